Context: an optimization exercise on an open-source flow, tuned for small area, a short achievable clock period and few clock cycles per item. The choices shown serve that exercise and are no tape-out recipe. Only simulation tests tie the RTL to the original design; equivalence was not proved. The runs stand in the order in which they began. Some may have run side by side, so a run need not build on the results above it, and the first need not be the original design. Some runs may be left out. An edit can pass the tests and still lose a function that they never use.

### run.sh
#!/bin/bash
# synth_recipe.tcl (not shown) runs the flow's synth.tcl, then flattens the netlist and writes it again
# the make line also repeats each setting of config.mk as NAME=value (left out here)
make -C /OpenROAD-flow-scripts/flow DESIGN_CONFIG=/design/flow/config.mk WORK_HOME=/design/flow/orfs CLKGATE_MAP_FILE= SYNTH_SCRIPT=/design/flow/synth_recipe.tcl finish
### config.mk
export PLATFORM = sky130hd
export DESIGN_NAME = RSA_TOP
export DESIGN_NICKNAME = RSA_TOP
export VERILOG_FILES = /design/flow/design.v
export SDC_FILE = /design/flow/constraint.sdc
export NUM_CORES = 4
export LEC_CHECK = 0
export CAP_MARGIN = 20
export CORE_MARGIN = 2
export CORE_UTILIZATION = 40
export SLEW_MARGIN = 20
### constraint.sdc
create_clock -name core_clock -period 160.0 [get_ports {clk}]
set_input_delay 32.0000 -clock core_clock [delete_from_list [all_inputs] [get_ports {clk}]]
set_output_delay 32.0000 -clock core_clock [all_outputs]
set_load 0.01 [all_outputs]
### design.v
module RSA_IP #(parameter WIDTH = 3) (
    IN_P, IN_Q, IN_E,
    OUT_N, OUT_D
);
input  [WIDTH-1:0]   IN_P, IN_Q;
input  [WIDTH*2-1:0] IN_E;
output [WIDTH*2-1:0] OUT_N;
output signed[WIDTH*2-1:0] OUT_D;
wire signed[WIDTH*2-1:0]   x[0:WIDTH*2-2];
wire signed[WIDTH*2-1:0]   y[0:WIDTH*2-2];
wire [WIDTH*2-1:0]   a[0:WIDTH*2-2];
wire [WIDTH*2-1:0]   b[0:WIDTH*2-2];
wire [WIDTH*2-1:0] phi;
assign phi = (IN_P-1)* (IN_Q-1);
assign OUT_N = IN_P* IN_Q;
wire [WIDTH*2-1:0] tmp_result[0:WIDTH*2-1];
genvar i;
generate
assign OUT_D = (y[0][WIDTH*2-1])? y[0] + phi: y[0] ;
for ( i=0; i<WIDTH*2-1; i=i+1) begin: loop_l
    if(i==0)begin
        assign a[i] = IN_E;
        assign b[i] = phi % IN_E;
        assign x[i] = y[1];
        assign y[i] = x[1] - (phi/IN_E)*y[1];
    end
    else begin
        assign a[i] = b[i-1];
        assign b[i] = a[i-1] % b[i-1];
        assign x[i] = (b[i-1]==1)? 'd0 : y[i+1];
        assign y[i] = (b[i-1]==1)? 'd1 : x[i+1] - (a[i-1]/b[i-1])*y[i+1];
    end    
end
endgenerate
endmodule
module RSA_TOP (
    clk, rst_n, in_valid,
    in_p, in_q, in_e, in_c,
    out_valid, out_m
);
input clk, rst_n, in_valid;
input [3:0] in_p, in_q;
input [7:0] in_e, in_c;
output reg out_valid;
output reg [7:0] out_m;
parameter IDLE = 2'b00;
parameter LOAD = 2'b01;
parameter CAL  = 2'b11;
parameter OUT  = 2'b10;
integer i;
reg [1:0] current_state, next_state;
wire [7:0] out_n, out_d;
reg [3:0] in_q_reg;
reg [3:0] in_p_reg;
reg [7:0] in_e_reg;
reg ld_flag;
wire out_flag;
reg [7:0] private_key;
reg [15:0] res;
reg [15:0] base;
reg [7:0] exp;
reg [7:0] mod;
reg [7:0] message [0:7];
reg [2:0] counter;
RSA_IP #(4) I_RSA_IP ( .IN_P(in_p_reg), .IN_Q(in_q_reg), .IN_E(in_e_reg), .OUT_N(out_n), .OUT_D(out_d) );
assign out_flag = (counter == 'd7 && ld_flag)?1:0;
always @(posedge clk or negedge rst_n)begin
	if(!rst_n) res <= 'd1;
	else if(ld_flag) res <= 'd1;
	else if(exp[0] == 1'b1) res <= (res * base) % mod;
end
always @(posedge clk or negedge rst_n)begin
	if(!rst_n) exp <= 8'b0;
	else if(in_valid) exp <= 8'b0;
	else if(ld_flag) exp <= private_key;
	else exp <= exp >> 1;
end
always @(posedge clk or negedge rst_n)begin
	if(!rst_n) base <= 'd0;
	else if(ld_flag) begin
		case(counter)
		0: base <= message[1];
		1: base <= message[2];
		2: base <= message[3];
		3: base <= message[4];
		4: base <= message[5];
		5: base <= message[6];
		6: base <= message[7];
		7: base <= message[0];
		endcase
	end 
	else base <= (base * base) % mod;
end
always @(*)begin
	if(!rst_n) ld_flag = 0;
	else if(exp == 8'b0) ld_flag = 1;
	else ld_flag = 0;
end
always @(posedge clk) begin
	if(in_valid && counter == 0)begin
		in_q_reg <= in_q;
		in_p_reg <= in_p;
		in_e_reg <= in_e;	
	end			
end
always @(posedge clk) begin
	if(in_valid && counter == 1)
		mod <= out_n;			
end
always @(posedge clk) begin
	if(in_valid && counter == 1)
		private_key <= out_d;			
end
always @(posedge clk or negedge rst_n) begin
	if (!rst_n) counter <= 0;
	else if(in_valid)
		counter <= (counter==7)?counter: counter + 1;			
	else if(current_state[0] && ld_flag)
		counter <= counter + 1;
	else if(current_state == OUT)
		counter <= counter + 1;
	else if(current_state == IDLE)
		counter <= 0;
end
always @(posedge clk or negedge rst_n)begin
	if(!rst_n)begin
		for(i=0; i<8; i=i+1) message[i] <= 'd0;
	end 
	else if(in_valid) begin
		message[counter] <= in_c;
	end
	else if(current_state==CAL && ld_flag)begin
		message[counter] <= res;
	end
end
always @(posedge clk or negedge rst_n) begin
    if (!rst_n) current_state <= IDLE;
    else        current_state <= next_state;
end 
always @(*) begin
    if (!rst_n) next_state = IDLE;
    else begin
        case (current_state)
        IDLE : next_state = (in_valid)? LOAD: IDLE;
        LOAD : next_state = (!in_valid)? CAL: LOAD;
        CAL  : next_state = (out_flag)? OUT: CAL;
		OUT  : next_state = (counter == 'd7)? IDLE: OUT;
        default: next_state = IDLE;
        endcase
    end
end
always@(posedge clk or negedge rst_n) begin
	if(!rst_n) begin
		out_valid   <= 'd0 ;
        out_m <= 'd0;
	end
	else if(current_state == OUT) begin 
		out_valid   <= 'd1 ;
        out_m <= message[counter];
	end 
	else begin
		out_valid   <= 'd0 ;
        out_m <= 'd0;
	end
end
endmodule
==> results of run 1 <==
logic make-up (layout without fill, tap and decap cells):
| kind of cell | after synthesis | after routing | share of synthesized area, % |
|---|---|---|---|
| and+or+nand+nor | 7281 | 7288 | 29.26 |
| AOI/OAI and AO/OA | 5277 | 5277 | 29.30 |
| adders and majority gates | 2004 | 2004 | 21.58 |
| buffers and inverters | 1285 | 1614 | 4.090 |
| xor gates and xnor gates | 1076 | 1076 | 7.607 |
| muxes | 576 | 576 | 5.022 |
| DFF | 150 | 150 | 3.138 |
| other | 1 | 101 | 0.003006 |
final cells by class:
| cell class | count | area, um^2 | share of cell area [%] |
|---|---|---|---|
| diodes | 1 | 2.502 | 0.001827 |
| clock buffers | 20 | 457.9 | 0.3344 |
| clock inverters | 12 | 142.6 | 0.1042 |
| inverters | 813 | 3078 | 2.248 |
| multi-input cells | 16320 | 118300 | 86.35 |
| flip-flops and latches | 150 | 3915 | 2.859 |
| well taps | 4140 | 5180 | 3.782 |
| repair buffers | 768 | 5907 | 4.313 |
| repair inverters | 1 | 3.754 | 0.002741 |
synthesized netlist by cell type, types with 56 or more instances:
cell,count,share of area (%)
sky130_fd_sc_hd__nor2_1,1810,5.4
sky130_fd_sc_hd__ha_1,1741,17
sky130_fd_sc_hd__nand2_1,1566,4.7
sky130_fd_sc_hd__nor3_1,1198,4.8
sky130_fd_sc_hd__a21oi_1,1036,4.2
sky130_fd_sc_hd__o21a_1,965,5.8
sky130_fd_sc_hd__inv_1,789,2.4
sky130_fd_sc_hd__o21ai_0,766,3.1
sky130_fd_sc_hd__xnor2_1,694,4.9
sky130_fd_sc_hd__o31ai_1,473,2.8
sky130_fd_sc_hd__nand3_1,429,1.7
sky130_fd_sc_hd__xor2_1,377,2.6
sky130_fd_sc_hd__mux2_2,360,3.2
sky130_fd_sc_hd__a21o_1,335,2.0
sky130_fd_sc_hd__clkbuf_1,319,0.96
sky130_fd_sc_hd__and2_1,313,1.6
sky130_fd_sc_hd__nand2b_1,255,1.3
sky130_fd_sc_hd__fa_1,251,4.0
sky130_fd_sc_hd__nand4_1,230,1.2
sky130_fd_sc_hd__nor2b_1,224,1.1
sky130_fd_sc_hd__mux2i_1,204,1.6
sky130_fd_sc_hd__or2_2,196,0.98
sky130_fd_sc_hd__or3_1,191,0.96
sky130_fd_sc_hd__and3_1,189,0.95
sky130_fd_sc_hd__a31oi_1,171,0.86
sky130_fd_sc_hd__a211oi_1,160,0.96
sky130_fd_sc_hd__nor4_1,150,0.75
sky130_fd_sc_hd__o211ai_1,135,0.81
sky130_fd_sc_hd__dfrtp_1,117,2.3
sky130_fd_sc_hd__o21bai_1,98,0.59
sky130_fd_sc_hd__o21ai_1,79,0.32
sky130_fd_sc_hd__buf_2,76,0.30
sky130_fd_sc_hd__or4_1,73,0.44
sky130_fd_sc_hd__a211o_1,71,0.50
sky130_fd_sc_hd__and4_1,65,0.46
sky130_fd_sc_hd__o31a_1,59,0.41
sky130_fd_sc_hd__o22ai_1,58,0.29
sky130_fd_sc_hd__a21boi_0,56,0.34
stage by stage:
step	setup TNS (ps)	utilization, %	cells	hold WS [ps]	area, um^2
after floorplan	0	-	17750	455.8	125400
after global placement	-15560	42.76	21990	470.3	133000
after detailed placement	-31200	42.77	21990	473.1	133100
after CTS	0	43.01	22030	488.9	133800
after global routing	-5771	44.02	22230	519.3	136900
final	0	44.02	22230	486.9	136900
layer usage:
| layer | global-route usage, % | up-vias |
|---|---|---|
| li1 | - | 67000 |
| met1 | 33.61 | 62730 |
| met2 | 41.89 | 3075 |
| met3 | 1.273 | 545 |
| met4 | 5.351 | 4 |
| met5 | 0 | - |
repair_timing:
action / CTS / global route
hold buffers: 0 / 0
setup buffers: 8 / 182
resized for setup: 30 / 382
gates cloned: 1 / 9
hold endpoints to repair: 0 / 0
endpoints found under the setup margin: 8 / 8
pin swaps: 6 / 126
==> impl_results.md, run 1 <==
* Number of unique standard cell types used by synthesis at ~170
* Registers with the highest flip-flop counts: message (64), res (16), base (15)
* Die span in x at approximately 560 um
* Global-route usage over all layers at about 24%
* Beginning of the worst register-to-register path: in_q_reg[0]$_DFFE_PP_
* Sink count of the clock tree at 150
* Cell seen most often among critical-path stages: sky130_fd_sc_hd__o21a_1
* GPL Wtd Cong at approximately 1
* Cells on worst reg2reg path at about 790
* Pre-antenna DRT Iters at 8
* Worst stage delay on the critical path at 640 ps
* Data arrival time at the worst-slack endpoint at roughly 150000 ps
* Slack of the worst reg-to-reg path at 8490 ps
* Worst Min Path Start: private_key[6]$_DFFE_PP_
* Area growth from synthesis to layout at 9.764%
* Sum of met2 wire segment lengths after detailed routing at between 150 and 200 mm
* Post-detailed-route DRC marker count at 0
* Port-buffer cells at 35
* Endpoint of the most critical setup path: private_key[5]$_DFFE_PP_
* Register area share after synthesis at 3.138%
* Launch point of the critical path: in_q_reg[0]$_DFFE_PP_
* Async set-or-reset flop fraction in the synthesized netlist at between 70% and 80%
* Clock latency (worst-skew pair) at 440 ps
* Maximum fanout count along the critical path at 13
* Buffers from clock root to sink, at most at 2
* Average cell area after synthesis at slightly above 7 um^2
* Worst slew margin relative to its limit at 11.89%
* Endpoint with the worst hold slack: exp[6]$_DFF_PN0_
* Most frequent cells in the layout: 1757 x sky130_fd_sc_hd__nor2_1, 1728 x sky130_fd_sc_hd__ha_1, 1560 x sky130_fd_sc_hd__nand2_1
* Kind of end point of the critical path: register
* Endpoint of the worst-slack reg-to-reg timing path: private_key[5]$_DFFE_PP_
* Fmax at 0.006600 GHz
* NumNets Final at between 20000 and 25000
* Global-route congestion overflow total at 0
* Met3 layer wire length in the routed design at about 17 mm
* Number of warnings printed during yosys synthesis at 3
* Top-level I/O count at 36
* Initial standard-cell utilization of the core at between 40% and 50%
* CTS Buf Count at 17
* H-tree depth at 4
* Netlist area before placement at 0.1248 mm^2
* Worst Hold Path Cells at 2
* Setup clock skew after layout at about 7.9 ps
* Number of enable-type register cells in the synthesized netlist at 32
* ANT nets after route at 0
* Die Y at about 560 um
* Placeable core region at ~0.31 mm^2
* Transition at the pin with the smallest max-transition slack at 1310 ps
* Final setup violation count at 0
* Buffers plus inverters on the worst setup path at a little over 80
* Max capacitance violation total at 0
* Max FFs per register at 64
* Fraction of layout cells with a size suffix above 1 at between 10% and 20%
* Crit path required time at 160180 ps
* Pin count of the biggest net entering global routing at 51
* Post-DP HPWL at about 330 mm
* Final count of hold timing violations at 0
* Share of the cycle needed by the critical path after routing at between 90% and 100%
* Final Slew Violations at 0
* Top flip-flop cell by instance count after synthesis: sky130_fd_sc_hd__dfrtp_1
* DR top layer: met5
* Worst slack at placement at -4013 ps
* Result of the run: complete, no violations
* Die area at approximately 0.32 mm^2
* Std-Cell Rows at 205
* Number of vias per cell after detailed routing at between 5 and 6
* Clock root buffer: sky130_fd_sc_hd__clkbuf_16
* CP Class: reg -> reg
* First-pass GRT wire length at about 660 mm
* Largest reg by FF count: message
* Register clock-pin slew on the reported worst setup and hold paths at 70 ps
* Routed length per placed instance at 18.39 um
* Shortest clock period the worst path allows after layout at around 150000 ps
* Number of standard cells after synthesis at 17650
* Filler cells at approximately 32000
* Type of element launching the critical path: register
* Most common cell after layout, fill and taps aside: sky130_fd_sc_hd__nor2_1
* Via count at ~130k
* Initial antenna violation count at 6
* Via count of the first global-routing pass at ~120k
* Synthesized flop and latch total at 150
* PnR worst setup slack at ~8500 ps
* WL met1 at 193.2 mm
* Logic depth of the worst setup path including buffers at around 910
* Worst hold path type: reg -> reg
* Final wirelength at about 410 mm
* Cell family contributing the most delay on the critical path: compound AO/OA/AOI/OAI gates
* Cell type of the slowest stage on the worst timing path: sky130_fd_sc_hd__or4b_2
* Clock tree from TritonCTS: done
* Violation count after the first detailed-routing iteration at between 9000 and 10000
Testbench counts, summed over its fixed seeds: cycles 27,528, items 480.
Power of run 1 is not shown: the default activity estimate is doubtful for this run.
==> run 2, diff against run 1 <==
==> design.v (replaced) <==
module RSA_MOD8 (input [7:0] X, input [3:0] M, output [3:0] R);
  wire [8:0] r3 = {1'b0, X};
  wire [8:0] d3 = r3 - {2'b0, M, 3'b0};
  wire [7:0] x3 = d3[8] ? r3[7:0] : d3[7:0];
  wire [7:0] d2 = {1'b0, x3[6:0]} - {2'b0, M, 2'b0};
  wire [6:0] x2 = d2[7] ? x3[6:0] : d2[6:0];
  wire [6:0] d1 = {1'b0, x2[5:0]} - {2'b0, M, 1'b0};
  wire [5:0] x1 = d1[6] ? x2[5:0] : d1[5:0];
  wire [5:0] d0 = {1'b0, x1[4:0]} - {2'b0, M};
  wire [4:0] x0 = d0[5] ? x1[4:0] : d0[4:0];
  assign R = x0[3:0];
endmodule
module RSA_POW (input [3:0] P, input [6:0] E, input [3:0] R, output reg [3:0] Y);
  always @(*) begin
    Y = R;
    case (P)
      4'd5: if (E[1]) case (R) 4'd2: Y = 4'd3; 4'd3: Y = 4'd2; default: Y = R; endcase
      4'd7: if ((E % 3) == 2) case (R)
              4'd2: Y = 4'd4; 4'd4: Y = 4'd2; 4'd3: Y = 4'd5; 4'd5: Y = 4'd3; default: Y = R; endcase
      4'd11: case (E % 10)
              7'd3: case (R) 4'd2: Y=4'd7; 4'd3: Y=4'd9; 4'd4: Y=4'd5; 4'd5: Y=4'd3; 4'd6: Y=4'd8;
                              4'd7: Y=4'd6; 4'd8: Y=4'd2; 4'd9: Y=4'd4; default: Y=R; endcase
              7'd7: case (R) 4'd2: Y=4'd8; 4'd3: Y=4'd5; 4'd4: Y=4'd9; 4'd5: Y=4'd4; 4'd6: Y=4'd7;
                              4'd7: Y=4'd2; 4'd8: Y=4'd6; 4'd9: Y=4'd3; default: Y=R; endcase
              7'd9: case (R) 4'd2: Y=4'd6; 4'd3: Y=4'd4; 4'd4: Y=4'd3; 4'd5: Y=4'd9; 4'd6: Y=4'd2;
                              4'd7: Y=4'd8; 4'd8: Y=4'd7; 4'd9: Y=4'd5; default: Y=R; endcase
              default: Y = R;
            endcase
      4'd13: case (E % 12)
              7'd5: case (R) 4'd2: Y=4'd6; 4'd3: Y=4'd9; 4'd4: Y=4'd10; 4'd5: Y=4'd5; 4'd6: Y=4'd2;
                              4'd7: Y=4'd11; 4'd8: Y=4'd8; 4'd9: Y=4'd3; 4'd10: Y=4'd4; 4'd11: Y=4'd7; 4'd12: Y=4'd12; default: Y=R; endcase
              7'd7: case (R) 4'd2: Y=4'd11; 4'd3: Y=4'd3; 4'd4: Y=4'd4; 4'd5: Y=4'd8; 4'd6: Y=4'd7;
                              4'd7: Y=4'd6; 4'd8: Y=4'd5; 4'd9: Y=4'd9; 4'd10: Y=4'd10; 4'd11: Y=4'd2; 4'd12: Y=4'd12; default: Y=R; endcase
              7'd11: case (R) 4'd2: Y=4'd7; 4'd3: Y=4'd9; 4'd4: Y=4'd10; 4'd5: Y=4'd8; 4'd6: Y=4'd11;
                              4'd7: Y=4'd2; 4'd8: Y=4'd5; 4'd9: Y=4'd3; 4'd10: Y=4'd4; 4'd11: Y=4'd6; 4'd12: Y=4'd12; default: Y=R; endcase
              default: Y = R;
            endcase
      default: Y = R;
    endcase
  end
endmodule
module RSA_IP (
    input  [3:0] IN_P, IN_Q,
    input  [6:0] IN_E,
    input  [7:0] IN_C,
    output [7:0] OUT_M
);
  wire       swp = IN_Q > IN_P;
  wire [3:0] s = swp ? IN_P : IN_Q;    
  wire [3:0] b = swp ? IN_Q : IN_P;    
  wire [3:0] rs, rb, ms, mb;
  RSA_MOD8 u_ms (.X(IN_C), .M(s), .R(rs));
  RSA_MOD8 u_mb (.X(IN_C), .M(b), .R(rb));
  RSA_POW  u_ps (.P(s), .E(IN_E), .R(rs), .Y(ms));
  RSA_POW  u_pb (.P(b), .E(IN_E), .R(rb), .Y(mb));
  reg [3:0] sinv;
  always @(*) begin
    case ({s, b})
      {4'd2, 4'd5}: sinv = 4'd3;  {4'd2, 4'd7}: sinv = 4'd4;  {4'd2, 4'd11}: sinv = 4'd6;  {4'd2, 4'd13}: sinv = 4'd7;
      {4'd3, 4'd5}: sinv = 4'd2;  {4'd3, 4'd7}: sinv = 4'd5;  {4'd3, 4'd11}: sinv = 4'd4;  {4'd3, 4'd13}: sinv = 4'd9;
      {4'd5, 4'd7}: sinv = 4'd3;  {4'd5, 4'd11}: sinv = 4'd9; {4'd5, 4'd13}: sinv = 4'd8;
      {4'd7, 4'd11}: sinv = 4'd8; {4'd7, 4'd13}: sinv = 4'd2; {4'd11, 4'd13}: sinv = 4'd6;
      default: sinv = 4'd1;
    endcase
  end
  wire [4:0] w0 = {1'b0, mb} - {1'b0, ms};
  wire [3:0] w  = w0[4] ? w0[3:0] + b : w0[3:0];
  wire [7:0] wk = w * sinv;
  wire [3:0] t;
  RSA_MOD8 u_mt (.X(wk), .M(b), .R(t));
  assign OUT_M = ms + s * t;
endmodule
module RSA_TOP (
    clk, rst_n, in_valid,
    in_p, in_q, in_e, in_c,
    out_valid, out_m
);
input clk, rst_n, in_valid;
input [3:0] in_p, in_q;
input [7:0] in_e, in_c;
output out_valid;
output [7:0] out_m;
reg [3:0] st;
always @(posedge clk or negedge rst_n) begin
  if (!rst_n) st <= 4'd0;
  else if (st[3]) st <= (st[2:0] == 3'd7) ? {3'd0, in_valid} : st + 4'd1;
  else if (in_valid) st <= 4'd1;
  else st <= {st[0], 3'd0};
end
wire first = in_valid & (st[3] | ~st[0]);
reg [3:0] kp, kq;
reg [6:0] ke;
always @(posedge clk) if (first) begin
  kp <= in_p; kq <= in_q; ke <= in_e[6:0];
end
reg [7:0] dl [0:7];
reg [7:0] mo;
integer i;
wire [7:0] m_w;
always @(posedge clk) begin
  dl[0] <= in_c;
  for (i = 1; i < 8; i = i + 1) dl[i] <= dl[i-1];
  mo <= m_w;
end
RSA_IP I_RSA_IP (.IN_P(kp), .IN_Q(kq), .IN_E(ke), .IN_C(dl[7]), .OUT_M(m_w));
assign out_valid = st[3];
assign out_m = mo & {8{st[3]}};
endmodule
--- a/config.mk
+++ b/config.mk
@@ -6,6 +6,7 @@
 export NUM_CORES = 4
 export LEC_CHECK = 0
+export ABC_AREA = 1
 export CAP_MARGIN = 20
 export CORE_MARGIN = 2
-export CORE_UTILIZATION = 40
+export CORE_UTILIZATION = 60
 export SLEW_MARGIN = 20
==> impl_results.md, run 2 <==
* Most frequent cells in the layout: 336 x sky130_fd_sc_hd__nand2_1, 203 x sky130_fd_sc_hd__inv_1, 123 x sky130_fd_sc_hd__nor2_1 (was 1757 x sky130_fd_sc_hd__nor2_1, 1728 x sky130_fd_sc_hd__ha_1, 1560 x sky130_fd_sc_hd__nand2_1)
* Setup TNS at 0 ps (unchanged)
* Final wirelength at 20.73 mm (was 408.7 mm)
* Port-buffer cells at 34 (was 35)
* Worst slew margin relative to its limit at 43.30% (was 11.89%)
* Slack of the worst reg-to-reg path at 137760 ps (was 8490 ps)
* Pre-antenna DRT Iters at 5 (was 8)
* Initial antenna violation count at 0 (was 6)
* Largest family of logic cells by synthesized area: simple AND/OR/NAND/NOR gates (was compound AO/OA/AOI/OAI gates)
* Die area at 0.01626 mm^2 (was 0.3164 mm^2)
* Launch point of the critical path: st[3]$_DFF_PN0_ (was in_q_reg[0]$_DFFE_PP_)
* Crit path required time at 128000 ps (was 160180 ps)
* First-pass GRT wire length at 35.58 mm (was 655.2 mm)
* Die span in x at 127.5 um (was 562.5 um)
* Xor and xnor area share after synthesis at 3.253% (was 7.607%)
* Buffers from clock root to sink, at most at 2 (unchanged)
* Number of unique standard cell types used by synthesis at 59 (was 168)
* Top-level I/O count at 36 (unchanged)
* Cts repair resizes at 0 (was 30)
* Worst slack at placement at 126810 ps (was -4013 ps)
* Endpoint of the worst-slack reg-to-reg timing path: mo[6]$_DFF_P_ (was private_key[5]$_DFFE_PP_)
* Placeable core region at 0.01503 mm^2 (was 0.3111 mm^2)
* Count of hold-fix buffers inserted at cts at 0 (unchanged)
* Top flip-flop cell by instance count after synthesis: sky130_fd_sc_hd__dfxtp_1 (was sky130_fd_sc_hd__dfrtp_1)
* Beginning of the worst register-to-register path: kq[3]$_DFFE_PP_ (was in_q_reg[0]$_DFFE_PP_)
* Worst slack on hold paths at 325.3 ps (was 486.9 ps)
* Cell types occupying the most area after synthesis: sky130_fd_sc_hd__dfxtp_1 16%, sky130_fd_sc_hd__nand2_1 14%, sky130_fd_sc_hd__ha_1 13% (was sky130_fd_sc_hd__ha_1 17%, sky130_fd_sc_hd__o21a_1 5.8%, sky130_fd_sc_hd__nor2_1 5.4%)
* Clock root buffer: sky130_fd_sc_hd__clkbuf_16 (unchanged)
* Largest reg by FF count: dl (was message)
* Number of post-CTS setup repair buffers at 0 (was 8)
* PnR worst setup slack at 126450 ps (was 8494 ps)
* Fmax at 0.02981 GHz (was 0.006600 GHz)
* Via count at 8512 (was 133400)
* Netlist area before placement at 0.009155 mm^2 (was 0.1248 mm^2)
* Shortest clock period the worst path allows after layout at 33550 ps (was 151510 ps)
* Max capacitance violation total at 0 (unchanged)
* Final Slew Violations at 0 (unchanged)
* Data arrival time at the worst-slack endpoint at 1550 ps (was 151690 ps)
* Fraction of layout cells with a size suffix above 1 at 8.327% (was 10.89%)
* Setup clock skew after layout at 3.722 ps (was 7.887 ps)
* Clock tree from TritonCTS: done (unchanged)
* Transition at the pin with the smallest max-transition slack at 841.7 ps (was 1310 ps)
* ANT nets after route at 0 (unchanged)
* Type of element launching the critical path: register (unchanged)
* ANT cells at 0 (was 1)
* Library cell occupying the most area in the post-synthesis netlist: sky130_fd_sc_hd__dfxtp_1 (was sky130_fd_sc_hd__ha_1)
* Register clock-pin slew on the reported worst setup and hold paths at 60 ps (was 70 ps)
* Average cell area after synthesis at 6.817 um^2 (was 7.069 um^2)
* Maximum fanout count along the critical path at 11 (was 13)
* Number of enable-type register cells in the synthesized netlist at 15 (was 32)
* Result of the run: complete, no violations (unchanged)
* Max FFs per register at 64 (unchanged)
* Sink count of the clock tree at 91 (was 150)
* Worst hold path type: reg -> reg (unchanged)
* Multiplexer share of the synthesized area at 0.2323% (was 5.022%)
* Registers with the highest flip-flop counts: dl (64), mo (8), ke (7) (was message (64), res (16), base (15))
* Number of standard cells after synthesis at 1343 (was 17650)
* GPL Wtd Cong at 0.9560 (was 0.9950)
* Area growth from synthesis to layout at 8.678% (was 9.764%)
* Synthesized-area fraction occupied by ao, oa, aoi and oai cells at 11.64% (was 29.30%)
* Number of warnings printed during yosys synthesis at 5 (was 3)
* Synthesized flop and latch total at 91 (was 150)
* Std-Cell Rows at 45 (was 205)
* Via count of the first global-routing pass at 7738 (was 124100)
* Number of vias per cell after detailed routing at 5.425 (was 6.000)
* Clock latency (worst-skew pair) at 330 ps (was 440 ps)
* Routed length per placed instance at 13.21 um (was 18.39 um)
* Final setup violation count at 0 (unchanged)
* Endpoint of the most critical setup path: out_m[6] (was private_key[5]$_DFFE_PP_)
* Share of synthesized cell area in full adder, half adder and majority cells at 18.45% (was 21.58%)
* Initial standard-cell utilization of the core at 60.90% (was 40.10%)
* NumNets Final at 1523 (was 20090)
* Die Y at 127.5 um (was 562.5 um)
* Cells on worst reg2reg path at 111 (was 792)
* CP Class: reg -> out (was reg -> reg)
* Leading cell type by number of instances after synthesis: sky130_fd_sc_hd__nand2_1 (was sky130_fd_sc_hd__nor2_1)
* Post-DP HPWL at 16.22 mm (was 330.8 mm)
* Violation count after the first detailed-routing iteration at 718 (was 9307)
* Share of synthesized cell area in and, or, nand and nor gates at 34.43% (was 29.26%)
* Cell types with the highest counts after synthesis: 336 x sky130_fd_sc_hd__nand2_1, 203 x sky130_fd_sc_hd__inv_1, 123 x sky130_fd_sc_hd__nor2_1 (was 1810 x sky130_fd_sc_hd__nor2_1, 1741 x sky130_fd_sc_hd__ha_1, 1566 x sky130_fd_sc_hd__nand2_1)
* Kind of end point of the critical path: output pin (was register)
* CTS Buf Count at 9 (was 17)
* Pin count of the biggest net entering global routing at 17 (was 51)
* Global-route usage over all layers at 26.01% (was 24.46%)
* Share of the cycle needed by the critical path after routing at 20.97% (was 94.69%)
* Async set-or-reset flop fraction in the synthesized netlist at 4.396% (was 78.67%)
* Final count of hold timing violations at 0 (unchanged)
* Top-area cell type share of the netlist area at 15.74% (was 17.46%)
* Setup repair after global routing missed its margin: no
* Most common cell after layout, fill and taps aside: sky130_fd_sc_hd__nand2_1 (was sky130_fd_sc_hd__nor2_1)
* H-tree depth at 3 (was 4)
* Register area share after synthesis at 21.76% (was 3.138%)
* Global-route congestion overflow total at 0 (unchanged)
* Post-detailed-route DRC marker count at 0 (unchanged)
[run 2: cell count changes after synthesis, moves of 333 or more]
cell / before / now
sky130_fd_sc_hd__o21a_1: 965 / 1
sky130_fd_sc_hd__xnor2_1: 694 / 10
sky130_fd_sc_hd__nor3_1: 1198 / 10
sky130_fd_sc_hd__nand2_1: 1566 / 336
sky130_fd_sc_hd__o31ai_1: 473 / 2
sky130_fd_sc_hd__o21ai_0: 766 / 63
sky130_fd_sc_hd__mux2_2: 360 / 1
sky130_fd_sc_hd__nor2_1: 1810 / 123
sky130_fd_sc_hd__a21o_1: 335 / 2
sky130_fd_sc_hd__inv_1: 789 / 203
sky130_fd_sc_hd__ha_1: 1741 / 95
sky130_fd_sc_hd__a21oi_1: 1036 / 52
sky130_fd_sc_hd__xor2_1: 377 / 24
[run 2: stage by stage]
step,utilization (%),area (um^2),instances
finish,66.18,9950,1569
global route,66.18,9950,1569
CTS,66.18,9950,1569
detailed placement,64.19,9649,1553
global placement,64.19,9649,1553
floorplan,-,9155,1343
[run 2: kinds of logic (layout without fill, tap and decap cells)]
kind of cell,after synthesis,after routing
flops,91,91
mux,2,2
fa+ha+maj,120,120
buf+inv,235,273
simple gates,680,680
xor+xnor,34,34
compound gates,181,181
[run 2: layout make-up]
type / instances / area (um^2)
flip-flops and latches: 91 / 1992
fillers: 1384 / 5084
inverters: 219 / 825.8
multi-input cells: 1017 / 6226
clock buffers: 10 / 229.0
repair buffers: 38 / 370.4
clock inverters: 6 / 71.32
well taps: 188 / 235.2
[run 2: worst min-delay path by stage]
stage / from / endpoint / slack [ps] / cells after the start
after global placement: dl[0][7]$_DFF_P_ / dl[1][7]$_DFF_P_ / 310 / 0
after global routing: dl[3][2]$_DFF_P_ / dl[4][2]$_DFF_P_ / 330 / 0
after floorplan: dl[0][0]$_DFF_P_ / dl[1][0]$_DFF_P_ / 310 / 0
after CTS: dl[3][2]$_DFF_P_ / dl[4][2]$_DFF_P_ / 330 / 0
final: dl[2][5]$_DFF_P_ / dl[3][5]$_DFF_P_ / 330 / 0
after detailed placement: dl[0][3]$_DFF_P_ / dl[1][3]$_DFF_P_ / 310 / 0
[run 2: per-layer routing]
layer	track usage, %	up-vias	wire length (um)
met5	0	-	0
met4	5.688	0	286
met3	2.010	27	1113
met2	42.91	243	9430
met1	37.42	3797	9901
li1	-	4445	-
[run 2: critical path, cell delays in order (launching register included)]
cell                              delay (ps)
sky130_fd_sc_hd__dfrtp_1                 530
sky130_fd_sc_hd__nand2_1                  90
sky130_fd_sc_hd__inv_1                    70
sky130_fd_sc_hd__clkdlybuf4s50_1         530
Testbench counts for the RTL of run 2, summed over its fixed seeds: cycles 8,160, items 480.
Power of run 2 is left out: the tool's default activity adds up to more than one toggle a clock period on the data nets, which glitch-free logic cannot reach.
==> run 3, diff against run 2 <==
==> design.v (replaced) <==
module RSA_CS #(parameter W = 5) (input [W-1:0] X, input [W-1:0] M, output [W-1:0] Y);
  wire [W:0] br;
  wire [W-1:0] d;
  assign br[0] = 1'b0;
  genvar i;
  generate for (i = 0; i < W; i = i + 1) begin : g
    assign d[i] = X[i] ^ M[i] ^ br[i];
    assign br[i+1] = (~X[i] & M[i]) | (~(X[i] ^ M[i]) & br[i]);
  end endgenerate
  assign Y = br[W] ? X : d;
endmodule
module RSA_MOD (input [7:0] X, input [3:0] M, output [3:0] R);
  wire [4:0] y3, y2, y1, y0;
  RSA_CS #(5) s3 (.X(X[7:3]),            .M({1'b0, M}), .Y(y3));
  RSA_CS #(5) s2 (.X({y3[3:0], X[2]}),   .M({1'b0, M}), .Y(y2));
  RSA_CS #(5) s1 (.X({y2[3:0], X[1]}),   .M({1'b0, M}), .Y(y1));
  RSA_CS #(5) s0 (.X({y1[3:0], X[0]}),   .M({1'b0, M}), .Y(y0));
  assign R = y0[3:0];
endmodule
module RSA_ADD #(parameter W = 8) (input [W-1:0] A, input [W-1:0] B, output [W-1:0] S);
  wire [W:0] c;
  assign c[0] = 1'b0;
  genvar i;
  generate for (i = 0; i < W; i = i + 1) begin : g
    assign S[i] = A[i] ^ B[i] ^ c[i];
    assign c[i+1] = (A[i] & B[i]) | ((A[i] ^ B[i]) & c[i]);
  end endgenerate
endmodule
module RSA_IP (
    input  [3:0] IN_P, IN_Q,
    input  [6:0] IN_E,
    input  [7:0] IN_C,
    output [7:0] OUT_M
);
  wire [5:0] ph = {IN_P == 4'd13, IN_P == 4'd11, IN_P == 4'd7, IN_P == 4'd5, IN_P == 4'd3, IN_P == 4'd2};
  wire [5:0] qh = {IN_Q == 4'd13, IN_Q == 4'd11, IN_Q == 4'd7, IN_Q == 4'd5, IN_Q == 4'd3, IN_Q == 4'd2};
  wire plt = ~|(qh & ~(ph | (ph << 1) | (ph << 2) | (ph << 3) | (ph << 4) | (ph << 5)));
  wire [5:0] sh = plt ? ph : qh;    
  wire [5:0] bh = plt ? qh : ph;    
  wire [3:0] s  = plt ? IN_P : IN_Q;
  wire [3:0] b  = plt ? IN_Q : IN_P;
  wire [4:0] ef = {2'b0, IN_E[6:4]} + {1'b0, IN_E[3:0]};
  reg x3;             
  reg [1:0] k11;      
  always @(*) begin
    case (ef)
      5'd2, 5'd5, 5'd8, 5'd11, 5'd14, 5'd17, 5'd20: x3 = 1'b1;
      default: x3 = 1'b0;
    endcase
    case (ef)
      5'd2, 5'd7, 5'd12, 5'd17, 5'd22: k11 = 2'd1;
      5'd3, 5'd8, 5'd13, 5'd18:        k11 = 2'd2;
      5'd4, 5'd9, 5'd14, 5'd19:        k11 = 2'd3;
      default: k11 = 2'd0;
    endcase
  end
  wire x4 = IN_E[1];                        
  wire [3:0] rs, rb;
  RSA_MOD u_rs (.X(IN_C), .M(s), .R(rs));
  RSA_MOD u_rb (.X(IN_C), .M(b), .R(rb));
  wire [3:0] r5  = sh[2] ? rs : rb;
  wire [3:0] r7  = sh[3] ? rs : rb;
  wire [3:0] r11 = sh[4] ? rs : rb;
  wire [3:0] y5, y7, y11, y13;
  RSA_POW5  u_p5  (.K(x4),        .R(r5),  .Y(y5));
  RSA_POW7  u_p7  (.K(x3),        .R(r7),  .Y(y7));
  RSA_POW11 u_p11 (.K(k11),       .R(r11), .Y(y11));
  RSA_POW13 u_p13 (.K({x4, x3}),  .R(rb),  .Y(y13));
  wire [3:0] ms = ({4{sh[0] | sh[1]}} & rs) | ({4{sh[2]}} & y5) | ({4{sh[3]}} & y7) | ({4{sh[4]}} & y11);
  wire [3:0] mb = ({4{bh[1]}} & rb) | ({4{bh[2]}} & y5) | ({4{bh[3]}} & y7) | ({4{bh[4]}} & y11) | ({4{bh[5]}} & y13);
  wire [4:0] wd;
  RSA_ADD #(5) u_wd (.A({1'b0, mb}), .B({1'b1, ~ms}), .S(wd));    
  wire [3:0] wn;
  RSA_ADD #(4) u_wn (.A(wd[3:0]), .B(4'd1), .S(wn));
  wire [3:0] wb;
  RSA_ADD #(4) u_wb (.A(wd[3:0]), .B(b + 4'd1), .S(wb));
  wire [3:0] w = wd[4] ? wb : wn;
  wire [13:0] pr = {sh[4] & bh[5], sh[3] & bh[5], sh[3] & bh[4], sh[2] & bh[5], sh[2] & bh[4], sh[2] & bh[3],
                    sh[1] & bh[5], sh[1] & bh[4], sh[1] & bh[3], sh[1] & bh[2],
                    sh[0] & bh[5], sh[0] & bh[4], sh[0] & bh[3], sh[0] & bh[2]};
  wire [3:0] t;
  RSA_TINV u_t (.PR(pr), .W(w), .T(t));
  wire [7:0] e48 = s[2] ? {2'd0, t, 2'd0} : s[3] ? {1'd0, t, 3'd0} : 8'd0;
  wire [7:0] e2  = {3'd0, t & {4{s[1]}}, 1'b0};
  wire [7:0] e1  = {4'd0, t & {4{s[0]}}};
  wire [7:0] a0, a1;
  RSA_ADD #(8) u_a0 (.A(e1), .B({4'd0, ms}), .S(a0));
  RSA_ADD #(8) u_a1 (.A(a0), .B(e2), .S(a1));
  RSA_ADD #(8) u_a2 (.A(a1), .B(e48), .S(OUT_M));
endmodule
module RSA_POW5 (input [0:0] K, input [3:0] R, output reg [3:0] Y);
  always @(*) begin
    case ({K, R})
      {1'd0, 4'd0}: Y = 4'd0;
      {1'd0, 4'd1}: Y = 4'd1;
      {1'd0, 4'd2}: Y = 4'd2;
      {1'd0, 4'd3}: Y = 4'd3;
      {1'd0, 4'd4}: Y = 4'd4;
      {1'd1, 4'd0}: Y = 4'd0;
      {1'd1, 4'd1}: Y = 4'd1;
      {1'd1, 4'd2}: Y = 4'd3;
      {1'd1, 4'd3}: Y = 4'd2;
      {1'd1, 4'd4}: Y = 4'd4;
      default: Y = 4'd0;
    endcase
  end
endmodule
module RSA_POW7 (input [0:0] K, input [3:0] R, output reg [3:0] Y);
  always @(*) begin
    case ({K, R})
      {1'd0, 4'd0}: Y = 4'd0;
      {1'd0, 4'd1}: Y = 4'd1;
      {1'd0, 4'd2}: Y = 4'd2;
      {1'd0, 4'd3}: Y = 4'd3;
      {1'd0, 4'd4}: Y = 4'd4;
      {1'd0, 4'd5}: Y = 4'd5;
      {1'd0, 4'd6}: Y = 4'd6;
      {1'd1, 4'd0}: Y = 4'd0;
      {1'd1, 4'd1}: Y = 4'd1;
      {1'd1, 4'd2}: Y = 4'd4;
      {1'd1, 4'd3}: Y = 4'd5;
      {1'd1, 4'd4}: Y = 4'd2;
      {1'd1, 4'd5}: Y = 4'd3;
      {1'd1, 4'd6}: Y = 4'd6;
      default: Y = 4'd0;
    endcase
  end
endmodule
module RSA_POW11 (input [1:0] K, input [3:0] R, output reg [3:0] Y);
  always @(*) begin
    case ({K, R})
      {2'd0, 4'd0}: Y = 4'd0;
      {2'd0, 4'd1}: Y = 4'd1;
      {2'd0, 4'd2}: Y = 4'd2;
      {2'd0, 4'd3}: Y = 4'd3;
      {2'd0, 4'd4}: Y = 4'd4;
      {2'd0, 4'd5}: Y = 4'd5;
      {2'd0, 4'd6}: Y = 4'd6;
      {2'd0, 4'd7}: Y = 4'd7;
      {2'd0, 4'd8}: Y = 4'd8;
      {2'd0, 4'd9}: Y = 4'd9;
      {2'd0, 4'd10}: Y = 4'd10;
      {2'd1, 4'd0}: Y = 4'd0;
      {2'd1, 4'd1}: Y = 4'd1;
      {2'd1, 4'd2}: Y = 4'd8;
      {2'd1, 4'd3}: Y = 4'd5;
      {2'd1, 4'd4}: Y = 4'd9;
      {2'd1, 4'd5}: Y = 4'd4;
      {2'd1, 4'd6}: Y = 4'd7;
      {2'd1, 4'd7}: Y = 4'd2;
      {2'd1, 4'd8}: Y = 4'd6;
      {2'd1, 4'd9}: Y = 4'd3;
      {2'd1, 4'd10}: Y = 4'd10;
      {2'd2, 4'd0}: Y = 4'd0;
      {2'd2, 4'd1}: Y = 4'd1;
      {2'd2, 4'd2}: Y = 4'd7;
      {2'd2, 4'd3}: Y = 4'd9;
      {2'd2, 4'd4}: Y = 4'd5;
      {2'd2, 4'd5}: Y = 4'd3;
      {2'd2, 4'd6}: Y = 4'd8;
      {2'd2, 4'd7}: Y = 4'd6;
      {2'd2, 4'd8}: Y = 4'd2;
      {2'd2, 4'd9}: Y = 4'd4;
      {2'd2, 4'd10}: Y = 4'd10;
      {2'd3, 4'd0}: Y = 4'd0;
      {2'd3, 4'd1}: Y = 4'd1;
      {2'd3, 4'd2}: Y = 4'd6;
      {2'd3, 4'd3}: Y = 4'd4;
      {2'd3, 4'd4}: Y = 4'd3;
      {2'd3, 4'd5}: Y = 4'd9;
      {2'd3, 4'd6}: Y = 4'd2;
      {2'd3, 4'd7}: Y = 4'd8;
      {2'd3, 4'd8}: Y = 4'd7;
      {2'd3, 4'd9}: Y = 4'd5;
      {2'd3, 4'd10}: Y = 4'd10;
      default: Y = 4'd0;
    endcase
  end
endmodule
module RSA_POW13 (input [1:0] K, input [3:0] R, output reg [3:0] Y);
  always @(*) begin
    case ({K, R})
      {2'd0, 4'd0}: Y = 4'd0;
      {2'd0, 4'd1}: Y = 4'd1;
      {2'd0, 4'd2}: Y = 4'd2;
      {2'd0, 4'd3}: Y = 4'd3;
      {2'd0, 4'd4}: Y = 4'd4;
      {2'd0, 4'd5}: Y = 4'd5;
      {2'd0, 4'd6}: Y = 4'd6;
      {2'd0, 4'd7}: Y = 4'd7;
      {2'd0, 4'd8}: Y = 4'd8;
      {2'd0, 4'd9}: Y = 4'd9;
      {2'd0, 4'd10}: Y = 4'd10;
      {2'd0, 4'd11}: Y = 4'd11;
      {2'd0, 4'd12}: Y = 4'd12;
      {2'd1, 4'd0}: Y = 4'd0;
      {2'd1, 4'd1}: Y = 4'd1;
      {2'd1, 4'd2}: Y = 4'd6;
      {2'd1, 4'd3}: Y = 4'd9;
      {2'd1, 4'd4}: Y = 4'd10;
      {2'd1, 4'd5}: Y = 4'd5;
      {2'd1, 4'd6}: Y = 4'd2;
      {2'd1, 4'd7}: Y = 4'd11;
      {2'd1, 4'd8}: Y = 4'd8;
      {2'd1, 4'd9}: Y = 4'd3;
      {2'd1, 4'd10}: Y = 4'd4;
      {2'd1, 4'd11}: Y = 4'd7;
      {2'd1, 4'd12}: Y = 4'd12;
      {2'd2, 4'd0}: Y = 4'd0;
      {2'd2, 4'd1}: Y = 4'd1;
      {2'd2, 4'd2}: Y = 4'd11;
      {2'd2, 4'd3}: Y = 4'd3;
      {2'd2, 4'd4}: Y = 4'd4;
      {2'd2, 4'd5}: Y = 4'd8;
      {2'd2, 4'd6}: Y = 4'd7;
      {2'd2, 4'd7}: Y = 4'd6;
      {2'd2, 4'd8}: Y = 4'd5;
      {2'd2, 4'd9}: Y = 4'd9;
      {2'd2, 4'd10}: Y = 4'd10;
      {2'd2, 4'd11}: Y = 4'd2;
      {2'd2, 4'd12}: Y = 4'd12;
      {2'd3, 4'd0}: Y = 4'd0;
      {2'd3, 4'd1}: Y = 4'd1;
      {2'd3, 4'd2}: Y = 4'd7;
      {2'd3, 4'd3}: Y = 4'd9;
      {2'd3, 4'd4}: Y = 4'd10;
      {2'd3, 4'd5}: Y = 4'd8;
      {2'd3, 4'd6}: Y = 4'd11;
      {2'd3, 4'd7}: Y = 4'd2;
      {2'd3, 4'd8}: Y = 4'd5;
      {2'd3, 4'd9}: Y = 4'd3;
      {2'd3, 4'd10}: Y = 4'd4;
      {2'd3, 4'd11}: Y = 4'd6;
      {2'd3, 4'd12}: Y = 4'd12;
      default: Y = 4'd0;
    endcase
  end
endmodule
module RSA_TINV (input [13:0] PR, input [3:0] W, output [3:0] T);
  reg [3:0] t0;
  always @(*) case (W) 4'd0: t0 = 4'd0; 4'd1: t0 = 4'd3; 4'd2: t0 = 4'd1; 4'd3: t0 = 4'd4; 4'd4: t0 = 4'd2; default: t0 = 4'd0; endcase
  reg [3:0] t1;
  always @(*) case (W) 4'd0: t1 = 4'd0; 4'd1: t1 = 4'd4; 4'd2: t1 = 4'd1; 4'd3: t1 = 4'd5; 4'd4: t1 = 4'd2; 4'd5: t1 = 4'd6; 4'd6: t1 = 4'd3; default: t1 = 4'd0; endcase
  reg [3:0] t2;
  always @(*) case (W) 4'd0: t2 = 4'd0; 4'd1: t2 = 4'd6; 4'd2: t2 = 4'd1; 4'd3: t2 = 4'd7; 4'd4: t2 = 4'd2; 4'd5: t2 = 4'd8; 4'd6: t2 = 4'd3; 4'd7: t2 = 4'd9; 4'd8: t2 = 4'd4; 4'd9: t2 = 4'd10; 4'd10: t2 = 4'd5; default: t2 = 4'd0; endcase
  reg [3:0] t3;
  always @(*) case (W) 4'd0: t3 = 4'd0; 4'd1: t3 = 4'd7; 4'd2: t3 = 4'd1; 4'd3: t3 = 4'd8; 4'd4: t3 = 4'd2; 4'd5: t3 = 4'd9; 4'd6: t3 = 4'd3; 4'd7: t3 = 4'd10; 4'd8: t3 = 4'd4; 4'd9: t3 = 4'd11; 4'd10: t3 = 4'd5; 4'd11: t3 = 4'd12; 4'd12: t3 = 4'd6; default: t3 = 4'd0; endcase
  reg [3:0] t4;
  always @(*) case (W) 4'd0: t4 = 4'd0; 4'd1: t4 = 4'd2; 4'd2: t4 = 4'd4; 4'd3: t4 = 4'd1; 4'd4: t4 = 4'd3; default: t4 = 4'd0; endcase
  reg [3:0] t5;
  always @(*) case (W) 4'd0: t5 = 4'd0; 4'd1: t5 = 4'd5; 4'd2: t5 = 4'd3; 4'd3: t5 = 4'd1; 4'd4: t5 = 4'd6; 4'd5: t5 = 4'd4; 4'd6: t5 = 4'd2; default: t5 = 4'd0; endcase
  reg [3:0] t6;
  always @(*) case (W) 4'd0: t6 = 4'd0; 4'd1: t6 = 4'd4; 4'd2: t6 = 4'd8; 4'd3: t6 = 4'd1; 4'd4: t6 = 4'd5; 4'd5: t6 = 4'd9; 4'd6: t6 = 4'd2; 4'd7: t6 = 4'd6; 4'd8: t6 = 4'd10; 4'd9: t6 = 4'd3; 4'd10: t6 = 4'd7; default: t6 = 4'd0; endcase
  reg [3:0] t7;
  always @(*) case (W) 4'd0: t7 = 4'd0; 4'd1: t7 = 4'd9; 4'd2: t7 = 4'd5; 4'd3: t7 = 4'd1; 4'd4: t7 = 4'd10; 4'd5: t7 = 4'd6; 4'd6: t7 = 4'd2; 4'd7: t7 = 4'd11; 4'd8: t7 = 4'd7; 4'd9: t7 = 4'd3; 4'd10: t7 = 4'd12; 4'd11: t7 = 4'd8; 4'd12: t7 = 4'd4; default: t7 = 4'd0; endcase
  reg [3:0] t8;
  always @(*) case (W) 4'd0: t8 = 4'd0; 4'd1: t8 = 4'd3; 4'd2: t8 = 4'd6; 4'd3: t8 = 4'd2; 4'd4: t8 = 4'd5; 4'd5: t8 = 4'd1; 4'd6: t8 = 4'd4; default: t8 = 4'd0; endcase
  reg [3:0] t9;
  always @(*) case (W) 4'd0: t9 = 4'd0; 4'd1: t9 = 4'd9; 4'd2: t9 = 4'd7; 4'd3: t9 = 4'd5; 4'd4: t9 = 4'd3; 4'd5: t9 = 4'd1; 4'd6: t9 = 4'd10; 4'd7: t9 = 4'd8; 4'd8: t9 = 4'd6; 4'd9: t9 = 4'd4; 4'd10: t9 = 4'd2; default: t9 = 4'd0; endcase
  reg [3:0] t10;
  always @(*) case (W) 4'd0: t10 = 4'd0; 4'd1: t10 = 4'd8; 4'd2: t10 = 4'd3; 4'd3: t10 = 4'd11; 4'd4: t10 = 4'd6; 4'd5: t10 = 4'd1; 4'd6: t10 = 4'd9; 4'd7: t10 = 4'd4; 4'd8: t10 = 4'd12; 4'd9: t10 = 4'd7; 4'd10: t10 = 4'd2; 4'd11: t10 = 4'd10; 4'd12: t10 = 4'd5; default: t10 = 4'd0; endcase
  reg [3:0] t11;
  always @(*) case (W) 4'd0: t11 = 4'd0; 4'd1: t11 = 4'd8; 4'd2: t11 = 4'd5; 4'd3: t11 = 4'd2; 4'd4: t11 = 4'd10; 4'd5: t11 = 4'd7; 4'd6: t11 = 4'd4; 4'd7: t11 = 4'd1; 4'd8: t11 = 4'd9; 4'd9: t11 = 4'd6; 4'd10: t11 = 4'd3; default: t11 = 4'd0; endcase
  reg [3:0] t12;
  always @(*) case (W) 4'd0: t12 = 4'd0; 4'd1: t12 = 4'd2; 4'd2: t12 = 4'd4; 4'd3: t12 = 4'd6; 4'd4: t12 = 4'd8; 4'd5: t12 = 4'd10; 4'd6: t12 = 4'd12; 4'd7: t12 = 4'd1; 4'd8: t12 = 4'd3; 4'd9: t12 = 4'd5; 4'd10: t12 = 4'd7; 4'd11: t12 = 4'd9; 4'd12: t12 = 4'd11; default: t12 = 4'd0; endcase
  reg [3:0] t13;
  always @(*) case (W) 4'd0: t13 = 4'd0; 4'd1: t13 = 4'd6; 4'd2: t13 = 4'd12; 4'd3: t13 = 4'd5; 4'd4: t13 = 4'd11; 4'd5: t13 = 4'd4; 4'd6: t13 = 4'd10; 4'd7: t13 = 4'd3; 4'd8: t13 = 4'd9; 4'd9: t13 = 4'd2; 4'd10: t13 = 4'd8; 4'd11: t13 = 4'd1; 4'd12: t13 = 4'd7; default: t13 = 4'd0; endcase
  assign T = ({4{PR[0]}} & t0) | ({4{PR[1]}} & t1) | ({4{PR[2]}} & t2) | ({4{PR[3]}} & t3) | ({4{PR[4]}} & t4) | ({4{PR[5]}} & t5) | ({4{PR[6]}} & t6) | ({4{PR[7]}} & t7) | ({4{PR[8]}} & t8) | ({4{PR[9]}} & t9) | ({4{PR[10]}} & t10) | ({4{PR[11]}} & t11) | ({4{PR[12]}} & t12) | ({4{PR[13]}} & t13);
endmodule
module RSA_TOP (
    clk, rst_n, in_valid,
    in_p, in_q, in_e, in_c,
    out_valid, out_m
);
input clk, rst_n, in_valid;
input [3:0] in_p, in_q;
input [7:0] in_e, in_c;
output out_valid;
output [7:0] out_m;
reg [3:0] st;
always @(posedge clk or negedge rst_n) begin
  if (!rst_n) st <= 4'd0;
  else if (st[3]) st <= (st[2:0] == 3'd7) ? {3'd0, in_valid} : st + 4'd1;
  else if (in_valid) st <= 4'd1;
  else st <= {st[0], 3'd0};
end
wire first = in_valid & (st[3] | ~st[0]);
reg [3:0] kp, kq;
reg [6:0] ke;
always @(posedge clk) if (first) begin
  kp <= in_p; kq <= in_q; ke <= in_e[6:0];
end
reg [7:0] dl [0:7];
reg [7:0] mo;
integer i;
wire [7:0] m_w;
always @(posedge clk) begin
  dl[0] <= in_c;
  for (i = 1; i < 8; i = i + 1) dl[i] <= dl[i-1];
  mo <= m_w;
end
RSA_IP I_RSA_IP (.IN_P(kp), .IN_Q(kq), .IN_E(ke), .IN_C(dl[7]), .OUT_M(m_w));
assign out_valid = st[3];
assign out_m = mo & {8{st[3]}};
endmodule
==> flow/run.sh (new file) <==
#!/bin/bash
# Standard ORFS layout with two changes to how it is made:
#  - synthesis is the standard flow's own script, but ABC maps for minimum area (deepsyn +
#    area mapping, flow/abc_min.script) instead of minimum delay, and full
#    adders are left to ABC instead of being extracted first;
#  - the port buffers are the smallest buffer cell.
# Each tool's output goes to its own log in this folder (synth.log, layout.log)
# besides ORFS's logs under orfs/logs.
set -euo pipefail
W=$PWD
{
  head -n 1 synth_recipe.tcl
  cat <<TCL
proc abc {args} {
  set i [lsearch -exact \$args -script]
  if { \$i >= 0 } { set args [lreplace \$args [expr {\$i + 1}] [expr {\$i + 1}] $W/flow/abc_min.script] }
  yosys abc {*}\$args
}
proc extract_fa {args} {}
TCL
  tail -n +2 synth_recipe.tcl
} > my_synth.tcl
sed "s#SYNTH_SCRIPT=[^ ]*#SYNTH_SCRIPT=$W/my_synth.tcl#" standard.sh > my_standard.sh
bash my_standard.sh synth > synth.log 2>&1
bash standard.sh "BUFFER_PORTS_ARGS=-buffer_cell sky130_fd_sc_hd__buf_1" finish > layout.log 2>&1
==> flow/abc_min.script (new file) <==
strash
&get -n
&deepsyn -T 300
&put
dch
amap
topo
==> standard.sh (new file) <==
#!/bin/bash
# synth_recipe.tcl (not shown) runs the flow's synth.tcl, then flattens the netlist and writes it again
# the make line also repeats each setting of config.mk as NAME=value (left out here)
make -C /OpenROAD-flow-scripts/flow DESIGN_CONFIG=/design/flow/config.mk WORK_HOME=/design/flow/orfs CLKGATE_MAP_FILE= SYNTH_SCRIPT=/design/flow/synth_recipe.tcl "${@:-finish}"
--- a/config.mk
+++ b/config.mk
@@ -6,7 +6,7 @@
 export NUM_CORES = 4
 export LEC_CHECK = 0
-export ABC_AREA = 1
 export CAP_MARGIN = 20
 export CORE_MARGIN = 2
 export CORE_UTILIZATION = 60
+export CTS_BUF_LIST = sky130_fd_sc_hd__clkbuf_8
 export SLEW_MARGIN = 20
removed: run.sh
==> impl_results.md, run 3 <==
* Cells traversed along the worst timing path: clkinv_1 > nor2b_1 > buf_1 (was nand2_1 > inv_1 > clkdlybuf4s50_1)
* Pre-antenna DRT Iters at 5 (unchanged)
* Die Y at 97.48 um (was 127.5 um)
* Filler cells at 704 (was 1384)
* Final count of hold timing violations at 0 (unchanged)
* Worst slew margin relative to its limit at 26.39% (was 43.30%)
* Data arrival time at the worst-slack endpoint at 1480 ps (was 1550 ps)
* Via count of the first global-routing pass at 5526 (was 7738)
* Sum of met2 wire segment lengths after detailed routing at 7.392 mm (was 9.430 mm)
* Post-DP HPWL at 11.36 mm (was 16.22 mm)
* NumNets Final at 822 (was 1523)
* DR top layer: met4 (unchanged)
* Violation count after the first detailed-routing iteration at 504 (was 718)
* Setup TNS at 0 ps (unchanged)
* Worst slack on hold paths at 320.2 ps (was 325.3 ps)
* Finished Cell Area at 0.005768 mm^2 (was 0.009950 mm^2)
* Clock tree from TritonCTS: done (unchanged)
* Clock root buffer: sky130_fd_sc_hd__clkbuf_8 (was sky130_fd_sc_hd__clkbuf_16)
* Setup repair after global routing missed its margin: no (unchanged)
* Cell types occupying the most area after synthesis: sky130_fd_sc_hd__dfxtp_1 27%, sky130_fd_sc_hd__nor2_1 14%, sky130_fd_sc_hd__edfxtp_1 8.6% (was sky130_fd_sc_hd__dfxtp_1 16%, sky130_fd_sc_hd__nand2_1 14%, sky130_fd_sc_hd__ha_1 13%)
* Initial standard-cell utilization of the core at 61.01% (was 60.90%)
* Placeable core region at 0.008593 mm^2 (was 0.01503 mm^2)
* Port-buffer cells at 34 (unchanged)
* Kind of end point of the critical path: output pin (unchanged)
* Buffers from clock root to sink, at most at 2 (unchanged)
* Top-level I/O count at 36 (unchanged)
* First-pass GRT wire length at 25.96 mm (was 35.58 mm)
* Average cell area after synthesis at 7.046 um^2 (was 6.817 um^2)
* Routed length per placed instance at 17.47 um (was 13.21 um)
* Fraction of layout cells with a size suffix above 1 at 2.750% (was 8.327%)
* Worst stage delay on the critical path at 460 ps (was 530 ps)
* Worst hold path type: reg -> reg (unchanged)
* Number of enable-type register cells in the synthesized netlist at 15 (unchanged)
* Count of hold-fix buffers inserted at cts at 0 (unchanged)
* Cell types with the highest counts after synthesis: 201 x sky130_fd_sc_hd__nor2_1, 78 x sky130_fd_sc_hd__clkinv_1, 72 x sky130_fd_sc_hd__dfxtp_1 (was 336 x sky130_fd_sc_hd__nand2_1, 203 x sky130_fd_sc_hd__inv_1, 123 x sky130_fd_sc_hd__nor2_1)
* Buffers plus inverters on the worst setup path at 2 (unchanged)
* Leading cell type by number of instances after synthesis: sky130_fd_sc_hd__nor2_1 (was sky130_fd_sc_hd__nand2_1)
* Std-Cell Rows at 34 (was 45)
* Share of the cycle needed by the critical path after routing at 20.92% (was 20.97%)
* Registers with the highest flip-flop counts: dl (64), mo (8), ke (7) (unchanged)
* Netlist area before placement at 0.005243 mm^2 (was 0.009155 mm^2)
* Number of warnings printed during yosys synthesis at 9 (was 5)
* Shortest clock period the worst path allows after layout at 33480 ps (was 33550 ps)
* Final wirelength at 15.87 mm (was 20.73 mm)
* CP Class: reg -> out (unchanged)
* Max capacitance violation total at 0 (unchanged)
* Initial antenna violation count at 0 (unchanged)
* GPL Wtd Cong at 0.9692 (was 0.9560)
* Crit path required time at 128000 ps (about the same)
* Register area share after synthesis at 38.00% (was 21.76%)
* Cts repair resizes at 0 (unchanged)
* Result of the run: complete, no violations (unchanged)
* WL met1 at 6.193 mm (was 9.901 mm)
* Area growth from synthesis to layout at 10.02% (was 8.678%)
* Cell family contributing the most delay on the critical path: flip-flops (was buffers and inverters)
* Final standard cell utilization of the core at 67.12% (was 66.18%)
* Type of element launching the critical path: register (unchanged)
* Max FFs per register at 64 (unchanged)
* Global-route congestion overflow total at 0 (unchanged)
* Pin count of the biggest net entering global routing at 19 (was 17)
* Fmax at 0.02987 GHz (was 0.02981 GHz)
* Die span in x at 97.48 um (was 127.5 um)
* Top flip-flop cell by instance count after synthesis: sky130_fd_sc_hd__dfxtp_1 (unchanged)
* Final setup violation count at 0 (unchanged)
* Register clock-pin slew on the reported worst setup and hold paths at 110 ps (was 60 ps)
* Async set-or-reset flop fraction in the synthesized netlist at 4.396% (unchanged)
* Most common cell after layout, fill and taps aside: sky130_fd_sc_hd__nor2_1 (was sky130_fd_sc_hd__nand2_1)
* H-tree depth at 3 (unchanged)
* Library cell occupying the most area in the post-synthesis netlist: sky130_fd_sc_hd__dfxtp_1 (unchanged)
* Number of post-CTS setup repair buffers at 0 (unchanged)
* Global-route usage over all layers at 33.37% (was 26.01%)
* Post-detailed-route DRC marker count at 0 (unchanged)
* ANT cells at 0 (unchanged)
* Maximum fanout count along the critical path at 10 (was 11)
* CTS Buf Count at 9 (unchanged)
* Largest reg by FF count: dl (unchanged)
* Top-area cell type share of the netlist area at 27.49% (was 15.74%)
* Transition at the pin with the smallest max-transition slack at 1104 ps (was 841.7 ps)
* Setup clock skew after layout at 15.39 ps (was 3.722 ps)
* Final Slew Violations at 0 (unchanged)
* Most frequent cells in the layout: 201 x sky130_fd_sc_hd__nor2_1, 78 x sky130_fd_sc_hd__clkinv_1, 72 x sky130_fd_sc_hd__dfxtp_1 (was 336 x sky130_fd_sc_hd__nand2_1, 203 x sky130_fd_sc_hd__inv_1, 123 x sky130_fd_sc_hd__nor2_1)
* ANT nets after route at 0 (unchanged)
* Cell type of the slowest stage on the worst timing path: sky130_fd_sc_hd__dfrtp_1 (unchanged)
* Met3 layer wire length in the routed design at 1.529 mm (was 1.113 mm)
* Number of standard cells after synthesis at 744 (was 1343)
* Number of unique standard cell types used by synthesis at 44 (was 59)
* Placement-stage cell area at 0.005550 mm^2 (was 0.009649 mm^2)
* Sink count of the clock tree at 91 (unchanged)
* Die area at 0.009501 mm^2 (was 0.01626 mm^2)
* Number of vias per cell after detailed routing at 6.471 (was 5.425)
* Via count at 5876 (was 8512)
* Synthesized flop and latch total at 91 (unchanged)
* Clock latency (worst-skew pair) at 370 ps (was 330 ps)
==> run 3: through the flow <==
stage | worst slack, ps | cells
floorplan | 127100 | 744
global placement | 126870 | 892
detailed placement | 126820 | 892
CTS | 126520 | 908
global route | 126390 | 908
finish | 126520 | 908
==> run 3: worst paths after layout <==
path                                   from                to  slack, ps  cells after the start
setup / recovery            st[3]$_DFF_PN0_          out_m[0]     126520                      3
hold / removal             dl[2][0]$_DFF_P_  dl[3][0]$_DFF_P_        320                      0
setup reg to reg            kq[1]$_DFFE_PP_     mo[6]$_DFF_P_     140590                     79
hold reg to reg            dl[2][0]$_DFF_P_  dl[3][0]$_DFF_P_        320                      0
max in group asynchronous             rst_n   st[1]$_DFF_PN0_     128360                      1
min in group asynchronous             rst_n   st[3]$_DFF_PN0_      31440                      1
==> run 3: area by class of cell <==
cell class	count	area, um^2	area share, %
clock inverter	7	93.84	1.627
tap	108	135.1	2.343
multi-input combinational	575	2958	51.28
inverter	78	292.8	5.076
clock buffer	9	123.9	2.148
timing repair buffer	40	172.7	2.994
sequential	91	1992	34.53
==> run 3: cell families (layout without fill, tap and decap cells) <==
| group | after synthesis | in the layout | share of synthesized area (%) |
|---|---|---|---|
| AOI/OAI and AO/OA | 234 | 234 | 28.57 |
| DFF | 91 | 91 | 38.00 |
| buffers and inverters | 78 | 134 | 5.585 |
| and+or+nand+nor | 341 | 341 | 27.85 |
==> run 3: worst reg2reg max path, delay by kind of cell, from the launching register on <==
family	cells	cell delay [ps]
flops	1	420
compound gates	37	10150
buf+inv	9	2140
simple gates	33	6670
==> run 3: metal layers <==
layer  vias up  global-route usage [%]
met2       405                   55.38
met5         -                       0
met3        93                   5.899
met4         0                   16.13
met1      2633                   42.09
li1       2745                       -
Testbench counts for the RTL of run 3, summed over its fixed seeds: cycles 8,160, items 480.
Power of run 3 is left out for the same reason.
==> run 4, diff against run 3 <==
--- a/design.v
+++ b/design.v
@@ -59,33 +59,32 @@
   RSA_MOD u_rs (.X(IN_C), .M(s), .R(rs));
   RSA_MOD u_rb (.X(IN_C), .M(b), .R(rb));
-  wire [3:0] r5  = sh[2] ? rs : rb;
-  wire [3:0] r7  = sh[3] ? rs : rb;
   wire [3:0] r11 = sh[4] ? rs : rb;
-  wire [3:0] y5, y7, y11, y13;
-  RSA_POW5  u_p5  (.K(x4),        .R(r5),  .Y(y5));
-  RSA_POW7  u_p7  (.K(x3),        .R(r7),  .Y(y7));
-  RSA_POW11 u_p11 (.K(k11),       .R(r11), .Y(y11));
-  RSA_POW13 u_p13 (.K({x4, x3}),  .R(rb),  .Y(y13));
-  wire [3:0] ms = ({4{sh[0] | sh[1]}} & rs) | ({4{sh[2]}} & y5) | ({4{sh[3]}} & y7) | ({4{sh[4]}} & y11);
-  wire [3:0] mb = ({4{bh[1]}} & rb) | ({4{bh[2]}} & y5) | ({4{bh[3]}} & y7) | ({4{bh[4]}} & y11) | ({4{bh[5]}} & y13);
-  wire [4:0] wd;
-  RSA_ADD #(5) u_wd (.A({1'b0, mb}), .B({1'b1, ~ms}), .S(wd));    
-  wire [3:0] wn;
-  RSA_ADD #(4) u_wn (.A(wd[3:0]), .B(4'd1), .S(wn));
-  wire [3:0] wb;
-  RSA_ADD #(4) u_wb (.A(wd[3:0]), .B(b + 4'd1), .S(wb));
-  wire [3:0] w = wd[4] ? wb : wn;
+  wire [3:0] ys5, ys7, yb5, yb7, y11, y13;
+  RSA_POW5  u_ps5 (.K(x4),       .R(rs),  .Y(ys5));
+  RSA_POW7  u_ps7 (.K(x3),       .R(rs),  .Y(ys7));
+  RSA_POW5  u_pb5 (.K(x4),       .R(rb),  .Y(yb5));
+  RSA_POW7  u_pb7 (.K(x3),       .R(rb),  .Y(yb7));
+  RSA_POW11 u_p11 (.K(k11),      .R(r11), .Y(y11));
+  RSA_POW13 u_p13 (.K({x4, x3}), .R(rb),  .Y(y13));
+  wire [3:0] ms = ({4{sh[0] | sh[1]}} & rs) | ({4{sh[2]}} & ys5) | ({4{sh[3]}} & ys7) | ({4{sh[4]}} & y11);
+  wire [3:0] mb = ({4{bh[1]}} & rb) | ({4{bh[2]}} & yb5) | ({4{bh[3]}} & yb7) | ({4{bh[4]}} & y11) | ({4{bh[5]}} & y13);
+  wire [3:0] mbs;
+  RSA_MODS u_mbs (.SH(sh[4:0]), .M(mb), .R(mbs));
+  wire [4:0] vd;
+  RSA_ADD #(5) u_vd (.A({1'b0, ms}), .B({1'b1, ~mbs}), .S(vd));    
+  wire [3:0] vn, vs;
+  RSA_ADD #(4) u_vn (.A(vd[3:0]), .B(4'd1), .S(vn));
+  RSA_ADD #(4) u_vs (.A(vd[3:0]), .B(s + 4'd1), .S(vs));
+  wire [3:0] v = vd[4] ? vs : vn;
   wire [13:0] pr = {sh[4] & bh[5], sh[3] & bh[5], sh[3] & bh[4], sh[2] & bh[5], sh[2] & bh[4], sh[2] & bh[3],
                     sh[1] & bh[5], sh[1] & bh[4], sh[1] & bh[3], sh[1] & bh[2],
                     sh[0] & bh[5], sh[0] & bh[4], sh[0] & bh[3], sh[0] & bh[2]};
-  wire [3:0] t;
-  RSA_TINV u_t (.PR(pr), .W(w), .T(t));
-  wire [7:0] e48 = s[2] ? {2'd0, t, 2'd0} : s[3] ? {1'd0, t, 3'd0} : 8'd0;
-  wire [7:0] e2  = {3'd0, t & {4{s[1]}}, 1'b0};
-  wire [7:0] e1  = {4'd0, t & {4{s[0]}}};
-  wire [7:0] a0, a1;
-  RSA_ADD #(8) u_a0 (.A(e1), .B({4'd0, ms}), .S(a0));
-  RSA_ADD #(8) u_a1 (.A(a0), .B(e2), .S(a1));
-  RSA_ADD #(8) u_a2 (.A(a1), .B(e48), .S(OUT_M));
+  wire [3:0] u;
+  RSA_UINV u_u (.PR(pr), .V(v), .U(u));
+  wire [7:0] a0, a1, a2;
+  RSA_ADD #(8) u_a0 (.A({4'd0, u}), .B({4'd0, mb}), .S(a0));
+  RSA_ADD #(8) u_a1 (.A(a0), .B({3'd0, u & {4{b[1]}}, 1'b0}), .S(a1));
+  RSA_ADD #(8) u_a2 (.A(a1), .B({2'd0, u & {4{b[2]}}, 2'b0}), .S(a2));
+  RSA_ADD #(8) u_a3 (.A(a2), .B({1'd0, u & {4{b[3]}}, 3'b0}), .S(OUT_M));
 endmodule
 module RSA_POW5 (input [0:0] K, input [3:0] R, output reg [3:0] Y);
@@ -237,34 +236,47 @@
   end
 endmodule
-module RSA_TINV (input [13:0] PR, input [3:0] W, output [3:0] T);
-  reg [3:0] t0;
-  always @(*) case (W) 4'd0: t0 = 4'd0; 4'd1: t0 = 4'd3; 4'd2: t0 = 4'd1; 4'd3: t0 = 4'd4; 4'd4: t0 = 4'd2; default: t0 = 4'd0; endcase
-  reg [3:0] t1;
-  always @(*) case (W) 4'd0: t1 = 4'd0; 4'd1: t1 = 4'd4; 4'd2: t1 = 4'd1; 4'd3: t1 = 4'd5; 4'd4: t1 = 4'd2; 4'd5: t1 = 4'd6; 4'd6: t1 = 4'd3; default: t1 = 4'd0; endcase
-  reg [3:0] t2;
-  always @(*) case (W) 4'd0: t2 = 4'd0; 4'd1: t2 = 4'd6; 4'd2: t2 = 4'd1; 4'd3: t2 = 4'd7; 4'd4: t2 = 4'd2; 4'd5: t2 = 4'd8; 4'd6: t2 = 4'd3; 4'd7: t2 = 4'd9; 4'd8: t2 = 4'd4; 4'd9: t2 = 4'd10; 4'd10: t2 = 4'd5; default: t2 = 4'd0; endcase
-  reg [3:0] t3;
-  always @(*) case (W) 4'd0: t3 = 4'd0; 4'd1: t3 = 4'd7; 4'd2: t3 = 4'd1; 4'd3: t3 = 4'd8; 4'd4: t3 = 4'd2; 4'd5: t3 = 4'd9; 4'd6: t3 = 4'd3; 4'd7: t3 = 4'd10; 4'd8: t3 = 4'd4; 4'd9: t3 = 4'd11; 4'd10: t3 = 4'd5; 4'd11: t3 = 4'd12; 4'd12: t3 = 4'd6; default: t3 = 4'd0; endcase
-  reg [3:0] t4;
-  always @(*) case (W) 4'd0: t4 = 4'd0; 4'd1: t4 = 4'd2; 4'd2: t4 = 4'd4; 4'd3: t4 = 4'd1; 4'd4: t4 = 4'd3; default: t4 = 4'd0; endcase
-  reg [3:0] t5;
-  always @(*) case (W) 4'd0: t5 = 4'd0; 4'd1: t5 = 4'd5; 4'd2: t5 = 4'd3; 4'd3: t5 = 4'd1; 4'd4: t5 = 4'd6; 4'd5: t5 = 4'd4; 4'd6: t5 = 4'd2; default: t5 = 4'd0; endcase
-  reg [3:0] t6;
-  always @(*) case (W) 4'd0: t6 = 4'd0; 4'd1: t6 = 4'd4; 4'd2: t6 = 4'd8; 4'd3: t6 = 4'd1; 4'd4: t6 = 4'd5; 4'd5: t6 = 4'd9; 4'd6: t6 = 4'd2; 4'd7: t6 = 4'd6; 4'd8: t6 = 4'd10; 4'd9: t6 = 4'd3; 4'd10: t6 = 4'd7; default: t6 = 4'd0; endcase
-  reg [3:0] t7;
-  always @(*) case (W) 4'd0: t7 = 4'd0; 4'd1: t7 = 4'd9; 4'd2: t7 = 4'd5; 4'd3: t7 = 4'd1; 4'd4: t7 = 4'd10; 4'd5: t7 = 4'd6; 4'd6: t7 = 4'd2; 4'd7: t7 = 4'd11; 4'd8: t7 = 4'd7; 4'd9: t7 = 4'd3; 4'd10: t7 = 4'd12; 4'd11: t7 = 4'd8; 4'd12: t7 = 4'd4; default: t7 = 4'd0; endcase
-  reg [3:0] t8;
-  always @(*) case (W) 4'd0: t8 = 4'd0; 4'd1: t8 = 4'd3; 4'd2: t8 = 4'd6; 4'd3: t8 = 4'd2; 4'd4: t8 = 4'd5; 4'd5: t8 = 4'd1; 4'd6: t8 = 4'd4; default: t8 = 4'd0; endcase
-  reg [3:0] t9;
-  always @(*) case (W) 4'd0: t9 = 4'd0; 4'd1: t9 = 4'd9; 4'd2: t9 = 4'd7; 4'd3: t9 = 4'd5; 4'd4: t9 = 4'd3; 4'd5: t9 = 4'd1; 4'd6: t9 = 4'd10; 4'd7: t9 = 4'd8; 4'd8: t9 = 4'd6; 4'd9: t9 = 4'd4; 4'd10: t9 = 4'd2; default: t9 = 4'd0; endcase
-  reg [3:0] t10;
-  always @(*) case (W) 4'd0: t10 = 4'd0; 4'd1: t10 = 4'd8; 4'd2: t10 = 4'd3; 4'd3: t10 = 4'd11; 4'd4: t10 = 4'd6; 4'd5: t10 = 4'd1; 4'd6: t10 = 4'd9; 4'd7: t10 = 4'd4; 4'd8: t10 = 4'd12; 4'd9: t10 = 4'd7; 4'd10: t10 = 4'd2; 4'd11: t10 = 4'd10; 4'd12: t10 = 4'd5; default: t10 = 4'd0; endcase
-  reg [3:0] t11;
-  always @(*) case (W) 4'd0: t11 = 4'd0; 4'd1: t11 = 4'd8; 4'd2: t11 = 4'd5; 4'd3: t11 = 4'd2; 4'd4: t11 = 4'd10; 4'd5: t11 = 4'd7; 4'd6: t11 = 4'd4; 4'd7: t11 = 4'd1; 4'd8: t11 = 4'd9; 4'd9: t11 = 4'd6; 4'd10: t11 = 4'd3; default: t11 = 4'd0; endcase
-  reg [3:0] t12;
-  always @(*) case (W) 4'd0: t12 = 4'd0; 4'd1: t12 = 4'd2; 4'd2: t12 = 4'd4; 4'd3: t12 = 4'd6; 4'd4: t12 = 4'd8; 4'd5: t12 = 4'd10; 4'd6: t12 = 4'd12; 4'd7: t12 = 4'd1; 4'd8: t12 = 4'd3; 4'd9: t12 = 4'd5; 4'd10: t12 = 4'd7; 4'd11: t12 = 4'd9; 4'd12: t12 = 4'd11; default: t12 = 4'd0; endcase
-  reg [3:0] t13;
-  always @(*) case (W) 4'd0: t13 = 4'd0; 4'd1: t13 = 4'd6; 4'd2: t13 = 4'd12; 4'd3: t13 = 4'd5; 4'd4: t13 = 4'd11; 4'd5: t13 = 4'd4; 4'd6: t13 = 4'd10; 4'd7: t13 = 4'd3; 4'd8: t13 = 4'd9; 4'd9: t13 = 4'd2; 4'd10: t13 = 4'd8; 4'd11: t13 = 4'd1; 4'd12: t13 = 4'd7; default: t13 = 4'd0; endcase
-  assign T = ({4{PR[0]}} & t0) | ({4{PR[1]}} & t1) | ({4{PR[2]}} & t2) | ({4{PR[3]}} & t3) | ({4{PR[4]}} & t4) | ({4{PR[5]}} & t5) | ({4{PR[6]}} & t6) | ({4{PR[7]}} & t7) | ({4{PR[8]}} & t8) | ({4{PR[9]}} & t9) | ({4{PR[10]}} & t10) | ({4{PR[11]}} & t11) | ({4{PR[12]}} & t12) | ({4{PR[13]}} & t13);
+module RSA_MODS (input [4:0] SH, input [3:0] M, output [3:0] R);
+  reg [3:0] r0;
+  always @(*) case (M) 4'd0: r0 = 4'd0; 4'd1: r0 = 4'd1; 4'd2: r0 = 4'd0; 4'd3: r0 = 4'd1; 4'd4: r0 = 4'd0; 4'd5: r0 = 4'd1; 4'd6: r0 = 4'd0; 4'd7: r0 = 4'd1; 4'd8: r0 = 4'd0; 4'd9: r0 = 4'd1; 4'd10: r0 = 4'd0; 4'd11: r0 = 4'd1; 4'd12: r0 = 4'd0; default: r0 = 4'd0; endcase
+  reg [3:0] r1;
+  always @(*) case (M) 4'd0: r1 = 4'd0; 4'd1: r1 = 4'd1; 4'd2: r1 = 4'd2; 4'd3: r1 = 4'd0; 4'd4: r1 = 4'd1; 4'd5: r1 = 4'd2; 4'd6: r1 = 4'd0; 4'd7: r1 = 4'd1; 4'd8: r1 = 4'd2; 4'd9: r1 = 4'd0; 4'd10: r1 = 4'd1; 4'd11: r1 = 4'd2; 4'd12: r1 = 4'd0; default: r1 = 4'd0; endcase
+  reg [3:0] r2;
+  always @(*) case (M) 4'd0: r2 = 4'd0; 4'd1: r2 = 4'd1; 4'd2: r2 = 4'd2; 4'd3: r2 = 4'd3; 4'd4: r2 = 4'd4; 4'd5: r2 = 4'd0; 4'd6: r2 = 4'd1; 4'd7: r2 = 4'd2; 4'd8: r2 = 4'd3; 4'd9: r2 = 4'd4; 4'd10: r2 = 4'd0; 4'd11: r2 = 4'd1; 4'd12: r2 = 4'd2; default: r2 = 4'd0; endcase
+  reg [3:0] r3;
+  always @(*) case (M) 4'd0: r3 = 4'd0; 4'd1: r3 = 4'd1; 4'd2: r3 = 4'd2; 4'd3: r3 = 4'd3; 4'd4: r3 = 4'd4; 4'd5: r3 = 4'd5; 4'd6: r3 = 4'd6; 4'd7: r3 = 4'd0; 4'd8: r3 = 4'd1; 4'd9: r3 = 4'd2; 4'd10: r3 = 4'd3; 4'd11: r3 = 4'd4; 4'd12: r3 = 4'd5; default: r3 = 4'd0; endcase
+  reg [3:0] r4;
+  always @(*) case (M) 4'd0: r4 = 4'd0; 4'd1: r4 = 4'd1; 4'd2: r4 = 4'd2; 4'd3: r4 = 4'd3; 4'd4: r4 = 4'd4; 4'd5: r4 = 4'd5; 4'd6: r4 = 4'd6; 4'd7: r4 = 4'd7; 4'd8: r4 = 4'd8; 4'd9: r4 = 4'd9; 4'd10: r4 = 4'd10; 4'd11: r4 = 4'd0; 4'd12: r4 = 4'd1; default: r4 = 4'd0; endcase
+  assign R = ({4{SH[0]}} & r0) | ({4{SH[1]}} & r1) | ({4{SH[2]}} & r2) | ({4{SH[3]}} & r3) | ({4{SH[4]}} & r4);
+endmodule
+module RSA_UINV (input [13:0] PR, input [3:0] V, output [3:0] U);
+  reg [3:0] u0;
+  always @(*) case (V) 4'd0: u0 = 4'd0; 4'd1: u0 = 4'd1; default: u0 = 4'd0; endcase
+  reg [3:0] u1;
+  always @(*) case (V) 4'd0: u1 = 4'd0; 4'd1: u1 = 4'd1; default: u1 = 4'd0; endcase
+  reg [3:0] u2;
+  always @(*) case (V) 4'd0: u2 = 4'd0; 4'd1: u2 = 4'd1; default: u2 = 4'd0; endcase
+  reg [3:0] u3;
+  always @(*) case (V) 4'd0: u3 = 4'd0; 4'd1: u3 = 4'd1; default: u3 = 4'd0; endcase
+  reg [3:0] u4;
+  always @(*) case (V) 4'd0: u4 = 4'd0; 4'd1: u4 = 4'd2; 4'd2: u4 = 4'd1; default: u4 = 4'd0; endcase
+  reg [3:0] u5;
+  always @(*) case (V) 4'd0: u5 = 4'd0; 4'd1: u5 = 4'd1; 4'd2: u5 = 4'd2; default: u5 = 4'd0; endcase
+  reg [3:0] u6;
+  always @(*) case (V) 4'd0: u6 = 4'd0; 4'd1: u6 = 4'd2; 4'd2: u6 = 4'd1; default: u6 = 4'd0; endcase
+  reg [3:0] u7;
+  always @(*) case (V) 4'd0: u7 = 4'd0; 4'd1: u7 = 4'd1; 4'd2: u7 = 4'd2; default: u7 = 4'd0; endcase
+  reg [3:0] u8;
+  always @(*) case (V) 4'd0: u8 = 4'd0; 4'd1: u8 = 4'd3; 4'd2: u8 = 4'd1; 4'd3: u8 = 4'd4; 4'd4: u8 = 4'd2; default: u8 = 4'd0; endcase
+  reg [3:0] u9;
+  always @(*) case (V) 4'd0: u9 = 4'd0; 4'd1: u9 = 4'd1; 4'd2: u9 = 4'd2; 4'd3: u9 = 4'd3; 4'd4: u9 = 4'd4; default: u9 = 4'd0; endcase
+  reg [3:0] u10;
+  always @(*) case (V) 4'd0: u10 = 4'd0; 4'd1: u10 = 4'd2; 4'd2: u10 = 4'd4; 4'd3: u10 = 4'd1; 4'd4: u10 = 4'd3; default: u10 = 4'd0; endcase
+  reg [3:0] u11;
+  always @(*) case (V) 4'd0: u11 = 4'd0; 4'd1: u11 = 4'd2; 4'd2: u11 = 4'd4; 4'd3: u11 = 4'd6; 4'd4: u11 = 4'd1; 4'd5: u11 = 4'd3; 4'd6: u11 = 4'd5; default: u11 = 4'd0; endcase
+  reg [3:0] u12;
+  always @(*) case (V) 4'd0: u12 = 4'd0; 4'd1: u12 = 4'd6; 4'd2: u12 = 4'd5; 4'd3: u12 = 4'd4; 4'd4: u12 = 4'd3; 4'd5: u12 = 4'd2; 4'd6: u12 = 4'd1; default: u12 = 4'd0; endcase
+  reg [3:0] u13;
+  always @(*) case (V) 4'd0: u13 = 4'd0; 4'd1: u13 = 4'd6; 4'd2: u13 = 4'd1; 4'd3: u13 = 4'd7; 4'd4: u13 = 4'd2; 4'd5: u13 = 4'd8; 4'd6: u13 = 4'd3; 4'd7: u13 = 4'd9; 4'd8: u13 = 4'd4; 4'd9: u13 = 4'd10; 4'd10: u13 = 4'd5; default: u13 = 4'd0; endcase
+  assign U = ({4{PR[0]}} & u0) | ({4{PR[1]}} & u1) | ({4{PR[2]}} & u2) | ({4{PR[3]}} & u3) | ({4{PR[4]}} & u4) | ({4{PR[5]}} & u5) | ({4{PR[6]}} & u6) | ({4{PR[7]}} & u7) | ({4{PR[8]}} & u8) | ({4{PR[9]}} & u9) | ({4{PR[10]}} & u10) | ({4{PR[11]}} & u11) | ({4{PR[12]}} & u12) | ({4{PR[13]}} & u13);
 endmodule
 module RSA_TOP (
@@ -277,29 +289,30 @@
 input [7:0] in_e, in_c;
 output out_valid;
-output [7:0] out_m;
+output reg [7:0] out_m;
 reg [3:0] st;
+wire [3:0] st_nx = st[3]     ? ((st[2:0] == 3'd7) ? {3'd0, in_valid} : st + 4'd1) :
+                   in_valid  ? 4'd1 : {st[0], 3'd0};
 always @(posedge clk or negedge rst_n) begin
   if (!rst_n) st <= 4'd0;
-  else if (st[3]) st <= (st[2:0] == 3'd7) ? {3'd0, in_valid} : st + 4'd1;
-  else if (in_valid) st <= 4'd1;
-  else st <= {st[0], 3'd0};
+  else st <= st_nx;
 end
 wire first = in_valid & (st[3] | ~st[0]);
 reg [3:0] kp, kq;
-reg [6:0] ke;
+reg [6:0] ke;    
 always @(posedge clk) if (first) begin
   kp <= in_p; kq <= in_q; ke <= in_e[6:0];
 end
 reg [7:0] dl [0:7];
-reg [7:0] mo;
 integer i;
-wire [7:0] m_w;
 always @(posedge clk) begin
   dl[0] <= in_c;
   for (i = 1; i < 8; i = i + 1) dl[i] <= dl[i-1];
-  mo <= m_w;
 end
+wire [7:0] m_w;
 RSA_IP I_RSA_IP (.IN_P(kp), .IN_Q(kq), .IN_E(ke), .IN_C(dl[7]), .OUT_M(m_w));
+always @(posedge clk or negedge rst_n) begin
+  if (!rst_n) out_m <= 8'd0;
+  else out_m <= m_w & {8{st_nx[3]}};
+end
 assign out_valid = st[3];
-assign out_m = mo & {8{st[3]}};
 endmodule
==> impl_results.md, run 4 <==
* Register area share after synthesis at 41.13% (was 38.00%)
* Area growth from synthesis to layout at 9.828% (was 10.02%)
* Shortest clock period the worst path allows after layout at 32900 ps (was 33480 ps)
* Xor and xnor area share after synthesis at 0.1773% (was 0%)
* Buffers from clock root to sink, at most at 2 (unchanged)
* Filler cells at 682 (was 704)
* Cell family contributing the most delay on the critical path: compound AO/OA/AOI/OAI gates (was flip-flops)
* Most common cell after layout, fill and taps aside: sky130_fd_sc_hd__nor2_1 (unchanged)
* Top-area cell type share of the netlist area at 25.94% (was 27.49%)
* Largest family of logic cells by synthesized area: compound AO/OA/AOI/OAI gates (unchanged)
* Result of the run: complete, no violations (unchanged)
* GPL Wtd Cong at 0.9991 (was 0.9692)
* Maximum fanout count along the critical path at 5 (was 10)
* Initial antenna violation count at 0 (unchanged)
* PnR worst setup slack at 127100 ps (was 126520 ps)
* Std-Cell Rows at 33 (was 34)
* Final setup violation count at 0 (unchanged)
* Fmax at 0.03040 GHz (was 0.02987 GHz)
* Setup repair after global routing missed its margin: no (unchanged)
* Worst Min Path Start: dl[1][7]$_DFF_P_ (was dl[2][0]$_DFF_P_)
* Max capacitance violation total at 0 (unchanged)
* Number of post-CTS setup repair buffers at 0 (unchanged)
* Setup clock skew after layout at 13.27 ps (was 15.39 ps)
* Clock root buffer: sky130_fd_sc_hd__clkbuf_8 (unchanged)
* Die Y at 94.74 um (was 97.48 um)
* Pre-antenna DRT Iters at 5 (unchanged)
* Die area at 0.008975 mm^2 (was 0.009501 mm^2)
* Worst slew margin relative to its limit at 27.03% (was 26.39%)
* Top-level I/O count at 36 (unchanged)
* Number of unique standard cell types used by synthesis at 38 (was 44)
* Number of enable-type register cells in the synthesized netlist at 15 (unchanged)
* Library cell occupying the most area in the post-synthesis netlist: sky130_fd_sc_hd__dfxtp_1 (unchanged)
* Async set-or-reset flop fraction in the synthesized netlist at 13.19% (was 4.396%)
* Number of standard cells after synthesis at 686 (was 744)
* Data arrival time at the worst-slack endpoint at 33170 ps (was 1480 ps)
* Cts repair resizes at 0 (unchanged)
* ANT cells at 0 (unchanged)
* Share of synthesized cell area in and, or, nand and nor gates at 22.44% (was 27.85%)
* Max FFs per register at 64 (unchanged)
* Kind of end point of the critical path: register (was output pin)
* Placement-stage cell area at 0.005244 mm^2 (was 0.005550 mm^2)
* Global-route congestion overflow total at 0 (unchanged)
* CP Class: in -> reg (was reg -> out)
* CTS Buf Count at 9 (unchanged)
* Cell type of the slowest stage on the worst timing path: sky130_fd_sc_hd__a31oi_1 (was sky130_fd_sc_hd__dfrtp_1)
* Final wirelength at 12.43 mm (was 15.87 mm)
* Fraction of layout cells with a size suffix above 1 at 2.965% (was 2.750%)
* Number of vias per cell after detailed routing at 5.982 (was 6.471)
* Violation count after the first detailed-routing iteration at 290 (was 504)
* Buffers plus inverters on the worst setup path at 2 (unchanged)
* Crit path required time at 160270 ps (was 128000 ps)
* Share of synthesized cell area in full adder, half adder and majority cells at 0% (unchanged)
* Largest reg by FF count: dl (unchanged)
* Average cell area after synthesis at 7.201 um^2 (was 7.046 um^2)
* Share of the cycle needed by the critical path after routing at 20.56% (was 20.92%)
* Die span in x at 94.74 um (was 97.48 um)
* Launch point of the critical path: in_valid (was st[3]$_DFF_PN0_)
* Register clock-pin slew on the reported worst setup and hold paths at 90 ps (was 110 ps)
* Number of warnings printed during yosys synthesis at 10 (was 9)
* Clock latency (worst-skew pair) at 350 ps (was 370 ps)
* Finished Cell Area at 0.005425 mm^2 (was 0.005768 mm^2)
* Worst slack at placement at 126750 ps (was 126820 ps)
* First-pass GRT wire length at 20.78 mm (was 25.96 mm)
* Registers with the highest flip-flop counts: dl (64), out_m (8), ke (7) (was dl (64), mo (8), ke (7))
* Multiplexer share of the synthesized area at 0% (unchanged)
* Worst hold path type: reg -> reg (unchanged)
* Beginning of the worst register-to-register path: kq[2]$_DFFE_PP_ (was kq[1]$_DFFE_PP_)
* Global-route usage over all layers at 29.07% (was 33.37%)
* Via count of the first global-routing pass at 4789 (was 5526)
* Initial standard-cell utilization of the core at 61.04% (was 61.01%)
* Port-buffer cells at 34 (unchanged)
* Transition at the pin with the smallest max-transition slack at 1095 ps (was 1104 ps)
* Type of element launching the critical path: primary input (was register)
* Most frequent cells in the layout: 158 x sky130_fd_sc_hd__nor2_1, 85 x sky130_fd_sc_hd__clkinv_1, 65 x sky130_fd_sc_hd__o21ai_0 (was 201 x sky130_fd_sc_hd__nor2_1, 78 x sky130_fd_sc_hd__clkinv_1, 72 x sky130_fd_sc_hd__dfxtp_1)
* Pin count of the biggest net entering global routing at 18 (was 19)
* Cell types with the highest counts after synthesis: 158 x sky130_fd_sc_hd__nor2_1, 85 x sky130_fd_sc_hd__clkinv_1, 65 x sky130_fd_sc_hd__o21ai_0 (was 201 x sky130_fd_sc_hd__nor2_1, 78 x sky130_fd_sc_hd__clkinv_1, 72 x sky130_fd_sc_hd__dfxtp_1)
* Worst stage delay on the critical path at 420 ps (was 460 ps)
* Netlist area before placement at 0.004940 mm^2 (was 0.005243 mm^2)
* Leading cell type by number of instances after synthesis: sky130_fd_sc_hd__nor2_1 (unchanged)
* H-tree depth at 3 (unchanged)
* Post-DP HPWL at 9.489 mm (was 11.36 mm)
* Final count of hold timing violations at 0 (unchanged)
* Clock tree from TritonCTS: done (unchanged)
* Post-detailed-route DRC marker count at 0 (unchanged)
* Cell types occupying the most area after synthesis: sky130_fd_sc_hd__dfxtp_1 26%, sky130_fd_sc_hd__nor2_1 12%, sky130_fd_sc_hd__edfxtp_1 9.1% (was sky130_fd_sc_hd__dfxtp_1 27%, sky130_fd_sc_hd__nor2_1 14%, sky130_fd_sc_hd__edfxtp_1 8.6%)
* Final Slew Violations at 0 (unchanged)
* Setup TNS at 0 ps (unchanged)
* Synthesized-area fraction occupied by ao, oa, aoi and oai cells at 29.79% (was 28.57%)
* Synthesized flop and latch total at 91 (unchanged)
* Top flip-flop cell by instance count after synthesis: sky130_fd_sc_hd__dfxtp_1 (unchanged)
* Sink count of the clock tree at 91 (unchanged)
* Routed length per placed instance at 14.67 um (was 17.47 um)
* Count of hold-fix buffers inserted at cts at 0 (unchanged)
* ANT nets after route at 0 (unchanged)
* Worst slack on hold paths at 332.3 ps (was 320.2 ps)
* Via count at 5067 (was 5876)
* Cells traversed along the worst timing path: buf_1 > clkinv_1 > a31oi_1 > a21oi_1 > o21ai_0 > nand2_1 > o22ai_1 (was clkinv_1 > nor2b_1 > buf_1)
* NumNets Final at 764 (was 822)
* Placeable core region at 0.008093 mm^2 (was 0.008593 mm^2)
## run 4: changes by cell type in the layout (fill, tap and decap cells not counted), moves of 9 or more
cell,change
sky130_fd_sc_hd__a21oi_1,+11
sky130_fd_sc_hd__nand2_1,+9
sky130_fd_sc_hd__o22ai_1,-11
sky130_fd_sc_hd__nor2_1,-43
sky130_fd_sc_hd__a31oi_1,+10
sky130_fd_sc_hd__nor3_1,-11
## run 4: routing by layer
layer  track usage, %  wire length (um)  vias to the layer above
met5                0                 0                        -
met4            14.13               420                        0
met3            3.911               655                       47
met2            50.71              5976                      191
met1            35.23              5373                     2294
li1                 -                 -                     2535
## run 4: final cells by class
class	count	area (um^2)	share of cell area, %
flip-flops and latches	91	2032	37.45
clock buffers	9	123.9	2.283
repair buffers	40	172.7	3.183
inverters	85	319.1	5.881
multi-input cells	510	2589	47.72
well taps	105	131.4	2.422
clock inverters	7	57.56	1.061
## run 4: per-stage QoR
| stage | std cells | utilization (%) |
|---|---|---|
| after floorplan | 686 | - |
| after global placement | 831 | 64.80 |
| after detailed placement | 831 | 64.80 |
| after CTS | 847 | 67.04 |
| after global routing | 847 | 67.04 |
| final | 847 | 67.04 |
## run 4: path summary, 6_finish.rpt
kind                                       to  slack (ps)  depth (start not counted)
max                        out_m[5]$_DFF_PN0_      127100                          7
min                          dl[2][7]$_DFF_P_         330                          0
max reg2reg                out_m[6]$_DFF_PN0_      141000                         96
min reg2reg                  dl[2][7]$_DFF_P_         330                          0
max in group asynchronous     st[0]$_DFF_PN0_      127940                          1
min in group asynchronous  out_m[0]$_DFF_PN0_       31640                          1
## run 4: logic make-up after synthesis
| logic type | Yosys count |
|---|---|
| buf+inv | 85 |
| compound gates | 238 |
| flops | 91 |
| xor+xnor | 1 |
| simple gates | 271 |
## run 4: worst reg2reg max path: cells and delay by family (launching register included)
family	cells	cell delay [ps]
compound gates	43	9500
simple gates	37	6090
buf+inv	15	2530
flops	1	490
xor+xnor	1	250
Testbench counts for the RTL of run 4, summed over its fixed seeds: cycles 8,160, items 480.
Power of run 4 is left out for the same reason.
==> run 5, diff against run 4 <==
--- a/design.v
+++ b/design.v
@@ -299,7 +299,7 @@
 wire first = in_valid & (st[3] | ~st[0]);
 reg [3:0] kp, kq;
-reg [6:0] ke;    
+reg [6:1] ke;
 always @(posedge clk) if (first) begin
-  kp <= in_p; kq <= in_q; ke <= in_e[6:0];
+  kp <= in_p; kq <= in_q; ke <= in_e[6:1];
 end
 reg [7:0] dl [0:7];
@@ -310,5 +310,5 @@
 end
 wire [7:0] m_w;
-RSA_IP I_RSA_IP (.IN_P(kp), .IN_Q(kq), .IN_E(ke), .IN_C(dl[7]), .OUT_M(m_w));
+RSA_IP I_RSA_IP (.IN_P(kp), .IN_Q(kq), .IN_E({ke, 1'b1}), .IN_C(dl[7]), .OUT_M(m_w));
 always @(posedge clk or negedge rst_n) begin
   if (!rst_n) out_m <= 8'd0;
--- a/flow/run.sh
+++ b/flow/run.sh
@@ -4,5 +4,6 @@
 #    area mapping, flow/abc_min.script) instead of minimum delay, and full
 #    adders are left to ABC instead of being extracted first;
-#  - the port buffers are the smallest buffer cell.
+#  - the port buffers are the smallest buffer cell;
+#  - clock tree synthesis adds no dummy loads to the clock tree leaves.
 # Each tool's output goes to its own log in this folder (synth.log, layout.log)
 # besides ORFS's logs under orfs/logs.
@@ -23,3 +24,5 @@
 sed "s#SYNTH_SCRIPT=[^ ]*#SYNTH_SCRIPT=$W/my_synth.tcl#" standard.sh > my_standard.sh
 bash my_standard.sh synth > synth.log 2>&1
-bash standard.sh "BUFFER_PORTS_ARGS=-buffer_cell sky130_fd_sc_hd__buf_1" finish > layout.log 2>&1
+bash standard.sh "BUFFER_PORTS_ARGS=-buffer_cell sky130_fd_sc_hd__buf_1" \
+  "CTS_ARGS=-sink_clustering_enable -repair_clock_nets -dont_use_dummy_load -buf_list sky130_fd_sc_hd__clkbuf_8" \
+  finish > layout.log 2>&1
==> flow/abc_min.script (replaced) <==
strash
&get -n
&deepsyn -T 90
&put
dch
amap
topo
==> impl_results.md, run 5 <==
* Fmax at 0.03031 GHz (was 0.03040 GHz)
* Routed length per placed instance at 14.35 um (was 14.67 um)
* Pin count of the biggest net entering global routing at 20 (was 18)
* H-tree depth at 3 (unchanged)
* Cell types occupying the most area after synthesis: sky130_fd_sc_hd__dfxtp_1 25%, sky130_fd_sc_hd__nor2_1 13%, sky130_fd_sc_hd__edfxtp_1 8.3% (was sky130_fd_sc_hd__dfxtp_1 26%, sky130_fd_sc_hd__nor2_1 12%, sky130_fd_sc_hd__edfxtp_1 9.1%)
* Synthesized-area fraction occupied by ao, oa, aoi and oai cells at 28.92% (was 29.79%)
* GPL Wtd Cong at 1.001 (was 0.9991)
* Cell count after placement at 855 (was 831)
* Cell types with the highest counts after synthesis: 173 x sky130_fd_sc_hd__nor2_1, 96 x sky130_fd_sc_hd__clkinv_1, 68 x sky130_fd_sc_hd__o21ai_0 (was 158 x sky130_fd_sc_hd__nor2_1, 85 x sky130_fd_sc_hd__clkinv_1, 65 x sky130_fd_sc_hd__o21ai_0)
* ANT cells at 0 (unchanged)
* Fraction of layout cells with a size suffix above 1 at 1.713% (was 2.965%)
* Registers with the highest flip-flop counts: dl (64), out_m (8), ke (6) (was dl (64), out_m (8), ke (7))
* Synthesized flop and latch total at 90 (was 91)
* NumNets Final at 788 (was 764)
* Std-Cell Rows at 33 (unchanged)
* Setup repair after global routing missed its margin: no (unchanged)
* Transition at the pin with the smallest max-transition slack at 1014 ps (was 1095 ps)
* Count of hold-fix buffers inserted at cts at 0 (unchanged)
* Kind of end point of the critical path: register (unchanged)
* Via count at 5202 (was 5067)
* Placeable core region at 0.008175 mm^2 (was 0.008093 mm^2)
* Largest family of logic cells by synthesized area: compound AO/OA/AOI/OAI gates (unchanged)
* Setup clock skew after layout at 23.36 ps (was 13.27 ps)
* Post-detailed-route DRC marker count at 0 (unchanged)
* Worst slew margin relative to its limit at 32.41% (was 27.03%)
* Port-buffer cells at 33 (was 34)
* Launch point of the critical path: in_valid (unchanged)
* Post-DP HPWL at 9.551 mm (was 9.489 mm)
* Number of post-CTS setup repair buffers at 0 (unchanged)
* Data arrival time at the worst-slack endpoint at 33260 ps (was 33170 ps)
* Worst hold path type: reg -> reg (unchanged)
* First-pass GRT wire length at 20.59 mm (was 20.78 mm)
* Most frequent cells in the layout: 173 x sky130_fd_sc_hd__nor2_1, 96 x sky130_fd_sc_hd__clkinv_1, 67 x sky130_fd_sc_hd__o21ai_0 (was 158 x sky130_fd_sc_hd__nor2_1, 85 x sky130_fd_sc_hd__clkinv_1, 65 x sky130_fd_sc_hd__o21ai_0)
* Most common cell after layout, fill and taps aside: sky130_fd_sc_hd__nor2_1 (unchanged)
* Final setup violation count at 0 (unchanged)
* Crit path required time at 160260 ps (was 160270 ps)
* Library cell occupying the most area in the post-synthesis netlist: sky130_fd_sc_hd__dfxtp_1 (unchanged)
* Worst Min Path Start: dl[1][7]$_DFF_P_ (unchanged)
* Setup TNS at 0 ps (unchanged)
* Final count of hold timing violations at 0 (unchanged)
* Global-route congestion overflow total at 0 (unchanged)
* Result of the run: complete, no violations (unchanged)
* Async set-or-reset flop fraction in the synthesized netlist at 13.33% (was 13.19%)
* Buffers from clock root to sink, at most at 2 (unchanged)
* Share of the cycle needed by the critical path after routing at 20.62% (was 20.56%)
* Number of enable-type register cells in the synthesized netlist at 14 (was 15)
* Final wirelength at 12.40 mm (was 12.43 mm)
* Share of synthesized cell area in full adder, half adder and majority cells at 0% (unchanged)
* CP Class: in -> reg (unchanged)
* Leading cell type by number of instances after synthesis: sky130_fd_sc_hd__nor2_1 (unchanged)
* Die Y at 95.65 um (was 94.74 um)
* Initial standard-cell utilization of the core at 61.65% (was 61.04%)
* Top-level I/O count at 36 (unchanged)
* Shortest clock period the worst path allows after layout at 33000 ps (was 32900 ps)
* Largest reg by FF count: dl (unchanged)
* Share of synthesized cell area in and, or, nand and nor gates at 23.86% (was 22.44%)
* Area growth from synthesis to layout at 8.093% (was 9.828%)
* Final Instance Count excl. Fillers at 864 (was 847)
* Number of standard cells after synthesis at 714 (was 686)
* Violation count after the first detailed-routing iteration at 341 (was 290)
* Top flip-flop cell by instance count after synthesis: sky130_fd_sc_hd__dfxtp_1 (unchanged)
* Beginning of the worst register-to-register path: kp[3]$_DFFE_PP_ (was kq[2]$_DFFE_PP_)
* Clock root buffer: sky130_fd_sc_hd__clkbuf_8 (unchanged)
* Average cell area after synthesis at 7.059 um^2 (was 7.201 um^2)
* Max capacitance violation total at 0 (unchanged)
* Die area at 0.009149 mm^2 (was 0.008975 mm^2)
* Sink count of the clock tree at 90 (was 91)
* Die span in x at 95.65 um (was 94.74 um)
* Max FFs per register at 64 (unchanged)
* Netlist area before placement at 0.005040 mm^2 (was 0.004940 mm^2)
* Type of element launching the critical path: primary input (unchanged)
* Number of vias per cell after detailed routing at 6.021 (was 5.982)
* Maximum fanout count along the critical path at 6 (was 5)
* Final standard cell utilization of the core at 66.64% (was 67.04%)
* Initial antenna violation count at 0 (unchanged)
* Clock tree from TritonCTS: done (unchanged)
* Cts repair resizes at 0 (unchanged)
* Top-area cell type share of the netlist area at 25.42% (was 25.94%)
* Multiplexer share of the synthesized area at 0% (unchanged)
* Register area share after synthesis at 39.72% (was 41.13%)
* Final Slew Violations at 0 (unchanged)
* Register clock-pin slew on the reported worst setup and hold paths at 100 ps (was 90 ps)
* Clock latency (worst-skew pair) at 370 ps (was 350 ps)
* Pre-antenna DRT Iters at 7 (was 5)
* Global-route usage over all layers at 28.66% (was 29.07%)
* CTS Buf Count at 9 (unchanged)
* Xor and xnor area share after synthesis at 0.3476% (was 0.1773%)
* Via count of the first global-routing pass at 4578 (was 4789)
* Number of warnings printed during yosys synthesis at 10 (unchanged)
* Number of unique standard cell types used by synthesis at 43 (was 38)
* ANT nets after route at 0 (unchanged)
[run 5: layer usage]
metal	part of all wire, %	GRT usage [%]	vias up
met4	2.3	9.524	0
met2	45	45.86	242
li1	-	-	2624
met1	45	38.90	2302
met3	7.9	5.613	34
met5	0	0	-
[run 5: cell type report]
class	instances	area, um^2
clock buffers	9	123.9
inverters	96	360.3
repair buffers	36	146.4
well taps	105	131.4
fillers	711	2728
multi-input cells	528	2684
flip-flops and latches	90	2002
[run 5: kinds of logic after synthesis]
logic type             after synthesis
flip-flops                          90
XOR/XNOR                             2
buffers and inverters               96
AO/OA/AOI/OAI                      236
AND/OR/NAND/NOR                    290
[run 5: final timing paths]
path / slack (ps) / cells past startpoint / endpoint
max: 127000 / 6 / out_m[4]$_DFF_PN0_
min: 300 / 0 / dl[2][7]$_DFF_P_
max reg2reg: 139960 / 97 / out_m[5]$_DFF_PN0_
min reg2reg: 300 / 0 / dl[2][7]$_DFF_P_
max in group asynchronous: 127890 / 1 / st[3]$_DFF_PN0_
min in group asynchronous: 31660 / 1 / st[2]$_DFF_PN0_
[run 5: through the flow]
stage / setup WS (ps) / hold WS, ps / instance area (um^2)
final: 127000 / 302.7 / 5448
after global routing: 126850 / 310.7 / 5448
after CTS: 127030 / 310.3 / 5441
after detailed placement: 126680 / 312.1 / 5318
after global placement: 126740 / 309.6 / 5318
after floorplan: 126800 / 309.6 / 5040
[run 5: critical path: stages]
cell                       delay, ps
sky130_fd_sc_hd__buf_1            70
sky130_fd_sc_hd__clkinv_1         60
sky130_fd_sc_hd__a21oi_1          70
sky130_fd_sc_hd__a31oi_1         440
sky130_fd_sc_hd__clkinv_1        340
sky130_fd_sc_hd__a211oi_1        280
Testbench counts for the RTL of run 5, summed over its fixed seeds: cycles 8,160, items 480.
Power of run 5 is left out for the same reason.
==> run 6, diff against run 5 <==
--- a/design.v
+++ b/design.v
@@ -28,16 +28,31 @@
 endmodule
 module RSA_IP (
-    input  [3:0] IN_P, IN_Q,
+    input  [3:0] IN_X,     
+    input        IN_H,     
     input  [6:0] IN_E,
     input  [7:0] IN_C,
     output [7:0] OUT_M
 );
-  wire [5:0] ph = {IN_P == 4'd13, IN_P == 4'd11, IN_P == 4'd7, IN_P == 4'd5, IN_P == 4'd3, IN_P == 4'd2};
-  wire [5:0] qh = {IN_Q == 4'd13, IN_Q == 4'd11, IN_Q == 4'd7, IN_Q == 4'd5, IN_Q == 4'd3, IN_Q == 4'd2};
-  wire plt = ~|(qh & ~(ph | (ph << 1) | (ph << 2) | (ph << 3) | (ph << 4) | (ph << 5)));
-  wire [5:0] sh = plt ? ph : qh;    
-  wire [5:0] bh = plt ? qh : ph;    
-  wire [3:0] s  = plt ? IN_P : IN_Q;
-  wire [3:0] b  = plt ? IN_Q : IN_P;
+  wire [13:0] pr;
+  assign pr[ 0] = (IN_X == 4'd7);    
+  assign pr[ 1] = (IN_X == 4'd5);    
+  assign pr[ 2] = (IN_X == 4'd9);    
+  assign pr[ 3] = (IN_X == 4'd15);    
+  assign pr[ 4] = (IN_X == 4'd6) & IN_H;    
+  assign pr[ 5] = (IN_X == 4'd4);    
+  assign pr[ 6] = (IN_X == 4'd8) & IN_H;    
+  assign pr[ 7] = (IN_X == 4'd14) & IN_H;    
+  assign pr[ 8] = (IN_X == 4'd2);    
+  assign pr[ 9] = (IN_X == 4'd14) & ~IN_H;    
+  assign pr[10] = (IN_X == 4'd8) & ~IN_H;    
+  assign pr[11] = (IN_X == 4'd12);    
+  assign pr[12] = (IN_X == 4'd10);    
+  assign pr[13] = (IN_X == 4'd6) & ~IN_H;    
+  wire [5:0] sh = {1'b0, pr[13], pr[12] | pr[11], pr[10] | pr[9] | pr[8],
+                   pr[7] | pr[6] | pr[5] | pr[4], pr[3] | pr[2] | pr[1] | pr[0]};
+  wire [5:0] bh = {pr[13] | pr[12] | pr[10] | pr[7] | pr[3], pr[11] | pr[9] | pr[6] | pr[2],
+                   pr[8] | pr[5] | pr[1], pr[4] | pr[0], 2'b00};
+  wire [3:0] s = {sh[4], sh[2] | sh[3], sh[0] | sh[1] | sh[3] | sh[4], sh[1] | sh[2] | sh[3] | sh[4]};
+  wire [3:0] b = {bh[4] | bh[5], bh[2] | bh[3] | bh[5], bh[1] | bh[3] | bh[4], 1'b1};
   wire [4:0] ef = {2'b0, IN_E[6:4]} + {1'b0, IN_E[3:0]};
   reg x3;             
@@ -77,7 +92,4 @@
   RSA_ADD #(4) u_vs (.A(vd[3:0]), .B(s + 4'd1), .S(vs));
   wire [3:0] v = vd[4] ? vs : vn;
-  wire [13:0] pr = {sh[4] & bh[5], sh[3] & bh[5], sh[3] & bh[4], sh[2] & bh[5], sh[2] & bh[4], sh[2] & bh[3],
-                    sh[1] & bh[5], sh[1] & bh[4], sh[1] & bh[3], sh[1] & bh[2],
-                    sh[0] & bh[5], sh[0] & bh[4], sh[0] & bh[3], sh[0] & bh[2]};
   wire [3:0] u;
   RSA_UINV u_u (.PR(pr), .V(v), .U(u));
@@ -298,8 +310,11 @@
 end
 wire first = in_valid & (st[3] | ~st[0]);
-reg [3:0] kp, kq;
+reg [3:0] kx;
+reg       kh;
 reg [6:1] ke;
 always @(posedge clk) if (first) begin
-  kp <= in_p; kq <= in_q; ke <= in_e[6:1];
+  kx <= in_p ^ in_q;
+  kh <= (~in_p[3] & ~in_p[2] & in_p[0]) | (~in_q[3] & ~in_q[2] & in_q[0]);
+  ke <= in_e[6:1];
 end
 reg [7:0] dl [0:7];
@@ -310,5 +325,5 @@
 end
 wire [7:0] m_w;
-RSA_IP I_RSA_IP (.IN_P(kp), .IN_Q(kq), .IN_E({ke, 1'b1}), .IN_C(dl[7]), .OUT_M(m_w));
+RSA_IP I_RSA_IP (.IN_X(kx), .IN_H(kh), .IN_E({ke, 1'b1}), .IN_C(dl[7]), .OUT_M(m_w));
 always @(posedge clk or negedge rst_n) begin
   if (!rst_n) out_m <= 8'd0;
==> impl_results.md, run 6 <==
* Worst stage delay on the critical path at 820 ps (was 440 ps)
* Final setup violation count at 0 (unchanged)
* Leading cell type by number of instances after synthesis: sky130_fd_sc_hd__nor2_1 (unchanged)
* CTS Buf Count at 9 (unchanged)
* Routed length per placed instance at 14.35 um (about the same)
* Port-buffer cells at 33 (unchanged)
* Cell types with the highest counts after synthesis: 153 x sky130_fd_sc_hd__nor2_1, 86 x sky130_fd_sc_hd__clkinv_1, 66 x sky130_fd_sc_hd__o21ai_0 (was 173 x sky130_fd_sc_hd__nor2_1, 96 x sky130_fd_sc_hd__clkinv_1, 68 x sky130_fd_sc_hd__o21ai_0)
* Worst hold path type: reg -> reg (unchanged)
* Cell types occupying the most area after synthesis: sky130_fd_sc_hd__dfxtp_1 27%, sky130_fd_sc_hd__nor2_1 12%, sky130_fd_sc_hd__edfxtp_1 6.9% (was sky130_fd_sc_hd__dfxtp_1 25%, sky130_fd_sc_hd__nor2_1 13%, sky130_fd_sc_hd__edfxtp_1 8.3%)
* Via count of the first global-routing pass at 4479 (was 4578)
* Slack of the worst reg-to-reg path at 137400 ps (was 139960 ps)
* Flip-flop and latch area at 0.001912 mm^2 (was 0.002002 mm^2)
* Clock root buffer: sky130_fd_sc_hd__clkbuf_8 (unchanged)
* Number of enable-type register cells in the synthesized netlist at 11 (was 14)
* Worst slew margin relative to its limit at 28.14% (was 32.41%)
* Logic depth of the worst setup path including buffers at 3 (was 6)
* Initial antenna violation count at 0 (unchanged)
* Largest reg by FF count: dl (unchanged)
* ANT nets after route at 0 (unchanged)
* Final count of hold timing violations at 0 (unchanged)
* Pre-antenna DRT Iters at 6 (was 7)
* Most common cell after layout, fill and taps aside: sky130_fd_sc_hd__nor2_1 (unchanged)
* Cell count after placement at 818 (was 855)
* Beginning of the worst register-to-register path: kx[1]$_DFFE_PP_ (was kp[3]$_DFFE_PP_)
* Library cell occupying the most area in the post-synthesis netlist: sky130_fd_sc_hd__dfxtp_1 (unchanged)
* Register clock-pin slew on the reported worst setup and hold paths at 70 ps (was 100 ps)
* Placeable core region at 0.007767 mm^2 (was 0.008175 mm^2)
* Setup clock skew after layout at 28.44 ps (was 23.36 ps)
* Cell family contributing the most delay on the critical path: compound AO/OA/AOI/OAI gates (unchanged)
* Filler cells at 682 (was 711)
* Pin count of the biggest net entering global routing at 21 (was 20)
* Count of hold-fix buffers inserted at cts at 0 (unchanged)
* Global-route usage over all layers at 28.45% (was 28.66%)
* Setup repair after global routing missed its margin: no (unchanged)
* Shortest clock period the worst path allows after layout at 33040 ps (was 33000 ps)
* Synthesized flop and latch total at 87 (was 90)
* CP Class: in -> reg (unchanged)
* ANT cells at 0 (unchanged)
* Final wirelength at 11.87 mm (was 12.40 mm)
* Multi-input logic area at 0.002582 mm^2 (was 0.002684 mm^2)
* Worst slack on hold paths at 313.9 ps (was 302.7 ps)
* Top-level I/O count at 36 (unchanged)
* Data arrival time at the worst-slack endpoint at 33000 ps (was 33260 ps)
* Register area share after synthesis at 39.69% (was 39.72%)
* Max capacitance violation total at 0 (unchanged)
* Top-area cell type share of the netlist area at 26.60% (was 25.42%)
* Clock latency (worst-skew pair) at 370 ps (about the same)
* Result of the run: complete, no violations (unchanged)
* Cells traversed along the worst timing path: buf_1 > clkinv_1 > a21oi_1 (was buf_1 > clkinv_1 > a21oi_1 > a31oi_1 > clkinv_1 > a211oi_1)
* Crit path required time at 159960 ps (was 160260 ps)
* Clock tree from TritonCTS: done (unchanged)
* First-pass GRT wire length at 19.95 mm (was 20.59 mm)
* Post-DP HPWL at 9.126 mm (was 9.551 mm)
* Netlist area before placement at 0.004817 mm^2 (was 0.005040 mm^2)
* Maximum fanout count along the critical path at 11 (was 6)
* Number of warnings printed during yosys synthesis at 10 (unchanged)
* Buffers from clock root to sink, at most at 2 (unchanged)
* Die Y at 93.60 um (was 95.65 um)
* Launch point of the critical path: in_valid (unchanged)
* Number of vias per cell after detailed routing at 5.960 (was 6.021)
* H-tree depth at 3 (unchanged)
* Endpoint of the most critical setup path: ke[6]$_DFFE_PP_ (was out_m[4]$_DFF_PN0_)
* GPL Wtd Cong at 0.9981 (was 1.001)
* Buffers plus inverters on the worst setup path at 2 (was 3)
* Fmax at 0.03027 GHz (was 0.03031 GHz)
* Setup TNS at 0 ps (unchanged)
* Number of unique standard cell types used by synthesis at 42 (was 43)
* Final Slew Violations at 0 (unchanged)
* Via count at 4929 (was 5202)
* Die span in x at 93.60 um (was 95.65 um)
* Post-detailed-route DRC marker count at 0 (unchanged)
* Number of standard cells after synthesis at 677 (was 714)
* Transition at the pin with the smallest max-transition slack at 1078 ps (was 1014 ps)
* Type of element launching the critical path: primary input (unchanged)
* Most frequent cells in the layout: 153 x sky130_fd_sc_hd__nor2_1, 86 x sky130_fd_sc_hd__clkinv_1, 66 x sky130_fd_sc_hd__o21ai_0 (was 173 x sky130_fd_sc_hd__nor2_1, 96 x sky130_fd_sc_hd__clkinv_1, 67 x sky130_fd_sc_hd__o21ai_0)
* Global-route congestion overflow total at 0 (unchanged)
* Violation count after the first detailed-routing iteration at 436 (was 341)
* Fraction of layout cells with a size suffix above 1 at 2.069% (was 1.713%)
* Top flip-flop cell by instance count after synthesis: sky130_fd_sc_hd__dfxtp_1 (unchanged)
* Cell type of the slowest stage on the worst timing path: sky130_fd_sc_hd__a21oi_1 (was sky130_fd_sc_hd__a31oi_1)
* Die area at 0.008761 mm^2 (was 0.009149 mm^2)
* Registers with the highest flip-flop counts: dl (64), out_m (8), ke (6) (unchanged)
* Average cell area after synthesis at 7.115 um^2 (was 7.059 um^2)
* Area growth from synthesis to layout at 8.727% (was 8.093%)
* Number of post-CTS setup repair buffers at 0 (unchanged)
* NumNets Final at 754 (was 788)
* Max FFs per register at 64 (unchanged)
* Std-Cell Rows at 32 (was 33)
* Cts repair resizes at 0 (unchanged)
* Kind of end point of the critical path: register (unchanged)
* Endpoint of the worst-slack reg-to-reg timing path: out_m[6]$_DFF_PN0_ (was out_m[5]$_DFF_PN0_)
* Final Instance Count excl. Fillers at 827 (was 864)
* Sink count of the clock tree at 87 (was 90)
* Cells on worst reg2reg path at 100 (was 97)
* Initial standard-cell utilization of the core at 62.02% (was 61.65%)
* Async set-or-reset flop fraction in the synthesized netlist at 13.79% (was 13.33%)
* Share of the cycle needed by the critical path after routing at 20.65% (was 20.62%)
-- run 6: cell types whose count changed in the layout (fill, tap and decap cells not counted), sizes merged, moves of 6 or more --
cell,before,now
nand2,54,64
o22ai,43,26
a21oi,53,59
nor3,27,20
nor2,173,153
clkinv,96,86
a211oi,13,20
-- run 6: cell families (layout without fill, tap and decap cells) --
logic type	after synthesis	after routing	synth area share, %
buffers and inverters	86	134	6.701
AOI/OAI and AO/OA	235	235	30.62
and+or+nand+nor	269	269	22.99
DFF	87	87	39.69
-- run 6: layer usage --
layer | part of all wire [%] | track usage, % | vias up
met5 | 0 | 0 | -
met4 | 2.1 | 11.23 | 0
li1 | - | - | 2512
met3 | 6.9 | 5.318 | 24
met1 | 45 | 36.33 | 2188
met2 | 46 | 47.72 | 205
-- run 6: stage by stage --
step                      area (um^2)  setup slack (ps)  utilization [%]
final                            5238            126960            67.43
after global routing             5238            126860            67.43
after CTS                        5238            126960            67.43
after detailed placement         5114            126590            65.83
after global placement           5114            126690            65.83
after floorplan                  4817            126970                -
-- run 6: how the worst min path moves through the flow --
stage,startpoint,end,slack [ps],cells after the start
floorplan,dl[0][0]$_DFF_P_,dl[1][0]$_DFF_P_,310,0
global placement,dl[1][5]$_DFF_P_,dl[2][5]$_DFF_P_,310,0
detailed placement,dl[2][5]$_DFF_P_,dl[3][5]$_DFF_P_,310,0
CTS,dl[2][4]$_DFF_P_,dl[3][4]$_DFF_P_,310,0
global route,dl[2][4]$_DFF_P_,dl[3][4]$_DFF_P_,320,0
finish,dl[6][2]$_DFF_P_,dl[7][2]$_DFF_P_,310,0
-- run 6: cell type report --
cell class	instances	share of cell area, %
clock buffers	9	2.365
repair buffers	39	3.225
inverters	86	6.163
well taps	102	2.437
multi-input cells	504	49.31
flip-flops and latches	87	36.50
Testbench counts for the RTL of run 6, summed over its fixed seeds: cycles 8,160, items 480.
Power of run 6 is left out for the same reason.
==> run 7, diff against run 6 <==
--- a/design.v
+++ b/design.v
@@ -30,5 +30,7 @@
     input  [3:0] IN_X,     
     input        IN_H,     
-    input  [6:0] IN_E,
+    input        IN_X3,    
+    input        IN_X4,    
+    input  [1:0] IN_K11,   
     input  [7:0] IN_C,
     output [7:0] OUT_M
@@ -55,20 +57,7 @@
   wire [3:0] s = {sh[4], sh[2] | sh[3], sh[0] | sh[1] | sh[3] | sh[4], sh[1] | sh[2] | sh[3] | sh[4]};
   wire [3:0] b = {bh[4] | bh[5], bh[2] | bh[3] | bh[5], bh[1] | bh[3] | bh[4], 1'b1};
-  wire [4:0] ef = {2'b0, IN_E[6:4]} + {1'b0, IN_E[3:0]};
-  reg x3;             
-  reg [1:0] k11;      
-  always @(*) begin
-    case (ef)
-      5'd2, 5'd5, 5'd8, 5'd11, 5'd14, 5'd17, 5'd20: x3 = 1'b1;
-      default: x3 = 1'b0;
-    endcase
-    case (ef)
-      5'd2, 5'd7, 5'd12, 5'd17, 5'd22: k11 = 2'd1;
-      5'd3, 5'd8, 5'd13, 5'd18:        k11 = 2'd2;
-      5'd4, 5'd9, 5'd14, 5'd19:        k11 = 2'd3;
-      default: k11 = 2'd0;
-    endcase
-  end
-  wire x4 = IN_E[1];                        
+  wire x3 = IN_X3;
+  wire x4 = IN_X4;
+  wire [1:0] k11 = IN_K11;
   wire [3:0] rs, rb;
   RSA_MOD u_rs (.X(IN_C), .M(s), .R(rs));
@@ -292,4 +281,75 @@
   assign U = ({4{PR[0]}} & u0) | ({4{PR[1]}} & u1) | ({4{PR[2]}} & u2) | ({4{PR[3]}} & u3) | ({4{PR[4]}} & u4) | ({4{PR[5]}} & u5) | ({4{PR[6]}} & u6) | ({4{PR[7]}} & u7) | ({4{PR[8]}} & u8) | ({4{PR[9]}} & u9) | ({4{PR[10]}} & u10) | ({4{PR[11]}} & u11) | ({4{PR[12]}} & u12) | ({4{PR[13]}} & u13);
 endmodule
+module RSA_ECLS (input [6:1] E, output reg X3, output reg [1:0] K11);
+  always @(*) begin
+    case (E)
+      6'd0: begin X3 = 1'b0; K11 = 2'd0; end
+      6'd1: begin X3 = 1'b0; K11 = 2'd2; end
+      6'd2: begin X3 = 1'b1; K11 = 2'd0; end
+      6'd3: begin X3 = 1'b0; K11 = 2'd1; end
+      6'd4: begin X3 = 1'b0; K11 = 2'd3; end
+      6'd5: begin X3 = 1'b1; K11 = 2'd0; end
+      6'd6: begin X3 = 1'b0; K11 = 2'd2; end
+      6'd7: begin X3 = 1'b0; K11 = 2'd0; end
+      6'd8: begin X3 = 1'b1; K11 = 2'd1; end
+      6'd9: begin X3 = 1'b0; K11 = 2'd3; end
+      6'd10: begin X3 = 1'b0; K11 = 2'd0; end
+      6'd11: begin X3 = 1'b1; K11 = 2'd2; end
+      6'd12: begin X3 = 1'b0; K11 = 2'd0; end
+      6'd13: begin X3 = 1'b0; K11 = 2'd1; end
+      6'd14: begin X3 = 1'b1; K11 = 2'd3; end
+      6'd15: begin X3 = 1'b0; K11 = 2'd0; end
+      6'd16: begin X3 = 1'b0; K11 = 2'd2; end
+      6'd17: begin X3 = 1'b1; K11 = 2'd0; end
+      6'd18: begin X3 = 1'b0; K11 = 2'd1; end
+      6'd19: begin X3 = 1'b0; K11 = 2'd3; end
+      6'd20: begin X3 = 1'b1; K11 = 2'd0; end
+      6'd21: begin X3 = 1'b0; K11 = 2'd2; end
+      6'd22: begin X3 = 1'b0; K11 = 2'd0; end
+      6'd23: begin X3 = 1'b1; K11 = 2'd1; end
+      6'd24: begin X3 = 1'b0; K11 = 2'd3; end
+      6'd25: begin X3 = 1'b0; K11 = 2'd0; end
+      6'd26: begin X3 = 1'b1; K11 = 2'd2; end
+      6'd27: begin X3 = 1'b0; K11 = 2'd0; end
+      6'd28: begin X3 = 1'b0; K11 = 2'd1; end
+      6'd29: begin X3 = 1'b1; K11 = 2'd3; end
+      6'd30: begin X3 = 1'b0; K11 = 2'd0; end
+      6'd31: begin X3 = 1'b0; K11 = 2'd2; end
+      6'd32: begin X3 = 1'b1; K11 = 2'd0; end
+      6'd33: begin X3 = 1'b0; K11 = 2'd1; end
+      6'd34: begin X3 = 1'b0; K11 = 2'd3; end
+      6'd35: begin X3 = 1'b1; K11 = 2'd0; end
+      6'd36: begin X3 = 1'b0; K11 = 2'd2; end
+      6'd37: begin X3 = 1'b0; K11 = 2'd0; end
+      6'd38: begin X3 = 1'b1; K11 = 2'd1; end
+      6'd39: begin X3 = 1'b0; K11 = 2'd3; end
+      6'd40: begin X3 = 1'b0; K11 = 2'd0; end
+      6'd41: begin X3 = 1'b1; K11 = 2'd2; end
+      6'd42: begin X3 = 1'b0; K11 = 2'd0; end
+      6'd43: begin X3 = 1'b0; K11 = 2'd1; end
+      6'd44: begin X3 = 1'b1; K11 = 2'd3; end
+      6'd45: begin X3 = 1'b0; K11 = 2'd0; end
+      6'd46: begin X3 = 1'b0; K11 = 2'd2; end
+      6'd47: begin X3 = 1'b1; K11 = 2'd0; end
+      6'd48: begin X3 = 1'b0; K11 = 2'd1; end
+      6'd49: begin X3 = 1'b0; K11 = 2'd3; end
+      6'd50: begin X3 = 1'b1; K11 = 2'd0; end
+      6'd51: begin X3 = 1'b0; K11 = 2'd2; end
+      6'd52: begin X3 = 1'b0; K11 = 2'd0; end
+      6'd53: begin X3 = 1'b1; K11 = 2'd1; end
+      6'd54: begin X3 = 1'b0; K11 = 2'd3; end
+      6'd55: begin X3 = 1'b0; K11 = 2'd0; end
+      6'd56: begin X3 = 1'b1; K11 = 2'd2; end
+      6'd57: begin X3 = 1'b0; K11 = 2'd0; end
+      6'd58: begin X3 = 1'b0; K11 = 2'd1; end
+      6'd59: begin X3 = 1'b1; K11 = 2'd3; end
+      6'd60: begin X3 = 1'b0; K11 = 2'd0; end
+      6'd61: begin X3 = 1'b0; K11 = 2'd2; end
+      6'd62: begin X3 = 1'b1; K11 = 2'd0; end
+      6'd63: begin X3 = 1'b0; K11 = 2'd1; end
+      default: begin X3 = 1'b0; K11 = 2'd0; end
+    endcase
+  end
+endmodule
 module RSA_TOP (
     clk, rst_n, in_valid,
@@ -310,11 +370,16 @@
 end
 wire first = in_valid & (st[3] | ~st[0]);
+wire       ex3;
+wire [1:0] ek11;
+RSA_ECLS I_RSA_ECLS (.E(in_e[6:1]), .X3(ex3), .K11(ek11));
 reg [3:0] kx;
-reg       kh;
-reg [6:1] ke;
+reg       kh, kx3, kx4;
+reg [1:0] kk11;
 always @(posedge clk) if (first) begin
-  kx <= in_p ^ in_q;
-  kh <= (~in_p[3] & ~in_p[2] & in_p[0]) | (~in_q[3] & ~in_q[2] & in_q[0]);
-  ke <= in_e[6:1];
+  kx   <= in_p ^ in_q;
+  kh   <= (~in_p[3] & ~in_p[2] & in_p[0]) | (~in_q[3] & ~in_q[2] & in_q[0]);
+  kx3  <= ex3;
+  kx4  <= in_e[1];
+  kk11 <= ek11;
 end
 reg [7:0] dl [0:7];
@@ -325,5 +390,5 @@
 end
 wire [7:0] m_w;
-RSA_IP I_RSA_IP (.IN_X(kx), .IN_H(kh), .IN_E({ke, 1'b1}), .IN_C(dl[7]), .OUT_M(m_w));
+RSA_IP I_RSA_IP (.IN_X(kx), .IN_H(kh), .IN_X3(kx3), .IN_X4(kx4), .IN_K11(kk11), .IN_C(dl[7]), .OUT_M(m_w));
 always @(posedge clk or negedge rst_n) begin
   if (!rst_n) out_m <= 8'd0;
==> impl_results.md, run 7 <==
* Result of the run: complete, no violations (unchanged)
* Registers with the highest flip-flop counts: dl (64), out_m (8) (was dl (64), out_m (8), ke (6))
* Setup TNS at 0 ps (unchanged)
* ANT cells at 0 (unchanged)
* Number of standard cells after synthesis at 666 (was 677)
* Number of vias per cell after detailed routing at 6.133 (was 5.960)
* GPL Wtd Cong at 0.9454 (was 0.9981)
* Clock tree from TritonCTS: done (unchanged)
* Post-detailed-route DRC marker count at 0 (unchanged)
* Initial antenna violation count at 0 (unchanged)
* Top-area cell type share of the netlist area at 27.10% (was 26.60%)
* Beginning of the worst register-to-register path: kx[2]$_DFFE_PP_ (was kx[1]$_DFFE_PP_)
* Area growth from synthesis to layout at 8.258% (was 8.727%)
* Synthesized flop and latch total at 85 (was 87)
* Post-DP HPWL at 9.172 mm (was 9.126 mm)
* Library cell occupying the most area in the post-synthesis netlist: sky130_fd_sc_hd__dfxtp_1 (unchanged)
* Worst slack at placement at 126470 ps (was 126590 ps)
* Synthesized-area fraction occupied by ao, oa, aoi and oai cells at 32.00% (was 30.62%)
* Die span in x at 92.76 um (was 93.60 um)
* Number of post-CTS setup repair buffers at 0 (unchanged)
* Leading cell type by number of instances after synthesis: sky130_fd_sc_hd__nor2_1 (unchanged)
* Clock latency (worst-skew pair) at 350 ps (was 370 ps)
* Violation count after the first detailed-routing iteration at 395 (was 436)
* Via count of the first global-routing pass at 4418 (was 4479)
* Worst hold path type: reg -> reg (unchanged)
* Endpoint of the worst-slack reg-to-reg timing path: out_m[5]$_DFF_PN0_ (was out_m[6]$_DFF_PN0_)
* Routed length per placed instance at 14.74 um (was 14.35 um)
* Transition at the pin with the smallest max-transition slack at 1047 ps (was 1078 ps)
* First-pass GRT wire length at 19.78 mm (was 19.95 mm)
* ANT nets after route at 0 (unchanged)
* Cts repair resizes at 0 (unchanged)
* H-tree depth at 3 (unchanged)
* Count of hold-fix buffers inserted at cts at 0 (unchanged)
* Type of element launching the critical path: primary input (unchanged)
* Final count of hold timing violations at 0 (unchanged)
* Via count at 4980 (was 4929)
* Port-buffer cells at 33 (unchanged)
* Fmax at 0.03013 GHz (was 0.03027 GHz)
* CTS Buf Count at 9 (unchanged)
* Number of unique standard cell types used by synthesis at 43 (was 42)
* Global-route usage over all layers at 28.43% (was 28.45%)
* Final wirelength at 11.97 mm (was 11.87 mm)
* Netlist area before placement at 0.004727 mm^2 (was 0.004817 mm^2)
* Most common cell after layout, fill and taps aside: sky130_fd_sc_hd__nor2_1 (unchanged)
* Launch point of the critical path: in_e[2] (was in_valid)
* Pin count of the biggest net entering global routing at 20 (was 21)
* Top-level I/O count at 36 (unchanged)
* Setup repair after global routing missed its margin: no (unchanged)
* Largest reg by FF count: dl (unchanged)
* Cell types with the highest counts after synthesis: 140 x sky130_fd_sc_hd__nor2_1, 87 x sky130_fd_sc_hd__clkinv_1, 79 x sky130_fd_sc_hd__o21ai_0 (was 153 x sky130_fd_sc_hd__nor2_1, 86 x sky130_fd_sc_hd__clkinv_1, 66 x sky130_fd_sc_hd__o21ai_0)
* Filler cells at 691 (was 682)
* Share of synthesized cell area in full adder, half adder and majority cells at 0% (unchanged)
* Share of synthesized cell area in and, or, nand and nor gates at 21.92% (was 22.99%)
* Placeable core region at 0.007687 mm^2 (was 0.007767 mm^2)
* Xor and xnor area share after synthesis at 0% (unchanged)
* Initial standard-cell utilization of the core at 61.49% (was 62.02%)
* Kind of end point of the critical path: register (unchanged)
* Top flip-flop cell by instance count after synthesis: sky130_fd_sc_hd__dfxtp_1 (unchanged)
* NumNets Final at 739 (was 754)
* Data arrival time at the worst-slack endpoint at 33280 ps (was 33000 ps)
* Final standard cell utilization of the core at 66.57% (was 67.43%)
* Max capacitance violation total at 0 (unchanged)
* Final Slew Violations at 0 (unchanged)
* Final setup violation count at 0 (unchanged)
* PnR worst setup slack at 126810 ps (was 126960 ps)
* Average cell area after synthesis at 7.098 um^2 (was 7.115 um^2)
* Multiplexer share of the synthesized area at 0% (unchanged)
* Global-route congestion overflow total at 0 (unchanged)
* Crit path required time at 160090 ps (was 159960 ps)
* CP Class: in -> reg (unchanged)
* Slack of the worst reg-to-reg path at 138110 ps (was 137400 ps)
* Finished Cell Area at 0.005117 mm^2 (was 0.005238 mm^2)
* Register clock-pin slew on the reported worst setup and hold paths at 80 ps (was 70 ps)
* Endpoint of the most critical setup path: kk11[1]$_DFFE_PP_ (was ke[6]$_DFFE_PP_)
* Die Y at 92.76 um (was 93.60 um)
* Placement-stage cell area at 0.004994 mm^2 (was 0.005114 mm^2)
* Cell types occupying the most area after synthesis: sky130_fd_sc_hd__dfxtp_1 27%, sky130_fd_sc_hd__nor2_1 11%, sky130_fd_sc_hd__o21ai_0 8.4% (was sky130_fd_sc_hd__dfxtp_1 27%, sky130_fd_sc_hd__nor2_1 12%, sky130_fd_sc_hd__edfxtp_1 6.9%)
* Async set-or-reset flop fraction in the synthesized netlist at 14.12% (was 13.79%)
* Most frequent cells in the layout: 140 x sky130_fd_sc_hd__nor2_1, 87 x sky130_fd_sc_hd__clkinv_1, 79 x sky130_fd_sc_hd__o21ai_0 (was 153 x sky130_fd_sc_hd__nor2_1, 86 x sky130_fd_sc_hd__clkinv_1, 66 x sky130_fd_sc_hd__o21ai_0)
* Shortest clock period the worst path allows after layout at 33190 ps (was 33040 ps)
* Cells on worst reg2reg path at 103 (was 100)
* Number of warnings printed during yosys synthesis at 10 (unchanged)
* Clock root buffer: sky130_fd_sc_hd__clkbuf_8 (unchanged)
* Share of the cycle needed by the critical path after routing at 20.74% (was 20.65%)
* Largest family of logic cells by synthesized area: compound AO/OA/AOI/OAI gates (unchanged)
* Max FFs per register at 64 (unchanged)
* Worst slew margin relative to its limit at 29.44% (was 28.14%)
* Std-Cell Rows at 32 (unchanged)
* Fraction of layout cells with a size suffix above 1 at 1.549% (was 2.069%)
* Die area at 0.008604 mm^2 (was 0.008761 mm^2)
* Maximum fanout count along the critical path at 4 (was 11)
* Pre-antenna DRT Iters at 5 (was 6)
* Setup clock skew after layout at 30.92 ps (was 28.44 ps)
* Buffers from clock root to sink, at most at 2 (unchanged)
* Number of enable-type register cells in the synthesized netlist at 9 (was 11)
* Register area share after synthesis at 39.17% (was 39.69%)
* Sink count of the clock tree at 85 (was 87)
## run 7: changes by cell type after synthesis, sizes merged, moves of 4 or more
cell / delta
a21oi: -17
nor2: -13
o21ai: +13
nor3: +9
a31oi: +7
or2: -6
o2111ai: -4
o22ai: +4
o31ai: +4
## run 7: worst min-delay path by stage
stage	startpoint	to	cells after the start
floorplan	dl[0][0]$_DFF_P_	dl[1][0]$_DFF_P_	0
CTS	dl[2][7]$_DFF_P_	dl[3][7]$_DFF_P_	0
finish	dl[2][7]$_DFF_P_	dl[3][7]$_DFF_P_	0
detailed placement	dl[1][2]$_DFF_P_	dl[2][2]$_DFF_P_	0
global placement	dl[0][7]$_DFF_P_	dl[1][7]$_DFF_P_	0
global route	dl[3][4]$_DFF_P_	dl[4][4]$_DFF_P_	0
## run 7: per-layer routing
metal  vias up  global-route usage, %  part of all wire (%)
met1      2229                  36.18                    42
met4         0                  9.191                   2.4
li1       2487                      -                     -
met2       227                  48.43                    48
met5         -                      0                     0
met3        37                  5.696                   7.7
## run 7: layout make-up
class / count / area (um^2) / area share, %
timing repair buffer: 35 / 138.9 / 2.714
multi-input combinational: 494 / 2549 / 49.80
tap: 102 / 127.6 / 2.494
clock buffer: 9 / 123.9 / 2.421
sequential: 85 / 1852 / 36.19
inverter: 87 / 326.6 / 6.381
## run 7: metrics by stage
step	hold slack, ps	instances
2_1_floorplan	309.6	666
3_3_place_gp	309.7	803
3_5_place_dp	312.1	803
4_1_cts	306.8	812
5_1_grt	314.9	812
6_report	305.3	812
## run 7: logic make-up after synthesis
family | count (synthesis)
DFF | 85
and+or+nand+nor | 253
AOI/OAI and AO/OA | 241
buffers and inverters | 87
## run 7: critical path, stage by stage
cell	delay, ps
sky130_fd_sc_hd__buf_1	90
sky130_fd_sc_hd__nand2_1	110
sky130_fd_sc_hd__clkinv_1	120
sky130_fd_sc_hd__nor3_1	240
sky130_fd_sc_hd__or2_0	200
sky130_fd_sc_hd__nor3_1	60
sky130_fd_sc_hd__a2111oi_0	380
sky130_fd_sc_hd__a21oi_1	70
Testbench counts for the RTL of run 7, summed over its fixed seeds: cycles 8,160, items 480.
Power of run 7 is left out for the same reason.
==> run 8, diff against run 7 <==
--- a/design.v
+++ b/design.v
@@ -369,5 +369,5 @@
   else st <= st_nx;
 end
-wire first = in_valid & (st[3] | ~st[0]);
+wire kload = (st == 4'd0) | (st == 4'd15);
 wire       ex3;
 wire [1:0] ek11;
@@ -376,5 +376,5 @@
 reg       kh, kx3, kx4;
 reg [1:0] kk11;
-always @(posedge clk) if (first) begin
+always @(posedge clk) if (kload) begin
   kx   <= in_p ^ in_q;
   kh   <= (~in_p[3] & ~in_p[2] & in_p[0]) | (~in_q[3] & ~in_q[2] & in_q[0]);
--- a/config.mk
+++ b/config.mk
@@ -10,3 +10,4 @@
 export CORE_UTILIZATION = 60
 export CTS_BUF_LIST = sky130_fd_sc_hd__clkbuf_8
+export GPL_TIMING_DRIVEN = 0
 export SLEW_MARGIN = 20
==> impl_results.md, run 8 <==
* Final wirelength at 12.26 mm (was 11.97 mm)
* Die Y at 92.53 um (was 92.76 um)
* Average cell area after synthesis at 7.103 um^2 (was 7.098 um^2)
* Worst slack on hold paths at 298.4 ps (was 305.3 ps)
* Initial standard-cell utilization of the core at 61.49% (about the same)
* Max capacitance violation total at 0 (unchanged)
* Die span in x at 92.53 um (was 92.76 um)
* Register clock-pin slew on the reported worst setup and hold paths at 100 ps (was 80 ps)
* Port-buffer cells at 33 (unchanged)
* Worst slew margin relative to its limit at 35.53% (was 29.44%)
* Worst slack at placement at 126470 ps (about the same)
* Number of post-CTS setup repair buffers at 0 (unchanged)
* Via count at 4955 (was 4980)
* Largest reg by FF count: dl (unchanged)
* Top flip-flop cell by instance count after synthesis: sky130_fd_sc_hd__dfxtp_1 (unchanged)
* Final Instance Count excl. Fillers at 807 (was 812)
* Endpoint with the worst hold slack: dl[1][5]$_DFF_P_ (was dl[3][7]$_DFF_P_)
* Shortest clock period the worst path allows after layout at 33240 ps (was 33190 ps)
* First-pass GRT wire length at 20.16 mm (was 19.78 mm)
* Registers with the highest flip-flop counts: dl (64), out_m (8) (unchanged)
* Type of element launching the critical path: primary input (unchanged)
* Cts repair resizes at 0 (unchanged)
* CTS Buf Count at 9 (unchanged)
* Leading cell type by number of instances after synthesis: sky130_fd_sc_hd__nor2_1 (unchanged)
* Pre-antenna DRT Iters at 6 (was 5)
* Clock latency (worst-skew pair) at 370 ps (was 350 ps)
* GPL Wtd Cong at 0.9159 (was 0.9454)
* Fmax at 0.03009 GHz (was 0.03013 GHz)
* Cell types with the highest counts after synthesis: 156 x sky130_fd_sc_hd__nor2_1, 83 x sky130_fd_sc_hd__clkinv_1, 64 x sky130_fd_sc_hd__dfxtp_1, 64 x sky130_fd_sc_hd__o21ai_0, 59 x sky130_fd_sc_hd__nand2_1 (was 140 x sky130_fd_sc_hd__nor2_1, 87 x sky130_fd_sc_hd__clkinv_1, 79 x sky130_fd_sc_hd__o21ai_0)
* Max FFs per register at 64 (unchanged)
* Transition at the pin with the smallest max-transition slack at 960.6 ps (was 1047 ps)
* Async set-or-reset flop fraction in the synthesized netlist at 14.12% (unchanged)
* ANT nets after route at 0 (unchanged)
* Area growth from synthesis to layout at 8.249% (was 8.258%)
* Clock tree from TritonCTS: done (unchanged)
* Most common cell after layout, fill and taps aside: sky130_fd_sc_hd__nor2_1 (unchanged)
* Number of unique standard cell types used by synthesis at 40 (was 43)
* Buffers from clock root to sink, at most at 2 (unchanged)
* Final Slew Violations at 0 (unchanged)
* Kind of end point of the critical path: register (unchanged)
* Clock root buffer: sky130_fd_sc_hd__clkbuf_8 (unchanged)
* Crit path required time at 160080 ps (was 160090 ps)
* Number of enable-type register cells in the synthesized netlist at 9 (unchanged)
* Routed length per placed instance at 15.20 um (was 14.74 um)
* Maximum fanout count along the critical path at 5 (was 4)
* Cells on worst reg2reg path at 99 (was 103)
* Via count of the first global-routing pass at 4415 (was 4418)
* Worst Min Path Start: dl[0][5]$_DFF_P_ (was dl[2][7]$_DFF_P_)
* Worst hold path type: reg -> reg (unchanged)
* Cell types occupying the most area after synthesis: sky130_fd_sc_hd__dfxtp_1 27%, sky130_fd_sc_hd__nor2_1 12%, sky130_fd_sc_hd__o21ai_0 6.8% (was sky130_fd_sc_hd__dfxtp_1 27%, sky130_fd_sc_hd__nor2_1 11%, sky130_fd_sc_hd__o21ai_0 8.4%)
* Initial antenna violation count at 0 (unchanged)
* Final setup violation count at 0 (unchanged)
* Cell count after placement at 798 (was 803)
* Number of vias per cell after detailed routing at 6.140 (was 6.133)
* Std-Cell Rows at 32 (unchanged)
* Share of the cycle needed by the critical path after routing at 20.77% (was 20.74%)
* Library cell occupying the most area in the post-synthesis netlist: sky130_fd_sc_hd__dfxtp_1 (unchanged)
* Register area share after synthesis at 39.38% (was 39.17%)
* Setup clock skew after layout at 38.30 ps (was 30.92 ps)
* Fraction of layout cells with a size suffix above 1 at 1.560% (was 1.549%)
* Synthesized flop and latch total at 85 (unchanged)
* Count of hold-fix buffers inserted at cts at 0 (unchanged)
* NumNets Final at 734 (was 739)
* ANT cells at 0 (unchanged)
* Top-area cell type share of the netlist area at 27.25% (was 27.10%)
* Slack of the worst reg-to-reg path at 138590 ps (was 138110 ps)
* Global-route congestion overflow total at 0 (unchanged)
* Final count of hold timing violations at 0 (unchanged)
* Post-detailed-route DRC marker count at 0 (unchanged)
* Post-DP HPWL at 9.314 mm (was 9.172 mm)
* Sink count of the clock tree at 85 (unchanged)
* Worst Hold Path Cells at 0 (unchanged)
* Setup TNS at 0 ps (unchanged)
* CP Class: in -> reg (unchanged)
* Beginning of the worst register-to-register path: kx[0]$_DFFE_PP_ (was kx[2]$_DFFE_PP_)
* Die area at 0.008561 mm^2 (was 0.008604 mm^2)
* Global-route usage over all layers at 29.44% (was 28.43%)
* Endpoint of the worst-slack reg-to-reg timing path: out_m[6]$_DFF_PN0_ (was out_m[5]$_DFF_PN0_)
* Pin count of the biggest net entering global routing at 23 (was 20)
* H-tree depth at 3 (unchanged)
* Most frequent cells in the layout: 156 x sky130_fd_sc_hd__nor2_1, 83 x sky130_fd_sc_hd__clkinv_1, 64 x sky130_fd_sc_hd__dfxtp_1 (was 140 x sky130_fd_sc_hd__nor2_1, 87 x sky130_fd_sc_hd__clkinv_1, 79 x sky130_fd_sc_hd__o21ai_0)
* Top-level I/O count at 36 (unchanged)
* Violation count after the first detailed-routing iteration at 463 (was 395)
* Result of the run: complete, no violations (unchanged)
* Setup repair after global routing missed its margin: no (unchanged)
* Placeable core region at 0.007647 mm^2 (was 0.007687 mm^2)
* Number of standard cells after synthesis at 662 (was 666)
* Data arrival time at the worst-slack endpoint at 33320 ps (was 33280 ps)
* Filler cells at 662 (was 691)
* PnR worst setup slack at 126770 ps (was 126810 ps)
* Netlist area before placement at 0.004702 mm^2 (was 0.004727 mm^2)
* Number of warnings printed during yosys synthesis at 10 (unchanged)
-- run 8: cell types whose count changed after synthesis, moves of 5 or more --
cell / before / now
sky130_fd_sc_hd__nor2_1: 140 / 156
sky130_fd_sc_hd__o21ai_0: 79 / 64
sky130_fd_sc_hd__a21oi_1: 42 / 52
sky130_fd_sc_hd__a31oi_1: 11 / 4
sky130_fd_sc_hd__nor3_1: 29 / 22
sky130_fd_sc_hd__o221ai_1: 4 / 10
sky130_fd_sc_hd__a211oi_1: 19 / 14
sky130_fd_sc_hd__o21a_1: 9 / 14
sky130_fd_sc_hd__o31ai_1: 6 / 1
-- run 8: cells by family (layout without fill, tap and decap cells) --
group	Yosys count	after routing	share of synthesized area [%]
buf+inv	83	126	6.626
flops	85	85	39.38
simple gates	262	262	22.62
compound gates	232	232	31.37
-- run 8: through the flow --
step,utilization (%),cell area [um^2]
6_report,66.56,5090
3_3_place_gp,64.77,4954
5_1_grt,66.56,5090
3_5_place_dp,64.94,4966
4_1_cts,66.56,5090
2_1_floorplan,-,4702
-- run 8: cell type report --
class / count / area (um^2) / area share (%)
repair buffers: 34 / 131.4 / 2.581
inverters: 83 / 311.5 / 6.121
well taps: 102 / 127.6 / 2.507
clock buffers: 9 / 123.9 / 2.434
multi-input cells: 494 / 2544 / 49.98
flip-flops and latches: 85 / 1852 / 36.38
-- run 8: layer usage --
| metal | track usage, % | vias up | share of wire, % |
|---|---|---|---|
| li1 | - | 2457 | - |
| met2 | 47.57 | 263 | 46 |
| met5 | 0 | - | 0 |
| met4 | 11.82 | 0 | 2.8 |
| met3 | 5.777 | 37 | 8.7 |
| met1 | 38.79 | 2198 | 42 |
-- run 8: how the worst max path moves through the flow --
stage | start | to | slack, ps
after floorplan | in_e[2] | kk11[1]$_DFFE_PP_ | 126780
after global placement | in_e[2] | kk11[1]$_DFFE_PP_ | 126550
after detailed placement | in_e[2] | kk11[1]$_DFFE_PP_ | 126470
after CTS | in_e[2] | kk11[1]$_DFFE_PP_ | 126820
after global routing | in_e[2] | kk11[1]$_DFFE_PP_ | 126650
final | in_e[2] | kk11[1]$_DFFE_PP_ | 126770
-- run 8: critical path, stage by stage --
cell and delay (ps):
sky130_fd_sc_hd__buf_1 80, sky130_fd_sc_hd__nor2_1 290, sky130_fd_sc_hd__clkinv_1 190, sky130_fd_sc_hd__nand3_1 140, sky130_fd_sc_hd__o21ai_0 110, sky130_fd_sc_hd__nor2_1 160
sky130_fd_sc_hd__nor2_1 90, sky130_fd_sc_hd__a31oi_1 170, sky130_fd_sc_hd__o21ai_0 90
Testbench counts for the RTL of run 8, summed over its fixed seeds: cycles 8,160, items 480.
Power of run 8 is left out for the same reason.
==> run 9, diff against run 8 <==
--- a/design.v
+++ b/design.v
@@ -30,7 +30,5 @@
     input  [3:0] IN_X,     
     input        IN_H,     
-    input        IN_X3,    
-    input        IN_X4,    
-    input  [1:0] IN_K11,   
+    input  [6:0] IN_E,
     input  [7:0] IN_C,
     output [7:0] OUT_M
@@ -57,7 +55,20 @@
   wire [3:0] s = {sh[4], sh[2] | sh[3], sh[0] | sh[1] | sh[3] | sh[4], sh[1] | sh[2] | sh[3] | sh[4]};
   wire [3:0] b = {bh[4] | bh[5], bh[2] | bh[3] | bh[5], bh[1] | bh[3] | bh[4], 1'b1};
-  wire x3 = IN_X3;
-  wire x4 = IN_X4;
-  wire [1:0] k11 = IN_K11;
+  wire [4:0] ef = {2'b0, IN_E[6:4]} + {1'b0, IN_E[3:0]};
+  reg x3;             
+  reg [1:0] k11;      
+  always @(*) begin
+    case (ef)
+      5'd2, 5'd5, 5'd8, 5'd11, 5'd14, 5'd17, 5'd20: x3 = 1'b1;
+      default: x3 = 1'b0;
+    endcase
+    case (ef)
+      5'd2, 5'd7, 5'd12, 5'd17, 5'd22: k11 = 2'd1;
+      5'd3, 5'd8, 5'd13, 5'd18:        k11 = 2'd2;
+      5'd4, 5'd9, 5'd14, 5'd19:        k11 = 2'd3;
+      default: k11 = 2'd0;
+    endcase
+  end
+  wire x4 = IN_E[1];                        
   wire [3:0] rs, rb;
   RSA_MOD u_rs (.X(IN_C), .M(s), .R(rs));
@@ -281,75 +292,4 @@
   assign U = ({4{PR[0]}} & u0) | ({4{PR[1]}} & u1) | ({4{PR[2]}} & u2) | ({4{PR[3]}} & u3) | ({4{PR[4]}} & u4) | ({4{PR[5]}} & u5) | ({4{PR[6]}} & u6) | ({4{PR[7]}} & u7) | ({4{PR[8]}} & u8) | ({4{PR[9]}} & u9) | ({4{PR[10]}} & u10) | ({4{PR[11]}} & u11) | ({4{PR[12]}} & u12) | ({4{PR[13]}} & u13);
 endmodule
-module RSA_ECLS (input [6:1] E, output reg X3, output reg [1:0] K11);
-  always @(*) begin
-    case (E)
-      6'd0: begin X3 = 1'b0; K11 = 2'd0; end
-      6'd1: begin X3 = 1'b0; K11 = 2'd2; end
-      6'd2: begin X3 = 1'b1; K11 = 2'd0; end
-      6'd3: begin X3 = 1'b0; K11 = 2'd1; end
-      6'd4: begin X3 = 1'b0; K11 = 2'd3; end
-      6'd5: begin X3 = 1'b1; K11 = 2'd0; end
-      6'd6: begin X3 = 1'b0; K11 = 2'd2; end
-      6'd7: begin X3 = 1'b0; K11 = 2'd0; end
-      6'd8: begin X3 = 1'b1; K11 = 2'd1; end
-      6'd9: begin X3 = 1'b0; K11 = 2'd3; end
-      6'd10: begin X3 = 1'b0; K11 = 2'd0; end
-      6'd11: begin X3 = 1'b1; K11 = 2'd2; end
-      6'd12: begin X3 = 1'b0; K11 = 2'd0; end
-      6'd13: begin X3 = 1'b0; K11 = 2'd1; end
-      6'd14: begin X3 = 1'b1; K11 = 2'd3; end
-      6'd15: begin X3 = 1'b0; K11 = 2'd0; end
-      6'd16: begin X3 = 1'b0; K11 = 2'd2; end
-      6'd17: begin X3 = 1'b1; K11 = 2'd0; end
-      6'd18: begin X3 = 1'b0; K11 = 2'd1; end
-      6'd19: begin X3 = 1'b0; K11 = 2'd3; end
-      6'd20: begin X3 = 1'b1; K11 = 2'd0; end
-      6'd21: begin X3 = 1'b0; K11 = 2'd2; end
-      6'd22: begin X3 = 1'b0; K11 = 2'd0; end
-      6'd23: begin X3 = 1'b1; K11 = 2'd1; end
-      6'd24: begin X3 = 1'b0; K11 = 2'd3; end
-      6'd25: begin X3 = 1'b0; K11 = 2'd0; end
-      6'd26: begin X3 = 1'b1; K11 = 2'd2; end
-      6'd27: begin X3 = 1'b0; K11 = 2'd0; end
-      6'd28: begin X3 = 1'b0; K11 = 2'd1; end
-      6'd29: begin X3 = 1'b1; K11 = 2'd3; end
-      6'd30: begin X3 = 1'b0; K11 = 2'd0; end
-      6'd31: begin X3 = 1'b0; K11 = 2'd2; end
-      6'd32: begin X3 = 1'b1; K11 = 2'd0; end
-      6'd33: begin X3 = 1'b0; K11 = 2'd1; end
-      6'd34: begin X3 = 1'b0; K11 = 2'd3; end
-      6'd35: begin X3 = 1'b1; K11 = 2'd0; end
-      6'd36: begin X3 = 1'b0; K11 = 2'd2; end
-      6'd37: begin X3 = 1'b0; K11 = 2'd0; end
-      6'd38: begin X3 = 1'b1; K11 = 2'd1; end
-      6'd39: begin X3 = 1'b0; K11 = 2'd3; end
-      6'd40: begin X3 = 1'b0; K11 = 2'd0; end
-      6'd41: begin X3 = 1'b1; K11 = 2'd2; end
-      6'd42: begin X3 = 1'b0; K11 = 2'd0; end
-      6'd43: begin X3 = 1'b0; K11 = 2'd1; end
-      6'd44: begin X3 = 1'b1; K11 = 2'd3; end
-      6'd45: begin X3 = 1'b0; K11 = 2'd0; end
-      6'd46: begin X3 = 1'b0; K11 = 2'd2; end
-      6'd47: begin X3 = 1'b1; K11 = 2'd0; end
-      6'd48: begin X3 = 1'b0; K11 = 2'd1; end
-      6'd49: begin X3 = 1'b0; K11 = 2'd3; end
-      6'd50: begin X3 = 1'b1; K11 = 2'd0; end
-      6'd51: begin X3 = 1'b0; K11 = 2'd2; end
-      6'd52: begin X3 = 1'b0; K11 = 2'd0; end
-      6'd53: begin X3 = 1'b1; K11 = 2'd1; end
-      6'd54: begin X3 = 1'b0; K11 = 2'd3; end
-      6'd55: begin X3 = 1'b0; K11 = 2'd0; end
-      6'd56: begin X3 = 1'b1; K11 = 2'd2; end
-      6'd57: begin X3 = 1'b0; K11 = 2'd0; end
-      6'd58: begin X3 = 1'b0; K11 = 2'd1; end
-      6'd59: begin X3 = 1'b1; K11 = 2'd3; end
-      6'd60: begin X3 = 1'b0; K11 = 2'd0; end
-      6'd61: begin X3 = 1'b0; K11 = 2'd2; end
-      6'd62: begin X3 = 1'b1; K11 = 2'd0; end
-      6'd63: begin X3 = 1'b0; K11 = 2'd1; end
-      default: begin X3 = 1'b0; K11 = 2'd0; end
-    endcase
-  end
-endmodule
 module RSA_TOP (
     clk, rst_n, in_valid,
@@ -370,16 +310,11 @@
 end
 wire kload = (st == 4'd0) | (st == 4'd15);
-wire       ex3;
-wire [1:0] ek11;
-RSA_ECLS I_RSA_ECLS (.E(in_e[6:1]), .X3(ex3), .K11(ek11));
 reg [3:0] kx;
-reg       kh, kx3, kx4;
-reg [1:0] kk11;
+reg       kh;
+reg [6:1] ke;
 always @(posedge clk) if (kload) begin
-  kx   <= in_p ^ in_q;
-  kh   <= (~in_p[3] & ~in_p[2] & in_p[0]) | (~in_q[3] & ~in_q[2] & in_q[0]);
-  kx3  <= ex3;
-  kx4  <= in_e[1];
-  kk11 <= ek11;
+  kx <= in_p ^ in_q;
+  kh <= (~in_p[3] & ~in_p[2] & in_p[0]) | (~in_q[3] & ~in_q[2] & in_q[0]);
+  ke <= in_e[6:1];
 end
 reg [7:0] dl [0:7];
@@ -390,5 +325,5 @@
 end
 wire [7:0] m_w;
-RSA_IP I_RSA_IP (.IN_X(kx), .IN_H(kh), .IN_X3(kx3), .IN_X4(kx4), .IN_K11(kk11), .IN_C(dl[7]), .OUT_M(m_w));
+RSA_IP I_RSA_IP (.IN_X(kx), .IN_H(kh), .IN_E({ke, 1'b1}), .IN_C(dl[7]), .OUT_M(m_w));
 always @(posedge clk or negedge rst_n) begin
   if (!rst_n) out_m <= 8'd0;
--- a/config.mk
+++ b/config.mk
@@ -10,4 +10,3 @@
 export CORE_UTILIZATION = 60
 export CTS_BUF_LIST = sky130_fd_sc_hd__clkbuf_8
-export GPL_TIMING_DRIVEN = 0
 export SLEW_MARGIN = 20
==> impl_results.md, run 9 <==
* Result of the run: complete, no violations (unchanged)
* Final standard cell utilization of the core at 67.37% (was 66.56%)
* Netlist area before placement at 0.004767 mm^2 (was 0.004702 mm^2)
* Area growth from synthesis to layout at 9.213% (was 8.249%)
* Clock latency (worst-skew pair) at 360 ps (was 370 ps)
* Max capacitance violation total at 0 (unchanged)
* Count of hold-fix buffers inserted at cts at 0 (unchanged)
* Cell count after placement at 818 (was 798)
* Setup TNS at 0 ps (unchanged)
* Most frequent cells in the layout: 163 x sky130_fd_sc_hd__nor2_1, 74 x sky130_fd_sc_hd__o21ai_0, 71 x sky130_fd_sc_hd__clkinv_1 (was 156 x sky130_fd_sc_hd__nor2_1, 83 x sky130_fd_sc_hd__clkinv_1, 64 x sky130_fd_sc_hd__dfxtp_1)
* Final count of hold timing violations at 0 (unchanged)
* Std-Cell Rows at 32 (unchanged)
* Violation count after the first detailed-routing iteration at 544 (was 463)
* Register area share after synthesis at 40.10% (was 39.38%)
* Filler cells at 661 (was 662)
* Clock root buffer: sky130_fd_sc_hd__clkbuf_8 (unchanged)
* Number of enable-type register cells in the synthesized netlist at 11 (was 9)
* Top-level I/O count at 36 (unchanged)
* Number of standard cells after synthesis at 675 (was 662)
* Beginning of the worst register-to-register path: kx[1]$_DFFE_PP_ (was kx[0]$_DFFE_PP_)
* Cell type of the slowest stage on the worst timing path: sky130_fd_sc_hd__dfrtp_1 (was sky130_fd_sc_hd__nor2_1)
* Final Instance Count excl. Fillers at 827 (was 807)
* Placement-stage cell area at 0.005079 mm^2 (was 0.004966 mm^2)
* Global-route congestion overflow total at 0 (unchanged)
* Setup clock skew after layout at 41.44 ps (was 38.30 ps)
* Crit path required time at 128000 ps (was 160080 ps)
* Type of element launching the critical path: register (was primary input)
* Cells on worst reg2reg path at 99 (unchanged)
* Maximum fanout count along the critical path at 1 (was 5)
* Top-area cell type share of the netlist area at 26.88% (was 27.25%)
* Cts repair resizes at 0 (unchanged)
* Via count of the first global-routing pass at 4602 (was 4415)
* Global-route usage over all layers at 29.64% (was 29.44%)
* Async set-or-reset flop fraction in the synthesized netlist at 13.79% (was 14.12%)
* Leading cell type by number of instances after synthesis: sky130_fd_sc_hd__nor2_1 (unchanged)
* Data arrival time at the worst-slack endpoint at 840 ps (was 33320 ps)
* Number of warnings printed during yosys synthesis at 10 (unchanged)
* Buffers from clock root to sink, at most at 2 (unchanged)
* Cell types with the highest counts after synthesis: 163 x sky130_fd_sc_hd__nor2_1, 74 x sky130_fd_sc_hd__o21ai_0, 71 x sky130_fd_sc_hd__clkinv_1 (was 156 x sky130_fd_sc_hd__nor2_1, 83 x sky130_fd_sc_hd__clkinv_1, 64 x sky130_fd_sc_hd__dfxtp_1, 64 x sky130_fd_sc_hd__o21ai_0, 59 x sky130_fd_sc_hd__nand2_1)
* Initial antenna violation count at 0 (unchanged)
* Die Y at 93.14 um (was 92.53 um)
* Library cell occupying the most area in the post-synthesis netlist: sky130_fd_sc_hd__dfxtp_1 (unchanged)
* Worst stage delay on the critical path at 380 ps (was 290 ps)
* DR top layer: met4 (unchanged)
* Final wirelength at 12.27 mm (was 12.26 mm)
* Average cell area after synthesis at 7.062 um^2 (was 7.103 um^2)
* NumNets Final at 754 (was 734)
* Endpoint of the worst-slack reg-to-reg timing path: out_m[6]$_DFF_PN0_ (unchanged)
* Register clock-pin slew on the reported worst setup and hold paths at 100 ps (about the same)
* Post-DP HPWL at 9.332 mm (was 9.314 mm)
* CTS Buf Count at 9 (unchanged)
* Setup repair after global routing missed its margin: no (unchanged)
* Post-detailed-route DRC marker count at 0 (unchanged)
* Top flip-flop cell by instance count after synthesis: sky130_fd_sc_hd__dfxtp_1 (unchanged)
* Cells traversed along the worst timing path: buf_1 (was buf_1 > nor2_1 > clkinv_1 > nand3_1 > o21ai_0 > nor2_1 > nor2_1 > a31oi_1 > o21ai_0)
* Transition at the pin with the smallest max-transition slack at 1064 ps (was 960.6 ps)
* Number of unique standard cell types used by synthesis at 37 (was 40)
* Number of vias per cell after detailed routing at 6.094 (was 6.140)
* Die area at 0.008674 mm^2 (was 0.008561 mm^2)
* Endpoint of the most critical setup path: out_m[4] (was kk11[1]$_DFFE_PP_)
* First-pass GRT wire length at 20.75 mm (was 20.16 mm)
* Shortest clock period the worst path allows after layout at 32840 ps (was 33240 ps)
* Fraction of layout cells with a size suffix above 1 at 2.483% (was 1.560%)
* Routed length per placed instance at 14.84 um (was 15.20 um)
* Die span in x at 93.14 um (was 92.53 um)
* Worst slew margin relative to its limit at 28.16% (was 35.53%)
* Largest reg by FF count: dl (unchanged)
* Max FFs per register at 64 (unchanged)
* Logic depth of the worst setup path including buffers at 1 (was 9)
* Placeable core region at 0.007727 mm^2 (was 0.007647 mm^2)
* Finished Cell Area at 0.005206 mm^2 (was 0.005090 mm^2)
* Kind of end point of the critical path: output pin (was register)
* Fmax at 0.03045 GHz (was 0.03009 GHz)
* GPL Wtd Cong at 0.9239 (was 0.9159)
* Worst hold path type: reg -> reg (unchanged)
* Cell types occupying the most area after synthesis: sky130_fd_sc_hd__dfxtp_1 27%, sky130_fd_sc_hd__nor2_1 13%, sky130_fd_sc_hd__o21ai_0 7.8% (was sky130_fd_sc_hd__dfxtp_1 27%, sky130_fd_sc_hd__nor2_1 12%, sky130_fd_sc_hd__o21ai_0 6.8%)
* Cell family contributing the most delay on the critical path: flip-flops (was simple AND/OR/NAND/NOR gates)
* ANT cells at 0 (unchanged)
* Sink count of the clock tree at 87 (was 85)
* CP Class: reg -> out (was in -> reg)
* Sum of met2 wire segment lengths after detailed routing at 5.937 mm (was 5.682 mm)
* Initial standard-cell utilization of the core at 61.69% (was 61.49%)
* Share of the cycle needed by the critical path after routing at 20.53% (was 20.77%)
* WL met1 at 5.290 mm (was 5.169 mm)
* Pin count of the biggest net entering global routing at 20 (was 23)
* Slack of the worst reg-to-reg path at 140050 ps (was 138590 ps)
* Pre-antenna DRT Iters at 5 (was 6)
* ANT nets after route at 0 (unchanged)
* H-tree depth at 3 (unchanged)
* Final setup violation count at 0 (unchanged)
* Final Slew Violations at 0 (unchanged)
* Most common cell after layout, fill and taps aside: sky130_fd_sc_hd__nor2_1 (unchanged)
* Clock tree from TritonCTS: done (unchanged)
* Met3 layer wire length in the routed design at 875 um (was 1.065 mm)
* Launch point of the critical path: out_m[4]$_DFF_PN0_ (was in_e[2])
* Buffers plus inverters on the worst setup path at 1 (was 2)
* Registers with the highest flip-flop counts: dl (64), out_m (8), ke (6) (was dl (64), out_m (8))
* Port-buffer cells at 33 (unchanged)
* Number of post-CTS setup repair buffers at 0 (unchanged)
* Via count at 5040 (was 4955)
* Synthesized flop and latch total at 87 (was 85)
-- run 9: cell types whose count changed in the layout (fill, tap and decap cells not counted), moves of 9 or more --
| cell | change |
|---|---|
| sky130_fd_sc_hd__clkinv_1 | -12 |
| sky130_fd_sc_hd__nor3_1 | +12 |
| sky130_fd_sc_hd__o21ai_0 | +11 |
| sky130_fd_sc_hd__a31oi_1 | +10 |
| sky130_fd_sc_hd__o21a_1 | -9 |
-- run 9: per-stage QoR --
step | hold slack (ps) | setup WS [ps]
4_1_cts | 304.3 | 127140
5_1_grt | 300.3 | 127110
3_5_place_dp | 312.1 | 126900
3_3_place_gp | 310.2 | 126910
6_report | 303.5 | 127160
2_1_floorplan | 309.6 | 127200
-- run 9: final cells by class --
type	instances	area, um^2	area share, %
timing repair buffer	41	183.9	3.533
inverter	71	266.5	5.119
sequential	87	1912	36.72
tap	102	127.6	2.451
multi-input combinational	517	2592	49.80
clock buffer	9	123.9	2.379
-- run 9: cells by family (layout without fill, tap and decap cells) --
group	count (synthesis)	after routing	synth area share, %
AO/OA/AOI/OAI	229	229	29.06
XOR/XNOR	2	2	0.3675
buffers and inverters	71	121	5.591
flip-flops	87	87	40.11
AND/OR/NAND/NOR	286	286	24.88
-- run 9: worst min-delay path by stage --
stage | startpoint | cells past startpoint | endpoint | slack, ps
global placement | dl[0][4]$_DFF_P_ | 0 | dl[1][4]$_DFF_P_ | 310
finish | dl[1][1]$_DFF_P_ | 0 | dl[2][1]$_DFF_P_ | 300
global route | dl[1][1]$_DFF_P_ | 0 | dl[2][1]$_DFF_P_ | 300
CTS | dl[1][1]$_DFF_P_ | 0 | dl[2][1]$_DFF_P_ | 300
detailed placement | dl[0][3]$_DFF_P_ | 0 | dl[1][3]$_DFF_P_ | 310
floorplan | dl[0][0]$_DFF_P_ | 0 | dl[1][0]$_DFF_P_ | 310
-- run 9: per-layer routing --
| metal | vias to the layer above | global-route usage (%) |
|---|---|---|
| met3 | 17 | 3.626 |
| met1 | 2307 | 39.51 |
| li1 | 2503 | - |
| met4 | 0 | 9.069 |
| met2 | 213 | 50.54 |
| met5 | - | 0 |
Testbench counts for the RTL of run 9, summed over its fixed seeds: cycles 8,160, items 480.
Power of run 9 is left out for the same reason.
==> run 10, diff against run 9 <==
==> design.v: back to that of run 8 <==
--- a/flow/run.sh
+++ b/flow/run.sh
@@ -25,4 +25,4 @@
 bash my_standard.sh synth > synth.log 2>&1
 bash standard.sh "BUFFER_PORTS_ARGS=-buffer_cell sky130_fd_sc_hd__buf_1" \
-  "CTS_ARGS=-sink_clustering_enable -repair_clock_nets -dont_use_dummy_load -buf_list sky130_fd_sc_hd__clkbuf_8" \
+  "CTS_ARGS=-sink_clustering_enable -repair_clock_nets -dont_use_dummy_load -sink_clustering_size 24 -sink_clustering_max_diameter 150 -buf_list sky130_fd_sc_hd__clkbuf_8" \
   finish > layout.log 2>&1
--- a/config.mk
+++ b/config.mk
@@ -10,3 +10,4 @@
 export CORE_UTILIZATION = 60
 export CTS_BUF_LIST = sky130_fd_sc_hd__clkbuf_8
+export GPL_TIMING_DRIVEN = 0
 export SLEW_MARGIN = 20
==> impl_results.md, run 10 <==
* Result of the run: complete, no violations (unchanged)
* GPL Wtd Cong at 0.9159 (was 0.9239)
* Routed length per placed instance at 15.20 um (was 14.84 um)
* Post-detailed-route DRC marker count at 0 (unchanged)
* Type of element launching the critical path: primary input (was register)
* Number of unique standard cell types used by synthesis at 40 (was 37)
* Cell seen most often among critical-path stages: sky130_fd_sc_hd__nor2_1
* Cell types with the highest counts after synthesis: 156 x sky130_fd_sc_hd__nor2_1, 83 x sky130_fd_sc_hd__clkinv_1, 64 x sky130_fd_sc_hd__dfxtp_1, 64 x sky130_fd_sc_hd__o21ai_0, 59 x sky130_fd_sc_hd__nand2_1 (was 163 x sky130_fd_sc_hd__nor2_1, 74 x sky130_fd_sc_hd__o21ai_0, 71 x sky130_fd_sc_hd__clkinv_1)
* Top-level I/O count at 36 (unchanged)
* Finished Cell Area at 0.005090 mm^2 (was 0.005206 mm^2)
* Register area share after synthesis at 39.38% (was 40.10%)
* Filler cells at 662 (was 661)
* Number of post-CTS setup repair buffers at 0 (unchanged)
* Cts repair resizes at 0 (unchanged)
* Number of enable-type register cells in the synthesized netlist at 9 (was 11)
* Die area at 0.008561 mm^2 (was 0.008674 mm^2)
* Fmax at 0.03009 GHz (was 0.03045 GHz)
* Registers with the highest flip-flop counts: dl (64), out_m (8) (was dl (64), out_m (8), ke (6))
* Pin count of the biggest net entering global routing at 23 (was 20)
* Via count at 4955 (was 5040)
* Placeable core region at 0.007647 mm^2 (was 0.007727 mm^2)
* Cell type of the slowest stage on the worst timing path: sky130_fd_sc_hd__nor2_1 (was sky130_fd_sc_hd__dfrtp_1)
* Die span in x at 92.53 um (was 93.14 um)
* Multi-input logic area at 0.002544 mm^2 (was 0.002592 mm^2)
* Clock latency (worst-skew pair) at 370 ps (was 360 ps)
* Clock root buffer: sky130_fd_sc_hd__clkbuf_8 (unchanged)
* Most common cell after layout, fill and taps aside: sky130_fd_sc_hd__nor2_1 (unchanged)
* Worst slack at placement at 126470 ps (was 126900 ps)
* H-tree depth at 3 (unchanged)
* Maximum fanout count along the critical path at 5 (was 1)
* PnR worst setup slack at 126770 ps (was 127160 ps)
* Worst stage delay on the critical path at 290 ps (was 380 ps)
* Count of hold-fix buffers inserted at cts at 0 (unchanged)
* Data arrival time at the worst-slack endpoint at 33320 ps (was 840 ps)
* Port-buffer cells at 33 (unchanged)
* Setup repair after global routing missed its margin: no (unchanged)
* Initial antenna violation count at 0 (unchanged)
* Global-route congestion overflow total at 0 (unchanged)
* Async set-or-reset flop fraction in the synthesized netlist at 14.12% (was 13.79%)
* Setup TNS at 0 ps (unchanged)
* Final count of hold timing violations at 0 (unchanged)
* Final setup violation count at 0 (unchanged)
* Cells traversed along the worst timing path: buf_1 > nor2_1 > clkinv_1 > nand3_1 > o21ai_0 > nor2_1 > nor2_1 > a31oi_1 > o21ai_0 (was buf_1)
* Pre-antenna DRT Iters at 6 (was 5)
* Most frequent cells in the layout: 156 x sky130_fd_sc_hd__nor2_1, 83 x sky130_fd_sc_hd__clkinv_1, 64 x sky130_fd_sc_hd__dfxtp_1 (was 163 x sky130_fd_sc_hd__nor2_1, 74 x sky130_fd_sc_hd__o21ai_0, 71 x sky130_fd_sc_hd__clkinv_1)
* Shortest clock period the worst path allows after layout at 33240 ps (was 32840 ps)
* Post-DP HPWL at 9.314 mm (was 9.332 mm)
* Average cell area after synthesis at 7.103 um^2 (was 7.062 um^2)
* Global-route usage over all layers at 29.44% (was 29.64%)
* CTS Buf Count at 9 (unchanged)
* Max FFs per register at 64 (unchanged)
* Clock tree from TritonCTS: done (unchanged)
* Library cell occupying the most area in the post-synthesis netlist: sky130_fd_sc_hd__dfxtp_1 (unchanged)
* Register clock-pin slew on the reported worst setup and hold paths at 100 ps (about the same)
* Initial standard-cell utilization of the core at 61.49% (was 61.69%)
* Cell types occupying the most area after synthesis: sky130_fd_sc_hd__dfxtp_1 27%, sky130_fd_sc_hd__nor2_1 12%, sky130_fd_sc_hd__o21ai_0 6.8% (was sky130_fd_sc_hd__dfxtp_1 27%, sky130_fd_sc_hd__nor2_1 13%, sky130_fd_sc_hd__o21ai_0 7.8%)
* Top flip-flop cell by instance count after synthesis: sky130_fd_sc_hd__dfxtp_1 (unchanged)
* CP Class: in -> reg (was reg -> out)
* Top-area cell type share of the netlist area at 27.25% (was 26.88%)
* Sink count of the clock tree at 85 (was 87)
* Die Y at 92.53 um (was 93.14 um)
* Synthesized flop and latch total at 85 (was 87)
* Fraction of layout cells with a size suffix above 1 at 1.560% (was 2.483%)
* Setup clock skew after layout at 38.30 ps (was 41.44 ps)
* Via count of the first global-routing pass at 4415 (was 4602)
* Crit path required time at 160080 ps (was 128000 ps)
* Placement-stage cell area at 0.004966 mm^2 (was 0.005079 mm^2)
* Flip-flop and latch area at 0.001852 mm^2 (was 0.001912 mm^2)
* Transition at the pin with the smallest max-transition slack at 960.6 ps (was 1064 ps)
* Area growth from synthesis to layout at 8.249% (was 9.213%)
* Share of the cycle needed by the critical path after routing at 20.77% (was 20.53%)
* ANT nets after route at 0 (unchanged)
* NumNets Final at 734 (was 754)
* Cell family contributing the most delay on the critical path: simple AND/OR/NAND/NOR gates (was flip-flops)
* Netlist area before placement at 0.004702 mm^2 (was 0.004767 mm^2)
* Largest reg by FF count: dl (unchanged)
* Buffers from clock root to sink, at most at 2 (unchanged)
* Final Slew Violations at 0 (unchanged)
* Number of standard cells after synthesis at 662 (was 675)
* Leading cell type by number of instances after synthesis: sky130_fd_sc_hd__nor2_1 (unchanged)
* Max capacitance violation total at 0 (unchanged)
* Std-Cell Rows at 32 (unchanged)
* Number of warnings printed during yosys synthesis at 10 (unchanged)
* Worst hold path type: reg -> reg (unchanged)
* Violation count after the first detailed-routing iteration at 463 (was 544)
* First-pass GRT wire length at 20.16 mm (was 20.75 mm)
* Worst slew margin relative to its limit at 35.53% (was 28.16%)
* Kind of end point of the critical path: register (was output pin)
* Buffers plus inverters on the worst setup path at 2 (was 1)
* ANT cells at 0 (unchanged)
* Number of vias per cell after detailed routing at 6.140 (was 6.094)
* Final wirelength at 12.26 mm (was 12.27 mm)
-- run 10: changes by cell type in the layout (fill, tap and decap cells not counted), moves of 7 or more --
cell	delta
sky130_fd_sc_hd__buf_4	-7
sky130_fd_sc_hd__o21ai_0	-11
sky130_fd_sc_hd__clkinv_1	+12
sky130_fd_sc_hd__a31oi_1	-10
sky130_fd_sc_hd__nor3_1	-12
sky130_fd_sc_hd__nor2_1	-7
sky130_fd_sc_hd__o21a_1	+9
-- run 10: worst paths after layout --
check	start	depth (start not counted)	slack [ps]	to
min in group asynchronous	rst_n	1	31640	st[0]$_DFF_PN0_
setup / recovery	in_e[2]	9	126770	kk11[1]$_DFFE_PP_
hold / removal	dl[0][5]$_DFF_P_	0	300	dl[1][5]$_DFF_P_
max in group asynchronous	rst_n	1	127960	out_m[0]$_DFF_PN0_
hold reg to reg	dl[0][5]$_DFF_P_	0	300	dl[1][5]$_DFF_P_
setup reg to reg	kx[0]$_DFFE_PP_	99	138590	out_m[6]$_DFF_PN0_
-- run 10: logic make-up after synthesis --
group | synth area share, %
flip-flops | 39.38
AO/OA/AOI/OAI | 31.37
buffers and inverters | 6.626
AND/OR/NAND/NOR | 22.62
-- run 10: per-stage QoR --
| step | std cells | hold WS (ps) | utilization, % |
|---|---|---|---|
| 6_report | 807 | 298.4 | 66.56 |
| 5_1_grt | 807 | 295.2 | 66.56 |
| 4_1_cts | 807 | 294.3 | 66.56 |
| 3_5_place_dp | 798 | 312.1 | 64.94 |
| 3_3_place_gp | 797 | 309.6 | 64.77 |
| 2_1_floorplan | 662 | 309.6 | - |
-- run 10: area by class of cell --
type,instances,share of cell area (%)
Multi-Input combinational cell,494,49.98
Sequential cell,85,36.38
Inverter,83,6.121
Timing Repair Buffer,34,2.581
Tap cell,102,2.507
Clock buffer,9,2.434
-- run 10: worst reg2reg max path: cells and delay by family (launching register included) --
kind	cells	cell delay, ps
AND/OR/NAND/NOR	40	7310
flip-flops	1	690
buffers and inverters	12	2920
AO/OA/AOI/OAI	47	10400
-- run 10: routing by layer --
layer | part of all wire (%) | global-route usage (%)
met4 | 2.8 | 11.82
met2 | 46 | 47.57
met5 | 0 | 0
met3 | 8.7 | 5.777
met1 | 42 | 38.79
Testbench counts for the RTL of run 10, summed over its fixed seeds: cycles 8,160, items 480.
Power of run 10 is left out for the same reason.
==> run 11, diff against run 10 <==
--- a/design.v
+++ b/design.v
@@ -29,5 +29,4 @@
 module RSA_IP (
     input  [3:0] IN_X,     
-    input        IN_H,     
     input        IN_X3,    
     input        IN_X4,    
@@ -37,18 +36,18 @@
 );
   wire [13:0] pr;
-  assign pr[ 0] = (IN_X == 4'd7);    
-  assign pr[ 1] = (IN_X == 4'd5);    
-  assign pr[ 2] = (IN_X == 4'd9);    
-  assign pr[ 3] = (IN_X == 4'd15);    
-  assign pr[ 4] = (IN_X == 4'd6) & IN_H;    
-  assign pr[ 5] = (IN_X == 4'd4);    
-  assign pr[ 6] = (IN_X == 4'd8) & IN_H;    
-  assign pr[ 7] = (IN_X == 4'd14) & IN_H;    
-  assign pr[ 8] = (IN_X == 4'd2);    
-  assign pr[ 9] = (IN_X == 4'd14) & ~IN_H;    
-  assign pr[10] = (IN_X == 4'd8) & ~IN_H;    
-  assign pr[11] = (IN_X == 4'd12);    
-  assign pr[12] = (IN_X == 4'd10);    
-  assign pr[13] = (IN_X == 4'd6) & ~IN_H;    
+  assign pr[ 0] = (IN_X == 4'd9);    
+  assign pr[ 1] = (IN_X == 4'd8);    
+  assign pr[ 2] = (IN_X == 4'd14);    
+  assign pr[ 3] = (IN_X == 4'd11);    
+  assign pr[ 4] = (IN_X == 4'd13);    
+  assign pr[ 5] = (IN_X == 4'd12);    
+  assign pr[ 6] = (IN_X == 4'd10);    
+  assign pr[ 7] = (IN_X == 4'd15);    
+  assign pr[ 8] = (IN_X == 4'd1);    
+  assign pr[ 9] = (IN_X == 4'd7);    
+  assign pr[10] = (IN_X == 4'd2);    
+  assign pr[11] = (IN_X == 4'd6);    
+  assign pr[12] = (IN_X == 4'd3);    
+  assign pr[13] = (IN_X == 4'd5);    
   wire [5:0] sh = {1'b0, pr[13], pr[12] | pr[11], pr[10] | pr[9] | pr[8],
                    pr[7] | pr[6] | pr[5] | pr[4], pr[3] | pr[2] | pr[1] | pr[0]};
@@ -373,10 +372,11 @@
 wire [1:0] ek11;
 RSA_ECLS I_RSA_ECLS (.E(in_e[6:1]), .X3(ex3), .K11(ek11));
+wire [3:0] cp = {in_p[2] | in_p[3], in_p[0] & ~in_p[2], in_p[3], in_p[1]};
+wire [3:0] cq = {in_q[2] | in_q[3], in_q[0] & ~in_q[2], in_q[3], in_q[1]};
 reg [3:0] kx;
-reg       kh, kx3, kx4;
+reg       kx3, kx4;
 reg [1:0] kk11;
 always @(posedge clk) if (kload) begin
-  kx   <= in_p ^ in_q;
-  kh   <= (~in_p[3] & ~in_p[2] & in_p[0]) | (~in_q[3] & ~in_q[2] & in_q[0]);
+  kx   <= cp ^ cq;
   kx3  <= ex3;
   kx4  <= in_e[1];
@@ -390,5 +390,5 @@
 end
 wire [7:0] m_w;
-RSA_IP I_RSA_IP (.IN_X(kx), .IN_H(kh), .IN_X3(kx3), .IN_X4(kx4), .IN_K11(kk11), .IN_C(dl[7]), .OUT_M(m_w));
+RSA_IP I_RSA_IP (.IN_X(kx), .IN_X3(kx3), .IN_X4(kx4), .IN_K11(kk11), .IN_C(dl[7]), .OUT_M(m_w));
 always @(posedge clk or negedge rst_n) begin
   if (!rst_n) out_m <= 8'd0;
--- a/flow/run.sh
+++ b/flow/run.sh
@@ -25,4 +25,4 @@
 bash my_standard.sh synth > synth.log 2>&1
 bash standard.sh "BUFFER_PORTS_ARGS=-buffer_cell sky130_fd_sc_hd__buf_1" \
-  "CTS_ARGS=-sink_clustering_enable -repair_clock_nets -dont_use_dummy_load -sink_clustering_size 24 -sink_clustering_max_diameter 150 -buf_list sky130_fd_sc_hd__clkbuf_8" \
+  "CTS_ARGS=-sink_clustering_enable -repair_clock_nets -dont_use_dummy_load -buf_list sky130_fd_sc_hd__clkbuf_8" \
   finish > layout.log 2>&1
==> impl_results.md, run 11 <==
* Result of the run: complete, no violations (unchanged)
* Final Slew Violations at 0 (unchanged)
* Buffers from clock root to sink, at most at 2 (unchanged)
* Leading cell type by number of instances after synthesis: sky130_fd_sc_hd__nor2_1 (unchanged)
* Top flip-flop cell by instance count after synthesis: sky130_fd_sc_hd__dfxtp_1 (unchanged)
* Worst slew margin relative to its limit at 37.06% (was 35.53%)
* ANT nets after route at 0 (unchanged)
* Pin count of the biggest net entering global routing at 24 (was 23)
* Number of warnings printed during yosys synthesis at 10 (unchanged)
* Final Instance Count excl. Fillers at 827 (was 807)
* Final standard cell utilization of the core at 66.72% (was 66.56%)
* Transition at the pin with the smallest max-transition slack at 936.8 ps (was 960.6 ps)
* Worst slack on hold paths at 302.5 ps (was 298.4 ps)
* Final wirelength at 12.31 mm (was 12.26 mm)
* ANT cells at 0 (unchanged)
* Fraction of layout cells with a size suffix above 1 at 1.241% (was 1.560%)
* Number of unique standard cell types used by synthesis at 43 (was 40)
* Cell types with the highest counts after synthesis: 172 x sky130_fd_sc_hd__nor2_1, 82 x sky130_fd_sc_hd__clkinv_1, 80 x sky130_fd_sc_hd__o21ai_0 (was 156 x sky130_fd_sc_hd__nor2_1, 83 x sky130_fd_sc_hd__clkinv_1, 64 x sky130_fd_sc_hd__dfxtp_1, 64 x sky130_fd_sc_hd__o21ai_0, 59 x sky130_fd_sc_hd__nand2_1)
* Number of standard cells after synthesis at 683 (was 662)
* Setup repair after global routing missed its margin: no (unchanged)
* Most frequent cells in the layout: 172 x sky130_fd_sc_hd__nor2_1, 82 x sky130_fd_sc_hd__clkinv_1, 80 x sky130_fd_sc_hd__o21ai_0 (was 156 x sky130_fd_sc_hd__nor2_1, 83 x sky130_fd_sc_hd__clkinv_1, 64 x sky130_fd_sc_hd__dfxtp_1)
* Initial antenna violation count at 0 (unchanged)
* Clock root buffer: sky130_fd_sc_hd__clkbuf_8 (unchanged)
* Kind of end point of the critical path: register (unchanged)
* Die Y at 93.01 um (was 92.53 um)
* Port-buffer cells at 33 (unchanged)
* Setup clock skew after layout at 21.74 ps (was 38.30 ps)
* Number of vias per cell after detailed routing at 6.099 (was 6.140)
* CP Class: in -> reg (unchanged)
* Maximum fanout count along the critical path at 4 (was 5)
* Count of hold-fix buffers inserted at cts at 0 (unchanged)
* Sink count of the clock tree at 84 (was 85)
* Netlist area before placement at 0.004753 mm^2 (was 0.004702 mm^2)
* Average cell area after synthesis at 6.959 um^2 (was 7.103 um^2)
* Type of element launching the critical path: primary input (unchanged)
* Max capacitance violation total at 0 (unchanged)
* Die area at 0.008650 mm^2 (was 0.008561 mm^2)
* Clock tree from TritonCTS: done (unchanged)
* Std-Cell Rows at 32 (unchanged)
* Number of enable-type register cells in the synthesized netlist at 8 (was 9)
* Final count of hold timing violations at 0 (unchanged)
* Fmax at 0.02972 GHz (was 0.03009 GHz)
* Largest reg by FF count: dl (unchanged)
* Crit path required time at 160160 ps (was 160080 ps)
* Max FFs per register at 64 (unchanged)
* Library cell occupying the most area in the post-synthesis netlist: sky130_fd_sc_hd__dfxtp_1 (unchanged)
* Initial standard-cell utilization of the core at 61.83% (was 61.49%)
* Top-area cell type share of the netlist area at 26.95% (was 27.25%)
* Post-DP HPWL at 9.673 mm (was 9.314 mm)
* Worst hold path type: reg -> reg (unchanged)
* First-pass GRT wire length at 20.27 mm (was 20.16 mm)
* Async set-or-reset flop fraction in the synthesized netlist at 14.29% (was 14.12%)
* Data arrival time at the worst-slack endpoint at 33800 ps (was 33320 ps)
* Top-level I/O count at 36 (unchanged)
* Share of the cycle needed by the critical path after routing at 21.03% (was 20.77%)
* CTS Buf Count at 9 (unchanged)
* Register clock-pin slew on the reported worst setup and hold paths at 80 ps (was 100 ps)
* Cell types occupying the most area after synthesis: sky130_fd_sc_hd__dfxtp_1 27%, sky130_fd_sc_hd__nor2_1 14%, sky130_fd_sc_hd__o21ai_0 8.4% (was sky130_fd_sc_hd__dfxtp_1 27%, sky130_fd_sc_hd__nor2_1 12%, sky130_fd_sc_hd__o21ai_0 6.8%)
* Routed length per placed instance at 14.88 um (was 15.20 um)
* Registers with the highest flip-flop counts: dl (64), out_m (8) (unchanged)
* Most common cell after layout, fill and taps aside: sky130_fd_sc_hd__nor2_1 (unchanged)
* Number of post-CTS setup repair buffers at 0 (unchanged)
* Cell count after placement at 818 (was 798)
* Via count of the first global-routing pass at 4537 (was 4415)
* Die span in x at 93.01 um (was 92.53 um)
* Register area share after synthesis at 38.33% (was 39.38%)
* NumNets Final at 754 (was 734)
* Via count at 5044 (was 4955)
* Cts repair resizes at 0 (unchanged)
* Violation count after the first detailed-routing iteration at 437 (was 463)
* Final setup violation count at 0 (unchanged)
* Post-detailed-route DRC marker count at 0 (unchanged)
* Shortest clock period the worst path allows after layout at 33650 ps (was 33240 ps)
* H-tree depth at 3 (unchanged)
* GPL Wtd Cong at 0.9709 (was 0.9159)
* Global-route congestion overflow total at 0 (unchanged)
* Area growth from synthesis to layout at 7.897% (was 8.249%)
* Clock latency (worst-skew pair) at 330 ps (was 370 ps)
* Placeable core region at 0.007687 mm^2 (was 0.007647 mm^2)
* Global-route usage over all layers at 29.04% (was 29.44%)
* Pre-antenna DRT Iters at 7 (was 6)
* Synthesized flop and latch total at 84 (was 85)
* Setup TNS at 0 ps (unchanged)
* Filler cells at 689 (was 662)
run 11: cell types whose count changed in the layout (fill, tap and decap cells not counted), sizes merged, moves of 4 or more:
| cell | before | now |
|---|---|---|
| or2 | 2 | 8 |
| nand3 | 10 | 3 |
| nor2 | 156 | 172 |
| o21ai | 64 | 80 |
| a21oi | 52 | 43 |
| o221ai | 10 | 5 |
| a31oi | 4 | 8 |
| a21o | 7 | 3 |
| o211ai | 5 | 1 |
| nor2b | 3 | 7 |
| o21a | 14 | 7 |
run 11: metal layers:
| layer | track usage [%] | vias up | wire [um] |
|---|---|---|---|
| met5 | 0 | - | 0 |
| met1 | 37.25 | 2264 | 5320 |
| met3 | 4.110 | 33 | 893 |
| met2 | 49.21 | 242 | 5771 |
| met4 | 12.13 | 0 | 320 |
| li1 | - | 2505 | - |
run 11: cells by family (layout without fill, tap and decap cells):
| group | after synthesis | count (layout) | share of synthesized area (%) |
|---|---|---|---|
| simple gates | 288 | 288 | 25.01 |
| compound gates | 229 | 229 | 30.19 |
| buf+inv | 82 | 124 | 6.475 |
| flops | 84 | 84 | 38.33 |
run 11: per-stage QoR:
| step | setup slack (ps) | cell area (um^2) |
|---|---|---|
| after detailed placement | 126130 | 5005 |
| after CTS | 126460 | 5129 |
| after global placement | 126330 | 5005 |
| after floorplan | 126590 | 4753 |
| after global routing | 126210 | 5129 |
| final | 126350 | 5129 |
run 11: worst paths after layout:
path,start,cells past startpoint,slack [ps],end
worst min register to register,dl[6][3]$_DFF_P_,0,300,dl[7][3]$_DFF_P_
worst min-delay path,dl[6][3]$_DFF_P_,0,300,dl[7][3]$_DFF_P_
max in group asynchronous,rst_n,1,127920,st[1]$_DFF_PN0_
worst max register to register,kx[0]$_DFFE_PP_,93,139090,out_m[6]$_DFF_PN0_
worst max-delay path,in_e[3],11,126350,kk11[0]$_DFFE_PP_
min in group asynchronous,rst_n,1,31660,out_m[2]$_DFF_PN0_
run 11: final cells by class:
class,count,area [um^2],share of cell area (%)
multi-input combinational,517,2624,51.16
timing repair buffer,33,123.9,2.415
inverter,82,307.8,6.001
clock buffer,9,123.9,2.415
sequential,84,1822,35.52
tap,102,127.6,2.488
run 11: critical path, stage by stage:
cell	delay, ps
sky130_fd_sc_hd__buf_1	150
sky130_fd_sc_hd__clkinv_1	150
sky130_fd_sc_hd__nor2_1	250
sky130_fd_sc_hd__clkinv_1	130
sky130_fd_sc_hd__nor2_1	160
sky130_fd_sc_hd__nor2_1	80
sky130_fd_sc_hd__a21oi_1	160
sky130_fd_sc_hd__nor2_1	60
sky130_fd_sc_hd__a222oi_1	320
sky130_fd_sc_hd__o21ai_0	150
sky130_fd_sc_hd__a22oi_1	190
Testbench counts for the RTL of run 11, summed over its fixed seeds: cycles 8,160, items 480.
Power of run 11 is left out for the same reason.
==> run 12, diff against run 11 <==
--- a/design.v
+++ b/design.v
@@ -29,7 +29,5 @@
 module RSA_IP (
     input  [3:0] IN_X,     
-    input        IN_X3,    
-    input        IN_X4,    
-    input  [1:0] IN_K11,   
+    input  [6:1] IN_E,     
     input  [7:0] IN_C,
     output [7:0] OUT_M
@@ -56,7 +54,8 @@
   wire [3:0] s = {sh[4], sh[2] | sh[3], sh[0] | sh[1] | sh[3] | sh[4], sh[1] | sh[2] | sh[3] | sh[4]};
   wire [3:0] b = {bh[4] | bh[5], bh[2] | bh[3] | bh[5], bh[1] | bh[3] | bh[4], 1'b1};
-  wire x3 = IN_X3;
-  wire x4 = IN_X4;
-  wire [1:0] k11 = IN_K11;
+  wire x3;            
+  wire x4 = IN_E[1];  
+  wire [1:0] k11;     
+  RSA_ECLS u_ecls (.E(IN_E), .X3(x3), .K11(k11));
   wire [3:0] rs, rb;
   RSA_MOD u_rs (.X(IN_C), .M(s), .R(rs));
@@ -369,17 +368,11 @@
 end
 wire kload = (st == 4'd0) | (st == 4'd15);
-wire       ex3;
-wire [1:0] ek11;
-RSA_ECLS I_RSA_ECLS (.E(in_e[6:1]), .X3(ex3), .K11(ek11));
 wire [3:0] cp = {in_p[2] | in_p[3], in_p[0] & ~in_p[2], in_p[3], in_p[1]};
 wire [3:0] cq = {in_q[2] | in_q[3], in_q[0] & ~in_q[2], in_q[3], in_q[1]};
 reg [3:0] kx;
-reg       kx3, kx4;
-reg [1:0] kk11;
+reg [6:1] ke;
 always @(posedge clk) if (kload) begin
-  kx   <= cp ^ cq;
-  kx3  <= ex3;
-  kx4  <= in_e[1];
-  kk11 <= ek11;
+  kx <= cp ^ cq;
+  ke <= in_e[6:1];
 end
 reg [7:0] dl [0:7];
@@ -390,5 +383,5 @@
 end
 wire [7:0] m_w;
-RSA_IP I_RSA_IP (.IN_X(kx), .IN_X3(kx3), .IN_X4(kx4), .IN_K11(kk11), .IN_C(dl[7]), .OUT_M(m_w));
+RSA_IP I_RSA_IP (.IN_X(kx), .IN_E(ke), .IN_C(dl[7]), .OUT_M(m_w));
 always @(posedge clk or negedge rst_n) begin
   if (!rst_n) out_m <= 8'd0;
==> impl_results.md, run 12 <==
* Register clock-pin slew on the reported worst setup and hold paths at 100 ps (was 80 ps)
* Worst stage delay on the critical path at 310 ps (was 320 ps)
* Slack of the worst reg-to-reg path at 139200 ps (was 139090 ps)
* Post-DP HPWL at 9.442 mm (was 9.673 mm)
* Cells on worst reg2reg path at 100 (was 93)
* Number of warnings printed during yosys synthesis at 10 (unchanged)
* Cell type of the slowest stage on the worst timing path: sky130_fd_sc_hd__a311o_1 (was sky130_fd_sc_hd__a222oi_1)
* Number of post-CTS setup repair buffers at 0 (unchanged)
* Cell types with the highest counts after synthesis: 169 x sky130_fd_sc_hd__nor2_1, 79 x sky130_fd_sc_hd__clkinv_1, 67 x sky130_fd_sc_hd__dfxtp_1 (was 172 x sky130_fd_sc_hd__nor2_1, 82 x sky130_fd_sc_hd__clkinv_1, 80 x sky130_fd_sc_hd__o21ai_0)
* Beginning of the worst register-to-register path: kx[2]$_DFFE_PN_ (was kx[0]$_DFFE_PP_)
* First-pass GRT wire length at 20.30 mm (was 20.27 mm)
* Endpoint of the most critical setup path: I_RSA_IP.u_p11.K[0]$_DFF_P_ (was kk11[0]$_DFFE_PP_)
* Top-level I/O count at 36 (unchanged)
* ANT cells at 0 (unchanged)
* Number of enable-type register cells in the synthesized netlist at 10 (was 8)
* Die Y at 94.26 um (was 93.01 um)
* Buffers from clock root to sink, at most at 2 (unchanged)
* Cell seen most often among critical-path stages: sky130_fd_sc_hd__clkinv_1 (was sky130_fd_sc_hd__nor2_1)
* Average cell area after synthesis at 7.085 um^2 (was 6.959 um^2)
* Crit path required time at 160230 ps (was 160160 ps)
* Final count of hold timing violations at 0 (unchanged)
* Initial antenna violation count at 0 (unchanged)
* ANT nets after route at 0 (unchanged)
* Die area at 0.008885 mm^2 (was 0.008650 mm^2)
* Leading cell type by number of instances after synthesis: sky130_fd_sc_hd__nor2_1 (unchanged)
* Clock tree from TritonCTS: done (unchanged)
* Std-Cell Rows at 32 (unchanged)
* Synthesized flop and latch total at 89 (was 84)
* Setup repair after global routing missed its margin: no (unchanged)
* Number of standard cells after synthesis at 690 (was 683)
* Worst slew margin relative to its limit at 34.29% (was 37.06%)
* Endpoint of the worst-slack reg-to-reg timing path: out_m[6]$_DFF_PN0_ (unchanged)
* Library cell occupying the most area in the post-synthesis netlist: sky130_fd_sc_hd__dfxtp_1 (unchanged)
* Buffers plus inverters on the worst setup path at 4 (was 3)
* Result of the run: complete, no violations (unchanged)
* Violation count after the first detailed-routing iteration at 626 (was 437)
* Post-detailed-route DRC marker count at 0 (unchanged)
* Clock root buffer: sky130_fd_sc_hd__clkbuf_8 (unchanged)
* Launch point of the critical path: in_e[1] (was in_e[3])
* Worst slack on hold paths at 309.7 ps (was 302.5 ps)
* Cells traversed along the worst timing path: buf_1 > clkinv_1 > a31oi_1 > clkinv_1 > nand2_1 > clkinv_1 > a21oi_1 > a21oi_1 > a311o_1 (was buf_1 > clkinv_1 > nor2_1 > clkinv_1 > nor2_1 > nor2_1 > a21oi_1 > nor2_1 > a222oi_1 > o21ai_0 > a22oi_1)
* Final Slew Violations at 0 (unchanged)
* Pin count of the biggest net entering global routing at 20 (was 24)
* Cts repair resizes at 0 (unchanged)
* Number of unique standard cell types used by synthesis at 40 (was 43)
* Top-area cell type share of the netlist area at 27.44% (was 26.95%)
* NumNets Final at 762 (was 754)
* Via count at 5043 (was 5044)
* Number of vias per cell after detailed routing at 6.040 (was 6.099)
* Clock latency (worst-skew pair) at 360 ps (was 330 ps)
* Die span in x at 94.26 um (was 93.01 um)
* Pre-antenna DRT Iters at 6 (was 7)
* Worst hold path type: reg -> reg (unchanged)
* GPL Wtd Cong at 0.9663 (was 0.9709)
* Placeable core region at 0.007807 mm^2 (was 0.007687 mm^2)
* Final wirelength at 12.35 mm (was 12.31 mm)
* Area growth from synthesis to layout at 7.934% (was 7.897%)
* Kind of end point of the critical path: register (unchanged)
* CP Class: in -> reg (unchanged)
* Registers with the highest flip-flop counts: dl (64), out_m (8), ke (6) (was dl (64), out_m (8))
* H-tree depth at 3 (unchanged)
* Fmax at 0.03011 GHz (was 0.02972 GHz)
* Sink count of the clock tree at 89 (was 84)
* Routed length per placed instance at 14.78 um (was 14.88 um)
* Global-route congestion overflow total at 0 (unchanged)
* Setup TNS at 0 ps (unchanged)
* Register area share after synthesis at 39.72% (was 38.33%)
* Fraction of layout cells with a size suffix above 1 at 1.501% (was 1.241%)
* Cell types occupying the most area after synthesis: sky130_fd_sc_hd__dfxtp_1 27%, sky130_fd_sc_hd__nor2_1 13%, sky130_fd_sc_hd__dfrtp_1 6.1% (was sky130_fd_sc_hd__dfxtp_1 27%, sky130_fd_sc_hd__nor2_1 14%, sky130_fd_sc_hd__o21ai_0 8.4%)
* Max FFs per register at 64 (unchanged)
* Logic depth of the worst setup path including buffers at 9 (was 11)
* Initial standard-cell utilization of the core at 62.61% (was 61.83%)
* Most frequent cells in the layout: 169 x sky130_fd_sc_hd__nor2_1, 79 x sky130_fd_sc_hd__clkinv_1, 67 x sky130_fd_sc_hd__dfxtp_1 (was 172 x sky130_fd_sc_hd__nor2_1, 82 x sky130_fd_sc_hd__clkinv_1, 80 x sky130_fd_sc_hd__o21ai_0)
* Count of hold-fix buffers inserted at cts at 0 (unchanged)
* Largest reg by FF count: dl (unchanged)
* Max capacitance violation total at 0 (unchanged)
* Transition at the pin with the smallest max-transition slack at 975.3 ps (was 936.8 ps)
* Type of element launching the critical path: primary input (unchanged)
* Top flip-flop cell by instance count after synthesis: sky130_fd_sc_hd__dfxtp_1 (unchanged)
* Via count of the first global-routing pass at 4600 (was 4537)
* Port-buffer cells at 33 (unchanged)
* Global-route usage over all layers at 28.66% (was 29.04%)
* CTS Buf Count at 9 (unchanged)
* Maximum fanout count along the critical path at 4 (unchanged)
* Most common cell after layout, fill and taps aside: sky130_fd_sc_hd__nor2_1 (unchanged)
* Cell family contributing the most delay on the critical path: compound AO/OA/AOI/OAI gates (unchanged)
* Netlist area before placement at 0.004888 mm^2 (was 0.004753 mm^2)
* Shortest clock period the worst path allows after layout at 33210 ps (was 33650 ps)
* Final setup violation count at 0 (unchanged)
* Data arrival time at the worst-slack endpoint at 33440 ps (was 33800 ps)
* Share of the cycle needed by the critical path after routing at 20.76% (was 21.03%)
* Async set-or-reset flop fraction in the synthesized netlist at 13.48% (was 14.29%)
* Setup clock skew after layout at 23.18 ps (was 21.74 ps)
==> run 12: cell count changes in the layout (fill, tap and decap cells not counted), sizes merged, moves of 4 or more <==
cell	change
o211ai	+4
o32ai	-4
a211oi	+5
nor3	+8
a31oi	+6
or2	-4
o21ai	-23
a21oi	+15
o21a	+6
==> run 12: cell type report <==
type | count | area, um^2
Inverter | 79 | 296.5
Sequential cell | 89 | 1942
Multi-Input combinational cell | 522 | 2655
Tap cell | 102 | 127.6
Timing Repair Buffer | 34 | 131.4
Clock buffer | 9 | 123.9
Fill cell | 713 | 2531
==> run 12: worst register-to-register path: cells and delay by family (launching register included) <==
family | cells | cell delay, ps
compound gates | 46 | 11370
simple gates | 40 | 5960
buf+inv | 14 | 2840
flops | 1 | 480
==> run 12: worst min path at each step <==
stage / start / cells after the start / to
final: dl[0][2]$_DFF_P_ / 0 / dl[1][2]$_DFF_P_
after global routing: dl[5][4]$_DFF_P_ / 0 / dl[6][4]$_DFF_P_
after CTS: dl[0][2]$_DFF_P_ / 0 / dl[1][2]$_DFF_P_
after detailed placement: dl[0][2]$_DFF_P_ / 0 / dl[1][2]$_DFF_P_
after global placement: dl[0][7]$_DFF_P_ / 0 / dl[1][7]$_DFF_P_
after floorplan: dl[0][0]$_DFF_P_ / 0 / dl[1][0]$_DFF_P_
==> run 12: per-layer routing <==
| layer | vias to the layer above | routed length (um) | global-route usage, % |
|---|---|---|---|
| li1 | 2533 | - | - |
| met1 | 2224 | 5302 | 36.76 |
| met2 | 247 | 5732 | 48.10 |
| met3 | 39 | 954 | 4.414 |
| met4 | 0 | 356 | 11.71 |
| met5 | - | 0 | 0 |
==> run 12: logic make-up after synthesis <==
family          count (synthesis)  share of synthesized area, %
simple gates                  289                         24.44
compound gates                232                         29.59
flops                          89                         39.72
xor+xnor                        1                        0.1792
buf+inv                        79                         6.066
==> run 12: per-stage QoR <==
step,instances,setup WS [ps],utilization [%],area [um^2]
global placement,825,126510,65.83,5140
finish,835,126790,67.58,5276
floorplan,690,126770,-,4888
detailed placement,826,126430,65.99,5152
CTS,835,126790,67.58,5276
global route,835,126560,67.58,5276
Testbench counts for the RTL of run 12, summed over its fixed seeds: cycles 8,160, items 480.
Power of run 12 is left out for the same reason.
==> run 13, diff against run 12 <==
--- a/design.v
+++ b/design.v
@@ -280,70 +280,26 @@
 endmodule
 module RSA_ECLS (input [6:1] E, output reg X3, output reg [1:0] K11);
+  wire [4:0] s = {3'b0, E[6:5]} + {1'b0, E[4:1]};
   always @(*) begin
-    case (E)
-      6'd0: begin X3 = 1'b0; K11 = 2'd0; end
-      6'd1: begin X3 = 1'b0; K11 = 2'd2; end
-      6'd2: begin X3 = 1'b1; K11 = 2'd0; end
-      6'd3: begin X3 = 1'b0; K11 = 2'd1; end
-      6'd4: begin X3 = 1'b0; K11 = 2'd3; end
-      6'd5: begin X3 = 1'b1; K11 = 2'd0; end
-      6'd6: begin X3 = 1'b0; K11 = 2'd2; end
-      6'd7: begin X3 = 1'b0; K11 = 2'd0; end
-      6'd8: begin X3 = 1'b1; K11 = 2'd1; end
-      6'd9: begin X3 = 1'b0; K11 = 2'd3; end
-      6'd10: begin X3 = 1'b0; K11 = 2'd0; end
-      6'd11: begin X3 = 1'b1; K11 = 2'd2; end
-      6'd12: begin X3 = 1'b0; K11 = 2'd0; end
-      6'd13: begin X3 = 1'b0; K11 = 2'd1; end
-      6'd14: begin X3 = 1'b1; K11 = 2'd3; end
-      6'd15: begin X3 = 1'b0; K11 = 2'd0; end
-      6'd16: begin X3 = 1'b0; K11 = 2'd2; end
-      6'd17: begin X3 = 1'b1; K11 = 2'd0; end
-      6'd18: begin X3 = 1'b0; K11 = 2'd1; end
-      6'd19: begin X3 = 1'b0; K11 = 2'd3; end
-      6'd20: begin X3 = 1'b1; K11 = 2'd0; end
-      6'd21: begin X3 = 1'b0; K11 = 2'd2; end
-      6'd22: begin X3 = 1'b0; K11 = 2'd0; end
-      6'd23: begin X3 = 1'b1; K11 = 2'd1; end
-      6'd24: begin X3 = 1'b0; K11 = 2'd3; end
-      6'd25: begin X3 = 1'b0; K11 = 2'd0; end
-      6'd26: begin X3 = 1'b1; K11 = 2'd2; end
-      6'd27: begin X3 = 1'b0; K11 = 2'd0; end
-      6'd28: begin X3 = 1'b0; K11 = 2'd1; end
-      6'd29: begin X3 = 1'b1; K11 = 2'd3; end
-      6'd30: begin X3 = 1'b0; K11 = 2'd0; end
-      6'd31: begin X3 = 1'b0; K11 = 2'd2; end
-      6'd32: begin X3 = 1'b1; K11 = 2'd0; end
-      6'd33: begin X3 = 1'b0; K11 = 2'd1; end
-      6'd34: begin X3 = 1'b0; K11 = 2'd3; end
-      6'd35: begin X3 = 1'b1; K11 = 2'd0; end
-      6'd36: begin X3 = 1'b0; K11 = 2'd2; end
-      6'd37: begin X3 = 1'b0; K11 = 2'd0; end
-      6'd38: begin X3 = 1'b1; K11 = 2'd1; end
-      6'd39: begin X3 = 1'b0; K11 = 2'd3; end
-      6'd40: begin X3 = 1'b0; K11 = 2'd0; end
-      6'd41: begin X3 = 1'b1; K11 = 2'd2; end
-      6'd42: begin X3 = 1'b0; K11 = 2'd0; end
-      6'd43: begin X3 = 1'b0; K11 = 2'd1; end
-      6'd44: begin X3 = 1'b1; K11 = 2'd3; end
-      6'd45: begin X3 = 1'b0; K11 = 2'd0; end
-      6'd46: begin X3 = 1'b0; K11 = 2'd2; end
-      6'd47: begin X3 = 1'b1; K11 = 2'd0; end
-      6'd48: begin X3 = 1'b0; K11 = 2'd1; end
-      6'd49: begin X3 = 1'b0; K11 = 2'd3; end
-      6'd50: begin X3 = 1'b1; K11 = 2'd0; end
-      6'd51: begin X3 = 1'b0; K11 = 2'd2; end
-      6'd52: begin X3 = 1'b0; K11 = 2'd0; end
-      6'd53: begin X3 = 1'b1; K11 = 2'd1; end
-      6'd54: begin X3 = 1'b0; K11 = 2'd3; end
-      6'd55: begin X3 = 1'b0; K11 = 2'd0; end
-      6'd56: begin X3 = 1'b1; K11 = 2'd2; end
-      6'd57: begin X3 = 1'b0; K11 = 2'd0; end
-      6'd58: begin X3 = 1'b0; K11 = 2'd1; end
-      6'd59: begin X3 = 1'b1; K11 = 2'd3; end
-      6'd60: begin X3 = 1'b0; K11 = 2'd0; end
-      6'd61: begin X3 = 1'b0; K11 = 2'd2; end
-      6'd62: begin X3 = 1'b1; K11 = 2'd0; end
-      6'd63: begin X3 = 1'b0; K11 = 2'd1; end
+    case (s)
+      5'd0: begin X3 = 1'b0; K11 = 2'd0; end
+      5'd1: begin X3 = 1'b0; K11 = 2'd2; end
+      5'd2: begin X3 = 1'b1; K11 = 2'd0; end
+      5'd3: begin X3 = 1'b0; K11 = 2'd1; end
+      5'd4: begin X3 = 1'b0; K11 = 2'd3; end
+      5'd5: begin X3 = 1'b1; K11 = 2'd0; end
+      5'd6: begin X3 = 1'b0; K11 = 2'd2; end
+      5'd7: begin X3 = 1'b0; K11 = 2'd0; end
+      5'd8: begin X3 = 1'b1; K11 = 2'd1; end
+      5'd9: begin X3 = 1'b0; K11 = 2'd3; end
+      5'd10: begin X3 = 1'b0; K11 = 2'd0; end
+      5'd11: begin X3 = 1'b1; K11 = 2'd2; end
+      5'd12: begin X3 = 1'b0; K11 = 2'd0; end
+      5'd13: begin X3 = 1'b0; K11 = 2'd1; end
+      5'd14: begin X3 = 1'b1; K11 = 2'd3; end
+      5'd15: begin X3 = 1'b0; K11 = 2'd0; end
+      5'd16: begin X3 = 1'b0; K11 = 2'd2; end
+      5'd17: begin X3 = 1'b1; K11 = 2'd0; end
+      5'd18: begin X3 = 1'b0; K11 = 2'd1; end
       default: begin X3 = 1'b0; K11 = 2'd0; end
     endcase
==> impl_results.md, run 13 <==
* Share of the cycle needed by the critical path after routing at 20.59% (was 20.76%)
* CTS Buf Count at 9 (unchanged)
* Sink count of the clock tree at 86 (was 89)
* Cts repair resizes at 0 (unchanged)
* Cell types with the highest counts after synthesis: 156 x sky130_fd_sc_hd__nor2_1, 82 x sky130_fd_sc_hd__clkinv_1, 66 x sky130_fd_sc_hd__o21ai_0 (was 169 x sky130_fd_sc_hd__nor2_1, 79 x sky130_fd_sc_hd__clkinv_1, 67 x sky130_fd_sc_hd__dfxtp_1)
* Post-DP HPWL at 9.206 mm (was 9.442 mm)
* Violation count after the first detailed-routing iteration at 446 (was 626)
* Top flip-flop cell by instance count after synthesis: sky130_fd_sc_hd__dfxtp_1 (unchanged)
* GPL Wtd Cong at 0.9579 (was 0.9663)
* NumNets Final at 740 (was 762)
* Area growth from synthesis to layout at 8.216% (was 7.934%)
* Fmax at 0.03036 GHz (was 0.03011 GHz)
* Clock tree from TritonCTS: done (unchanged)
* Via count of the first global-routing pass at 4358 (was 4600)
* Final count of hold timing violations at 0 (unchanged)
* Average cell area after synthesis at 7.067 um^2 (was 7.085 um^2)
* Worst stage delay on the critical path at 420 ps (was 310 ps)
* First-pass GRT wire length at 19.89 mm (was 20.30 mm)
* Fraction of layout cells with a size suffix above 1 at 1.547% (was 1.501%)
* Number of post-CTS setup repair buffers at 0 (unchanged)
* Number of enable-type register cells in the synthesized netlist at 10 (unchanged)
* Final wirelength at 12.11 mm (was 12.35 mm)
* Std-Cell Rows at 32 (unchanged)
* Setup TNS at 0 ps (unchanged)
* Worst Hold Path Cells at 0 (unchanged)
* ANT nets after route at 0 (unchanged)
* Number of warnings printed during yosys synthesis at 10 (unchanged)
* Initial standard-cell utilization of the core at 61.41% (was 62.61%)
* Maximum fanout count along the critical path at 5 (was 4)
* ANT cells at 0 (unchanged)
* Pre-antenna DRT Iters at 7 (was 6)
* Placeable core region at 0.007687 mm^2 (was 0.007807 mm^2)
* Final Slew Violations at 0 (unchanged)
* Cell type of the slowest stage on the worst timing path: sky130_fd_sc_hd__dfrtp_1 (was sky130_fd_sc_hd__a311o_1)
* Worst slew margin relative to its limit at 26.86% (was 34.29%)
* Register area share after synthesis at 39.86% (was 39.72%)
* Die span in x at 92.70 um (was 94.26 um)
* Via count at 4911 (was 5043)
* Most common cell after layout, fill and taps aside: sky130_fd_sc_hd__nor2_1 (unchanged)
* Pin count of the biggest net entering global routing at 19 (was 20)
* Register clock-pin slew on the reported worst setup and hold paths at 80 ps (was 100 ps)
* Count of hold-fix buffers inserted at cts at 0 (unchanged)
* Setup clock skew after layout at 17.46 ps (was 23.18 ps)
* Async set-or-reset flop fraction in the synthesized netlist at 13.95% (was 13.48%)
* Top-level I/O count at 36 (unchanged)
* Kind of end point of the critical path: output pin (was register)
* Clock root buffer: sky130_fd_sc_hd__clkbuf_8 (unchanged)
* Crit path required time at 128000 ps (was 160230 ps)
* Die Y at 92.70 um (was 94.26 um)
* Leading cell type by number of instances after synthesis: sky130_fd_sc_hd__nor2_1 (unchanged)
* Cell family contributing the most delay on the critical path: flip-flops (was compound AO/OA/AOI/OAI gates)
* Clock latency (worst-skew pair) at 350 ps (was 360 ps)
* Transition at the pin with the smallest max-transition slack at 1097 ps (was 975.3 ps)
* Post-detailed-route DRC marker count at 0 (unchanged)
* Library cell occupying the most area in the post-synthesis netlist: sky130_fd_sc_hd__dfxtp_1 (unchanged)
* Shortest clock period the worst path allows after layout at 32940 ps (was 33210 ps)
* Registers with the highest flip-flop counts: dl (64), out_m (8), ke (6) (unchanged)
* H-tree depth at 3 (unchanged)
* Buffers from clock root to sink, at most at 2 (unchanged)
* Global-route usage over all layers at 29.04% (was 28.66%)
* Largest reg by FF count: dl (unchanged)
* Number of vias per cell after detailed routing at 6.041 (was 6.040)
* Max FFs per register at 64 (unchanged)
* CP Class: reg -> out (was in -> reg)
* Buffers plus inverters on the worst setup path at 1 (was 4)
* Worst hold path type: reg -> reg (unchanged)
* Die area at 0.008593 mm^2 (was 0.008885 mm^2)
* Global-route congestion overflow total at 0 (unchanged)
* Data arrival time at the worst-slack endpoint at 940 ps (was 33440 ps)
* Max capacitance violation total at 0 (unchanged)
* Cells on worst reg2reg path at 89 (was 100)
* Netlist area before placement at 0.004721 mm^2 (was 0.004888 mm^2)
* Logic depth of the worst setup path including buffers at 1 (was 9)
* Synthesized flop and latch total at 86 (was 89)
* Cells traversed along the worst timing path: buf_1 (was buf_1 > clkinv_1 > a31oi_1 > clkinv_1 > nand2_1 > clkinv_1 > a21oi_1 > a21oi_1 > a311o_1)
* Number of unique standard cell types used by synthesis at 41 (was 40)
* Cell types occupying the most area after synthesis: sky130_fd_sc_hd__dfxtp_1 27%, sky130_fd_sc_hd__nor2_1 12%, sky130_fd_sc_hd__o21ai_0 7.0% (was sky130_fd_sc_hd__dfxtp_1 27%, sky130_fd_sc_hd__nor2_1 13%, sky130_fd_sc_hd__dfrtp_1 6.1%)
* Top-area cell type share of the netlist area at 27.14% (was 27.44%)
* Most frequent cells in the layout: 155 x sky130_fd_sc_hd__nor2_1, 82 x sky130_fd_sc_hd__clkinv_1, 65 x sky130_fd_sc_hd__o21ai_0 (was 169 x sky130_fd_sc_hd__nor2_1, 79 x sky130_fd_sc_hd__clkinv_1, 67 x sky130_fd_sc_hd__dfxtp_1)
* Final setup violation count at 0 (unchanged)
* Routed length per placed instance at 14.89 um (was 14.78 um)
* Number of standard cells after synthesis at 668 (was 690)
* Initial antenna violation count at 0 (unchanged)
* Type of element launching the critical path: register (was primary input)
* Setup repair after global routing missed its margin: no (unchanged)
* Result of the run: complete, no violations (unchanged)
* Port-buffer cells at 33 (unchanged)
-- run 13: cell count changes after synthesis, moves of 5 or more --
cell	previous run	this run
sky130_fd_sc_hd__nor2_1	169	156
sky130_fd_sc_hd__o21a_1	13	3
sky130_fd_sc_hd__o21ai_0	57	66
sky130_fd_sc_hd__nand2_1	58	50
sky130_fd_sc_hd__a21oi_1	58	64
sky130_fd_sc_hd__a31oi_1	14	8
sky130_fd_sc_hd__a211oi_1	16	11
-- run 13: path summary, 6_finish.rpt --
kind                                       start            endpoint  slack [ps]
worst max register to register   kx[1]$_DFFE_PP_  out_m[6]$_DFF_PN0_      140050
worst max-delay path             st[3]$_DFF_PN0_           out_valid      127060
worst min register to register  dl[6][5]$_DFF_P_    dl[7][5]$_DFF_P_         310
min in group asynchronous                  rst_n  out_m[2]$_DFF_PN0_       31650
max in group asynchronous                  rst_n     st[1]$_DFF_PN0_      127930
worst min-delay path            dl[6][5]$_DFF_P_    dl[7][5]$_DFF_P_         310
-- run 13: cells by family after synthesis --
group / Yosys count / synth area share (%)
compound gates: 230 / 29.76
simple gates: 270 / 23.85
buf+inv: 82 / 6.520
flops: 86 / 39.86
-- run 13: layer usage --
metal  track usage [%]  vias to the layer above  wire length (um)
met5                 0                        -                 0
met4             9.436                        0               237
met1             37.53                     2195              5195
met2             47.69                      222              5579
met3             7.486                       31              1095
li1                  -                     2463                 -
-- run 13: layout make-up --
type,count,area [um^2]
inverters,82,307.8
repair buffers,34,127.6
multi-input cells,500,2540
fillers,682,2579
flip-flops and latches,86,1882
clock buffers,9,123.9
well taps,102,127.6
-- run 13: metrics by stage --
stage | worst slack, ps | hold slack, ps | util [%] | instances | instance area, um^2
after floorplan | 127240 | 309.6 | - | 668 | 4721
after global placement | 126840 | 309.7 | 64.68 | 803 | 4972
after detailed placement | 126820 | 312.1 | 64.78 | 804 | 4980
after CTS | 127060 | 313.0 | 66.39 | 813 | 5104
after global routing | 127020 | 315.1 | 66.46 | 813 | 5109
final | 127060 | 311.2 | 66.46 | 813 | 5109
Testbench counts for the RTL of run 13, summed over its fixed seeds: cycles 8,160, items 480.
Power of run 13 is left out for the same reason.

afterwards: timing with drivers on the ports:
How much do the figures lean on ideal ports? The routed layouts below were timed once more, with nothing changed but the port constraints.
Step 1 (the two cells are an assumption about what drives the block):
set clk [get_ports {clk}]
set_driving_cell -lib_cell sky130_fd_sc_hd__clkbuf_16 $clk
set_driving_cell -lib_cell sky130_fd_sc_hd__buf_2 [delete_from_list [all_inputs] $clk]
Step 2 moves the port delays by t, midway between the first and last clock arrival at a register: inputs arrive t later, outputs are due t later. That takes back most of the time a late clock gives input paths.
Slacks: ideal / step 1 / step 2; pairs: ideal / step 1.
run	shift t [ns]	setup WS [ns]	worst register clock-pin slew, ns	worst data-port slew with drivers (ns)
run 1	0.482	8.494 / 8.494 / 8.494	0.07 / 0.07	0.06
run 2	0.360	126.449 / 126.416 / 126.776	0.06 / 0.06	0.03
run 3	0.394	126.521 / 126.488 / 126.756	0.11 / 0.11	0.04
run 4	0.377	127.102 / 127.105 / 126.729	0.10 / 0.10	0.03
run 5	0.389	127.004 / 126.999 / 126.628	0.10 / 0.10	0.03
run 6	0.386	126.961 / 126.967 / 126.582	0.09 / 0.09	0.03
run 7	0.366	126.813 / 126.826 / 126.460	0.10 / 0.10	0.03
run 8	0.383	126.765 / 126.773 / 126.391	0.10 / 0.10	0.03
run 9	0.367	127.159 / 127.127 / 126.899	0.10 / 0.10	0.04
run 10	0.383	126.765 / 126.773 / 126.391	0.10 / 0.10	0.03
run 11	0.352	126.353 / 126.355 / 126.003	0.08 / 0.08	0.03
run 12	0.380	126.788 / 126.796 / 126.416	0.10 / 0.10	0.04
run 13	0.381	127.063 / 127.032 / 126.818	0.10 / 0.10	0.03
After both steps setup and hold are still met in every run listed. For run 6, which loses most, drivers alone change the setup slack by +0.006 ns; drivers and shift together by -0.379 ns.
